Source: an optimization exercise on an open RTL-to-GDS flow (aim: small area). Production flows keep margins and buffers that such runs may drop.
RTL that was checked went through simulation tests only; none was proved equivalent to the original.
The runs stand in the order in which they began. Some may have run side by side, so a run need not build on the results above it, and the first need not be the original design.
The series may have gaps, and a smaller design here may also do less where the tests do not look.
For runs 2 and 3, only the layout was checked, not whether the RTL still works.
Power and IR drop assume default switching activity.

==> design.v <==
module reg_file(
  input clk,
  input rst,
  input write_en,
  input [3:0] wrData, 
  input [15:0] DataIn,
  input [3:0] rdDataA,
  input [3:0] rdDataB,   
  input [3:0] rdDataC,
  output reg [15:0] A,
  output reg [15:0] B,
  output reg [15:0] C,  
  input       i2c_wr_en,
  input 		 [1:0] i2c_sts,
  input      [7:0] i2c_to_reg_file_data,      
  output reg [7:0] reg_file_to_i2c_data,      
  output reg [7:0] i2c_slave_addr,   
  output reg [8:0] i2c_addr,
  output reg [15:0] pwm_reg0,
  output reg [15:0] pwm_reg1,
  output reg [15:0] pwm_reg2,
  output reg [15:0] pwm_reg3,
  output reg [15:0] pwm_reg4,
  output reg [15:0] pwm_reg5,
  output reg [15:0] pwm_reg6,
  output reg [15:0] pwm_reg7);
  reg [15:0] reg1,  reg2,  reg3,  reg4;
  reg [15:0] reg5,  reg6,  reg7,  reg8;
  reg [15:0] reg9,  reg10, reg11, reg12;
  reg [15:0] reg13, reg14, reg15;
  always@(*)
  begin     
      i2c_addr 				= reg6[8:0];
		i2c_slave_addr 		= reg7[7:0];
		reg_file_to_i2c_data = reg7[15:8];
      pwm_reg0 = reg8;  
      pwm_reg1 = reg9;
      pwm_reg2 = reg10;
      pwm_reg3 = reg11;
      pwm_reg4 = reg12;
      pwm_reg5 = reg13;
      pwm_reg6 = reg14;
      pwm_reg7 = reg15;
      case (rdDataA)
        0  : A = 0;
  1  : A = reg1;
        2  : A = reg2;
  3  : A = reg3;
  4  : A = reg4;
  5  : A = reg5;
  6  : A = reg6;
  7  : A = reg7;
  8  : A = reg8;
  9  : A = reg9;
  10 : A = reg10;
  11 : A = reg11;
  12 : A = reg12;
  13 : A = reg13;
  14 : A = reg14;
  15 : A = reg15;
      endcase
      case (rdDataB)
  0  : B = 0;
  1  : B = reg1;
  2  : B = reg2;
  3  : B = reg3;
  4  : B = reg4;
  5  : B = reg5;
  6  : B = reg6;
  7  : B = reg7;
  8  : B = reg8;
  9  : B = reg9;
  10 : B = reg10;
  11 : B = reg11;
  12 : B = reg12;
  13 : B = reg13;
  14 : B = reg14;
  15 : B = reg15;
      endcase           
      case (rdDataC)
  0  : C = 0;
  1  : C = reg1;
  2  : C = reg2;
  3  : C = reg3;
  4  : C = reg4;
  5  : C = reg5;
  6  : C = reg6;
  7  : C = reg7;
  8  : C = reg8;
  9  : C = reg9;
  10 : C = reg10;
  11 : C = reg11;
  12 : C = reg12;
  13 : C = reg13;
  14 : C = reg14;
  15 : C = reg15;
     endcase 
  end
  always@(posedge clk)
  begin 
    if (rst == 1'b1)
		 begin
			reg1 <= 0;
			reg2 <= 0;
			reg3 <= 0;
			reg4 <= 0;
			reg5 <= 0;
			reg6 <= 0;
			reg7 <= 0;
			reg8 <= 0;
			reg9 <= 0;
			reg10 <= 0;
			reg11 <= 0;
			reg12 <= 0;
			reg13 <= 0;
			reg14 <= 0;
			reg15 <= 0;
		 end
    else 
		begin
			 if (i2c_wr_en == 1'b1)
				begin
					reg6[9:8] 	<= i2c_sts;
					reg7[15:8] 	<= i2c_to_reg_file_data;
				end
			 if (write_en)
			 case (wrData)
				 0  : begin end
				 1  : reg1 <= DataIn;
				 2  : reg2 <= DataIn;
				 3  : reg3 <= DataIn;
				 4  : reg4 <= DataIn;
				 5  : reg5 <= DataIn;
				 6  : reg6 <= DataIn;
				 7  : reg7 <= DataIn;
				 8  : reg8 <= DataIn;
				 9  : reg9 <= DataIn;
				 10 : reg10 <= DataIn;
				 11 : reg11 <= DataIn;
				 12 : reg12 <= DataIn;
				 13 : reg13 <= DataIn;
				 14 : reg14 <= DataIn;
				 15 : reg15 <= DataIn;
			 endcase	
	end
  end
endmodule
module Core(
  input             clk,
  input             rst,
  input      [15:0] mem_to_core_data,           
  output reg [15:0] core_to_mem_data,           
  output reg [9:0]  core_to_mem_address,        
  output reg        core_to_mem_write_enable,   
  input             i2c_wr_en,
  input      [1:0]  i2c_sts,
  input      [7:0]  i2c_to_core_data,      
  output      [7:0]  core_to_i2c_data,      
  output      [7:0]  i2c_reg_addr,    
  output     [8:0]  i2c_addr,
  output     [15:0] pwm_reg0,
  output     [15:0] pwm_reg1,
  output     [15:0] pwm_reg2,
  output     [15:0] pwm_reg3,
  output     [15:0] pwm_reg4,
  output     [15:0] pwm_reg5,
  output     [15:0] pwm_reg6,
  output     [15:0] pwm_reg7)
  ; 
  parameter LW  = 4'b0000;
  parameter SW  = 4'b0001;
  parameter JMP = 4'b0010;
  parameter BR  = 4'b0011;
  parameter LI  = 4'b0100;
  parameter OUI = 4'b0101;
  parameter AND = 4'b0110;
  parameter OR  = 4'b0111;
  parameter SLL = 4'b1000;
  parameter SLR = 4'b1001;
  parameter ADD = 4'b1010;
  parameter SUB = 4'b1011;
  parameter LT  = 4'b1100;
  parameter EQ  = 4'b1101;
  parameter NOT = 4'b1110;
  parameter FETCH   = 3'b000;
  parameter DECODE  = 3'b001;
  parameter EXECUTE = 3'b010;
  parameter LOAD    = 3'b011;
  parameter STORE   = 3'b100;
  parameter BRANCH  = 3'b101;
  parameter JUMP    = 3'b110;
  reg [2:0] core_state;                                            
  reg [2:0] next_state;
  reg [9:0] pc;     
  reg [9:0] next_pc;
  reg       cond;
  reg       cb;  
  reg       jal;
  reg 		flag_idx;
  reg [1:0] flag;    
  reg [3:0]  opcode;
  reg [3:0]  dest_index;  
  reg [3:0]  shift;
  reg [7:0]  immediate;
  reg        	write_enable;
  reg [3:0]  	reg_index1;
  reg [3:0] 	reg_index2;   
  reg [3:0]  	reg_index3;
  wire [15:0] 	reg_read1;
  wire [15:0] 	reg_read2;
  wire [15:0] 	reg_read3;
  reg [3:0]  	write_index;
  reg [15:0] 	write_data;   
  reg [15:0] 	reg_data1;
  reg [15:0] 	reg_data2;
  reg [15:0] 	reg_data3;
  reg_file _reg_file(
    .clk       (clk), 
	 .rst			(rst),
    .rdDataA   (reg_index1),
    .rdDataB   (reg_index2),
    .rdDataC   (reg_index3),
    .write_en  (write_enable),
    .DataIn    (write_data),
    .wrData    (write_index),
    .A	      (reg_read1),
    .B	      (reg_read2),
    .C         (reg_read3),
    .i2c_wr_en (i2c_wr_en),
    .i2c_sts   (i2c_sts),
    .i2c_addr  (i2c_addr),
    .i2c_to_reg_file_data       (i2c_to_core_data),      
    .reg_file_to_i2c_data       (core_to_i2c_data),      
    .i2c_slave_addr             (i2c_reg_addr),   
    .pwm_reg0  (pwm_reg0),
    .pwm_reg1  (pwm_reg1),
    .pwm_reg2  (pwm_reg2),
    .pwm_reg3  (pwm_reg3),
    .pwm_reg4  (pwm_reg4),
    .pwm_reg5  (pwm_reg5),
    .pwm_reg6  (pwm_reg6),
    .pwm_reg7  (pwm_reg7));	
  always@(*)
  begin
    reg_index1   = 0;
    reg_index2   = 0;    
    reg_index3   = 0;
    write_data   = 0;
    write_enable = 0;
    write_index  = 0;
	 next_pc = 0;
    core_to_mem_address      = 0;
    core_to_mem_data         = 0;
    core_to_mem_write_enable = 0;
		 case (core_state)
		  FETCH:  
				begin
					core_to_mem_address = pc;    
				end
		  DECODE:
				begin   
					core_to_mem_address = pc;
					if (mem_to_core_data[15:12] == LW || mem_to_core_data[15:12] == SW || mem_to_core_data[15:12] == OUI)
						begin
							reg_index1 = mem_to_core_data[11:8];  
							reg_index2 = mem_to_core_data[7:4];   
							reg_index3 = mem_to_core_data[3:0];   
						end
					else if (mem_to_core_data[15:12] == JMP)             
						begin  
							reg_index1 = mem_to_core_data[3:0];
						end
					else
						begin
							reg_index1 = mem_to_core_data[7:4];  
							reg_index2 = mem_to_core_data[3:0];  
						end
				end
		  EXECUTE: 
				begin 
					write_index  = dest_index;
					write_enable = 1;     
					if      (opcode == LI)
						write_data = {8'b0, immediate};
					else if (opcode == OUI)
						write_data = reg_data1 | {immediate, 8'b0};
					else if (opcode == AND)
						write_data = reg_data1 & reg_data2;						 
					else if (opcode == OR)
						write_data = reg_data1 | reg_data2;
					else if (opcode == SLL)
						write_data = reg_data1 << shift;
					else if (opcode == SLR)
						write_data = reg_data1 >> shift;
					else if (opcode == ADD)
						if (reg_data1 + reg_data2 > 16'hffff)
							write_data = 16'hffff;
						else
							write_data = reg_data1 + reg_data2;
					else if (opcode == SUB)      
						begin
							if (reg_data2 > reg_data1)
								write_data = 0;
							else
								write_data = reg_data1 - reg_data2;  
						end
					else if (opcode == LT)
						write_enable = 0;
					else if (opcode == EQ)
						write_enable = 0;
					else if (opcode == NOT)
						write_data = ~reg_data1;
				end
		  LOAD: 
				begin          
					write_index = dest_index;
					write_enable = 1;
					write_data = mem_to_core_data;
					core_to_mem_address  = reg_data1[9:0] + reg_data2[9:0];   
				end
		  STORE:   
				begin 
					core_to_mem_address      = reg_data1[9:0] + reg_data2[9:0];   
					core_to_mem_data         = reg_data3;
					core_to_mem_write_enable = 1;
				end
		  BRANCH:
					next_pc = (cb == flag[flag_idx]) ? pc + {{2{immediate[7]}}, {immediate[7:0]}} : pc;
		  JUMP:   
				begin 
					if (cond == 1'b1)
						next_pc = (cb == flag[flag_idx]) ? reg_data1[9:0] : pc;
					else
						next_pc = reg_data1[9:0];  
					if (jal == 1'b1)
						begin
							write_index  = 5;          
							write_enable = 1'b1;                   
							write_data   = pc;  
						end
				end  
		  default: begin
						end 
		 endcase
  end
  always@(*)
  begin	
	if (rst == 1'b1) 
		begin
			next_state = FETCH;
		end
	else begin 
		case (core_state)
			FETCH: next_state = DECODE;    
			DECODE: 
				begin
					if (mem_to_core_data[15:12] == LI  ||
						mem_to_core_data[15:12] == OUI ||
						mem_to_core_data[15:12] == AND ||
						mem_to_core_data[15:12] == OR  ||
						mem_to_core_data[15:12] == SLL ||
						mem_to_core_data[15:12] == SLR ||
						mem_to_core_data[15:12] == ADD ||
						mem_to_core_data[15:12] == SUB ||    
						mem_to_core_data[15:12] == LT  ||
						mem_to_core_data[15:12] == EQ  ||
						mem_to_core_data[15:12] == NOT)
							next_state = EXECUTE;
					else if (mem_to_core_data[15:12] == LW)
						next_state = LOAD;
					else if (mem_to_core_data[15:12] == SW)
						next_state = STORE;
					else if (mem_to_core_data[15:12] == BR)
						next_state = BRANCH;
					else if (mem_to_core_data[15:12] == JMP)
						next_state = JUMP;
					else
						next_state = FETCH;
				end
			EXECUTE: next_state = FETCH;   
			LOAD:    next_state = FETCH;
			STORE:   next_state = FETCH;
			BRANCH:  next_state = FETCH;
			JUMP:    next_state = FETCH;     
			default: next_state = FETCH;
		 endcase
		end
  end
  always@(posedge clk)
  begin 
    if (rst == 1'b1)
		begin
			core_state <= FETCH;
			pc         <= 0;
			flag       <= 2'b0;
		end
    else 
		begin 
			if (core_state == DECODE)
				begin	
					jal        	<= mem_to_core_data[6];
					cond       	<= mem_to_core_data[11];  
					shift      	<= mem_to_core_data[3:0];	
					immediate  	<= mem_to_core_data[7:0];  				
					opcode 		= mem_to_core_data[15:12];  
					dest_index 	<= (opcode == LW) ? mem_to_core_data[3:0] : mem_to_core_data[11:8];  				
					flag_idx 	<= (opcode == JMP) ? mem_to_core_data[7] : mem_to_core_data[8];
					cb 			<= (opcode == JMP) ? mem_to_core_data[10] : mem_to_core_data[11];			
					reg_data1 	<= reg_read1;
					reg_data2 	<= reg_read2;
					reg_data3 	<= reg_read3;
				end 
			if (core_state == EXECUTE)
				begin
					if (opcode == LT)
						flag[1] <= reg_data1 < reg_data2;
					if (opcode == EQ)
						flag[0] <= reg_data1 == reg_data2;
				end
			if (core_state == JUMP || core_state == BRANCH)
				pc <= next_pc;
			else if (core_state == DECODE)
				pc <= pc + 1'b1;
			core_state <= next_state;  
		end                       
	end 
endmodule
`timescale 1ns / 1ps
module counter(input clk, 
					input reset, 
					input [7:0] count_to,
					output reg [7:0] count
					);
	wire [7:0] next_count;
	assign next_count = (count_to == 8'd0) ? count + 1'b1 :(count < count_to) ? count + 1'b1 : 1'b0;
	always @(posedge clk)
	begin
		if(reset) begin
			count <= 0;
		end
		else count <= next_count;
	end
endmodule		
`timescale 1ns / 1ps
module pwm(	input clk, 
				input reset, 
				input [15:0] pwm_reg,
				output reg pwm_out
				);
	wire next_pwm_out;		
	wire [7:0] count;
	counter U1(.clk(clk), .reset(reset), .count_to(pwm_reg[15:8]), .count(count));
	assign next_pwm_out = (pwm_reg[7:0] >= count);
	always @(posedge clk)
	begin
		if(reset) begin
			pwm_out <= 0;
		end
		else begin
			pwm_out <= next_pwm_out;
		end
	end
endmodule
`timescale 1ns / 1ps
module I2C_state_controller(
	input				clock,
	input				reset,
	input 				req_next,
	input				ack_failed,
	input [8:0]			dev_address_s,
	input [7:0] 		reg_address_s,
	input [7:0] 		data_s,
	output reg [2:0]	send_next_state,
	output reg [7:0]	send_byte_data);
	parameter get_state		= 3'd0;
	parameter start	 		= 3'd1;
	parameter send_one	 	= 3'd2;
	parameter repeat_start	= 3'd3;
	parameter stop	 		= 3'd4;
	parameter send_byte		= 3'd5;
	parameter receive_byte	= 3'd6;
	reg [3:0] state_list;
	always@ (*)
	begin
		if (reset)
			begin
				send_byte_data = 0;
				send_next_state = 0;
			end
		else
			case (state_list)
				0 	: if (dev_address_s[8])  												 
						begin send_next_state = start;		send_byte_data = 0; 							end
					else
						begin send_next_state = get_state;	send_byte_data = 0;							end
				1 	: begin send_next_state = send_byte; 		send_byte_data = {dev_address_s[7:1], 1'b0}; 	end  
				2 	: begin send_next_state = send_byte; 		send_byte_data = reg_address_s[7:0]; 			end	 
				3 	: begin send_next_state = send_byte;		send_byte_data = data_s[7:0]; 					end	 
				4 	: begin send_next_state = repeat_start;  	send_byte_data = 0;								end	 
				5 	: begin send_next_state = send_byte; 		send_byte_data = {dev_address_s[7:1], 1'b1}; 	end  
				6	: begin send_next_state = receive_byte;		send_byte_data = 0;								end	 
				7 	: begin send_next_state = send_one;  		send_byte_data = 0;								end	 
				8 	: begin send_next_state = stop;				send_byte_data = 0;								end	 
				default : begin send_next_state = get_state; send_byte_data = 0;								end
			endcase
		end
	always@ (posedge clock)
		begin
			if (reset)
				state_list <= 4'd0;
			else
			begin
				if (ack_failed)
					state_list <= 4'd7;	
				if (req_next)
					if (state_list == 4'd2 && dev_address_s[0])				 
						state_list <= 4'd4;
					else if (state_list == 4'd3 && !dev_address_s[0])		 
						state_list <= 4'd8;
					else if (state_list == 4'd8)
						state_list <= 4'd0;
					else
						state_list <= state_list + 1'b1;
			end
		end
endmodule
`timescale 1ns / 1ps
module I2C(
	input 				clock,
	input 				reset,
	input			[8:0]	device_address,
	input			[7:0]	reg_address,
	input			[7:0]	data_in,
	input 				sda_read,
	input 				scl_read,
	output reg			sda_out,
	output reg			scl_out,	
	output reg		[7:0]	data_out,
	output reg  		[1:0] 	i2c_status,
	output reg			WE);
	parameter get_state	= 3'd0;
	parameter start_bit 	= 3'd1;
	parameter send_one	= 3'd2;
	parameter repeat_start	= 3'd3;
	parameter stop_bit 	= 3'd4;	
	parameter send_byte	= 3'd5;
	parameter receive_byte	= 3'd6;
	reg [2:0] 	state;
	reg [2:0] 	next_state;
	reg [9:0] 	counter;
	reg [5:0] 	sample_counter;
	reg		ended;
	wire [2:0] 	next_state_s;
	wire [7:0] 	send_byte_data;
	reg request_next_state;
	reg ack_failed;
	I2C_state_controller i2c_state ( 	.clock			(clock),
						.reset			(reset),
						.req_next		(request_next_state),
						.ack_failed		(ack_failed),
						.dev_address_s   	(device_address),
						.reg_address_s		(reg_address),
						.data_s			(data_in),
						.send_next_state	(next_state_s),
						.send_byte_data		(send_byte_data));
	always@ (reset, state, ended, get_state, device_address[8], next_state_s)
	begin
		if (reset)
			begin
				next_state = get_state;
				request_next_state = 0;
			end
		else
			case (state)
				get_state	: 	begin	next_state = device_address[8] ? next_state_s : get_state;		request_next_state = 0;		end
				start_bit	: 	begin	next_state = ended ? get_state : start_bit;				request_next_state = ended;	end
				send_one	:	begin	next_state = ended ? get_state : send_one;				request_next_state = ended;	end
				repeat_start	: 	begin	next_state = ended ? get_state : repeat_start;				request_next_state = ended;	end
				stop_bit	:	begin	next_state = ended ? get_state : stop_bit;				request_next_state = ended;	end
				send_byte	: 	begin	next_state = ended ? get_state : send_byte;				request_next_state = ended;	end
				receive_byte	:	begin	next_state = ended ? get_state : receive_byte;				request_next_state = ended;	end
				default		:	begin	next_state = get_state;							request_next_state = 0;		end
			endcase
	end
	always@ (posedge clock)
	begin
		state <= next_state;
		if (reset)
			begin
				sda_out		<= 1'b1;
				scl_out		<= 1'b1;
				data_out	<= 8'd0;
				i2c_status	<= 2'b0;
				WE		<= 1'b0;
				ack_failed	<= 1'b0;
				counter		<= 10'd0;
				ended		<= 1'b0;
				sample_counter	<= 6'd0;
			end
		else
		case (state)
			get_state:
				begin
					counter 	<= 10'd0;
					ended 		<= 1'b0;
					WE		<= 1'b0;
					sample_counter	<= 6'b0;
				end
			start_bit:
				begin
					sda_out <= 0;
					i2c_status[1:0] 	<= 2'b1;
					if (counter == 10'd41)   
						begin
							scl_out <= 0;
							ended 	<= 1'b1;
							counter <= 10'd0;
							data_out [7:0] <= data_in [7:0];
						end
					else
						counter <= counter + 1'b1;
				end
			send_one: 
				begin
					if (counter == 10'd1)
						sda_out <= 1;			 
					if (counter == 10'd51)   
						scl_out <= 1;
					if (counter == 10'd92)   
						scl_out <= 0;
					if (counter == 10'd101)  
						begin						 
							counter <= 10'd0;
							ended 	<= 1'b1;
						end
					else
						counter <= counter + 1'b1;
				end
			send_byte:
				begin
					case (counter)
						10'd1	: sda_out <= send_byte_data[7];	 
						10'd51	: scl_out <= 1;
						10'd95	: scl_out <= 0;			
						10'd101	: sda_out <= send_byte_data[6];	 
						10'd151	: scl_out <= 1;
						10'd195	: scl_out <= 0;	
						10'd201	: sda_out <= send_byte_data[5];	 
						10'd251	: scl_out <= 1;
						10'd295	: scl_out <= 0;	
						10'd301	: sda_out <= send_byte_data[4];	 
						10'd351	: scl_out <= 1;
						10'd395	: scl_out <= 0;	
						10'd401	: sda_out <= send_byte_data[3];	 
						10'd451	: scl_out <= 1;
						10'd495	: scl_out <= 0;	
						10'd501	: sda_out <= send_byte_data[2];	 
						10'd551	: scl_out <= 1;
						10'd595	: scl_out <= 0;	
						10'd601	: sda_out <= send_byte_data[1];	 
						10'd651	: scl_out <= 1;
						10'd695	: scl_out <= 0;	
						10'd701	: sda_out <= send_byte_data[0];	 
						10'd751	: scl_out <= 1;
						10'd795	: scl_out <= 0;			
						10'd801 : sda_out <= 1;			 
						10'd851	: begin scl_out <= 1;	sample_counter <= 6'd0;		end
						10'd895	: begin 
								scl_out <= 0;
								if (sample_counter > 30)
									begin
										ack_failed 	<= 1;
										i2c_status[1] 	<= 1'b1;							
									end
								else
									ack_failed <= 0;
							  end
						10'd900	: begin ack_failed <= 0;	ended <= 1;		end
						default : if ((!scl_out || scl_read) && sda_read) 
								sample_counter <= sample_counter + 1'b1;	
					endcase
					if (!scl_out || scl_read)	
						counter <= counter + 1'b1;
				end
			receive_byte :
				begin
					case (counter)
						10'd51	: begin scl_out <= 1;	sample_counter <= 6'd0;					end  
						10'd101	: begin	scl_out <= 0;	data_out [7] <= (sample_counter > 30) ? 1'b1 : 1'b0;	end 
						10'd151	: begin	scl_out <= 1;	sample_counter <= 6'd0;					end  
						10'd201	: begin	scl_out <= 0;	data_out [6] <= (sample_counter > 30) ? 1'b1 : 1'b0;	end 
						10'd251	: begin	scl_out <= 1;	sample_counter <= 6'd0;					end  
						10'd301	: begin	scl_out <= 0;	data_out [5] <= (sample_counter > 30) ? 1'b1 : 1'b0;	end 
						10'd351	: begin	scl_out <= 1;	sample_counter <= 6'd0;					end  
						10'd401	: begin	scl_out <= 0;	data_out [4] <= (sample_counter > 30) ? 1'b1 : 1'b0;	end 
						10'd451	: begin	scl_out <= 1;	sample_counter <= 6'd0;					end  
						10'd501	: begin	scl_out <= 0;	data_out [3] <= (sample_counter > 30) ? 1'b1 : 1'b0;	end 
						10'd551	: begin	scl_out <= 1;	sample_counter <= 6'd0;					end  
						10'd601	: begin	scl_out <= 0;	data_out [2] <= (sample_counter > 30) ? 1'b1 : 1'b0;	end 
						10'd651	: begin	scl_out <= 1;	sample_counter <= 6'd0;					end  
						10'd701	: begin	scl_out <= 0;	data_out [1] <= (sample_counter > 30) ? 1'b1 : 1'b0;	end 
						10'd751	: begin	scl_out <= 1;	sample_counter <= 6'd0;					end  
						10'd801	: begin	scl_out <= 0;	data_out [0] <= (sample_counter > 30) ? 1'b1 : 1'b0;	ended <= 1;		end	
						default : if ((!scl_out || scl_read) && sda_read) 
								sample_counter <= sample_counter + 1'b1;	
					endcase
					if (!scl_out || scl_read)	
						counter <= counter + 1'b1;
				end
			repeat_start:
				begin
					if (counter == 10'd1)
						sda_out <= 1;
					if (counter == 10'd51) 
						scl_out <= 1;
					if (counter == 10'd101) 		 
						sda_out <= 0;
					if (counter == 10'd151) 
						begin
							scl_out <= 0;
							counter <= 10'd0;
							ended <= 1'b1;
						end
					else
						counter <= counter + 1'b1;
				end
			stop_bit: 
				begin
					if (counter == 10'd1)
						sda_out <= 0;
					if (counter == 10'd51) 
						scl_out <= 1;
					if (counter == 10'd101) 		 
						begin
							i2c_status[0] <= 1'b0;
							sda_out <= 1;
						end
					if (counter == 10'd150)
						WE <= 1'b1;
					if (counter == 10'd151)			 
						begin
							counter <= 10'd0;
							WE <= 1'b0;
							i2c_status[1] <= 1'b0;
							ended <= 1'b1;
						end
					else
						counter <= counter + 1'b1;
				end
			default:
				begin
					ended <= 1'b1;
					counter <= 10'd0;
				end
		endcase
	end
endmodule
module synth_top(
 input 		  	reset_io,
 input		  	clk_io,	 
 input 	[15:0] 		data_in_io,
 output [15:0] 		data_out_io, 
 output [9:0]  		addr_out_io,
 output 		core_to_mem_enable_io,
 input		  	sda_read_io,
 input		  	scl_read_io,
 output			sda_out_io,
 output			scl_out_io,
 output 		pwm0_io,
 output 		pwm1_io,
 output 		pwm2_io,
 output 		pwm3_io,
 output 		pwm4_io,
 output 		pwm5_io,
 output 		pwm6_io,
 output 		pwm7_io
);
wire [1:0]		i2c_sts_wire;
wire [8:0]		i2c_addr_wire;
wire [15:0]		core_to_r0;
wire [15:0]		core_to_r1;
wire [15:0]		core_to_r2;
wire [15:0]		core_to_r3;
wire [15:0]		core_to_r4;
wire [15:0]		core_to_r5;
wire [15:0]		core_to_r6;
wire [15:0]		core_to_r7;
wire 			i2c_to_core_WE;
wire [7:0]		i2c_to_core_data_wire;
wire [7:0]		core_to_i2c_data_wire;
wire [7:0]		i2c_to_core_reg_addr_wire;
Core c1(
  .clk							(clk_io),
  .rst							(reset_io),
  .i2c_wr_en						(i2c_to_core_WE),
  .mem_to_core_data				(data_in_io),           
  .core_to_mem_data				(data_out_io),           
  .core_to_mem_address			(addr_out_io),       	  
  .core_to_mem_write_enable		(core_to_mem_enable_io), 		  
  .i2c_sts						(i2c_sts_wire),
  .i2c_to_core_data				(i2c_to_core_data_wire),    
  .core_to_i2c_data				(core_to_i2c_data_wire),      
  .i2c_reg_addr					(i2c_to_core_reg_addr_wire),    
  .i2c_addr						(i2c_addr_wire),
  .pwm_reg0						(core_to_r0),
  .pwm_reg1						(core_to_r1),
  .pwm_reg2						(core_to_r2),
  .pwm_reg3						(core_to_r3),
  .pwm_reg4						(core_to_r4),
  .pwm_reg5						(core_to_r5),
  .pwm_reg6						(core_to_r6),
  .pwm_reg7						(core_to_r7));
pwm p0	  (	
			.clk				(clk_io), 
			.reset				(reset_io), 
			.pwm_reg			(core_to_r0),
			.pwm_out			(pwm0_io)
		  );
pwm p1	  (	
			.clk				(clk_io), 
			.reset				(reset_io), 
			.pwm_reg			(core_to_r1),
			.pwm_out			(pwm1_io)
		  );
pwm p2	  (	
			.clk				(clk_io), 
			.reset				(reset_io), 
			.pwm_reg			(core_to_r2),
			.pwm_out			(pwm2_io)
		  );
pwm p3	  (	
			.clk				(clk_io), 
			.reset				(reset_io), 
			.pwm_reg			(core_to_r3),
			.pwm_out			(pwm3_io)
		  );
pwm p4	  (	
			.clk				(clk_io), 
			.reset				(reset_io), 
			.pwm_reg			(core_to_r4),
			.pwm_out			(pwm4_io)
		  );
pwm p5	  (	
			.clk				(clk_io), 
			.reset				(reset_io), 
			.pwm_reg			(core_to_r5),
			.pwm_out			(pwm5_io)
		  );
pwm p6	  (	
			.clk				(clk_io), 
			.reset				(reset_io), 
			.pwm_reg			(core_to_r6),
			.pwm_out			(pwm6_io)
		  );
pwm p7	  (	
			.clk				(clk_io), 
			.reset				(reset_io), 
			.pwm_reg			(core_to_r7),
			.pwm_out			(pwm7_io)
		  );
I2C i2c_1(  
			.clock				(clk_io),
			.reset				(reset_io),
			.device_address			(i2c_addr_wire),
			.reg_address			(i2c_to_core_reg_addr_wire),
			.data_in			(core_to_i2c_data_wire),
			.sda_read			(sda_read_io),
			.scl_read			(scl_read_io),
			.sda_out			(sda_out_io),
 			.scl_out			(scl_out_io),
			.data_out			(i2c_to_core_data_wire),
			.i2c_status			(i2c_sts_wire),
			.WE				    (i2c_to_core_WE)
			);
endmodule
==> run.sh <==
#!/bin/bash
# synth_recipe.tcl (not shown) runs the flow's synth.tcl, then flattens the netlist and writes it again
# the make line also repeats each setting of config.mk as NAME=value (left out here)
make -C /OpenROAD-flow-scripts/flow DESIGN_CONFIG=/design/flow/config.mk WORK_HOME=/design/flow/orfs CLKGATE_MAP_FILE= SYNTH_SCRIPT=/design/flow/synth_recipe.tcl finish
==> config.mk <==
export PLATFORM = sky130hd
export DESIGN_NAME = synth_top
export DESIGN_NICKNAME = synth_top
export VERILOG_FILES = /design/flow/design.v
export SDC_FILE = /design/flow/constraint.sdc
export NUM_CORES = 4
export LEC_CHECK = 0
export CAP_MARGIN = 20
export CORE_MARGIN = 2
export CORE_UTILIZATION = 40
export SLEW_MARGIN = 20
==> constraint.sdc <==
create_clock -name core_clock -period 10.0 [get_ports {clk_io}]
set_input_delay 2.0000 -clock core_clock [delete_from_list [all_inputs] [get_ports {clk_io}]]
set_output_delay 2.0000 -clock core_clock [all_outputs]
set_load 0.01 [all_outputs]
==> notes.md, run 1 <==
- Warnings from Yosys: 6
- Largest area contributor in the netlist: dfxtp_1
- Pwr dens: 136 nW/um2
- Setup violators final: 0
- Vias in the first global route: 29800
- # resized after CTS: 0
- Seq cells post-synth: 432
- Sequential power share: 40.6%
- LEAKAGE: 11.8 nW
- Dpl ws: 3.93 ns
- Top-area cell type share of the netlist area: 23.9%
- Comb pwr share: 14.5%
- FMAX: 155 MHz
- Num CTS Buffers: 52
- Clock power frac: 44.9%
- Run status: finished clean
- Post-Synthesis Cells: 3726
- CTS clk-pin slew, worst paths: 0.06 ns
- Max-slew headroom: 14.0%
- Non-Filler Instances: 4664
- EDFF count, synth: 67
- Post-synthesis sequential area ratio: 30.5%
- WL final: 148000 um
- CTS sink count: 432
- CP Data Arrival Time: 4.47 ns
- Sw Pwr: 0.00135 W
- Area Overhead vs Synth: 10.6%
- Vias per cell: 6.87
- RSZ-0062 raised after global routing: false
- Top-count cell post-synth: dfxtp_1
- Fillcell total: 7563
- Remaining Overflow, GRT: 0
- Core box area: 75800 um2
- Startpoint types: register
- Cell Rows: 101
- Hpwl dp: 103000 um
- Final setup slack of the worst path: 3.53 ns
- Async set or reset register ratio after synthesis: 0%
- Commonest cells post-synth: 365 x dfxtp_1, 361 x nor2_1, 239 x o21ai_0, 232 x a21oi_1, 232 x nand2_1
- DRC Markers: 0
- Largest net degree at the start of global routing: 120
- First-pass GRT wire length: 212000 um
- WS Path Type: register to output pin
- Clk buf depth: 3
- Internal power: 0.00324 W
- Max Slew Vio Count: 0
- Final net count: 3860
- Total of max-cap violations: 0
- # Post-CTS Setup Buffers: 0
- Placed Area: 31900 um2
- Multi-input logic area: 19400 um2
- Synth Flop Type: dfxtp_1
- Placer Congestion: 1.05
- Chip width: 280 um
- Root Buffer: clkbuf_16
- HP Class: register to register
- Sw frac: 29.5%
- First-pass iteration count of the detailed router: 13
- Syn nets: 3946
- Top post-synthesis cells by area: dfxtp_1 24%, ha_1 8.1%, edfxtp_1 6.6%, a22oi_1 5.0%, nor2_1 4.4%
- Post-synthesis cell type count: 111
- Cells after DPL: 4563
- Worst endpoint required time: 8.00 ns
- CTS H-Tree Depth: 2
- Worst Tran Pin Value: 1.28 ns
- Die area: 78700 um2
- Initial Util: 40.3%
- Routed Antenna Nets: 0
- Setup TNS: 0 ns
- Max VDD drop: 138 uV
- Total area of sequential cells: 9320 um2
- Final Cell Area: 33800 um2
- Period minus WS final: 6.47 ns
- Final Cycle Share: 64.7%
- Worst setup EP type: output pin
- Final Skew: 0.0282 ns
- Fin util: 44.6%
- Vias: 32100
- Layout cell share with drive strength beyond 1: 8.63%
- WL per Instance: 31.8 um
- PortBufs: 56
- Final hold vios: 0
- Synth Area per Inst: 8.21 um2
- Post-CTS Hold Buffers: 0
- Worst Path Max Fanout: 12
- CTS tree: yes
- DRT iter0 DRCs: 5324
- Worst skew pair latency: 0.64 ns
- Die Span Y: 280 um
- Total Routing Usage GR: 36.7%
- I/O pin count: 57
- Initial antenna violation count: 5
- Mapped cell area: 30600 um2
==> power groups by stage <==
stage	clock (W)	sequential (W)	combinational (W)
6_report	0.00206	0.00187	0.000667
5_1_grt	0.00214	0.00187	0.000703
4_1_cts	0.00208	0.00186	0.000643
3_5_place_dp	0	0.00190	0.000640
3_3_place_gp	0	0.00190	0.000641
2_1_floorplan	0	0.00187	0.000423
==> worst max-delay path, cell delays in order, from the launching register on <==
cell and delay (ns):
edfxtp_1 0.81, inv_1 0.14, ha_1 0.44, nand2_1 0.17, o31ai_4 0.42, nor2_1 0.06
o21ai_0 0.30, xor2_1 0.55, a21oi_1 0.14, o21ai_0 0.21, clkdlybuf4s50_1 0.58
==> logic make-up (layout without fill, tap and decap cells) <==
group | after synthesis | count (layout) | synth area share, %
buf+inv | 492 | 450 | 6.75
compound gates | 1255 | 1255 | 28.5
xor+xnor | 87 | 87 | 2.49
mux | 94 | 94 | 3.77
other cells | 0 | 2 | 0
flops | 432 | 432 | 30.5
simple gates | 1166 | 1166 | 19.7
fa+ha+maj | 200 | 200 | 8.26
==> layer usage <==
| layer | wire (um) | global-route usage (%) | up-vias |
|---|---|---|---|
| met5 | 23 | 0 | - |
| met4 | 11100 | 21.8 | 4 |
| met3 | 19200 | 13.0 | 635 |
| met2 | 59600 | 53.0 | 2278 |
| met1 | 58400 | 46.9 | 15300 |
| li1 | - | - | 13900 |
==> layout by cell type (no fill, tap or decap), types with 73 or more instances in the layout <==
cell type / Yosys / routed
a21oi_1: 232 / 230
nand2_1: 232 / 232
nand4_1: 77 / 77
dfxtp_1: 365 / 365
buf_4: 11 / 87
a22oi_1: 202 / 202
and3_1: 73 / 73
a22o_1: 73 / 73
xnor2_1: 73 / 73
nand3_1: 106 / 106
ha_1: 197 / 197
o21ai_0: 239 / 237
inv_1: 206 / 205
nor2_1: 361 / 346
==> final timing paths <==
path                            cells after the start                     to              from  slack, ns
worst max-delay path                               10         addr_out_io[9]   c1.reg_data1[4]       3.53
worst min-delay path                                1         p1.U1.count[0]    p1.U1.count[0]       0.48
worst max register to register                     10  c1._reg_file.reg6[10]  c1.reg_data1[13]       4.88
worst min register to register                      1         p1.U1.count[0]    p1.U1.count[0]       0.48
==> metrics by stage <==
step / total power [W] / hold slack (ns)
after floorplan: 0.00229 / 0.436
final: 0.00459 / 0.483
after CTS: 0.00458 / 0.494
after detailed placement: 0.00254 / 0.479
after global routing: 0.00471 / 0.525
after global placement: 0.00254 / 0.469
==> final cells by class <==
type                    count  area share, %
clock inverters            23          0.792
clock buffers              75           4.71
flip-flops and latches    432           27.6
repair buffers            145           3.69
diodes                      2         0.0148
well taps                 978           3.62
multi-input cells        2802           57.3
inverters                 207           2.31
==> run 2: changes to the inputs <==
==> design.v (replaced) <==
module reg_file(
  input             clk,
  input             rst,
  input             write_en,
  input      [3:0]  wrData,
  input      [15:0] DataIn,
  input      [3:0]  rdDataA,
  input      [3:0]  rdDataL,
  output     [15:0] A,
  output     [9:0]  L,
  input             hold_i2c,
  input             i2c_wr_en,
  input             i2c_ack_fail,
  input      [7:0]  i2c_to_reg_file_data,
  output     [7:0]  reg_file_to_i2c_data,
  output     [7:0]  i2c_slave_addr,
  output     [8:0]  i2c_addr,
  output     [15:0] pwm_reg0,
  output     [15:0] pwm_reg1,
  output     [15:0] pwm_reg2,
  output     [15:0] pwm_reg3,
  output     [15:0] pwm_reg4,
  output     [15:0] pwm_reg5,
  output     [15:0] pwm_reg6,
  output     [15:0] pwm_reg7);
  reg [15:0] r [1:15];
  reg        pend;
  wire        i2c_we = (i2c_wr_en & ~hold_i2c) | pend;
  wire [15:0] din    = rst ? 16'h0000 : DataIn;
  assign i2c_addr             = r[6][8:0];
  assign i2c_slave_addr       = r[7][7:0];
  assign reg_file_to_i2c_data = r[7][15:8];
  assign pwm_reg0 = r[8];
  assign pwm_reg1 = r[9];
  assign pwm_reg2 = r[10];
  assign pwm_reg3 = r[11];
  assign pwm_reg4 = r[12];
  assign pwm_reg5 = r[13];
  assign pwm_reg6 = r[14];
  assign pwm_reg7 = r[15];
  assign A = (rdDataA == 4'd0) ? 16'h0000 : r[rdDataA];
  wire [15:0] lfull = (rdDataL == 4'd0) ? 16'h0000 : r[rdDataL];
  assign L = lfull[9:0];
  integer i;
  always @(posedge clk) begin
    pend <= ~rst & i2c_wr_en & hold_i2c;
    for (i = 1; i < 16; i = i + 1) begin
      if (rst | (write_en & (wrData == i)))
        r[i] <= din;
      else if (i2c_we & (i == 6))
        r[i][9:8] <= {i2c_ack_fail, 1'b0};
      else if (i2c_we & (i == 7))
        r[i][15:8] <= i2c_to_reg_file_data;
    end
  end
endmodule
module Core(
  input             clk,
  input             rst,
  input      [15:0] mem_to_core_data,
  output     [15:0] core_to_mem_data,
  output     [9:0]  core_to_mem_address,
  output            core_to_mem_write_enable,
  input             i2c_wr_en,
  input             i2c_ack_fail,
  input      [7:0]  i2c_to_core_data,
  output     [7:0]  core_to_i2c_data,
  output     [7:0]  i2c_reg_addr,
  output     [8:0]  i2c_addr,
  output     [15:0] pwm_reg0,
  output     [15:0] pwm_reg1,
  output     [15:0] pwm_reg2,
  output     [15:0] pwm_reg3,
  output     [15:0] pwm_reg4,
  output     [15:0] pwm_reg5,
  output     [15:0] pwm_reg6,
  output     [15:0] pwm_reg7);
  wire [15:0] d = mem_to_core_data;
  reg        st_dec;
  reg        st_ex;
  reg [15:0] ir;
  reg [15:0] opr;
  reg [9:0]  pc;
  reg [1:0]  flag;
  wire st_fetch = ~st_dec & ~st_ex;
  wire [3:0] op = ir[15:12];
  wire op_lw  = op == 4'h0;
  wire op_sw  = op == 4'h1;
  wire op_jmp = op == 4'h2;
  wire op_br  = op == 4'h3;
  wire op_lt  = op == 4'hC;
  wire op_eq  = op == 4'hD;
  wire op_slr = op == 4'h9;
  wire op_ls  = op_lw | op_sw;
  wire d_sw  = d[15:12] == 4'h1;
  wire d_oui = d[15:12] == 4'h5;
  wire [3:0]  idx_a = st_dec ? (d_sw ? d[3:0] : (d_oui ? d[11:8] : d[7:4]))
                             : (op_ls ? ir[11:8] : ir[3:0]);
  wire [15:0] ra;
  wire [9:0]  rl;
  wire        sub = op_lt | op_eq | (op == 4'hB);
  wire [15:0] ax  = op_ls ? {6'b0, rl} : opr;
  wire [16:0] s   = {1'b0, ax} + {1'b0, ra ^ {16{sub}}} + {16'b0, sub};
  wire        borrow = ~s[16];
  wire        zero   = s[15:0] == 16'h0000;
  function [15:0] rev16(input [15:0] x);
    integer k;
    for (k = 0; k < 16; k = k + 1) rev16[k] = x[15-k];
  endfunction
  wire [15:0] sh_in  = op_slr ? rev16(opr) : opr;
  wire [15:0] sh_out = sh_in << ir[3:0];
  wire [15:0] shres  = op_slr ? rev16(sh_out) : sh_out;
  reg [15:0] alu;
  always @(*) begin
    case (op)
      4'h4:    alu = {8'h00, ir[7:0]};
      4'h5:    alu = opr | {ir[7:0], 8'h00};
      4'h6:    alu = opr & ra;
      4'h7:    alu = opr | ra;
      4'h8:    alu = shres;
      4'h9:    alu = shres;
      4'hA:    alu = s[15:0];
      4'hB:    alu = borrow ? 16'h0000 : s[15:0];
      default: alu = ~opr;
    endcase
  end
  wire        we   = st_ex & (op_lw | (op_jmp & ir[6]) | ~(op_sw | op_jmp | op_br | op_lt | op_eq));
  wire [3:0]  widx = op_lw ? ir[3:0] : (op_jmp ? 4'd5 : ir[11:8]);
  wire [15:0] wd   = op_lw ? d : (op_jmp ? {6'b0, pc} : alu);
  reg_file rf(
    .clk(clk), .rst(rst),
    .write_en(we), .wrData(widx), .DataIn(wd),
    .rdDataA(idx_a), .rdDataL(ir[7:4]), .A(ra), .L(rl),
    .hold_i2c(st_dec),
    .i2c_wr_en(i2c_wr_en), .i2c_ack_fail(i2c_ack_fail),
    .i2c_to_reg_file_data(i2c_to_core_data),
    .reg_file_to_i2c_data(core_to_i2c_data),
    .i2c_slave_addr(i2c_reg_addr), .i2c_addr(i2c_addr),
    .pwm_reg0(pwm_reg0), .pwm_reg1(pwm_reg1), .pwm_reg2(pwm_reg2), .pwm_reg3(pwm_reg3),
    .pwm_reg4(pwm_reg4), .pwm_reg5(pwm_reg5), .pwm_reg6(pwm_reg6), .pwm_reg7(pwm_reg7));
  wire flag_br  = ir[8] ? flag[1] : flag[0];
  wire flag_jmp = ir[7] ? flag[1] : flag[0];
  wire take_br  = st_ex & op_br & (ir[11] == flag_br);
  wire take_jmp = st_ex & op_jmp & (~ir[11] | (ir[10] == flag_jmp));
  wire [9:0] pc_sum = pc + (st_dec ? 10'd1 : {{2{ir[7]}}, ir[7:0]});
  assign core_to_mem_address      = st_ex ? (op_ls ? s[9:0] : 10'd0) : pc;
  assign core_to_mem_data         = (st_ex & op_sw) ? opr : 16'h0000;
  assign core_to_mem_write_enable = st_ex & op_sw;
  always @(posedge clk) begin
    ir  <= d;
    opr <= ra;
    st_dec <= ~rst & st_fetch;
    st_ex  <= ~rst & st_dec & (d[15:12] != 4'hF);
    if (rst | st_dec | take_br | take_jmp)
      pc <= rst ? 10'd0 : (take_jmp ? ra[9:0] : pc_sum);
    if (rst | (st_ex & op_lt))
      flag[1] <= ~rst & borrow;
    if (rst | (st_ex & op_eq))
      flag[0] <= ~rst & zero;
  end
endmodule
module counter(input clk,
               input reset,
               input [7:0] count_to,
               output reg [7:0] count);
  function ge8(input [7:0] a, input [7:0] b);
    integer k;
    reg g;
    begin
      g = 1'b1;
      for (k = 0; k < 8; k = k + 1)
        g = b[k] ? (a[k] & g) : (a[k] | g);
      ge8 = g;
    end
  endfunction
  wire wrap = (count_to != 8'd0) & ge8(count, count_to);
  always @(posedge clk)
    count <= (reset | wrap) ? 8'd0 : count + 8'd1;
endmodule
module pwm(input clk,
           input reset,
           input [15:0] pwm_reg,
           output reg pwm_out);
  function ge8(input [7:0] a, input [7:0] b);
    integer k;
    reg g;
    begin
      g = 1'b1;
      for (k = 0; k < 8; k = k + 1)
        g = b[k] ? (a[k] & g) : (a[k] | g);
      ge8 = g;
    end
  endfunction
  wire [7:0] count;
  counter U1(.clk(clk), .reset(reset), .count_to(pwm_reg[15:8]), .count(count));
  always @(posedge clk)
    pwm_out <= ~reset & ge8(pwm_reg[7:0], count);
endmodule
module I2C(
  input            clock,
  input            reset,
  input      [8:0] device_address,
  input      [7:0] reg_address,
  input      [7:0] data_in,
  input            sda_read,
  input            scl_read,
  output reg       sda_out,
  output reg       scl_out,
  output reg [7:0] data_out,
  output reg       ack_fail,     
  output           WE);
  reg       active;     
  reg [3:0] step;       
  reg [6:0] p;          
  reg [3:0] b;          
  reg [5:0] sample;     
  reg       ended;      
  wire ph_start = step == 4'd0;
  wire ph_send  = (step == 4'd1) | (step == 4'd2) | (step == 4'd3) | (step == 4'd5);
  wire ph_rep   = step == 4'd4;
  wire ph_recv  = step == 4'd6;
  wire ph_one   = step == 4'd7;
  wire ph_stop  = step == 4'd8;
  wire p0  = p == 7'd0;
  wire p1  = p == 7'd1;
  wire p41 = p == 7'd41;
  wire p51 = p == 7'd51;
  wire p92 = p == 7'd92;
  wire p95 = p == 7'd95;
  wire p99 = p == 7'd99;
  wire b0  = b == 4'd0;
  wire b1  = b == 4'd1;
  wire b8  = b == 4'd8;
  wire b9  = b == 4'd9;
  reg [7:0] byte_s;
  always @(*) begin
    case (step)
      4'd1:    byte_s = {device_address[7:1], 1'b0};
      4'd2:    byte_s = reg_address;
      4'd3:    byte_s = data_in;
      default: byte_s = {device_address[7:1], 1'b1};
    endcase
  end
  wire bit_s = byte_s[~b[2:0]];
  wire seq  = ph_send | ph_recv;
  wire adv  = ~(active & seq) | ~scl_out | scl_read;
  wire high = sample[5];
  assign WE = active & ph_stop & b1 & p51;
  wire fin = (ph_start & p41) | (ph_one & b1 & p1) | (ph_send & b9 & p0) |
             (ph_recv & b8 & p1) | ((ph_rep | ph_stop) & b1 & p51);
  reg [3:0] step_next;
  always @(*) begin
    if (ph_stop)                         step_next = 4'd0;
    else if (ack_fail)                   step_next = 4'd8;
    else if ((step == 4'd2) & device_address[0])  step_next = 4'd4;
    else if ((step == 4'd3) & ~device_address[0]) step_next = 4'd8;
    else                                 step_next = step + 4'd1;
  end
  always @(posedge clock) begin
    if (reset) begin
      active  <= 1'b0;
      step    <= 4'd0;
      sda_out <= 1'b1;
      scl_out <= 1'b1;
    end else if (~active) begin
      active <= device_address[8];
    end else begin
      if (ended) begin
        active <= 1'b0;
        step   <= step_next;
      end
      if (ph_start) begin
        sda_out <= 1'b0;
        if (p41) scl_out <= 1'b0;
      end
      if (ph_send) begin
        if (p1 & ~b9) sda_out <= b8 | bit_s;
        if (p51) scl_out <= 1'b1;
        if (p95) scl_out <= 1'b0;
      end
      if (ph_recv) begin
        if (p51) scl_out <= 1'b1;
        if (p1 & ~b0) scl_out <= 1'b0;
      end
      if (ph_one) begin
        if (b0 & p1)  sda_out <= 1'b1;
        if (b0 & p51) scl_out <= 1'b1;
        if (b0 & p92) scl_out <= 1'b0;
      end
      if (ph_rep) begin
        if (b0 & p1)  sda_out <= 1'b1;
        if (b0 & p51) scl_out <= 1'b1;
        if (b1 & p1)  sda_out <= 1'b0;
        if (b1 & p51) scl_out <= 1'b0;
      end
      if (ph_stop) begin
        if (b0 & p1)  sda_out <= 1'b0;
        if (b0 & p51) scl_out <= 1'b1;
        if (b1 & p1)  sda_out <= 1'b1;
      end
    end
  end
  always @(posedge clock) begin
    if (~active) begin
      p     <= 7'd0;
      b     <= 4'd0;
      ended <= 1'b0;
    end else begin
      if (adv) begin
        p <= p99 ? 7'd0 : p + 7'd1;
        if (p99) b <= b + 4'd1;
      end
      if (fin) ended <= 1'b1;
    end
    if (p51)
      sample <= 6'd1;
    else if (adv & sda_read)
      sample <= sample + 6'd1;
    if (active & ph_start & p41)
      data_out <= data_in;
    else if (active & ph_recv & p1 & ~b0 & scl_out)
      data_out <= {data_out[6:0], high};
    if (active & ph_start)
      ack_fail <= 1'b0;
    else if (active & ph_send & b8 & p95 & high)
      ack_fail <= 1'b1;
  end
endmodule
module synth_top(
 input 		  	reset_io,
 input		  	clk_io,	 
 input 	[15:0] 		data_in_io,
 output [15:0] 		data_out_io, 
 output [9:0]  		addr_out_io,
 output 		core_to_mem_enable_io,
 input		  	sda_read_io,
 input		  	scl_read_io,
 output			sda_out_io,
 output			scl_out_io,
 output 		pwm0_io,
 output 		pwm1_io,
 output 		pwm2_io,
 output 		pwm3_io,
 output 		pwm4_io,
 output 		pwm5_io,
 output 		pwm6_io,
 output 		pwm7_io
);
wire 			i2c_ack_fail;
wire [8:0]		i2c_addr_wire;
wire [15:0]		core_to_r0;
wire [15:0]		core_to_r1;
wire [15:0]		core_to_r2;
wire [15:0]		core_to_r3;
wire [15:0]		core_to_r4;
wire [15:0]		core_to_r5;
wire [15:0]		core_to_r6;
wire [15:0]		core_to_r7;
wire 			i2c_to_core_WE;
wire [7:0]		i2c_to_core_data_wire;
wire [7:0]		core_to_i2c_data_wire;
wire [7:0]		i2c_to_core_reg_addr_wire;
Core c1(
  .clk							(clk_io),
  .rst							(reset_io),
  .i2c_wr_en						(i2c_to_core_WE),
  .mem_to_core_data				(data_in_io),           
  .core_to_mem_data				(data_out_io),           
  .core_to_mem_address			(addr_out_io),       	  
  .core_to_mem_write_enable		(core_to_mem_enable_io), 		  
  .i2c_ack_fail					(i2c_ack_fail),
  .i2c_to_core_data				(i2c_to_core_data_wire),    
  .core_to_i2c_data				(core_to_i2c_data_wire),      
  .i2c_reg_addr					(i2c_to_core_reg_addr_wire),    
  .i2c_addr						(i2c_addr_wire),
  .pwm_reg0						(core_to_r0),
  .pwm_reg1						(core_to_r1),
  .pwm_reg2						(core_to_r2),
  .pwm_reg3						(core_to_r3),
  .pwm_reg4						(core_to_r4),
  .pwm_reg5						(core_to_r5),
  .pwm_reg6						(core_to_r6),
  .pwm_reg7						(core_to_r7));
pwm p0	  (	
			.clk				(clk_io), 
			.reset				(reset_io), 
			.pwm_reg			(core_to_r0),
			.pwm_out			(pwm0_io)
		  );
pwm p1	  (	
			.clk				(clk_io), 
			.reset				(reset_io), 
			.pwm_reg			(core_to_r1),
			.pwm_out			(pwm1_io)
		  );
pwm p2	  (	
			.clk				(clk_io), 
			.reset				(reset_io), 
			.pwm_reg			(core_to_r2),
			.pwm_out			(pwm2_io)
		  );
pwm p3	  (	
			.clk				(clk_io), 
			.reset				(reset_io), 
			.pwm_reg			(core_to_r3),
			.pwm_out			(pwm3_io)
		  );
pwm p4	  (	
			.clk				(clk_io), 
			.reset				(reset_io), 
			.pwm_reg			(core_to_r4),
			.pwm_out			(pwm4_io)
		  );
pwm p5	  (	
			.clk				(clk_io), 
			.reset				(reset_io), 
			.pwm_reg			(core_to_r5),
			.pwm_out			(pwm5_io)
		  );
pwm p6	  (	
			.clk				(clk_io), 
			.reset				(reset_io), 
			.pwm_reg			(core_to_r6),
			.pwm_out			(pwm6_io)
		  );
pwm p7	  (	
			.clk				(clk_io), 
			.reset				(reset_io), 
			.pwm_reg			(core_to_r7),
			.pwm_out			(pwm7_io)
		  );
I2C i2c_1(  
			.clock				(clk_io),
			.reset				(reset_io),
			.device_address			(i2c_addr_wire),
			.reg_address			(i2c_to_core_reg_addr_wire),
			.data_in			(core_to_i2c_data_wire),
			.sda_read			(sda_read_io),
			.scl_read			(scl_read_io),
			.sda_out			(sda_out_io),
 			.scl_out			(scl_out_io),
			.data_out			(i2c_to_core_data_wire),
			.ack_fail			(i2c_ack_fail),
			.WE				    (i2c_to_core_WE)
			);
endmodule
--- a/config.mk
+++ b/config.mk
@@ -7,5 +7,6 @@
 export LEC_CHECK = 0
 export CAP_MARGIN = 20
 export CORE_MARGIN = 2
-export CORE_UTILIZATION = 40
+export CORE_UTILIZATION = 60
+export CTS_BUF_LIST = sky130_fd_sc_hd__clkbuf_4
 export SLEW_MARGIN = 20
==> notes.md, run 2 <==
- Cells after DPL: 2969 (-35%)
- Total Routing Usage GR: 50.2% (+13 points)
- Post-CTS Hold Buffers: 0 (unchanged)
- CP Data Arrival Time: 7.75 ns (+3.28 ns)
- Top post-synthesis cells by area: edfxtp_1 33%, dfxtp_1 11%, nor2_1 3.6%, maj3_1 3.4%, nand2_1 3.3%
- Post-synthesis cell type count: 97 (-13%)
- Setup crit start: data_in_io[14]
- Max reg flops: 240
- Vias: 22800 (-29%)
- Num CTS Buffers: 100 (+92%)
- Placer Congestion: 1.13 (+7.9%)
- Worst Hold Launch: p0.U1.count[0]
- Area Overhead vs Synth: 12.0%
- Reg2reg start: c1.ir[15]
- PortBufs: 56 (unchanged)
- Vias per cell: 7.19 (+4.7%)
- CTS H-Tree Depth: 3 (+1)
- Final hold vios: 0 (unchanged)
- Setup TNS: 0 ns (unchanged)
- Synth Flop Type: edfxtp_1
- Flop2flop setup slack: 2.17 ns (-2.71 ns)
- Critical Path End: addr_out_io[8]
- Period minus WS final: 9.75 ns (+3.28 ns)
- Worst path slowest cell: clkdlybuf4s50_1
- Seq cells post-synth: 393 (-9.0%)
- I/O pin count: 57 (unchanged)
- Setup violators final: 0 (unchanged)
- CP Cell Sequence: clkdlybuf4s50_1 -> mux2i_1 -> a22o_1 -> nor2_2 -> buf_4 -> nand3_1 -> nor2_1 -> a221o_1 -> a2111oi_0 -> a22o_1 -> xnor2_1 -> ha_1 -> nand2_1 -> a21oi_1 -> o21a_1 -> o21ai_0 -> nand2b_1 -> a21oi_1 -> xnor2_1 -> inv_1 -> o22ai_1 -> clkdlybuf4s50_1
- Worst endpoint required time: 8.00 ns (about the same)
- Critical R2R Capture: c1.rf.r[7][14]
- CTS sink count: 393 (-9.0%)
- LEAKAGE: 9.98 nW (-16%)
- First-pass GRT wire length: 147000 um (-31%)
- Mapped cell area: 23400 um2 (-23%)
- Hpwl dp: 74700 um (-28%)
- Max VDD drop: 185 uV (+34%)
- Initial Util: 60.8% (+20 points)
- EDFF count, synth: 260 (+290%)
- Top-count cell post-synth: edfxtp_1
- Worst Path Max Fanout: 14 (+2)
- # Post-CTS Setup Buffers: 0 (unchanged)
- Top-area cell type share of the netlist area: 33.3% (+9.4 points)
- Commonest non-fill, non-tap cell in the layout: edfxtp_1
- Worst setup EP type: output pin
- Commonest cells post-synth: 260 x edfxtp_1, 226 x nor2_1, 206 x nand2_1, 159 x inv_1, 146 x a21oi_1
- Biggest regs: c1.rf.r x240, c1.ir x16, c1.opr x16
- Max Slew Vio Count: 0 (unchanged)
- Run status: finished clean
- Crit-path max cell delay: 0.78 ns (-0.03 ns)
- First-pass iteration count of the detailed router: 9 (-4)
- Startpoint types: input pin
- Non-Filler Instances: 3164 (-32%)
- Worst Tran Pin Value: 1.29 ns (+0.00922 ns)
- Pwr dens: 207 nW/um2 (+52%)
- Cell Rows: 72 (-29%)
- Clk buf depth: 3 (unchanged)
- Warnings from Yosys: 22 (+16)
- Largest area contributor in the netlist: edfxtp_1
- Fin Hold WS: 0.509 ns (+0.0262 ns)
- Reg2Reg Depth: 25 (+15)
- FMAX: 103 MHz (-34%)
- RSZ-0062 raised after global routing: false
- Post-synthesis sequential area ratio: 44.7% (+14 points)
- WL per Instance: 32.6 um (+2.4%)
- Total of max-cap violations: 0 (unchanged)
- Largest register by flop count: c1.rf.r
- Core box area: 38600 um2 (-49%)
- HP Class: register to register
- Largest net degree at the start of global routing: 73 (-39%)
- Initial antenna violation count: 11 (+6)
- Final Skew: 0.117 ns (+0.0892 ns)
- DRC Markers: 0 (unchanged)
- Root Buffer: clkbuf_4
- Syn nets: 2492 (-37%)
- Async set or reset register ratio after synthesis: 0% (unchanged)
- CTS clk-pin slew, worst paths: 0.07 ns (about the same)
- Die Span Y: 202 um (-28%)
- Most frequent cells in the layout: 260 x edfxtp_1, 223 x nor2_1, 205 x nand2_1
- # resized after CTS: 0 (unchanged)
- Fillcell total: 2948 (-61%)
- CTS tree: yes
- WL final: 103000 um (-31%)
- Worst skew pair latency: 0.90 ns (+0.26 ns)
- Total Power Consumption: 0.00543 W (+18%)
- DRT iter0 DRCs: 4177 (-22%)
- Die area: 40700 um2 (-48%)
- Vias in the first global route: 21600 (-28%)
- WS Path Type: input pin to output pin
- Remaining Overflow, GRT: 0 (unchanged)
- Layout cell share with drive strength beyond 1: 14.1% (+5.4 points)
- Final Cycle Share: 97.5% (+33 points)
- Chip width: 202 um (-28%)
- Synth Area per Inst: 9.67 um2 (+18%)
- Post-Synthesis Cells: 2423 (-35%)
- Routed Antenna Nets: 0 (unchanged)
- Final net count: 2623 (-32%)
- Max-slew headroom: 13.8% (-0.23 points)
-- run 2: worst min-delay path by stage --
stage	to	slack [ns]	cells past startpoint
global route	i2c_1.sda_out	0.53	1
CTS	p0.U1.count[0]	0.50	1
finish	p0.U1.count[0]	0.51	1
detailed placement	p0.U1.count[0]	0.48	1
global placement	p0.U1.count[0]	0.47	1
floorplan	p7.U1.count[0]	0.44	1
-- run 2: cell families after synthesis --
| kind of cell | Yosys count | synth area share (%) |
|---|---|---|
| AND/OR/NAND/NOR | 778 | 16.2 |
| AO/OA/AOI/OAI | 629 | 18.8 |
| XOR/XNOR | 100 | 3.74 |
| multiplexers | 98 | 5.17 |
| adder cells (fa/ha/maj) | 138 | 6.53 |
| buffers and inverters | 287 | 4.87 |
| flip-flops | 393 | 44.7 |
-- run 2: layout make-up --
cell class	count	area (um2)	area share [%]
Sequential cell	393	10500	39.9
Inverter	163	612	2.33
Multi-Input combinational cell	1743	11900	45.3
Clock buffer	148	1110	4.23
Tap cell	518	648	2.47
Clock inverter	39	190	0.724
Antenna cell	7	17.5	0.0667
Timing Repair Buffer	153	1300	4.95
-- run 2: metal layers --
layer	up-vias	wire length (um)	track usage, %	share of wire, %
li1	9315	-	-	-
met1	10700	35200	60.9	34
met2	2101	42400	71.6	41
met3	611	15500	19.8	15
met4	14	9880	38.4	9.6
met5	-	135	0.595	0.13
-- run 2: where the power goes --
part	internal (W)	switching, W	total, W
logic	0.000625	0.00111	0.00173
clock network	0.000708	0.000726	0.00143
registers	0.00196	0.000301	0.00226
-- run 2: worst max-delay path: cells and delay by family --
kind / cells / cell delay (ns)
fa+ha+maj: 1 / 0.30
compound gates: 9 / 2.17
mux: 1 / 0.45
xor+xnor: 2 / 0.37
simple gates: 5 / 0.75
buf+inv: 4 / 1.69
-- run 2: metrics by stage --
| stage | setup slack, ns | area, um2 | util (%) |
|---|---|---|---|
| after floorplan | 2.09 | 23400 | - |
| after global placement | 0.528 | 24900 | 64.6 |
| after detailed placement | 0.408 | 24900 | 64.6 |
| after CTS | 0.400 | 26200 | 68.0 |
| after global routing | 0.00627 | 26200 | 68.1 |
| final | 0.250 | 26300 | 68.1 |
==> run 3: changes to the inputs <==
==> flow/run.sh (new file) <==
#!/bin/bash
# Own flow: the standard layout, except that Yosys's ABC mapping step uses
# an area-oriented script (flow/abc_area.script) in place of ORFS's speed
# script. Everything else, registers included, is the standard synthesis and
# the standard ORFS steps.
set -euo pipefail
W=$(pwd)
rm -rf "$W/scripts_area"
cp -r "$FLOW_HOME/scripts" "$W/scripts_area"
cp "$W/flow/abc_area.script" "$W/scripts_area/abc_speed.script"
bash "$W/standard.sh" SCRIPTS_DIR="$W/scripts_area" synth > "$W/log_synth.txt" 2>&1
bash "$W/standard.sh" SCRIPTS_DIR="$W/scripts_area" finish > "$W/log_layout.txt" 2>&1
==> flow/abc_area.script (new file) <==
strash
&get -n
&st
&deepsyn -T 20
&dch -f
&nf -p -R 1000
&put
==> standard.sh (new file) <==
#!/bin/bash
# synth_recipe.tcl (not shown) runs the flow's synth.tcl, then flattens the netlist and writes it again
# the make line also repeats each setting of config.mk as NAME=value (left out here)
make -C /OpenROAD-flow-scripts/flow DESIGN_CONFIG=/design/flow/config.mk WORK_HOME=/design/flow/orfs CLKGATE_MAP_FILE= SYNTH_SCRIPT=/design/flow/synth_recipe.tcl "${@:-finish}"
removed: run.sh
==> notes.md, run 3 <==
- Initial Util: 60.7% (about the same)
- Pwr dens: 210 nW/um2 (+1.5%)
- Routed Antenna Nets: 0 (unchanged)
- RSZ-0062 raised after global routing: false
- Met3 routed WL: 14100 um (-9.0%)
- Flop2flop setup slack: 1.54 ns (-0.63 ns)
- Worst endpoint required time: 8.00 ns (about the same)
- Highest metal used: met5
- Largest area contributor in the netlist: edfxtp_1
- Synth Area per Inst: 10.1 um2 (+4.3%)
- CTS H-Tree Depth: 3 (unchanged)
- CP Cell Sequence: clkdlybuf4s50_1 -> nor3b_1 -> buf_4 -> nor2_1 -> a222oi_1 -> nand3_1 -> nand2b_1 -> nor2_1 -> buf_4 -> a22oi_1 -> nand4_1 -> o21ai_0 -> xnor2_1 -> ha_1 -> a21o_1 -> a21o_1 -> a21o_1 -> a21o_1 -> a21o_1 -> a21o_1 -> a21o_1 -> xnor2_1 -> o22ai_1 -> clkdlybuf4s50_1
- # Post-CTS Setup Buffers: 0 (unchanged)
- First-pass GRT wire length: 125000 um (-15%)
- Biggest regs: c1.rf.r x240, c1.ir x16, c1.opr x16
- Vias in the first global route: 19200 (-11%)
- Critical R2R Capture: c1.rf.r[8][1]
- Warnings from Yosys: 22 (unchanged)
- Worst Hold Launch: p2.U1.count[7]
- Worst path slowest cell: clkdlybuf4s50_1
- Largest net degree at the start of global routing: 40 (-45%)
- Max reg flops: 240 (unchanged)
- Setup crit start: data_in_io[13]
- Dpl ws: 0.255 ns (-0.153 ns)
- Sw frac: 37.4% (-1.9 points)
- Top post-synthesis cells by area: edfxtp_1 38%, dfxtp_1 13%, a22oi_1 5.4%, nor2_1 3.4%, nand2_1 3.0%
- Post-synthesis sequential area ratio: 51.5% (+6.9 points)
- Final hold vios: 0 (unchanged)
- PortBufs: 56 (unchanged)
- # resized after CTS: 0 (unchanged)
- Mapped cell area: 20300 um2 (-13%)
- HP Class: register to register
- Xor and xnor area share after synthesis: 2.80% (-0.93 points)
- Internal power: 0.00307 W (-6.8%)
- Post-synthesis mux area share: 0.998% (-4.2 points)
- WS Path Type: input pin to output pin
- Crit-path max cell delay: 0.51 ns (-0.27 ns)
- Max-slew headroom: 15.7% (+1.9 points)
- Setup violators final: 0 (unchanged)
- Routed wl met2: 35500 um (-16%)
- Comb pwr share: 25.5% (-6.4 points)
- WL per Instance: 31.0 um (-4.8%)
- Post-synthesis adder-cell area fraction: 3.93% (-2.6 points)
- Root Buffer: clkbuf_4
- Chip width: 188 um (-6.8%)
- Critical Path End: addr_out_io[9]
- Period minus WS final: 9.69 ns (-0.0627 ns)
- Fin Hold WS: 0.474 ns (-0.0355 ns)
- Async set or reset register ratio after synthesis: 0% (unchanged)
- Reg2Reg Depth: 37 (+48%)
- CTS sink count: 393 (unchanged)
- Largest register by flop count: c1.rf.r
- DRT iter0 DRCs: 3970 (-5.0%)
- Max Slew Vio Count: 0 (unchanged)
- Vias: 20300 (-11%)
- WL final: 86400 um (-16%)
- Remaining Overflow, GRT: 0 (unchanged)
- Seq cells post-synth: 393 (unchanged)
- CTS clk-pin slew, worst paths: 0.07 ns (about the same)
- Total Routing Usage GR: 48.4% (-1.8 points)
- Top-area cell type share of the netlist area: 38.4% (+5.1 points)
- Area Overhead vs Synth: 15.0%
- Placer Congestion: 1.12 (-1.0%)
- Die area: 35300 um2 (-13%)
- EDFF count, synth: 260 (unchanged)
- Commonest non-fill, non-tap cell in the layout: edfxtp_1
- Core box area: 33400 um2 (-13%)
- Post-Synthesis Cells: 2013 (-17%)
- Main combinational cell family by area after synthesis: compound AO/OA/AOI/OAI gates
- Worst Tran Pin Value: 1.26 ns (-0.0368 ns)
- Startpoint types: input pin
- DRC Markers: 0 (unchanged)
- CP Data Arrival Time: 7.69 ns (-0.06 ns)
- Final setup slack of the worst path: 0.313 ns (+0.0627 ns)
- Run status: finished clean
- Final net count: 2317 (-12%)
- Synth Flop Type: edfxtp_1
- Max VDD drop: 160 uV (-13%)
- Compound-Gate Fraction of Synth Area: 22.5% (+3.7 points)
- Commonest cells post-synth: 260 x edfxtp_1, 184 x nor2_1, 164 x nand2_1, 147 x a22oi_1, 140 x clkinv_1
- Worst Path Max Fanout: 15 (+1)
- Worst path depth: 24 (+9.1%)
- FMAX: 103 MHz (+0.65%)
- Setup TNS: 0 ns (unchanged)
- First-pass iteration count of the detailed router: 11 (+2)
- Top-count cell post-synth: edfxtp_1
- Synth Area in Simple Gates: 15.7% (-0.58 points)
- Initial antenna violation count: 6 (-5)
- CP delay by family, top: compound AO/OA/AOI/OAI gates
- Num CTS Buffers: 96 (-4.0%)
- Cell Rows: 67 (-6.9%)
- WL met1: 30500 um (-13%)
- Post-synthesis cell type count: 60 (-38%)
- Final Cycle Share: 96.9% (-0.63 points)
- Worst setup EP type: output pin
- Worst skew pair latency: 0.84 ns (-0.06 ns)
- I/O pin count: 57 (unchanged)
- Total of max-cap violations: 0 (unchanged)
- Die Span Y: 188 um (-6.8%)
- Sw Pwr: 0.00183 W (-14%)
- Hpwl dp: 62200 um (-17%)
- CP bufs+invs: 4 (unchanged)
- Final Skew: 0.0549 ns (-0.0625 ns)
- Post-CTS Hold Buffers: 0 (unchanged)
- Clock power frac: 28.2% (+1.8 points)
- Syn nets: 2082 (-16%)
- Reg2reg start: c1.ir[14]
- CTS tree: yes
- LEAKAGE: 8.38 nW (-16%)
- Sequential power share: 46.3% (+4.6 points)
- Total Power Consumption: 0.00490 W (-9.7%)
- Layout cell share with drive strength beyond 1: 10.7% (-3.4 points)
- Clk buf depth: 3 (unchanged)
- Most frequent cells in the layout: 260 x edfxtp_1, 184 x nor2_1, 164 x clkinv_1, 164 x nand2_1, 147 x a22oi_1
- Most used cell, CP: a21o_1
- Vias per cell: 7.28 (+1.2%)
-- run 3: cell count changes after synthesis, sizes merged, moves of 35 or more --
| cell | previous run | this run |
|---|---|---|
| a21oi | 147 | 111 |
| a22oi | 43 | 147 |
| buf | 42 | 0 |
| clkbuf | 82 | 0 |
| clkinv | 2 | 140 |
| inv | 161 | 0 |
| maj3 | 89 | 17 |
| mux2i | 57 | 9 |
| nand2 | 208 | 164 |
| nor2 | 229 | 184 |
| xor2 | 47 | 12 |
-- run 3: per-stage QoR --
stage                     util [%]  instance area, um2  instances
final                         69.8               23400       2785
after global routing          69.8               23300       2781
after CTS                     69.8               23300       2780
after detailed placement      66.0               22100       2598
after global placement        66.0               22100       2598
after floorplan                  -               20300       2013
-- run 3: cells by family after synthesis --
family                     count (synthesis)
and+or+nand+nor                          664
muxes                                     19
adders and majority gates                 66
AOI/OAI and AO/OA                        666
DFF                                      393
xor gates and xnor gates                  65
buffers and inverters                    140
-- run 3: power groups by stage --
stage,sequential (W),combinational (W),clock [W]
final,0.00227,0.00125,0.00138
after global routing,0.00226,0.00131,0.00143
after CTS,0.00224,0.00119,0.00137
after detailed placement,0.00227,0.00118,0
after global placement,0.00227,0.00116,0
after floorplan,0.00212,0.000711,0
-- run 3: final cells by class --
cell class	count	area (um2)
antenna	5	12.5
clock inverter	40	180
timing repair buffer	137	1180
multi-input combinational	1480	9370
clock buffer	142	1070
sequential	393	10500
tap	448	561
inverter	140	526
fill	2439	10100
-- run 3: how the worst min path moves through the flow --
stage / to / slack [ns] / cells after the start
final: p2.pwm_out / 0.47 / 1
after floorplan: p2.pwm_out / 0.43 / 1
after detailed placement: p7.U1.count[0] / 0.47 / 1
after CTS: p2.pwm_out / 0.48 / 1
after global placement: p6.U1.count[0] / 0.45 / 1
after global routing: p2.pwm_out / 0.49 / 1
-- run 3: metal layers --
metal / up-vias / track usage [%]
met3: 444 / 17.1
met4: 2 / 30.4
li1: 8390 / -
met1: 9377 / 63.7
met2: 2066 / 68.0
met5: - / 0
==> run 4: changes to the inputs <==
--- a/design.v
+++ b/design.v
@@ -38,9 +38,19 @@
   assign pwm_reg5 = r[13];
   assign pwm_reg6 = r[14];
   assign pwm_reg7 = r[15];
-  assign A = (rdDataA == 4'd0) ? 16'h0000 : r[rdDataA];
-  wire [15:0] lfull = (rdDataL == 4'd0) ? 16'h0000 : r[rdDataL];
-  assign L = lfull[9:0];
+  reg [15:0] a_or;
+  reg [9:0]  l_or;
+  integer j;
+  always @(*) begin
+    a_or = 16'h0000;
+    l_or = 10'h000;
+    for (j = 1; j < 16; j = j + 1) begin
+      a_or = a_or | ({16{rdDataA == j}} & r[j]);
+      l_or = l_or | ({10{rdDataL == j}} & r[j][9:0]);
+    end
+  end
+  assign A = a_or;
+  assign L = l_or;
   integer i;
   always @(posedge clk) begin
     pend <= ~rst & i2c_wr_en & hold_i2c;
@@ -92,15 +102,13 @@
   wire op_eq  = op == 4'hD;
   wire op_slr = op == 4'h9;
   wire op_ls  = op_lw | op_sw;
-  wire d_sw  = d[15:12] == 4'h1;
-  wire d_oui = d[15:12] == 4'h5;
-  wire [3:0]  idx_a = st_dec ? (d_sw ? d[3:0] : (d_oui ? d[11:8] : d[7:4]))
-                             : (op_ls ? ir[11:8] : ir[3:0]);
+  wire d_hi = (d[15:12] == 4'h0) | (d[15:12] == 4'h1) | (d[15:12] == 4'h5);
+  wire [3:0]  idx_a = st_dec ? (d_hi ? d[11:8] : d[7:4]) : ir[3:0];
   wire [15:0] ra;
   wire [9:0]  rl;
+  wire [9:0]  addr = opr[9:0] + rl;
   wire        sub = op_lt | op_eq | (op == 4'hB);
-  wire [15:0] ax  = op_ls ? {6'b0, rl} : opr;
-  wire [16:0] s   = {1'b0, ax} + {1'b0, ra ^ {16{sub}}} + {16'b0, sub};
+  wire [16:0] s   = {1'b0, opr} + {1'b0, ra ^ {16{sub}}} + {16'b0, sub};
   wire        borrow = ~s[16];
   wire        zero   = s[15:0] == 16'h0000;
   function [15:0] rev16(input [15:0] x);
@@ -143,8 +151,8 @@
   wire take_br  = st_ex & op_br & (ir[11] == flag_br);
   wire take_jmp = st_ex & op_jmp & (~ir[11] | (ir[10] == flag_jmp));
   wire [9:0] pc_sum = pc + (st_dec ? 10'd1 : {{2{ir[7]}}, ir[7:0]});
-  assign core_to_mem_address      = st_ex ? (op_ls ? s[9:0] : 10'd0) : pc;
-  assign core_to_mem_data         = (st_ex & op_sw) ? opr : 16'h0000;
+  assign core_to_mem_address      = st_ex ? (op_ls ? addr : 10'd0) : pc;
+  assign core_to_mem_data         = (st_ex & op_sw) ? ra : 16'h0000;
   assign core_to_mem_write_enable = st_ex & op_sw;
   always @(posedge clk) begin
     ir  <= d;
==> flow/run.sh (replaced) <==
#!/bin/bash
# Own flow: the standard layout (standard.sh) with these changes:
#  - synthesis: Yosys's ABC mapping step uses an area-oriented script
#    (flow/abc_area.script) in place of ORFS's speed script; everything else,
#    registers included, is the standard synthesis;
#  - port buffers are sky130_fd_sc_hd__buf_1 (every port still gets one);
#  - clock tree: clkbuf_8 buffers, sinks clustered by 16 within 60 um, no
#    dummy loads;
#  - after global routing, gates on paths with slack are downsized
#    (ORFS's RECOVER_POWER step).
# Each make run writes its full output to a log file here; ORFS's per-step
# logs are under orfs/logs/.
set -euo pipefail
W=$(pwd)
rm -rf "$W/scripts_area"
cp -r "$FLOW_HOME/scripts" "$W/scripts_area"
cp "$W/flow/abc_area.script" "$W/scripts_area/abc_speed.script"
VARS=(
  "SCRIPTS_DIR=$W/scripts_area"
  "BUFFER_PORTS_ARGS=-buffer_cell sky130_fd_sc_hd__buf_1"
  "CTS_ARGS=-sink_clustering_enable -repair_clock_nets -dont_use_dummy_load -buf_list sky130_fd_sc_hd__clkbuf_8 -sink_clustering_size 16 -sink_clustering_max_diameter 60"
  "RECOVER_POWER=100"
)
bash "$W/standard.sh" "${VARS[@]}" synth > "$W/log_synth.txt" 2>&1
bash "$W/standard.sh" "${VARS[@]}" finish > "$W/log_layout.txt" 2>&1
--- a/config.mk
+++ b/config.mk
@@ -8,5 +8,4 @@
 export CAP_MARGIN = 20
 export CORE_MARGIN = 2
 export CORE_UTILIZATION = 60
-export CTS_BUF_LIST = sky130_fd_sc_hd__clkbuf_4
 export SLEW_MARGIN = 20
==> notes.md, run 4 <==
- Total Routing Usage GR: 46.7% (-1.7 points)
- WL final: 83400 um (-3.5%)
- Most used cell, CP: o21ai_0
- Cell Rows: 67 (unchanged)
- EDFF count, synth: 260 (unchanged)
- Final Skew: 0.0885 ns (+0.0335 ns)
- Commonest cells post-synth: 260 x edfxtp_1, 202 x nor2_1, 136 x clkinv_1, 133 x dfxtp_1, 116 x a22oi_1
- Max Slew Vio Count: 136 (+136)
- Worst setup EP type: register
- Vias: 19300 (-4.7%)
- Max VDD drop: 142 uV (-11%)
- PortBufs: 56 (unchanged)
- First-pass iteration count of the detailed router: 9 (-2)
- Async set or reset register ratio after synthesis: 0% (unchanged)
- Worst Path Max Fanout: 11 (-4)
- Placer Congestion: 1.09 (-2.7%)
- Vias per cell: 7.52 (+3.3%)
- RSZ-0062 raised after global routing: false
- Remaining Overflow, GRT: 0 (unchanged)
- HP Class: register to register
- Crit-path max cell delay: 0.83 ns (+0.32 ns)
- Worst endpoint required time: 10.33 ns (+2.33 ns)
- Setup violators final: 0 (unchanged)
- CTS tree: yes
- CTS sink count: 393 (unchanged)
- Top-count cell post-synth: edfxtp_1
- Cells after DPL: 2537 (-2.3%)
- Area Overhead vs Synth: 8.39%
- Pwr dens: 191 nW/um2 (-9.0%)
- Worst skew pair latency: 0.64 ns (-0.20 ns)
- Largest net degree at the start of global routing: 52 (+30%)
- Period minus WS final: 9.46 ns (-0.224 ns)
- Vias in the first global route: 18300 (-5.0%)
- Biggest regs: c1.rf.r x240, c1.ir x16, c1.opr x16
- Seq cells post-synth: 393 (unchanged)
- Mapped cell area: 20400 um2 (+0.24%)
- Routed Antenna Nets: 0 (unchanged)
- CTS clk-pin slew, worst paths: 0.10 ns (+0.03 ns)
- Layout cell share with drive strength beyond 1: 3.86% (-6.8 points)
- LEAKAGE: 7.52 nW (-10%)
- Initial antenna violation count: 4 (-2)
- I/O pin count: 57 (unchanged)
- Post-synthesis cell type count: 63 (+5.0%)
- Top post-synthesis cells by area: edfxtp_1 38%, dfxtp_1 13%, a22oi_1 4.3%, nor2_1 3.7%, ha_1 3.6%
- DRT iter0 DRCs: 3560 (-10%)
- DRC Markers: 0 (unchanged)
- First-pass GRT wire length: 120000 um (-3.7%)
- WL per Instance: 32.4 um (+4.6%)
- Max-slew headroom: -20.6% (-36 points)
- Post-CTS Hold Buffers: 0 (unchanged)
- Non-Filler Instances: 2571 (-7.7%)
- Root Buffer: clkbuf_8
- Post-Synthesis Cells: 1954 (-2.9%)
- Run status: finished with violations
- Max reg flops: 240 (unchanged)
- Die area: 35400 um2 (+0.23%)
- Setup TNS: 0 ns (unchanged)
- SO Faults: max-capacitance violations, max-slew violations
- Final Cycle Share: 94.6% (-2.2 points)
- Chip width: 188 um (+0.12%)
- Total of max-cap violations: 7 (+7)
- Most frequent cells in the layout: 260 x edfxtp_1, 202 x nor2_1, 136 x clkinv_1
- Worst path slowest cell: o21ai_1
- Final net count: 2206 (-4.8%)
- Hpwl dp: 61600 um (-0.97%)
- Die Span Y: 188 um (+0.12%)
- CTS H-Tree Depth: 2 (-1)
- Clk buf depth: 3 (unchanged)
- Commonest non-fill, non-tap cell in the layout: edfxtp_1
- Initial Util: 60.9% (+0.15 points)
- Largest area contributor in the netlist: edfxtp_1
- Syn nets: 2035 (-2.3%)
- Post-synthesis sequential area ratio: 51.4% (-0.12 points)
- Synth Flop Type: edfxtp_1
- ANT cells: 0 (-5)
- Synth Area per Inst: 10.4 um2 (+3.3%)
- Final hold vios: 0 (unchanged)
- Warnings from Yosys: 6 (-73%)
- Startpoint types: input pin
- WS Path Type: input pin to register
- Worst Tran Pin Value: 1.81 ns (+0.553 ns)
- Largest register by flop count: c1.rf.r
- Top-area cell type share of the netlist area: 38.3% (-0.092 points)
- # resized after CTS: 0 (unchanged)
- # Post-CTS Setup Buffers: 0 (unchanged)
- FMAX: 106 MHz (+2.4%)
- CP Data Arrival Time: 9.79 ns (+2.10 ns)
- Num CTS Buffers: 34 (-65%)
- Core box area: 33400 um2 (unchanged)
==> run 4: cell count changes after synthesis, sizes merged, moves of 11 or more <==
cell	delta
nand2	-53
a22oi	-31
o21ai	-29
a222oi	+21
o22ai	-21
nor2	+18
a21oi	-14
o21bai	+13
mux2	+12
nor2b	-12
ha	+11
==> run 4: per-stage QoR <==
stage	cell area [um2]	total power, W	util [%]	hold slack, ns	setup WS, ns
2_1_floorplan	20400	0.00281	-	0.432	1.79
3_3_place_gp	21700	0.00331	65.0	0.458	0.907
3_5_place_dp	21700	0.00335	65.0	0.459	0.609
4_1_cts	22200	0.00414	66.4	0.480	1.19
5_1_grt	22100	0.00431	66.0	0.501	0.288
6_report	22100	0.00421	66.0	0.483	0.537
==> run 4: final cells by class <==
cell class	instances	area (um2)
clock buffers	34	468
fillers	2648	11400
inverters	136	510
multi-input cells	1425	9400
flip-flops and latches	393	10500
well taps	448	561
repair buffers	135	657
==> run 4: worst paths after layout <==
path | depth (start not counted) | start | to | slack, ns
max | 29 | data_in_io[14] | c1.rf.r[9][14] | 0.54
min | 1 | p6.U1.count[7] | p6.pwm_out | 0.48
max reg2reg | 30 | c1.ir[2] | c1.rf.r[7][12] | 1.51
min reg2reg | 1 | p6.U1.count[7] | p6.pwm_out | 0.48
==> run 4: logic make-up (layout without fill, tap and decap cells) <==
| logic type | after synthesis | in the layout | share of synthesized area, % |
|---|---|---|---|
| simple gates | 626 | 626 | 14.9 |
| buf+inv | 136 | 305 | 2.51 |
| xor+xnor | 68 | 68 | 2.92 |
| compound gates | 612 | 612 | 21.4 |
| flops | 393 | 393 | 51.4 |
| mux | 34 | 34 | 1.87 |
| fa+ha+maj | 85 | 85 | 5.04 |
==> run 4: worst max-delay path: cells and delay by family <==
kind,cells,cell delay (ns)
AOI/OAI and AO/OA,16,4.40
xor gates and xnor gates,1,0.15
buffers and inverters,6,2.05
adders and majority gates,1,0.36
and+or+nand+nor,5,0.80
==> run 4: power breakdown <==
part | internal [W] | switching, W | total (W)
Sequential | 0.00196 | 0.000304 | 0.00227
Combinational | 0.000382 | 0.000735 | 0.00112
Clock | 0.000306 | 0.000525 | 0.000832
==> run 4: layer usage <==
metal / GRT usage [%] / wire length [um] / up-vias
met1: 59.4 / 29100 / 9081
met4: 32.7 / 7560 / 2
li1: - / - / 7965
met3: 15.9 / 12600 / 515
met5: 0.687 / 14 / -
met2: 66.9 / 34000 / 1770
==> run 5: changes to the inputs <==
--- a/design.v
+++ b/design.v
@@ -182,8 +182,12 @@
     end
   endfunction
   wire wrap = (count_to != 8'd0) & ge8(count, count_to);
+  wire [7:0] inc = {count[7] ^ (&count[6:0]), count[6] ^ (&count[5:0]),
+                    count[5] ^ (&count[4:0]), count[4] ^ (&count[3:0]),
+                    count[3] ^ (&count[2:0]), count[2] ^ (&count[1:0]),
+                    count[1] ^ count[0], ~count[0]};
   always @(posedge clk)
-    count <= (reset | wrap) ? 8'd0 : count + 8'd1;
+    count <= (reset | wrap) ? 8'd0 : inc;
 endmodule
 module pwm(input clk,
            input reset,
@@ -220,6 +224,17 @@
   reg       active;     
   reg [3:0] step;       
   reg [6:0] p;          
+  function [6:0] lf(input integer n);
+    integer i;
+    reg [6:0] x;
+    begin
+      x = 7'd1;
+      for (i = 0; i < n; i = i + 1) x = {x[5:0], x[6] ^ x[5]};
+      lf = x;
+    end
+  endfunction
+  localparam [6:0] L0 = lf(0), L1 = lf(1), L41 = lf(41), L51 = lf(51),
+                   L92 = lf(92), L95 = lf(95), L99 = lf(99);
   reg [3:0] b;          
   reg [5:0] sample;     
   reg       ended;      
@@ -229,13 +244,13 @@
   wire ph_recv  = step == 4'd6;
   wire ph_one   = step == 4'd7;
   wire ph_stop  = step == 4'd8;
-  wire p0  = p == 7'd0;
-  wire p1  = p == 7'd1;
-  wire p41 = p == 7'd41;
-  wire p51 = p == 7'd51;
-  wire p92 = p == 7'd92;
-  wire p95 = p == 7'd95;
-  wire p99 = p == 7'd99;
+  wire p0  = p == L0;
+  wire p1  = p == L1;
+  wire p41 = p == L41;
+  wire p51 = p == L51;
+  wire p92 = p == L92;
+  wire p95 = p == L95;
+  wire p99 = p == L99;
   wire b0  = b == 4'd0;
   wire b1  = b == 4'd1;
   wire b8  = b == 4'd8;
@@ -310,12 +325,12 @@
   end
   always @(posedge clock) begin
     if (~active) begin
-      p     <= 7'd0;
+      p     <= L0;
       b     <= 4'd0;
       ended <= 1'b0;
     end else begin
       if (adv) begin
-        p <= p99 ? 7'd0 : p + 7'd1;
+        p <= p99 ? L0 : {p[5:0], p[6] ^ p[5]};
         if (p99) b <= b + 4'd1;
       end
       if (fin) ended <= 1'b1;
--- a/flow/run.sh
+++ b/flow/run.sh
@@ -6,8 +6,6 @@
 #  - port buffers are sky130_fd_sc_hd__buf_1 (every port still gets one);
 #  - clock tree: clkbuf_8 buffers, sinks clustered by 16 within 60 um, no
 #    dummy loads;
-#  - after global routing, gates on paths with slack are downsized
-#    (ORFS's RECOVER_POWER step).
 # Each make run writes its full output to a log file here; ORFS's per-step
 # logs are under orfs/logs/.
 set -euo pipefail
@@ -19,7 +17,6 @@
   "SCRIPTS_DIR=$W/scripts_area"
   "BUFFER_PORTS_ARGS=-buffer_cell sky130_fd_sc_hd__buf_1"
   "CTS_ARGS=-sink_clustering_enable -repair_clock_nets -dont_use_dummy_load -buf_list sky130_fd_sc_hd__clkbuf_8 -sink_clustering_size 16 -sink_clustering_max_diameter 60"
-  "RECOVER_POWER=100"
 )
 bash "$W/standard.sh" "${VARS[@]}" synth > "$W/log_synth.txt" 2>&1
 bash "$W/standard.sh" "${VARS[@]}" finish > "$W/log_layout.txt" 2>&1
==> flow/abc_area.script (replaced) <==
strash
&get -n
&st
&deepsyn -T 60
&dch -f
&nf -p -R 1000
&put
==> notes.md, run 5 <==
- Run status: finished clean
- Post-CTS Hold Buffers: 0 (unchanged)
- Hold endpoint: p5.U1.count[0]
- LEAKAGE: 7.85 nW (+4.3%)
- Syn nets: 2019 (-0.79%)
- WL final: 83100 um (-0.32%)
- CTS H-Tree Depth: 2 (unchanged)
- Placed Area: 21600 um2 (-0.71%)
- Top-area cell type share of the netlist area: 38.6% (+0.23 points)
- Post-synthesis sequential area ratio: 51.7% (+0.31 points)
- Initial antenna violation count: 2 (-2)
- Final Cycle Share: 90.8% (-3.9 points)
- Core box area: 33400 um2 (-0.25%)
- Fillcell total: 2540 (-4.1%)
- Most frequent cells in the layout: 260 x edfxtp_1, 186 x nor2_1, 142 x clkinv_1
- Setup TNS: 0 ns (unchanged)
- Max reg flops: 240 (unchanged)
- Pwr dens: 190 nW/um2 (-0.71%)
- Hold Path Cell Cnt: 1 (unchanged)
- Reg2reg start: c1.st_dec
- Chip width: 188 um (-0.29%)
- Max VDD drop: 146 uV (+2.6%)
- Die area: 35200 um2 (-0.58%)
- Top-count cell post-synth: edfxtp_1
- Worst path slowest cell: nor2_1
- Vias: 19000 (-1.8%)
- Worst setup EP type: register
- Worst Path Max Fanout: 15 (+4)
- First-pass iteration count of the detailed router: 13 (+4)
- Initial Util: 60.7% (-0.21 points)
- Largest register by flop count: c1.rf.r
- Cell Rows: 67 (unchanged)
- Setup violators final: 0 (unchanged)
- Multi-input logic area: 9330 um2 (-0.84%)
- Num CTS Buffers: 34 (unchanged)
- Largest area contributor in the netlist: edfxtp_1
- Final Skew: 0.0710 ns (-0.0175 ns)
- Remaining Overflow, GRT: 0 (unchanged)
- Worst endpoint required time: 10.37 ns (+0.04 ns)
- Warnings from Yosys: 6 (unchanged)
- Die Span Y: 188 um (-0.29%)
- DRC Markers: 0 (unchanged)
- CTS tree: yes
- Async set or reset register ratio after synthesis: 0% (unchanged)
- Routed Antenna Nets: 0 (unchanged)
- Largest net degree at the start of global routing: 49 (-5.8%)
- Total Power Consumption: 0.00419 W (-0.65%)
- Top post-synthesis cells by area: edfxtp_1 39%, dfxtp_1 13%, ha_1 4.4%, a22oi_1 3.9%, nor2_1 3.4%
- PortBufs: 56 (unchanged)
- Period minus WS final: 9.08 ns (-0.386 ns)
- Cells after DPL: 2495 (-1.7%)
- Total Routing Usage GR: 46.7% (about the same)
- Max-slew headroom: 25.4% (+46 points)
- Non-Filler Instances: 2535 (-1.4%)
- FMAX: 110 MHz (+4.3%)
- Vias in the first global route: 18000 (-1.4%)
- Post-Synthesis Cells: 1925 (-1.5%)
- Commonest cells post-synth: 260 x edfxtp_1, 186 x nor2_1, 142 x clkinv_1, 133 x dfxtp_1, 112 x a21oi_1
- Reg2Reg Depth: 30 (unchanged)
- CP Data Arrival Time: 9.45 ns (-0.34 ns)
- Placer Congestion: 1.11 (+1.5%)
- RSZ-0062 raised after global routing: false
- Clk buf depth: 3 (unchanged)
- DRT iter0 DRCs: 3311 (-7.0%)
- CTS sink count: 393 (unchanged)
- Commonest non-fill, non-tap cell in the layout: edfxtp_1
- # Post-CTS Setup Buffers: 0 (unchanged)
- Worst skew pair latency: 0.66 ns (+0.02 ns)
- WS Path Type: input pin to register
- # resized after CTS: 0 (unchanged)
- Most used cell, CP: a21oi_1
- Area Overhead vs Synth: 9.10%
- Critical R2R Capture: c1.rf.r[7][11]
- Hpwl dp: 61000 um (-0.99%)
- Flop2flop setup slack: 1.65 ns (+0.14 ns)
- HP Class: register to register
- Post-synthesis cell type count: 62 (-1.6%)
- Worst Tran Pin Value: 1.12 ns (-0.691 ns)
- Synth Area per Inst: 10.5 um2 (+0.91%)
- First-pass GRT wire length: 119000 um (-1.1%)
- Max Slew Vio Count: 0 (-100%)
- Synth Flop Type: edfxtp_1
- Worst Hold Launch: p5.U1.count[0]
- Biggest regs: c1.rf.r x240, c1.ir x16, c1.opr x16
- Vias per cell: 7.49 (-0.44%)
- Layout cell share with drive strength beyond 1: 5.62% (+1.8 points)
- Final hold vios: 0 (unchanged)
- Total of max-cap violations: 0 (-7)
- Mapped cell area: 20200 um2 (-0.59%)
- I/O pin count: 57 (unchanged)
- Fin Hold WS: 0.455 ns (-0.0277 ns)
- Startpoint types: input pin
- Root Buffer: clkbuf_8
- Final net count: 2178 (-1.3%)
- Crit-path max cell delay: 0.85 ns (+0.02 ns)
- Seq cells post-synth: 393 (unchanged)
- CTS clk-pin slew, worst paths: 0.09 ns (about the same)
- EDFF count, synth: 260 (unchanged)
- Final Cell Area: 22100 um2 (about the same)
- WL per Instance: 32.8 um (+1.1%)
- Total area of sequential cells: 10500 um2 (unchanged)
-- run 5: cell types whose count changed after synthesis, moves of 12 or more --
cell	previous run	this run
nor2b_1	37	57
nor3_1	60	40
nor2_1	202	186
a21oi_1	97	112
nand3_1	57	42
ha_1	58	71
a22oi_1	116	104
-- run 5: how the worst max path moves through the flow --
stage / startpoint / end / depth (start not counted)
after floorplan: data_in_io[14] / c1.rf.r[10][3] / 30
after CTS: data_in_io[14] / c1.rf.r[7][11] / 32
after global routing: data_in_io[14] / c1.rf.r[7][11] / 32
after detailed placement: data_in_io[14] / c1.rf.r[7][10] / 32
after global placement: data_in_io[14] / c1.rf.r[7][10] / 32
final: data_in_io[14] / c1.rf.r[7][11] / 32
-- run 5: worst max-delay path: cells and delay by family --
| kind | cells | cell delay (ns) |
|---|---|---|
| xor gates and xnor gates | 1 | 0.23 |
| and+or+nand+nor | 4 | 1.39 |
| AOI/OAI and AO/OA | 23 | 4.83 |
| adders and majority gates | 1 | 0.45 |
| buffers and inverters | 3 | 0.52 |
-- run 5: through the flow --
step	utilization (%)	setup slack (ns)
3_5_place_dp	64.7	0.627
4_1_cts	66.1	1.23
6_report	66.2	0.923
2_1_floorplan	-	1.25
5_1_grt	66.2	0.624
3_3_place_gp	64.7	0.915
-- run 5: layout make-up --
class / count / share of cell area, %
Sequential cell: 393 / 47.4
Clock buffer: 34 / 2.12
Antenna cell: 5 / 0.0567
Multi-Input combinational cell: 1390 / 42.2
Tap cell: 448 / 2.54
Timing Repair Buffer: 123 / 3.24
Inverter: 142 / 2.41
-- run 5: where the power goes --
group          total [W]  internal, W  switching [W]
combinational    0.00110     0.000381       0.000716
sequential       0.00226      0.00196       0.000305
clock           0.000827     0.000306       0.000521
-- run 5: cells by family (layout without fill, tap and decap cells) --
logic type / after synthesis / count (layout) / share of synthesized area (%)
flops: 393 / 393 / 51.7
simple gates: 597 / 597 / 14.6
compound gates: 617 / 617 / 21.6
buf+inv: 142 / 299 / 2.63
mux: 23 / 23 / 1.21
other cells: 0 / 5 / 0
fa+ha+maj: 93 / 93 / 5.62
xor+xnor: 60 / 60 / 2.60
-- run 5: layer usage --
metal / global-route usage (%) / vias to the layer above / wire length, um
met5: 0 / - / 0
met4: 31.2 / 0 / 7160
met3: 13.3 / 496 / 11800
met2: 69.7 / 1687 / 35000
met1: 59.5 / 8953 / 29100
li1: - / 7842 / -
==> run 6: changes to the inputs <==
==> run.sh (new file) <==
#!/bin/bash
# synth_recipe.tcl (not shown) runs the flow's synth.tcl, then flattens the netlist and writes it again
# the make line also repeats each setting of config.mk as NAME=value (left out here)
make -C /OpenROAD-flow-scripts/flow DESIGN_CONFIG=/design/flow/config.mk WORK_HOME=/design/flow/orfs CLKGATE_MAP_FILE= SYNTH_SCRIPT=/design/flow/synth_recipe.tcl finish
--- a/config.mk
+++ b/config.mk
@@ -8,4 +8,7 @@
 export CAP_MARGIN = 20
 export CORE_MARGIN = 2
 export CORE_UTILIZATION = 60
+export CTS_BUF_LIST = sky130_fd_sc_hd__clkbuf_8
+export CTS_CLUSTER_DIAMETER = 60
+export CTS_CLUSTER_SIZE = 16
 export SLEW_MARGIN = 20
removed: flow/run.sh
removed: flow/abc_area.script
removed: standard.sh
==> notes.md, run 6 <==
- DRT iter0 DRCs: 3958 (+20%)
- Area Overhead vs Synth: 10.2%
- Final Skew: 0.0367 ns (-0.0343 ns)
- Vias per cell: 7.21 (-3.7%)
- Fin util: 66.9% (+0.66 points)
- Post-synthesis cell type count: 92 (+48%)
- Worst endpoint required time: 10.44 ns (+0.07 ns)
- Top-area cell type share of the netlist area: 34.3% (-4.3 points)
- Total of max-cap violations: 0 (unchanged)
- Worst skew pair latency: 0.68 ns (+0.02 ns)
- CP delay by family, top: simple AND/OR/NAND/NOR gates
- Layout cell share with drive strength beyond 1: 8.54% (+2.9 points)
- Die area: 39500 um2 (+12%)
- WL final: 91100 um (+9.6%)
- Max-slew headroom: 11.9% (-14 points)
- First-pass iteration count of the detailed router: 13 (unchanged)
- CTS tree: yes
- Hpwl dp: 67500 um (+11%)
- Initial Util: 60.7% (about the same)
- Synth Area per Inst: 9.95 um2 (-5.4%)
- Initial antenna violation count: 5 (+3)
- CP Data Arrival Time: 9.40 ns (-0.05 ns)
- Post-synthesis sequential area ratio: 46.0% (-5.7 points)
- Syn nets: 2381 (+18%)
- Placed Area: 24200 um2 (+12%)
- Final hold vios: 0 (unchanged)
- # resized after CTS: 0 (unchanged)
- Async set or reset register ratio after synthesis: 0% (unchanged)
- Post-Synthesis Cells: 2287 (+19%)
- EDFF count, synth: 260 (unchanged)
- Total Routing Usage GR: 45.9% (-0.76 points)
- Synth Flop Type: edfxtp_1
- Pwr dens: 186 nW/um2 (-1.9%)
- CP Cell Sequence: clkdlybuf4s50_1 -> nor2_1 -> a211oi_1 -> or3_1 -> and2_1 -> a22oi_1 -> and4_1 -> nand3_1 -> xnor2_1 -> fa_1 -> a21o_1 -> a21oi_1 -> o21bai_1 -> a31oi_1 -> o21ai_0 -> a21oi_1 -> a21oi_1 -> buf_4 -> and3_1 -> a32oi_1 -> nand3_1 -> a21o_1
- Placer Congestion: 1.17 (+5.5%)
- Root Buffer: clkbuf_8
- First-pass GRT wire length: 130000 um (+9.2%)
- Final Cycle Share: 89.6% (-1.2 points)
- CTS sink count: 393 (unchanged)
- # Post-CTS Setup Buffers: 0 (unchanged)
- Sw Pwr: 0.00176 W (+14%)
- Worst path slowest cell: nand3_1
- Max Slew Vio Count: 0 (unchanged)
- FMAX: 112 MHz (+1.3%)
- Setup TNS: 0 ns (unchanged)
- WS Path Type: input pin to register
- WL per Instance: 31.5 um (-3.8%)
- LEAKAGE: 9.43 nW (+20%)
- DRC Markers: 0 (unchanged)
- Biggest regs: c1.rf.r x240, c1.ir x16, c1.opr x16
- Routed Antenna Nets: 0 (unchanged)
- Setup violators final: 0 (unchanged)
- Clk buf depth: 3 (unchanged)
- Most frequent cells in the layout: 260 x edfxtp_1, 219 x nor2_1, 177 x inv_1
- Clock power frac: 24.5% (+4.7 points)
- Final Cell Area: 25100 um2 (+13%)
- Fin Hold WS: 0.482 ns (+0.0275 ns)
- CP bufs+invs: 2 (-1)
- Largest net degree at the start of global routing: 50 (+2.0%)
- Period minus WS final: 8.96 ns (-0.118 ns)
- Post-CTS Hold Buffers: 0 (unchanged)
- Run status: finished clean
- Final net count: 2440 (+12%)
- Worst Tran Pin Value: 1.32 ns (+0.197 ns)
- Sequential power share: 47.4% (-6.6 points)
- CTS clk-pin slew, worst paths: 0.10 ns (about the same)
- Vias in the first global route: 19300 (+7.4%)
- Worst Path Max Fanout: 17 (+2)
- Mapped cell area: 22800 um2 (+12%)
- Chip width: 199 um (+5.9%)
- Largest register by flop count: c1.rf.r
- Most used cell, CP: a21oi_1
- Vias: 20800 (+9.7%)
- Warnings from Yosys: 6 (unchanged)
- Top-count cell post-synth: edfxtp_1
- Sw frac: 37.8% (+0.99 points)
- Remaining Overflow, GRT: 0 (unchanged)
- Max reg flops: 240 (unchanged)
- Num CTS Buffers: 39 (+15%)
- Comb pwr share: 28.1% (+1.9 points)
- I/O pin count: 57 (unchanged)
- Flop2flop setup slack: 2.18 ns (+0.53 ns)
- Top post-synthesis cells by area: edfxtp_1 34%, dfxtp_1 12%, ha_1 3.9%, nor2_1 3.6%, maj3_1 3.5%
- Max VDD drop: 140 uV (-3.6%)
- Core box area: 37500 um2 (+12%)
- HP Class: register to register
- Crit-path max cell delay: 0.83 ns (-0.02 ns)
- Worst setup EP type: register
- RSZ-0062 raised after global routing: false
- CTS H-Tree Depth: 2 (unchanged)
- Cell Rows: 71 (+6.0%)
- Die Span Y: 199 um (+5.9%)
- Commonest cells post-synth: 260 x edfxtp_1, 219 x nor2_1, 167 x inv_1, 166 x nand2_1, 133 x dfxtp_1
- Commonest non-fill, non-tap cell in the layout: edfxtp_1
- Startpoint types: input pin
- Internal power: 0.00290 W (+9.6%)
- Seq cells post-synth: 393 (unchanged)
- PortBufs: 56 (unchanged)
- Largest area contributor in the netlist: edfxtp_1
## run 6: cell types whose count changed in the layout (fill, tap and decap cells not counted), sizes merged, moves of 33 or more
cell	change
mux2i	+49
inv	+181
nand2	+57
a222oi	-33
clkinv	-128
maj3	+61
nor2	+34
clkdlybuf4s50	+55
o22ai	-36
buf	-57
## run 6: worst paths after layout
| kind | startpoint | end | depth (start not counted) |
|---|---|---|---|
| hold / removal | p1.U1.count[0] | p1.U1.count[0] | 1 |
| hold reg to reg | p1.U1.count[0] | p1.U1.count[0] | 1 |
| setup reg to reg | c1.ir[3] | c1.rf.r[7][11] | 21 |
| setup / recovery | data_in_io[15] | c1.rf.r[7][11] | 22 |
## run 6: final cells by class
type | count | area (um2)
Clock buffer | 40 | 551
Inverter | 171 | 642
Antenna cell | 1 | 2.50
Timing Repair Buffer | 120 | 1040
Clock inverter | 31 | 325
Sequential cell | 393 | 10500
Tap cell | 511 | 639
Fill cell | 2982 | 12400
Multi-Input combinational cell | 1621 | 11400
## run 6: cells by family after synthesis
logic type | share of synthesized area, %
xor+xnor | 3.43
simple gates | 15.1
buf+inv | 4.72
compound gates | 18.8
flops | 46.0
fa+ha+maj | 7.69
mux | 4.17
## run 6: per-layer routing
| metal | GRT usage [%] | wire length [um] | vias to the layer above |
|---|---|---|---|
| li1 | - | - | 8701 |
| met1 | 60.6 | 33300 | 9800 |
| met2 | 63.8 | 36100 | 1877 |
| met3 | 20.6 | 15800 | 437 |
| met4 | 22.8 | 5870 | 8 |
| met5 | 0.255 | 52 | - |
## run 6: per-stage QoR
step / cells / worst slack [ns] / total power (W)
after floorplan: 2287 / 2.56 / 0.00292
after global placement: 2815 / 0.830 / 0.00345
after detailed placement: 2815 / 0.707 / 0.00347
after CTS: 2886 / 1.35 / 0.00457
after global routing: 2888 / 0.855 / 0.00478
final: 2888 / 1.04 / 0.00466
## run 6: power groups by stage
| stage | clock (W) | sequential, W | combinational, W |
|---|---|---|---|
| finish | 0.00114 | 0.00221 | 0.00131 |
| global route | 0.00119 | 0.00221 | 0.00139 |
| CTS | 0.00113 | 0.00218 | 0.00125 |
| detailed placement | 0 | 0.00222 | 0.00125 |
| global placement | 0 | 0.00222 | 0.00123 |
| floorplan | 0 | 0.00208 | 0.000844 |
==> run 7: changes to the inputs <==
--- a/design.v
+++ b/design.v
@@ -170,43 +170,44 @@
 module counter(input clk,
                input reset,
                input [7:0] count_to,
-               output reg [7:0] count);
-  function ge8(input [7:0] a, input [7:0] b);
+               output reg [7:0] ncount);
+  function cout8(input [7:0] a, input [7:0] b, input cin);
     integer k;
-    reg g;
+    reg c;
     begin
-      g = 1'b1;
+      c = cin;
       for (k = 0; k < 8; k = k + 1)
-        g = b[k] ? (a[k] & g) : (a[k] | g);
-      ge8 = g;
+        c = (a[k] & b[k]) | (c & (a[k] | b[k]));
+      cout8 = c;
     end
   endfunction
-  wire wrap = (count_to != 8'd0) & ge8(count, count_to);
-  wire [7:0] inc = {count[7] ^ (&count[6:0]), count[6] ^ (&count[5:0]),
-                    count[5] ^ (&count[4:0]), count[4] ^ (&count[3:0]),
-                    count[3] ^ (&count[2:0]), count[2] ^ (&count[1:0]),
-                    count[1] ^ count[0], ~count[0]};
+  wire lt   = cout8(count_to, ncount, 1'b0);
+  wire wrap = (count_to != 8'd0) & ~lt;
+  wire [7:0] dec = {ncount[7] ^ ~(|ncount[6:0]), ncount[6] ^ ~(|ncount[5:0]),
+                    ncount[5] ^ ~(|ncount[4:0]), ncount[4] ^ ~(|ncount[3:0]),
+                    ncount[3] ^ ~(|ncount[2:0]), ncount[2] ^ ~(|ncount[1:0]),
+                    ncount[1] ^ ~ncount[0], ~ncount[0]};
   always @(posedge clk)
-    count <= (reset | wrap) ? 8'd0 : inc;
+    ncount <= (reset | wrap) ? 8'hFF : dec;
 endmodule
 module pwm(input clk,
            input reset,
            input [15:0] pwm_reg,
            output reg pwm_out);
-  function ge8(input [7:0] a, input [7:0] b);
+  function cout8(input [7:0] a, input [7:0] b, input cin);
     integer k;
-    reg g;
+    reg c;
     begin
-      g = 1'b1;
+      c = cin;
       for (k = 0; k < 8; k = k + 1)
-        g = b[k] ? (a[k] & g) : (a[k] | g);
-      ge8 = g;
+        c = (a[k] & b[k]) | (c & (a[k] | b[k]));
+      cout8 = c;
     end
   endfunction
-  wire [7:0] count;
-  counter U1(.clk(clk), .reset(reset), .count_to(pwm_reg[15:8]), .count(count));
+  wire [7:0] ncount;
+  counter U1(.clk(clk), .reset(reset), .count_to(pwm_reg[15:8]), .ncount(ncount));
   always @(posedge clk)
-    pwm_out <= ~reset & ge8(pwm_reg[7:0], count);
+    pwm_out <= ~reset & cout8(pwm_reg[7:0], ncount, 1'b1);
 endmodule
 module I2C(
   input            clock,
@@ -238,12 +239,15 @@
   reg [3:0] b;          
   reg [5:0] sample;     
   reg       ended;      
-  wire ph_start = step == 4'd0;
-  wire ph_send  = (step == 4'd1) | (step == 4'd2) | (step == 4'd3) | (step == 4'd5);
-  wire ph_rep   = step == 4'd4;
-  wire ph_recv  = step == 4'd6;
-  wire ph_one   = step == 4'd7;
-  wire ph_stop  = step == 4'd8;
+  localparam [3:0] S_START = 4'b0000, S_DEVW = 4'b0001, S_REG = 4'b0011,
+                   S_DATA = 4'b0111, S_REP = 4'b0110, S_DEVR = 4'b0101,
+                   S_RECV = 4'b0100, S_ONE = 4'b1100, S_STOP = 4'b1000;
+  wire ph_start = step == S_START;
+  wire ph_send  = ~step[3] & step[0];
+  wire ph_rep   = step == S_REP;
+  wire ph_recv  = step == S_RECV;
+  wire ph_one   = step == S_ONE;
+  wire ph_stop  = step == S_STOP;
   wire p0  = p == L0;
   wire p1  = p == L1;
   wire p41 = p == L41;
@@ -257,10 +261,10 @@
   wire b9  = b == 4'd9;
   reg [7:0] byte_s;
   always @(*) begin
-    case (step)
-      4'd1:    byte_s = {device_address[7:1], 1'b0};
-      4'd2:    byte_s = reg_address;
-      4'd3:    byte_s = data_in;
+    case (step[2:1])
+      2'b00:   byte_s = {device_address[7:1], 1'b0};
+      2'b01:   byte_s = reg_address;
+      2'b11:   byte_s = data_in;
       default: byte_s = {device_address[7:1], 1'b1};
     endcase
   end
@@ -273,16 +277,25 @@
              (ph_recv & b8 & p1) | ((ph_rep | ph_stop) & b1 & p51);
   reg [3:0] step_next;
   always @(*) begin
-    if (ph_stop)                         step_next = 4'd0;
-    else if (ack_fail)                   step_next = 4'd8;
-    else if ((step == 4'd2) & device_address[0])  step_next = 4'd4;
-    else if ((step == 4'd3) & ~device_address[0]) step_next = 4'd8;
-    else                                 step_next = step + 4'd1;
+    if (ph_stop)       step_next = S_START;
+    else if (ack_fail) step_next = S_STOP;
+    else begin
+      case (step)
+        S_START: step_next = S_DEVW;
+        S_DEVW:  step_next = S_REG;
+        S_REG:   step_next = device_address[0] ? S_REP : S_DATA;
+        S_DATA:  step_next = device_address[0] ? S_REP : S_STOP;
+        S_REP:   step_next = S_DEVR;
+        S_DEVR:  step_next = S_RECV;
+        S_RECV:  step_next = S_ONE;
+        default: step_next = S_STOP;
+      endcase
+    end
   end
   always @(posedge clock) begin
     if (reset) begin
       active  <= 1'b0;
-      step    <= 4'd0;
+      step    <= S_START;
       sda_out <= 1'b1;
       scl_out <= 1'b1;
     end else if (~active) begin
==> flow/run.sh (new file) <==
#!/bin/bash
# Own flow: the standard layout (standard.sh) with these changes:
#  - synthesis: Yosys's ABC mapping step uses an area-oriented script
#    (flow/abc_area.script) in place of ORFS's speed script; everything else,
#    registers included, is the standard synthesis;
#  - port buffers are sky130_fd_sc_hd__buf_1 (every port still gets one);
#  - clock tree: clkbuf_8 buffers, sinks clustered by 16 within 60 um, no
#    dummy loads;
# Each make run writes its full output to a log file here; ORFS's per-step
# logs are under orfs/logs/.
set -euo pipefail
W=$(pwd)
rm -rf "$W/scripts_area"
cp -r "$FLOW_HOME/scripts" "$W/scripts_area"
cp "$W/flow/abc_area.script" "$W/scripts_area/abc_speed.script"
VARS=(
  "SCRIPTS_DIR=$W/scripts_area"
  "BUFFER_PORTS_ARGS=-buffer_cell sky130_fd_sc_hd__buf_1"
  "CTS_ARGS=-sink_clustering_enable -repair_clock_nets -dont_use_dummy_load -buf_list sky130_fd_sc_hd__clkbuf_8 -sink_clustering_size 16 -sink_clustering_max_diameter 60"
)
bash "$W/standard.sh" "${VARS[@]}" synth > "$W/log_synth.txt" 2>&1
bash "$W/standard.sh" "${VARS[@]}" finish > "$W/log_layout.txt" 2>&1
==> flow/abc_area.script (new file) <==
strash
&get -n
&st
&deepsyn -T 60
&dch -f
&nf -p -R 1000
&put
==> standard.sh (new file) <==
#!/bin/bash
# synth_recipe.tcl (not shown) runs the flow's synth.tcl, then flattens the netlist and writes it again
# the make line also repeats each setting of config.mk as NAME=value (left out here)
make -C /OpenROAD-flow-scripts/flow DESIGN_CONFIG=/design/flow/config.mk WORK_HOME=/design/flow/orfs CLKGATE_MAP_FILE= SYNTH_SCRIPT=/design/flow/synth_recipe.tcl "${@:-finish}"
--- a/config.mk
+++ b/config.mk
@@ -8,7 +8,4 @@
 export CAP_MARGIN = 20
 export CORE_MARGIN = 2
 export CORE_UTILIZATION = 60
-export CTS_BUF_LIST = sky130_fd_sc_hd__clkbuf_8
-export CTS_CLUSTER_DIAMETER = 60
-export CTS_CLUSTER_SIZE = 16
 export SLEW_MARGIN = 20
removed: run.sh
==> notes.md, run 7 <==
- Max VDD drop: 153 uV (+8.9%)
- Worst path slowest cell: nor2_1
- Placed Area: 21400 um2 (-11%)
- HP Class: register to register
- Sw Pwr: 0.00156 W (-12%)
- Hold Path Cell Cnt: 1 (unchanged)
- CTS clk-pin slew, worst paths: 0.09 ns (about the same)
- Clock power frac: 19.9% (-4.6 points)
- Reg2Reg Depth: 31 (+48%)
- DRT iter0 DRCs: 3960 (+0.051%)
- Largest area contributor in the netlist: edfxtp_1
- Synth Flop Type: edfxtp_1
- Period minus WS final: 9.36 ns (+0.397 ns)
- Max-slew headroom: 16.6% (+4.7 points)
- Critical R2R Capture: c1.rf.r[7][12]
- Syn nets: 1968 (-17%)
- Total of max-cap violations: 0 (unchanged)
- Fillcell total: 2421 (-19%)
- Biggest regs: c1.rf.r x240, c1.ir x16, c1.opr x16
- Post-Synthesis Cells: 1878 (-18%)
- Clk buf depth: 3 (unchanged)
- Die Span Y: 186 um (-6.3%)
- CP delay by family, top: compound AO/OA/AOI/OAI gates
- Total Power Consumption: 0.00421 W (-9.8%)
- Final Cell Area: 21900 um2 (-13%)
- Setup TNS: 0 ns (unchanged)
- # Post-CTS Setup Buffers: 0 (unchanged)
- PortBufs: 56 (unchanged)
- Commonest non-fill, non-tap cell in the layout: edfxtp_1
- EDFF count, synth: 260 (unchanged)
- Synth Area per Inst: 10.6 um2 (+6.7%)
- Hold endpoint: p6.U1.ncount[0]
- CTS H-Tree Depth: 2 (unchanged)
- Mapped cell area: 19900 um2 (-12%)
- Initial antenna violation count: 3 (-2)
- Pwr dens: 192 nW/um2 (+3.3%)
- Hpwl dp: 61900 um (-8.4%)
- Routed Antenna Nets: 0 (unchanged)
- Final net count: 2142 (-12%)
- Flop2flop setup slack: 1.38 ns (-0.80 ns)
- First-pass GRT wire length: 121000 um (-6.4%)
- Post-synthesis cell type count: 61 (-34%)
- Top post-synthesis cells by area: edfxtp_1 39%, dfxtp_1 13%, ha_1 4.2%, a22oi_1 3.9%, nor2_1 3.1%
- Root Buffer: clkbuf_8
- Top-area cell type share of the netlist area: 39.2% (+4.9 points)
- Final hold vios: 0 (unchanged)
- Worst Path Max Fanout: 15 (-2)
- DRC Markers: 0 (unchanged)
- Most frequent cells in the layout: 260 x edfxtp_1, 166 x nor2_1, 164 x nand2_1
- Reg2reg start: c1.ir[2]
- Final Skew: 0.0942 ns (+0.0575 ns)
- # resized after CTS: 0 (unchanged)
- Final Cycle Share: 93.6% (+4.0 points)
- Core box area: 32600 um2 (-13%)
- Sw frac: 37.1% (-0.76 points)
- First-pass iteration count of the detailed router: 12 (-1)
- WS Path Type: input pin to register
- Num CTS Buffers: 34 (-13%)
- Seq cells post-synth: 393 (unchanged)
- Worst setup EP type: register
- Setup violators final: 0 (unchanged)
- Startpoint types: input pin
- I/O pin count: 57 (unchanged)
- Worst Tran Pin Value: 1.22 ns (-0.0956 ns)
- Total Routing Usage GR: 49.3% (+3.3 points)
- Multi-input logic area: 9180 um2 (-19%)
- Post-synthesis sequential area ratio: 52.5% (+6.5 points)
- Post-CTS Hold Buffers: 0 (unchanged)
- CTS sink count: 393 (unchanged)
- Most used cell, CP: a21oi_1
- RSZ-0062 raised after global routing: false
- Initial Util: 61.1% (+0.41 points)
- Placer Congestion: 1.07 (-8.2%)
- Cell Rows: 66 (-7.0%)
- Internal power: 0.00265 W (-8.7%)
- Area Overhead vs Synth: 9.83%
- FMAX: 107 MHz (-4.2%)
- Warnings from Yosys: 6 (unchanged)
- CP bufs+invs: 3 (+1)
- Commonest cells post-synth: 260 x edfxtp_1, 166 x nor2_1, 164 x nand2_1, 133 x dfxtp_1, 105 x clkinv_1
- Async set or reset register ratio after synthesis: 0% (unchanged)
- LEAKAGE: 7.75 nW (-18%)
- CP Data Arrival Time: 9.66 ns (+0.26 ns)
- WL final: 85200 um (-6.5%)
- Max Slew Vio Count: 0 (unchanged)
- Worst Hold Launch: p6.U1.ncount[0]
- Largest net degree at the start of global routing: 57 (+14%)
- Crit-path max cell delay: 0.96 ns (+0.13 ns)
- Run status: finished clean
- CTS tree: yes
- Chip width: 186 um (-6.3%)
- Total area of sequential cells: 10500 um2 (unchanged)
- Worst skew pair latency: 0.62 ns (-0.06 ns)
- WL per Instance: 34.2 um (+8.4%)
- Vias per cell: 7.76 (+7.6%)
- Sequential power share: 53.9% (+6.5 points)
- Layout cell share with drive strength beyond 1: 6.78% (-1.8 points)
- Comb pwr share: 26.2% (-1.9 points)
- Max reg flops: 240 (unchanged)
- Largest register by flop count: c1.rf.r
- Vias: 19300 (-7.1%)
- Vias in the first global route: 18100 (-6.5%)
- Remaining Overflow, GRT: 0 (unchanged)
- Die area: 34700 um2 (-12%)
- Worst endpoint required time: 10.31 ns (-0.13 ns)
- Top-count cell post-synth: edfxtp_1
## run 7: worst max-delay path by stage
stage                          end           start  slack (ns)  cells after the start
global route        c1.rf.r[7][12]  data_in_io[12]        0.37                     33
floorplan           c1.rf.r[10][0]  data_in_io[12]        0.86                     28
finish              c1.rf.r[7][12]  data_in_io[12]        0.64                     33
CTS                 c1.rf.r[7][12]  data_in_io[12]        1.04                     33
global placement    c1.rf.r[7][12]  data_in_io[12]        0.66                     33
detailed placement  c1.rf.r[7][12]  data_in_io[12]        0.50                     33
## run 7: final cells by class
class	instances	share of cell area, %
Inverter	105	1.80
Antenna cell	1	0.0114
Timing Repair Buffer	138	3.78
Sequential cell	393	47.8
Tap cell	442	2.53
Multi-Input combinational cell	1380	41.9
Clock buffer	34	2.14
## run 7: layer usage
layer | global-route usage (%) | vias up | wire (um)
met5 | 0 | - | 26
met4 | 31.5 | 4 | 7040
met3 | 19.1 | 510 | 14100
met2 | 70.7 | 1980 | 34700
met1 | 62.4 | 9060 | 29300
li1 | - | 7789 | -
## run 7: power by group through the flow
stage | Clock, W | Sequential, W | Combinational, W
after floorplan | 0 | 0.00212 | 0.000649
after global placement | 0 | 0.00226 | 0.00102
after detailed placement | 0 | 0.00227 | 0.00105
after CTS | 0.000816 | 0.00223 | 0.00105
after global routing | 0.000866 | 0.00226 | 0.00116
final | 0.000836 | 0.00227 | 0.00110
## run 7: per-stage QoR
stage / cells / util [%] / setup slack [ns] / hold slack [ns]
3_3_place_gp: 2458 / 65.7 / 0.656 / 0.401
5_1_grt: 2492 / 67.1 / 0.369 / 0.461
3_5_place_dp: 2458 / 65.7 / 0.499 / 0.415
4_1_cts: 2492 / 67.1 / 1.04 / 0.442
2_1_floorplan: 1878 / - / 0.862 / 0.388
6_report: 2493 / 67.1 / 0.645 / 0.442
## run 7: kinds of logic after synthesis
group                    after synthesis  synth area share, %
buffers and inverters                105                 1.98
multiplexers                          26                 1.56
AND/OR/NAND/NOR                      594                 14.2
adder cells (fa/ha/maj)               71                 4.56
AO/OA/AOI/OAI                        628                 22.5
XOR/XNOR                              61                 2.68
flip-flops                           393                 52.5
## run 7: worst reg2reg max path, delay by kind of cell, from the launching register on
kind	cells	cell delay [ns]
and+or+nand+nor	6	1.93
buffers and inverters	2	0.73
AOI/OAI and AO/OA	22	4.34
DFF	1	0.89
adders and majority gates	1	0.46
==> run 8: changes to the inputs <==
--- a/flow/run.sh
+++ b/flow/run.sh
@@ -6,6 +6,9 @@
 #  - port buffers are sky130_fd_sc_hd__buf_1 (every port still gets one);
 #  - clock tree: clkbuf_8 buffers, sinks clustered by 16 within 60 um, no
 #    dummy loads;
+#  - after global routing, gates on paths with slack are downsized (ORFS's
+#    RECOVER_POWER step), then flow/post_grt.tcl repairs slew and
+#    capacitance again.
 # Each make run writes its full output to a log file here; ORFS's per-step
 # logs are under orfs/logs/.
 set -euo pipefail
@@ -16,6 +19,8 @@
 VARS=(
   "SCRIPTS_DIR=$W/scripts_area"
   "BUFFER_PORTS_ARGS=-buffer_cell sky130_fd_sc_hd__buf_1"
+  "RECOVER_POWER=100"
+  "POST_GLOBAL_ROUTE_TCL=$W/flow/post_grt.tcl"
   "CTS_ARGS=-sink_clustering_enable -repair_clock_nets -dont_use_dummy_load -buf_list sky130_fd_sc_hd__clkbuf_8 -sink_clustering_size 16 -sink_clustering_max_diameter 60"
 )
 bash "$W/standard.sh" "${VARS[@]}" synth > "$W/log_synth.txt" 2>&1
==> flow/post_grt.tcl (new file) <==
# After ORFS's power recovery (which downsizes gates on paths with slack),
# repair any slew or capacitance violation it left, then legalize and
# re-route the nets that changed.
log_cmd global_route -start_incremental
log_cmd estimate_parasitics -global_routing
repair_design_helper
log_cmd detailed_placement
log_cmd global_route -end_incremental
log_cmd estimate_parasitics -global_routing
==> notes.md, run 8 <==
- Run status: finished clean
- Sw Pwr: 0.00156 W (-0.11%)
- Worst setup EP type: register
- Synth Area per Inst: 10.6 um2 (unchanged)
- Post-synthesis sequential area ratio: 52.5% (unchanged)
- # resized after CTS: 0 (unchanged)
- Final hold vios: 0 (unchanged)
- WL per Instance: 34.4 um (+0.66%)
- Die Span Y: 186 um (unchanged)
- DRT iter0 DRCs: 3831 (-3.3%)
- Warnings from Yosys: 6 (unchanged)
- PortBufs: 56 (unchanged)
- Largest area contributor in the netlist: edfxtp_1
- Placer Congestion: 1.07 (unchanged)
- Max Slew Vio Count: 0 (unchanged)
- Routed Antenna Nets: 0 (unchanged)
- Layout cell share with drive strength beyond 1: 5.17% (-1.6 points)
- Worst Path Max Fanout: 15 (unchanged)
- Placed Area: 21400 um2 (unchanged)
- Post-synthesis cell type count: 61 (unchanged)
- FMAX: 105 MHz (-1.4%)
- Max VDD drop: 153 uV (+0.26%)
- Post-Synthesis Cells: 1878 (unchanged)
- CTS H-Tree Depth: 2 (unchanged)
- First-pass GRT wire length: 121000 um (unchanged)
- Remaining Overflow, GRT: 0 (unchanged)
- Crit-path max cell delay: 0.62 ns (-0.34 ns)
- HP Class: register to register
- Internal power: 0.00263 W (-0.70%)
- Worst Tran Pin Value: 1.16 ns (-0.0575 ns)
- Setup violators final: 0 (unchanged)
- Top-count cell post-synth: edfxtp_1
- Most used cell, CP: a21oi_1
- Initial Util: 61.1% (unchanged)
- CTS sink count: 393 (unchanged)
- Cell Rows: 66 (unchanged)
- Post-CTS Hold Buffers: 0 (unchanged)
- Setup TNS: 0 ns (unchanged)
- Total Routing Usage GR: 49.3% (unchanged)
- Pwr dens: 193 nW/um2 (+0.36%)
- Vias in the first global route: 18100 (unchanged)
- Largest register by flop count: c1.rf.r
- CP Data Arrival Time: 9.84 ns (+0.18 ns)
- Top-area cell type share of the netlist area: 39.2% (unchanged)
- Final Cycle Share: 94.9% (+1.4 points)
- First-pass iteration count of the detailed router: 15 (+3)
- Biggest regs: c1.rf.r x240, c1.ir x16, c1.opr x16
- Initial antenna violation count: 4 (+1)
- Final Skew: 0.100 ns (+0.00623 ns)
- Top post-synthesis cells by area: edfxtp_1 39%, dfxtp_1 13%, ha_1 4.2%, a22oi_1 3.9%, nor2_1 3.1%
- Worst skew pair latency: 0.62 ns (about the same)
- WL final: 85800 um (+0.66%)
- Startpoint types: input pin
- Total of max-cap violations: 0 (unchanged)
- CP delay by family, top: compound AO/OA/AOI/OAI gates
- Seq cells post-synth: 393 (unchanged)
- Root Buffer: clkbuf_8
- CTS tree: yes
- EDFF count, synth: 260 (unchanged)
- Sequential power share: 54.2% (+0.3 points)
- Vias: 19400 (+0.17%)
- Commonest non-fill, non-tap cell in the layout: edfxtp_1
- Chip width: 186 um (unchanged)
- Period minus WS final: 9.49 ns (+0.136 ns)
- Clock power frac: 20.0% (about the same)
- Clk buf depth: 3 (unchanged)
- Sw frac: 37.2% (+0.14 points)
- CP bufs+invs: 5 (+2)
- I/O pin count: 57 (unchanged)
- LEAKAGE: 7.63 nW (-1.5%)
- Area Overhead vs Synth: 8.91%
- Comb pwr share: 25.9% (-0.3 points)
- Async set or reset register ratio after synthesis: 0% (unchanged)
- Syn nets: 1968 (unchanged)
- Worst endpoint required time: 10.35 ns (+0.04 ns)
- Core box area: 32600 um2 (unchanged)
- WS Path Type: input pin to register
- Vias per cell: 7.77 (+0.17%)
- Max reg flops: 240 (unchanged)
- CTS clk-pin slew, worst paths: 0.09 ns (about the same)
- Worst path slowest cell: nor2_1
- Max-slew headroom: 20.5% (+3.9 points)
- Total Power Consumption: 0.00419 W (-0.48%)
- Final net count: 2142 (unchanged)
- Num CTS Buffers: 34 (unchanged)
- Fin util: 66.5% (-0.56 points)
- Synth Flop Type: edfxtp_1
- Commonest cells post-synth: 260 x edfxtp_1, 166 x nor2_1, 164 x nand2_1, 133 x dfxtp_1, 105 x clkinv_1
- Final Cell Area: 21700 um2 (-0.84%)
- Die area: 34700 um2 (unchanged)
- Most frequent cells in the layout: 260 x edfxtp_1, 166 x nor2_1, 164 x nand2_1
- Mapped cell area: 19900 um2 (unchanged)
- # Post-CTS Setup Buffers: 0 (unchanged)
- DRC Markers: 0 (unchanged)
- Largest net degree at the start of global routing: 57 (unchanged)
- Hpwl dp: 61900 um (unchanged)
- Fin Hold WS: 0.439 ns (-0.00309 ns)
run 8: cell counts after synthesis:
No cell type changed its count.
run 8: cells by family after synthesis:
logic type	Yosys count	share of synthesized area (%)
fa+ha+maj	71	4.56
simple gates	594	14.2
xor+xnor	61	2.68
mux	26	1.56
flops	393	52.5
buf+inv	105	1.98
compound gates	628	22.5
run 8: per-stage QoR:
step           cells  worst slack [ns]
6_report        2493             0.508
3_5_place_dp    2458             0.499
3_3_place_gp    2458             0.656
4_1_cts         2492              1.04
2_1_floorplan   1878             0.862
run 8: final cells by class:
type | instances | area (um2)
diodes | 1 | 2.50
clock buffers | 34 | 468
fillers | 2460 | 10900
inverters | 105 | 394
multi-input cells | 1380 | 9130
flip-flops and latches | 393 | 10500
well taps | 442 | 553
repair buffers | 138 | 691
run 8: power groups by stage:
stage	logic, W	registers [W]	clock network [W]
floorplan	0.000649	0.00212	0
global placement	0.00102	0.00226	0
detailed placement	0.00105	0.00227	0
CTS	0.00105	0.00223	0.000816
finish	0.00108	0.00227	0.000835
run 8: layer usage:
metal  vias to the layer above  wire (um)  track usage, %
li1                       7790          -               -
met1                      9037      29400            62.4
met2                      2019      34500            70.7
met3                       526      14200            19.1
met4                         4       7540            31.5
met5                         -         39               0
run 8: final timing paths:
check | start | to | slack, ns | cells past startpoint
setup / recovery | data_in_io[12] | c1.rf.r[7][11] | 0.51 | 33
hold / removal | p6.U1.ncount[0] | p6.U1.ncount[0] | 0.44 | 1
setup reg to reg | c1.ir[2] | c1.rf.r[7][11] | 1.21 | 31
hold reg to reg | p6.U1.ncount[0] | p6.U1.ncount[0] | 0.44 | 1
==> run 9: changes to the inputs <==
--- a/design.v
+++ b/design.v
@@ -118,18 +118,31 @@
   wire [15:0] sh_in  = op_slr ? rev16(opr) : opr;
   wire [15:0] sh_out = sh_in << ir[3:0];
   wire [15:0] shres  = op_slr ? rev16(sh_out) : sh_out;
+  wire        op_li  = op == 4'h4;
+  wire        op_oui = op == 4'h5;
+  wire [15:0] y  = op_li ? {8'h00, ir[7:0]} : (op_oui ? {ir[7:0], 8'h00} : ra);
+  reg  [3:0]  tt;
+  always @(*) begin
+    case (op)
+      4'h4:    tt = 4'b1010;
+      4'h5:    tt = 4'b1110;
+      4'h6:    tt = 4'b1000;
+      4'h7:    tt = 4'b1110;
+      default: tt = 4'b0011;
+    endcase
+  end
+  reg [15:0] lres;
+  integer m;
+  always @(*)
+    for (m = 0; m < 16; m = m + 1)
+      lres[m] = tt[{opr[m], y[m]}];
   reg [15:0] alu;
   always @(*) begin
     case (op)
-      4'h4:    alu = {8'h00, ir[7:0]};
-      4'h5:    alu = opr | {ir[7:0], 8'h00};
-      4'h6:    alu = opr & ra;
-      4'h7:    alu = opr | ra;
-      4'h8:    alu = shres;
-      4'h9:    alu = shres;
-      4'hA:    alu = s[15:0];
-      4'hB:    alu = borrow ? 16'h0000 : s[15:0];
-      default: alu = ~opr;
+      4'h8, 4'h9: alu = shres;
+      4'hA:       alu = s[15:0];
+      4'hB:       alu = borrow ? 16'h0000 : s[15:0];
+      default:    alu = lres;
     endcase
   end
   wire        we   = st_ex & (op_lw | (op_jmp & ir[6]) | ~(op_sw | op_jmp | op_br | op_lt | op_eq));
==> flow/abc_area.script (replaced) <==
strash
&get -n
&st
&deepsyn -T 60
&dch -f
&nf -p -R 1000 -C 32
&put
==> notes.md, run 9 <==
- Run status: finished clean
- Post-synthesis adder-cell area fraction: 4.24% (-0.32 points)
- Post-Synthesis Cells: 1906 (+1.5%)
- Synth Flop Type: edfxtp_1
- FMAX: 107 MHz (+1.2%)
- Startpoint types: input pin
- Num CTS Buffers: 35 (+2.9%)
- Vias per cell: 7.57 (-2.5%)
- WS Path Type: input pin to register
- # Post-CTS Setup Buffers: 0 (unchanged)
- Die area: 34600 um2 (-0.21%)
- Clk buf depth: 3 (unchanged)
- Main combinational cell family by area after synthesis: compound AO/OA/AOI/OAI gates
- Max Slew Vio Count: 0 (unchanged)
- First-pass iteration count of the detailed router: 12 (-3)
- Top post-synthesis cells by area: edfxtp_1 39%, dfxtp_1 13%, a22oi_1 5.2%, nand2_1 4.1%, ha_1 3.8%
- Hpwl dp: 58600 um (-5.3%)
- Die Span Y: 186 um (-0.10%)
- DRT iter0 DRCs: 3576 (-6.7%)
- WL per Instance: 32.5 um (-5.5%)
- Setup TNS: 0 ns (unchanged)
- CTS tree: yes
- Commonest cells post-synth: 260 x edfxtp_1, 216 x nand2_1, 166 x nor2_1, 139 x a22oi_1, 133 x dfxtp_1
- Top-area cell type share of the netlist area: 39.3% (+0.084 points)
- Area Overhead vs Synth: 8.44%
- CP delay by family, top: compound AO/OA/AOI/OAI gates
- Async set or reset register ratio after synthesis: 0% (unchanged)
- Root Buffer: clkbuf_8
- Xor and xnor area share after synthesis: 2.77% (+0.094 points)
- Max-slew headroom: 16.9% (-3.7 points)
- Sequential power share: 53.8% (-0.4 points)
- Fin util: 66.1% (-0.43 points)
- Biggest regs: c1.rf.r x240, c1.ir x16, c1.opr x16
- Most frequent cells in the layout: 260 x edfxtp_1, 214 x nand2_1, 166 x nor2_1
- PortBufs: 56 (unchanged)
- Post-synthesis mux area share: 1.63% (+0.073 points)
- Initial antenna violation count: 4 (unchanged)
- Final net count: 2143 (+0.047%)
- Layout cell share with drive strength beyond 1: 4.28% (-0.89 points)
- Final hold vios: 0 (unchanged)
- Max reg flops: 240 (unchanged)
- Initial Util: 61.0% (-0.13 points)
- Crit-path max cell delay: 0.91 ns (+0.29 ns)
- Max VDD drop: 152 uV (-0.66%)
- Worst Path Max Fanout: 15 (unchanged)
- Fillcell total: 2531 (+2.9%)
- WL final: 81400 um (-5.1%)
- Dpl ws: 0.692 ns (+0.193 ns)
- HP Class: register to register
- Cell Rows: 66 (unchanged)
- Placer Congestion: 1.08 (+1.2%)
- Synth Area in Simple Gates: 15.1% (+0.84 points)
- Setup violators final: 0 (unchanged)
- Largest area contributor in the netlist: edfxtp_1
- Post-synthesis sequential area ratio: 52.6% (+0.11 points)
- Internal power: 0.00268 W (+1.9%)
- Placed Area: 21200 um2 (-1.2%)
- Worst skew pair latency: 0.62 ns (about the same)
- Sw frac: 37.5% (+0.26 points)
- # resized after CTS: 0 (unchanged)
- Final Cycle Share: 93.8% (-1.1 points)
- Routed Antenna Nets: 0 (unchanged)
- Worst endpoint required time: 10.33 ns (-0.02 ns)
- Final setup slack of the worst path: 0.621 ns (+0.112 ns)
- LEAKAGE: 7.64 nW (+0.17%)
- Worst path slowest cell: clkbuf_1
- Worst setup EP type: register
- CTS sink count: 393 (unchanged)
- Comb pwr share: 26.5% (+0.6 points)
- Seq cells post-synth: 393 (unchanged)
- CP Data Arrival Time: 9.70 ns (-0.14 ns)
- Sw Pwr: 0.00160 W (+3.0%)
- Largest register by flop count: c1.rf.r
- Core box area: 32600 um2 (unchanged)
- Mapped cell area: 19900 um2 (-0.21%)
- Worst Tran Pin Value: 1.24 ns (+0.0820 ns)
- Pwr dens: 199 nW/um2 (+2.9%)
- Warnings from Yosys: 6 (unchanged)
- Post-synthesis cell type count: 59 (-3.3%)
- Compound-Gate Fraction of Synth Area: 21.8% (-0.63 points)
- I/O pin count: 57 (unchanged)
- Largest net degree at the start of global routing: 41 (-28%)
- DRC Markers: 0 (unchanged)
- Total Routing Usage GR: 46.8% (-2.5 points)
- Post-CTS Hold Buffers: 0 (unchanged)
- Syn nets: 1990 (+1.1%)
- CP bufs+invs: 4 (-1)
- Most used cell, CP: nor2_1
- Chip width: 186 um (-0.10%)
- Final Cell Area: 21600 um2 (-0.65%)
- Vias: 19000 (-2.1%)
- Top-count cell post-synth: edfxtp_1
- Remaining Overflow, GRT: 0 (unchanged)
- CTS clk-pin slew, worst paths: 0.09 ns (about the same)
- Total of max-cap violations: 0 (unchanged)
- Clock power frac: 19.7% (-0.3 points)
- Period minus WS final: 9.38 ns (-0.112 ns)
- EDFF count, synth: 260 (unchanged)
- CTS H-Tree Depth: 2 (unchanged)
- Commonest non-fill, non-tap cell in the layout: edfxtp_1
- Final Skew: 0.0713 ns (-0.0292 ns)
- Synth Area per Inst: 10.4 um2 (-1.7%)
- Vias in the first global route: 17300 (-4.5%)
- First-pass GRT wire length: 115000 um (-5.4%)
## run 9: worst paths after layout
kind | slack [ns] | from | cells past startpoint | to
min reg2reg | 0.43 | p2.U1.ncount[0] | 1 | p2.U1.ncount[0]
max reg2reg | 1.53 | c1.ir[1] | 33 | c1.rf.r[7][14]
max | 0.62 | data_in_io[14] | 34 | c1.rf.r[7][14]
min | 0.43 | p2.U1.ncount[0] | 1 | p2.U1.ncount[0]
## run 9: power groups by stage
| stage | Combinational (W) | Clock [W] | Sequential, W |
|---|---|---|---|
| floorplan | 0.000691 | 0 | 0.00214 |
| global placement | 0.00106 | 0 | 0.00230 |
| detailed placement | 0.00108 | 0 | 0.00230 |
| CTS | 0.00109 | 0.000825 | 0.00227 |
| finish | 0.00113 | 0.000843 | 0.00230 |
## run 9: area by class of cell
| type | instances | area (um2) | share of cell area [%] |
|---|---|---|---|
| Inverter | 96 | 360 | 1.67 |
| Sequential cell | 393 | 10500 | 48.5 |
| Timing Repair Buffer | 116 | 593 | 2.75 |
| Multi-Input combinational cell | 1417 | 9100 | 42.2 |
| Antenna cell | 4 | 10.0 | 0.0464 |
| Tap cell | 442 | 553 | 2.56 |
| Clock buffer | 35 | 482 | 2.23 |
## run 9: worst reg2reg max path: cells and delay by family, from the launching register on
family,cells,cell delay (ns)
AOI/OAI and AO/OA,17,3.69
and+or+nand+nor,10,1.64
buffers and inverters,3,1.28
DFF,1,0.79
muxes,1,0.40
adders and majority gates,1,0.31
xor gates and xnor gates,1,0.14
## run 9: cell families after synthesis
family,after synthesis
AND/OR/NAND/NOR,642
AO/OA/AOI/OAI,617
flip-flops,393
buffers and inverters,96
adder cells (fa/ha/maj),66
XOR/XNOR,63
multiplexers,29
## run 9: layer usage
metal / vias to the layer above / GRT usage, % / part of all wire (%)
met3: 465 / 18.9 / 17
met5: - / 0 / 0.028
met2: 1821 / 65.9 / 40
li1: 7833 / - / -
met4: 4 / 27.7 / 7.4
met1: 8837 / 60.4 / 35
## run 9: per-stage QoR
stage | cells | power (W) | hold WS, ns
after detailed placement | 2463 | 0.00339 | 0.407
after global placement | 2462 | 0.00336 | 0.402
after floorplan | 1906 | 0.00283 | 0.388
final | 2503 | 0.00428 | 0.429
after CTS | 2498 | 0.00418 | 0.427
==> run 10: changes to the inputs <==
--- a/config.mk
+++ b/config.mk
@@ -7,5 +7,5 @@
 export LEC_CHECK = 0
 export CAP_MARGIN = 20
 export CORE_MARGIN = 2
-export CORE_UTILIZATION = 60
+export CORE_UTILIZATION = 66
 export SLEW_MARGIN = 20
==> notes.md, run 10 <==
- Run status: finished clean
- Post-synthesis cell type count: 65 (+10%)
- Seq cells post-synth: 393 (unchanged)
- Total of max-cap violations: 0 (unchanged)
- Core box area: 29600 um2 (-9.1%)
- Worst Hold Launch: p5.U1.ncount[0]
- CTS H-Tree Depth: 2 (unchanged)
- WL final: 81500 um (+0.13%)
- Reg2reg start: c1.st_dec
- Period minus WS final: 9.17 ns (-0.214 ns)
- Routed Antenna Nets: 0 (unchanged)
- Max-slew headroom: 17.8% (+0.96 points)
- First-pass GRT wire length: 116000 um (+0.87%)
- WL per Instance: 33.4 um (+2.6%)
- Remaining Overflow, GRT: 0 (unchanged)
- Startpoint types: input pin
- Warnings from Yosys: 6 (unchanged)
- Flop2flop setup slack: 1.38 ns (-0.15 ns)
- Commonest non-fill, non-tap cell in the layout: edfxtp_1
- Top-area cell type share of the netlist area: 39.3% (about the same)
- Worst endpoint required time: 10.15 ns (-0.18 ns)
- Vias in the first global route: 17700 (+2.6%)
- Max Slew Vio Count: 0 (unchanged)
- LEAKAGE: 7.62 nW (-0.27%)
- Final net count: 2137 (-0.28%)
- Worst path slowest cell: nor3_2
- Clk buf depth: 3 (unchanged)
- Largest area contributor in the netlist: edfxtp_1
- Top-count cell post-synth: edfxtp_1
- Hpwl dp: 59500 um (+1.5%)
- Most frequent cells in the layout: 260 x edfxtp_1, 212 x nand2_1, 164 x nor2_1
- PortBufs: 56 (unchanged)
- Syn nets: 1974 (-0.80%)
- First-pass iteration count of the detailed router: 12 (unchanged)
- Synth Flop Type: edfxtp_1
- Setup TNS: 0 ns (unchanged)
- Vias: 19600 (+3.3%)
- CTS tree: yes
- Pwr dens: 199 nW/um2 (+0.12%)
- CP Data Arrival Time: 9.32 ns (-0.38 ns)
- Worst skew pair latency: 0.59 ns (-0.03 ns)
- Layout cell share with drive strength beyond 1: 4.53% (+0.26 points)
- Die area: 31500 um2 (-9.0%)
- CTS clk-pin slew, worst paths: 0.10 ns (about the same)
- CTS sink count: 393 (unchanged)
- Critical R2R Capture: c1.rf.r[11][8]
- Max VDD drop: 183 uV (+20%)
- Worst Tran Pin Value: 1.23 ns (-0.0159 ns)
- Initial Util: 67.0% (+6.1 points)
- Worst setup EP type: register
- Max reg flops: 240 (unchanged)
- Post-synthesis sequential area ratio: 52.7% (about the same)
- Chip width: 178 um (-4.6%)
- Largest register by flop count: c1.rf.r
- Crit-path max cell delay: 0.81 ns (-0.10 ns)
- I/O pin count: 57 (unchanged)
- Mapped cell area: 19900 um2 (about the same)
- HP Class: register to register
- Root Buffer: clkbuf_8
- Final Skew: 0.0839 ns (+0.0126 ns)
- # resized after CTS: 0 (unchanged)
- Fin util: 72.7% (+6.6 points)
- Post-Synthesis Cells: 1890 (-0.84%)
- Largest net degree at the start of global routing: 47 (+15%)
- Vias per cell: 8.02 (+5.8%)
- Commonest cells post-synth: 260 x edfxtp_1, 213 x nand2_1, 165 x nor2_1, 133 x dfxtp_1, 117 x a22oi_1
- Placer Congestion: 1.14 (+5.7%)
- WS Path Type: input pin to register
- Initial antenna violation count: 5 (+1)
- DRT iter0 DRCs: 4382 (+23%)
- # Post-CTS Setup Buffers: 0 (unchanged)
- Setup violators final: 0 (unchanged)
- Final hold vios: 0 (unchanged)
- Total Routing Usage GR: 51.0% (+4.2 points)
- Worst Path Max Fanout: 13 (-2)
- Cell Rows: 63 (-4.5%)
- Hold Path Cell Cnt: 1 (unchanged)
- Synth Area per Inst: 10.5 um2 (+0.75%)
- Total Power Consumption: 0.00428 W (about the same)
- Top post-synthesis cells by area: edfxtp_1 39%, dfxtp_1 13%, a22oi_1 4.4%, nand2_1 4.0%, ha_1 3.8%
- Biggest regs: c1.rf.r x240, c1.ir x16, c1.opr x16
- Num CTS Buffers: 34 (-2.9%)
- Final Cycle Share: 91.7% (-2.1 points)
- Die Span Y: 178 um (-4.6%)
- Post-CTS Hold Buffers: 0 (unchanged)
- Reg2Reg Depth: 32 (-3.0%)
- FMAX: 109 MHz (+2.3%)
- Async set or reset register ratio after synthesis: 0% (unchanged)
- EDFF count, synth: 260 (unchanged)
- Area Overhead vs Synth: 8.45% (about the same)
- Hold endpoint: p5.U1.ncount[0]
- Fillcell total: 2031 (-20%)
- DRC Markers: 0 (unchanged)
==> run 10: changes by cell type after synthesis, moves of 6 or more <==
cell,change
o221ai_1,-7
xnor2_1,+6
o22ai_1,+6
nor2b_1,-10
a22oi_1,-22
a222oi_1,+6
o21ai_0,-8
a21oi_1,-7
xor2_1,-8
a221o_1,+9
a221oi_1,+11
==> run 10: metrics by stage <==
stage                     instance area (um2)  hold WS, ns  cells  setup WS (ns)
after floorplan                         19900        0.388   1890          0.535
after global placement                  21200        0.403   2405          0.785
after detailed placement                21200        0.407   2405          0.758
after CTS                               21600        0.429   2439           1.30
final                                   21500        0.428   2443          0.835
==> run 10: layer usage <==
layer | up-vias | global-route usage (%) | wire (um)
met2 | 2161 | 72.0 | 32300
li1 | 7799 | - | -
met4 | 4 | 31.2 | 7060
met5 | - | 0 | 37
met3 | 558 | 20.6 | 15100
met1 | 9060 | 65.5 | 27000
==> run 10: logic make-up after synthesis <==
kind of cell | after synthesis | synth area share [%]
XOR/XNOR | 61 | 2.69
AO/OA/AOI/OAI | 608 | 21.8
adder cells (fa/ha/maj) | 66 | 4.24
multiplexers | 30 | 1.69
buffers and inverters | 100 | 1.89
flip-flops | 393 | 52.7
AND/OR/NAND/NOR | 632 | 15.0
==> run 10: worst max path at each step <==
stage                     cells after the start           start  slack [ns]             end
after floorplan                              33  data_in_io[12]        0.53  c1.rf.r[7][14]
after detailed placement                     37  data_in_io[12]        0.76  c1.rf.r[7][10]
after CTS                                    33  data_in_io[12]        1.30   c1.rf.r[8][8]
final                                        33  data_in_io[12]        0.83  c1.rf.r[11][8]
after global placement                       36  data_in_io[12]        0.78  c1.rf.r[7][10]
==> run 10: layout make-up <==
class | count | area, um2 | share of cell area (%)
Sequential cell | 393 | 10500 | 48.6
Multi-Input combinational cell | 1397 | 9080 | 42.1
Timing Repair Buffer | 127 | 663 | 3.08
Tap cell | 390 | 488 | 2.26
Clock buffer | 34 | 468 | 2.17
Inverter | 100 | 375 | 1.74
Antenna cell | 2 | 5.00 | 0.0232
==> run 10: power breakdown <==
part           switching, W  internal (W)  leakage [nW]
registers          0.000333       0.00198          3.74
logic              0.000750      0.000391          3.64
clock network      0.000520      0.000306         0.244
total               0.00160       0.00268          7.62
==> run 10: critical path: cells and delay by family <==
family	cells	cell delay [ns]
muxes	1	0.35
and+or+nand+nor	12	2.07
buffers and inverters	4	1.03
AOI/OAI and AO/OA	15	3.38
adders and majority gates	1	0.44
==> run 11: changes to the inputs <==
--- a/design.v
+++ b/design.v
@@ -106,9 +106,10 @@
   wire [3:0]  idx_a = st_dec ? (d_hi ? d[11:8] : d[7:4]) : ir[3:0];
   wire [15:0] ra;
   wire [9:0]  rl;
-  wire [9:0]  addr = opr[9:0] + rl;
   wire        sub = op_lt | op_eq | (op == 4'hB);
-  wire [16:0] s   = {1'b0, opr} + {1'b0, ra ^ {16{sub}}} + {16'b0, sub};
+  wire [15:0] ay  = op_ls ? {6'b0, rl} : (ra ^ {16{sub}});
+  wire [16:0] s   = {1'b0, opr} + {1'b0, ay} + {16'b0, sub};
+  wire [9:0]  addr = s[9:0];
   wire        borrow = ~s[16];
   wire        zero   = s[15:0] == 16'h0000;
   function [15:0] rev16(input [15:0] x);
--- a/config.mk
+++ b/config.mk
@@ -7,5 +7,5 @@
 export LEC_CHECK = 0
 export CAP_MARGIN = 20
 export CORE_MARGIN = 2
-export CORE_UTILIZATION = 66
+export CORE_UTILIZATION = 60
 export SLEW_MARGIN = 20
==> notes.md, run 11 <==
- Cells after DPL: 2446 (+1.7%)
- FMAX: 105 MHz (-4.0%)
- Period minus WS final: 9.54 ns (+0.379 ns)
- Commonest non-fill, non-tap cell in the layout: edfxtp_1
- Max Slew Vio Count: 0 (unchanged)
- Worst Tran Pin Value: 1.26 ns (+0.0283 ns)
- Largest net degree at the start of global routing: 49 (+4.3%)
- Max reg flops: 240 (unchanged)
- Fillcell total: 2565 (+26%)
- Post-CTS Hold Buffers: 0 (unchanged)
- Pwr dens: 199 nW/um2 (+0.13%)
- Chip width: 185 um (+4.2%)
- Worst endpoint required time: 8.00 ns (-2.15 ns)
- Post-synthesis sequential area ratio: 53.3% (+0.59 points)
- Die Span Y: 185 um (+4.2%)
- DRC Markers: 0 (unchanged)
- Setup violators final: 0 (unchanged)
- Area Overhead vs Synth: 9.19%
- Multi-input logic area: 8900 um2 (-1.9%)
- Critical R2R Capture: c1.rf.r[2][0]
- Root Buffer: clkbuf_8
- Biggest regs: c1.rf.r x240, c1.ir x16, c1.opr x16
- Reg2reg start: c1.ir[3]
- Warnings from Yosys: 6 (unchanged)
- Die area: 34200 um2 (+8.6%)
- Remaining Overflow, GRT: 0 (unchanged)
- WL per Instance: 32.7 um (-2.1%)
- Initial antenna violation count: 5 (unchanged)
- Fin util: 66.3% (-6.4 points)
- Final net count: 2120 (-0.80%)
- Initial Util: 60.7% (-6.3 points)
- Seq cells post-synth: 393 (unchanged)
- Vias: 18900 (-3.4%)
- Synth Flop Type: edfxtp_1
- Placer Congestion: 1.08 (-5.3%)
- CTS tree: yes
- Commonest cells post-synth: 260 x edfxtp_1, 189 x nand2_1, 162 x nor2_1, 144 x a22oi_1, 133 x dfxtp_1
- Worst skew pair latency: 0.66 ns (+0.07 ns)
- Most frequent cells in the layout: 260 x edfxtp_1, 189 x nand2_1, 161 x nor2_1
- Core box area: 32400 um2 (+9.2%)
- PortBufs: 56 (unchanged)
- # Post-CTS Setup Buffers: 0 (unchanged)
- Syn nets: 1958 (-0.81%)
- LEAKAGE: 7.50 nW (-1.7%)
- WL final: 81300 um (-0.33%)
- Non-Filler Instances: 2488 (+1.8%)
- Max VDD drop: 178 uV (-2.8%)
- WS Path Type: input pin to output pin
- Fin Hold WS: 0.425 ns (-0.00242 ns)
- Total of max-cap violations: 0 (unchanged)
- Final Skew: 0.110 ns (+0.0259 ns)
- Vias per cell: 7.61 (-5.1%)
- Total area of sequential cells: 10500 um2 (unchanged)
- EDFF count, synth: 260 (unchanged)
- # resized after CTS: 0 (unchanged)
- Cell Rows: 66 (+4.8%)
- CTS H-Tree Depth: 2 (unchanged)
- Mapped cell area: 19700 um2 (-1.1%)
- CP Data Arrival Time: 7.54 ns (-1.78 ns)
- CTS sink count: 393 (unchanged)
- Run status: finished clean
- Async set or reset register ratio after synthesis: 0% (unchanged)
- DRT iter0 DRCs: 4013 (-8.4%)
- Flop2flop setup slack: 1.35 ns (-0.03 ns)
- Total Routing Usage GR: 48.0% (-3.0 points)
- Top-area cell type share of the netlist area: 39.7% (+0.44 points)
- Final hold vios: 0 (unchanged)
- Clk buf depth: 3 (unchanged)
- Reg2Reg Depth: 33 (+3.1%)
- Post-synthesis cell type count: 65 (unchanged)
- Top-count cell post-synth: edfxtp_1
- First-pass iteration count of the detailed router: 9 (-3)
- Vias in the first global route: 17700 (+0.017%)
- Worst Path Max Fanout: 15 (+2)
- Post-Synthesis Cells: 1883 (-0.37%)
- I/O pin count: 57 (unchanged)
- Layout cell share with drive strength beyond 1: 5.24% (+0.70 points)
- Worst setup EP type: output pin
- First-pass GRT wire length: 117000 um (+1.3%)
- Final Cycle Share: 95.4% (+3.8 points)
- Num CTS Buffers: 36 (+5.9%)
- Startpoint types: input pin
- Hpwl dp: 58400 um (-1.8%)
- Top post-synthesis cells by area: edfxtp_1 40%, dfxtp_1 14%, a22oi_1 5.5%, nand2_1 3.6%, a21oi_1 3.4%
- CTS clk-pin slew, worst paths: 0.08 ns (-0.02 ns)
- Max-slew headroom: 15.9% (-1.9 points)
- Critical Path End: addr_out_io[9]
- HP Class: register to register
- Largest area contributor in the netlist: edfxtp_1
- Synth Area per Inst: 10.4 um2 (-0.73%)
- Setup TNS: 0 ns (unchanged)
- Largest register by flop count: c1.rf.r
- Routed Antenna Nets: 0 (unchanged)
- Setup crit start: data_in_io[14]
## run 11: cell types whose count changed in the layout (fill, tap and decap cells not counted), moves of 13 or more
cell	before	now
nand2_1	212	189
xnor2_1	57	44
nand4_1	24	39
a21oi_1	100	132
a222oi_1	67	47
a22oi_1	117	144
## run 11: kinds of logic (layout without fill, tap and decap cells)
logic type      count (synthesis)  count (layout)  synth area share, %
compound gates                641             641                 22.6
simple gates                  616             616                 14.8
flops                         393             393                 53.3
buf+inv                        99             259                 1.89
fa+ha+maj                      58              58                 3.77
xor+xnor                       47              47                 2.09
mux                            29              29                 1.55
other cells                     0               3                    0
## run 11: how the worst min path moves through the flow
stage | startpoint | endpoint | slack (ns) | cells after the start
after detailed placement | p5.U1.ncount[0] | p5.U1.ncount[0] | 0.41 | 1
after CTS | p5.U1.ncount[0] | p5.U1.ncount[0] | 0.43 | 1
final | p5.U1.ncount[0] | p5.U1.ncount[0] | 0.43 | 1
after global placement | p7.U1.ncount[0] | p7.U1.ncount[0] | 0.40 | 1
after floorplan | p6.U1.ncount[0] | p6.U1.ncount[0] | 0.39 | 1
## run 11: worst max-delay path: stages
cell and delay [ns]:
buf_1 0.12, nor2b_1 0.15, nor4b_1 0.28, buf_4 0.21, nor2b_1 0.08, a221o_1 0.41, nand2_1 0.19, nor2_1 0.08
buf_4 0.23, a222oi_1 0.38, nand3_1 0.17, nor2_2 0.33, clkinv_1 0.18, o22ai_1 0.16, a21oi_1 0.11, ha_1 0.32
a21o_1 0.15, a21oi_1 0.21, o21bai_1 0.09, a21oi_1 0.24, o21bai_1 0.11, a21oi_1 0.25, o21bai_1 0.13, a21oi_1 0.24
xnor2_1 0.29, nand2_1 0.14, o21ai_0 0.11, buf_1 0.17
## run 11: cell type report
class | count | share of cell area, %
flip-flops and latches | 393 | 48.8
multi-input cells | 1391 | 41.5
inverters | 99 | 1.73
clock buffers | 36 | 2.31
repair buffers | 124 | 3.05
diodes | 3 | 0.0350
well taps | 442 | 2.58
## run 11: metrics by stage
stage | power [W] | cell area, um2 | worst slack [ns]
after global placement | 0.00333 | 21000 | 0.616
final | 0.00427 | 21500 | 0.456
after floorplan | 0.00280 | 19700 | 0.957
after detailed placement | 0.00336 | 21000 | 0.481
after CTS | 0.00418 | 21500 | 0.518
## run 11: metal layers
| metal | global-route usage [%] | share of wire, % | vias up |
|---|---|---|---|
| met5 | 1.63 | 0.10 | - |
| met4 | 31.9 | 7.8 | 6 |
| met3 | 15.5 | 15 | 434 |
| met2 | 70.6 | 43 | 1793 |
| met1 | 60.4 | 34 | 8927 |
| li1 | - | - | 7762 |
## run 11: report_power, final
group / internal [W] / switching, W / total (W)
sequential: 0.00199 / 0.000314 / 0.00230
clock: 0.000323 / 0.000543 / 0.000866
combinational: 0.000352 / 0.000748 / 0.00110
total: 0.00267 / 0.00160 / 0.00427

port drivers added, routing unchanged:
The flow's constraints put no driver on any port. The routed layouts listed below were extracted and timed again, unchanged, in two steps.
Step 1 (the two cells are an assumption about what drives the block):
set clk [get_ports {clk_io}]
set_driving_cell -lib_cell sky130_fd_sc_hd__clkbuf_16 $clk
set_driving_cell -lib_cell sky130_fd_sc_hd__buf_2 [delete_from_list [all_inputs] $clk]
Step 2 adds t to the input delays and takes it off the output delays; t is the mean of the earliest and latest rising clock arrival at the registers after step 1. Input paths then give back, and output paths get back, about the clock's delay inside the block.
Slacks: ideal / step 1 / step 2; pairs: ideal / step 1.
| run | t, ns | setup slack, ns | worst hold slack (ns) | latest minus earliest clock arrival (ns) | slew at the worst register clock pin (ns) |
|---|---|---|---|---|---|
| run 1 | 0.700 | 3.531 / 3.459 / 3.617 | 0.483 / 0.483 / 0.483 | 0.029 / 0.029 | 0.08 / 0.08 |
| run 2 | 0.899 | 0.250 / 0.218 / 0.218 | 0.509 / 0.509 / 0.509 | 0.117 / 0.118 | 0.09 / 0.09 |
| run 3 | 0.862 | 0.313 / 0.285 / -0.143 | 0.474 / 0.474 / 0.474 | 0.055 / 0.056 | 0.09 / 0.09 |
| run 4 | 0.641 | 0.537 / 0.563 / -0.078 | 0.483 / 0.483 / 0.483 | 0.089 / 0.088 | 0.11 / 0.11 |
| run 5 | 0.676 | 0.923 / 0.949 / 0.272 | 0.455 / 0.455 / 0.455 | 0.071 / 0.071 | 0.10 / 0.10 |
| run 6 | 0.716 | 1.042 / 1.073 / 0.357 | 0.482 / 0.482 / 0.482 | 0.037 / 0.037 | 0.12 / 0.12 |
| run 7 | 0.621 | 0.645 / 0.662 / 0.041 | 0.442 / 0.442 / 0.442 | 0.094 / 0.094 | 0.11 / 0.11 |
| run 8 | 0.619 | 0.508 / 0.527 / -0.092 | 0.439 / 0.439 / 0.439 | 0.100 / 0.100 | 0.11 / 0.11 |
| run 9 | 0.634 | 0.621 / 0.647 / 0.013 | 0.429 / 0.429 / 0.429 | 0.071 / 0.072 | 0.12 / 0.12 |
| run 10 | 0.602 | 0.835 / 0.859 / 0.257 | 0.428 / 0.428 / 0.428 | 0.084 / 0.084 | 0.11 / 0.11 |
| run 11 | 0.657 | 0.456 / 0.436 / -0.030 | 0.425 / 0.425 / 0.425 | 0.110 / 0.109 | 0.10 / 0.10 |
The setup slack of run 6, which loses most, moves by +0.031 ns with the drivers and by -0.685 ns with both steps.
